Context: an optimization exercise on an open-source flow, tuned for small area. The choices shown serve that exercise and are no tape-out recipe.
RTL that was checked went through simulation tests only; none was proved equivalent to the original.
Runs are listed by start time; runs that overlapped did not see each other's results, and the first one shown may already differ from the original design.
Some runs may be left out. An edit can pass the tests and still lose a function that they never use.
No functional check of the RTL was part of run 18.

==> design/flow/design.v <==
module CHIP #(                                                                                  
    parameter BIT_W = 32                                                                        
)(                                                                                              
        input               i_clk,                                                              
        input               i_rst_n,                                                            
        input  [BIT_W-1:0]  i_IMEM_data,                                                        
        output [BIT_W-1:0]  o_IMEM_addr,                                                        
        output              o_IMEM_cen,                                                         
        input               i_DMEM_stall,                                                       
        input  [BIT_W-1:0]  i_DMEM_rdata,                                                       
        output              o_DMEM_cen,                                                         
        output              o_DMEM_wen,                                                         
        output [BIT_W-1:0]  o_DMEM_addr,                                                        
        output [BIT_W-1:0]  o_DMEM_wdata,                                                       
        output              o_finish,                                                           
        input               i_cache_finish,                                                     
        output              o_proc_finish                                                       
);                                                                                              
    parameter aupicop = 7'b0010111;
    parameter jalop = 7'b1101111;
    parameter jalrop = 7'b1100111;
    parameter addop = 7'b0110011;
    parameter subop = 7'b0110011;
    parameter andop = 7'b0110011;
    parameter xorop = 7'b0110011;
    parameter addiop = 7'b0010011;
    parameter slliop = 7'b0010011;
    parameter slti = 7'b0010011;
    parameter srai = 7'b0010011;
    parameter lwop = 7'b0000011;
    parameter swop = 7'b0100011;
    parameter mulop = 7'b0110011;
    parameter divop = 7'b0110011;
    parameter beqop = 7'b1100011;
    parameter bgeop = 7'b1100011;
    parameter bltop = 7'b1100011;
    parameter bneop = 7'b1100011;
    parameter ecallop = 7'b1110011;
    parameter jalrf3 = 3'b000;
    parameter addf3 = 3'b000;
    parameter subf3 = 3'b000;
    parameter andf3 = 3'b111;
    parameter xorf3 = 3'b100;
    parameter addif3 = 3'b000;
    parameter sllif3 = 3'b001;
    parameter sltif3 = 3'b010;
    parameter sraif3 = 3'b101;
    parameter lwf3 = 3'b010;
    parameter swf3 = 3'b010;
    parameter mulf3 = 3'b000;
    parameter beqf3 = 3'b000;
    parameter bgef3 = 3'b101;
    parameter bltf3 = 3'b100;
    parameter bnef3 = 3'b001;
    parameter ecallf3 = 3'b000;
    parameter addf7 = 7'b0000000;
    parameter subf7 = 7'b0100000;
    parameter andf7 = 7'b0000000;
    parameter xorf7 = 7'b0000000;
    parameter sllif7 = 7'b0000000;
    parameter sraif7 = 7'b0100000;
    parameter mulf7 = 7'b0000001;
    parameter ecallimm = 12'b000000000000;
        reg [BIT_W-1: 0] PC, next_PC; 
        reg ecallreg;
        reg procreg;
        reg [4:0] register_source_1, register_source_2, register_destination;  
        reg [BIT_W-1: 0] write_data;  
        reg [BIT_W-1: 0] read_data_1, read_data_2;  
        reg [31:0] immediate;
        wire [4:0] rs1, rs2, rd;
        wire [BIT_W-1: 0] wdata;
        wire [BIT_W-1: 0] rdata1, rdata2;
        reg [6:0] opcode;  
        reg [2:0] func3;
        reg [6:0] func7;
        wire [6:0] opcode_w;
        wire [2:0] func3_w;
        wire [6:0] func7_w;
        wire MemRnW, MemtoReg, MemWrite, ALUSrc, RegWrite;  
        wire [1:0] Branch; 
        wire [3:0] ALUOp; 
        reg [BIT_W - 1:0] i_Breg;
        reg [BIT_W - 1:0] final_op;
        reg mul_en, mul_en_old;
        reg mul_valid, mul_counter_valid;
        reg mul_done_reg, mul_done_reg_old;
        wire [BIT_W - 1:0] i_A_wire, i_B_wire;
        wire [BIT_W - 1:0] o_ALU_wire, o_MULDIV_wire;
        wire mul_valid_wire, mul_counter_valid_wire, mul_done;
        reg state, state_nxt;
        assign o_IMEM_cen = state;
        assign o_IMEM_addr = PC;
        assign o_proc_finish = ecallreg;
        assign o_finish = i_cache_finish;
        assign rs1 = register_source_1; 
        assign rs2 = register_source_2;
        assign rd = register_destination;
        assign wdata = write_data;
        assign opcode_w = opcode;
        assign func3_w = func3;
        assign func7_w = func7;
        assign i_A_wire = read_data_1;
        assign i_B_wire = i_Breg;
        assign mul_valid_wire = mul_valid;
        assign mul_counter_valid_wire = mul_counter_valid;
        assign o_DMEM_cen = MemRnW;
        assign o_DMEM_wen = MemWrite;
        assign o_DMEM_wdata = read_data_2;
        assign o_DMEM_addr = final_op;
    Reg_file reg0(               
        .i_clk  (i_clk),
        .i_rst_n(i_rst_n),
        .wen    (RegWrite),
        .rs1    (rs1),
        .rs2    (rs2),
        .rd     (rd),
        .wdata  (wdata),
        .rdata1 (rdata1),
        .rdata2 (rdata2)
    );
    ALU alu0(
        .i_clk   (i_clk),
        .i_rst_n (i_rst_n),
        .i_A     (i_A_wire),
        .i_B     (i_B_wire),
        .ALUOp  (ALUOp),
        .o_data  (o_ALU_wire)
    );
    MULDIV_unit md0(
        .i_clk   (i_clk),
        .i_rst_n (i_rst_n),
        .i_valid (mul_valid_wire),
        .i_A     (i_A_wire),
        .i_B     (i_B_wire),
        .i_counter_valid(mul_counter_valid_wire),
        .o_data  (o_MULDIV_wire),
        .o_done  (mul_done)
    );
    ControlUnit cu0(
        .opcode  (opcode_w),
        .func3   (func3_w),
        .func7   (func7_w),
        .Branch  (Branch),
        .MemRnW  (MemRnW),
        .MemtoReg(MemtoReg),
        .ALUOp   (ALUOp),
        .MemWrite(MemWrite),
        .ALUSrc  (ALUSrc),
        .RegWrite(RegWrite)
    );
    always @(*) begin  
        opcode = i_IMEM_data[6:0];
    end
    always @(*) begin  
        if ( ( !i_DMEM_stall && !mul_en) || mul_done ) begin  
            state_nxt = 1'b1;
        end
        else begin
            state_nxt = 1'b0;
        end
    end
    always @(*) begin  
        case (i_IMEM_data)
            32'h73: begin
                ecallreg = 1;
            end
            default: begin
                ecallreg = 0;
            end
        endcase
        case (Branch)  
            2'b00: begin  
                case (o_IMEM_cen)
                    1'b0: begin
                        next_PC = PC;
                    end
                    1'b1: begin
                        next_PC = PC + 4;
                    end
                    default: begin
                        next_PC = PC;
                    end
                endcase
            end
            2'b01: begin  
                case (o_DMEM_addr)
                    1: begin
                        next_PC = PC + ({i_IMEM_data[31], i_IMEM_data[7], i_IMEM_data[30:25], i_IMEM_data[11:8]} << 1);
                    end
                    default: begin
                        next_PC = PC + 4;
                    end
                endcase
            end
            2'b10: begin  
                case (opcode)
                    aupicop: begin
                        next_PC = PC + 4;
                    end
                    jalop: begin
                        next_PC = $signed(PC) + $signed(immediate);
                    end
                    default: begin
                        next_PC = PC;
                    end
                endcase
            end
            2'b11: begin  
                next_PC = $signed(read_data_1) + $signed(immediate);
            end
            default: begin
                next_PC = PC + 4;
            end
        endcase
    end
    always @(*) begin  
        case (i_IMEM_data[6:0])
            7'b0110011: begin  
                register_source_1 = i_IMEM_data[19:15];
                register_source_2 = i_IMEM_data[24:20];
                register_destination = i_IMEM_data[11:7];
                immediate = 0;
                func3 = i_IMEM_data[14:12];
                func7 = i_IMEM_data[31:25];
            end
            7'b1100111: begin  
                register_source_1 = i_IMEM_data[19:15];
                register_source_2 = 0;
                register_destination = i_IMEM_data[11:7];
                immediate = $signed(i_IMEM_data[31:20]);
                func3 = i_IMEM_data[14:12];
                func7 = 7'b0;
            end
            7'b0010011: begin  
                register_source_1 = i_IMEM_data[19:15];
                register_source_2 = 0;
                register_destination = i_IMEM_data[11:7];
                func3 = i_IMEM_data[14:12];
                case (func3) 
                    3'b000: immediate = $signed(i_IMEM_data[31:20]);  
                    3'b010: immediate = $signed(i_IMEM_data[31:20]);  
                    3'b001: immediate = $signed(i_IMEM_data[24:20]);  
                    3'b101: immediate = $signed(i_IMEM_data[24:20]);  
                    default: immediate = 0;
                endcase
                func7 = 7'b0;
            end
            7'b0000011: begin  
                register_source_1 = i_IMEM_data[19:15];
                register_source_2 = 0;
                register_destination = i_IMEM_data[11:7];
                immediate = $signed(i_IMEM_data[31:20]);
                func3 = i_IMEM_data[14:12];
                func7 = 7'b0;
            end
            7'b1110011: begin  
                register_source_1 = i_IMEM_data[19:15];
                register_source_2 = 0;
                register_destination = i_IMEM_data[11:7];
                immediate = 0;
                func3 = i_IMEM_data[14:12];
                func7 = 7'b0;
            end
            7'b0100011: begin  
                register_source_1 = i_IMEM_data[19:15];
                register_source_2 = i_IMEM_data[24:20];
                register_destination = 0;
                immediate = $signed({i_IMEM_data[31:25], i_IMEM_data[11:7]});
                func3 = i_IMEM_data[14:12];
                func7 = 7'b0;
            end
            7'b1100011: begin  
                register_source_1 = i_IMEM_data[19:15];
                register_source_2 = i_IMEM_data[24:20];
                register_destination = 0;
                immediate = $signed({i_IMEM_data[31], i_IMEM_data[7], i_IMEM_data[30:25], i_IMEM_data[11:8]}  << 1);
                func3 = i_IMEM_data[14:12];
                func7 = 7'b0;
            end
            7'b0010111: begin  
                register_source_1 = 0;
                register_source_2 = 0;
                register_destination = i_IMEM_data[11:7];
                immediate = $signed(i_IMEM_data[31:12] << 12);
                func3 = 3'b0;
                func7 = 7'b0;
            end
            7'b1101111: begin  
                register_source_1 = 0;
                register_source_2 = 0;
                register_destination = i_IMEM_data[11:7];
                immediate = $signed({i_IMEM_data[31], i_IMEM_data[19:12], i_IMEM_data[20], i_IMEM_data[30:21]} << 1);
                func3 = 3'b0;
                func7 = 7'b0;
            end
            default: begin
                register_source_1 = 0;
                register_source_2 = 0;
                register_destination = 0;
                immediate = 0;
                func3 = 3'b0;
                func7 = 7'b0;
            end
        endcase
        case (MemtoReg)  
            0: begin
                case (opcode) 
                    aupicop: begin
                        write_data = $signed(PC) +$signed(immediate);
                    end
                    jalop: begin
                        write_data = PC + 4;
                    end
                    default: begin
                    write_data = o_DMEM_addr; 
                    end
                endcase                        
            end
            1: begin
                write_data = i_DMEM_rdata; 
            end
            default: begin
                write_data = 0;
            end
        endcase
    end
    always @(*) begin  
        read_data_1 = rdata1;
        read_data_2 = rdata2;
        mul_done_reg = mul_done;
    end
    always @(*) begin  
        case (ALUSrc)
            0: begin
                i_Breg = read_data_2; 
            end
            1: begin
                i_Breg = immediate; 
            end
        endcase
    end
    always @(*) begin  
        case (mul_en)
            1'b1: begin
                final_op = o_MULDIV_wire;
            end
            1'b0: begin
                final_op = o_ALU_wire;
            end
            default: begin
                final_op = o_ALU_wire;
            end
        endcase
    end
    always @(*) begin  
        case ({opcode, func7})
            {7'b0110011, 7'b0000001}: begin
                mul_en = 1'b1;
            end
            default begin
                mul_en = 1'b0;
            end
        endcase
    end
    always @(*) begin  
        if ( (!mul_en_old && mul_en) || (mul_done_reg_old && !mul_done_reg) ) begin
            mul_valid = 1;
        end
        else begin
            mul_valid = 0;
        end
    end
    always @(*) begin  
        if ( mul_en && !mul_done_reg ) begin
            mul_counter_valid = 1;
        end
        else begin
            mul_counter_valid = 0;
        end
    end
    always @(posedge i_clk or negedge i_rst_n) begin
        if (!i_rst_n) begin
            PC <= 32'h00010000;  
            state <= 1'b1;
            mul_en_old <= 1'b0;
            mul_done_reg_old <= 1'b0;
        end
        else begin
            PC <= next_PC;
            state <= state_nxt;
            mul_en_old <= mul_en;
            mul_done_reg_old <= mul_done_reg;
        end
    end
endmodule
module Reg_file(i_clk, i_rst_n, wen, rs1, rs2, rd, wdata, rdata1, rdata2);
    parameter BITS = 32;
    parameter word_depth = 32;
    parameter addr_width = 5;  
    input i_clk, i_rst_n, wen;  
    input [BITS-1:0] wdata;
    input [addr_width-1:0] rs1, rs2, rd;
    output [BITS-1:0] rdata1, rdata2;
    reg [BITS-1:0] mem [0:word_depth-1];
    reg [BITS-1:0] mem_nxt [0:word_depth-1];
    integer i;
    assign rdata1 = mem[rs1];
    assign rdata2 = mem[rs2];
    always @(*) begin
        for (i=0; i<word_depth; i=i+1)
            mem_nxt[i] = (wen && (rd == i)) ? wdata : mem[i];
    end
    always @(posedge i_clk or negedge i_rst_n) begin
        if (!i_rst_n) begin
            mem[0] <= 0;
            for (i=1; i<word_depth; i=i+1) begin
                case(i)
                    32'd2: mem[i] <= 32'hbffffff0;
                    32'd3: mem[i] <= 32'h10008000;
                    default: mem[i] <= 32'h0;
                endcase
            end
        end
        else begin
            mem[0] <= 0;
            for (i=1; i<word_depth; i=i+1)
                mem[i] <= mem_nxt[i];
        end       
    end
endmodule
module ALU #(
    parameter BIT_W = 32
)(
    input                       i_clk,    
    input                       i_rst_n,  
    input [BIT_W - 1 : 0]       i_A,      
    input [BIT_W - 1 : 0]       i_B,      
    input [        3 : 0]       ALUOp,   
    output [2*BIT_W - 1 : 0]    o_data   
);
    reg  [ BIT_W-1: 0 ] i_a;
    reg  [ BIT_W-1: 0 ] i_b;
    reg  [ 3: 0 ] aluop;
    reg  [ 2 * BIT_W-1: 0] op;
    assign o_data = op;
    always @(*) begin
        i_a = i_A;
        i_b = i_B;
        case (ALUOp)
            4'b0000: begin  
                op = $signed(i_a) + $signed(i_b);
            end
            4'b0001: begin  
                op = $signed(i_a) - $signed(i_b);
            end
            4'b0010: begin  
                op = i_a & i_b;
            end
            4'b0011: begin  
                op = i_a ^ i_b;
            end
            4'b0100: begin  
                op = i_a << i_b;
            end
            4'b0101: begin  
                op = ($signed(i_a) < $signed(i_b)) ? {63'b0, 1'b1} : {63'b0, 1'b0};
            end
            4'b0110: begin  
                op = i_a >>> i_b;
            end
            4'b1001: begin  
                op = (($signed(i_a) - $signed(i_b)) == 0) ? 1 : 0;
            end
            4'b1010: begin  
                op = (($signed(i_a) - $signed(i_b)) >= 0) ? 1 : 0;
            end      
            4'b1011: begin  
                op = (($signed(i_a) - $signed(i_b)) < 0) ? 1 : 0;
            end
            4'b1100: begin  
                op = (($signed(i_a) - $signed(i_b)) != 0) ? 1 : 0;
            end
            default: begin
                op = 0;
            end
        endcase
    end
endmodule
module MULDIV_unit #(
    parameter BIT_W = 32
)(
    input                       i_clk,    
    input                       i_rst_n,  
    input                       i_valid,  
    input [BIT_W - 1 : 0]       i_A,      
    input [BIT_W - 1 : 0]       i_B,      
    input                       i_counter_valid,
    output [2*BIT_W - 1 : 0]    o_data,   
    output                      o_done    
);
    reg  [  BIT_W-1: 0] operand_a, operand_a_nxt;
    reg  [  BIT_W-1: 0] operand_b, operand_b_nxt;
    reg  [  2*BIT_W: 0] result, result_nxt;    
    reg  [         4: 0] counter, counter_nxt;
    reg valid_signal, valid_signal_nxt;
    reg counter_accu;
    reg result_reset;
    assign o_data = result;
    assign o_done = valid_signal;
    always @(*) begin
        if(!i_valid && i_counter_valid && counter < 31) begin
            counter_nxt = counter + 1;
        end
        else begin
            counter_nxt = 0;
        end
    end
    always @(*) begin
        if (i_valid && counter === 0) begin
            operand_a_nxt = i_A;
            operand_b_nxt = i_B;
        end
        else begin
            operand_a_nxt = operand_a;
            operand_b_nxt = operand_b;
        end
        valid_signal_nxt = (counter == 31) ? 1 : 0;
    end
    always @(*) begin
        if (i_valid && counter === 0) begin
            result_nxt = 0;
        end
        else begin
            result_nxt = (operand_b[counter]) ? (result + ({33'b0, operand_a} << counter)) : result;    
            result_nxt = (counter == 31) ? result_nxt[31:0] : result_nxt;
        end
    end
    always @(posedge i_clk or negedge i_rst_n) begin
        if (!i_rst_n ) begin
            result      <= 0;
            valid_signal <= 0;
            operand_a   <= 0;
            operand_b   <= 0;
            counter <= 0;
        end
        else begin
            result      <= result_nxt;
            valid_signal <= valid_signal_nxt;
            operand_a   <= operand_a_nxt;
            operand_b   <= operand_b_nxt;
            counter <= counter_nxt;
        end
    end
endmodule
module ControlUnit(
    input[6:0]      opcode,
    input[2:0]      func3,
    input[6:0]      func7,
    output[1:0]     Branch,
    output          MemRnW,
    output          MemtoReg,
    output[3:0]     ALUOp,
    output          MemWrite,
    output          ALUSrc,
    output          RegWrite
);
    reg memrnw, memtoreg, memwrite, alusrc, regwrite;
    reg [1:0] branch;
    reg [3:0] aluop;
    assign Branch = branch;
    assign MemRnW = memrnw;
    assign MemtoReg = memtoreg;
    assign ALUOp = aluop;
    assign MemWrite = memwrite;
    assign ALUSrc = alusrc;
    assign RegWrite = regwrite;
    parameter aupicop = 7'b0010111;
    always @(*) begin
        case (opcode)
            7'b0110011: begin
                branch = 2'b00;
                memrnw = 0;
                memtoreg = 0;
                case (func3)
                    3'b000: begin
                        case (func7)
                            7'b0000000: aluop = 4'b0000;  
                            7'b0100000: aluop = 4'b0001;  
                            7'b0000001: aluop = 4'b0111;  
                            default: aluop = 4'b0000;
                        endcase
                    end
                    3'b111: aluop = 4'b0010;  
                    3'b100: begin
                        case(func7)
                            7'b0000000: aluop = 4'b0011;  
                            7'b0000001: aluop = 4'b1000;  
                            default: aluop = 4'b0000;
                        endcase
                    end
                    default: aluop = 4'b0000;
                endcase
                memwrite = 0;
                alusrc = 0;
                regwrite = 1;
            end
            7'b0000011: begin
                branch = 2'b00;
                memrnw = 1;
                memtoreg = 1;
                aluop = 4'b0000;
                memwrite = 0;
                alusrc = 1;
                regwrite = 1;
            end
            7'b0100011: begin
                branch = 2'b00;
                memrnw = 1;
                memtoreg = 0;
                aluop = 4'b0000;
                memwrite = 1;
                alusrc = 1;
                regwrite = 0;
            end
            7'b1100011: begin
                branch = 2'b01;
                memrnw = 0;
                memtoreg = 0;
                case (func3)
                    3'b000: aluop = 4'b1001;  
                    3'b101: aluop = 4'b1010;  
                    3'b100: aluop = 4'b1011;  
                    3'b001: aluop = 4'b1100;  
                    default: aluop = 4'b0000;
                endcase
                memwrite = 0;
                alusrc = 0;
                regwrite = 0;
            end
            7'b0010011: begin
                branch = 2'b00;
                memrnw = 0;
                memtoreg = 0;
                case (func3)
                    3'b000: aluop = 4'b0000;  
                    3'b001: aluop = 4'b0100;  
                    3'b010: aluop = 4'b0101;  
                    3'b101: aluop = 4'b0110;  
                    default: aluop = 4'b0000;
                endcase
                memwrite = 0;
                alusrc = 1;
                regwrite = 1;
            end
            7'b1101111: begin
                branch = 2'b10;
                memrnw = 0;
                memtoreg = 0;
                aluop = 4'b0000;
                memwrite = 0;
                alusrc = 0;
                regwrite = 1;
            end
            7'b1100111: begin
                branch = 2'b11;
                memrnw = 0;
                memtoreg = 0;
                aluop = 4'b0000;
                memwrite = 0;
                alusrc = 0;
                regwrite = 1;
            end
            7'b1110011: begin
                branch = 2'b00;
                memrnw = 0;
                memtoreg = 0;
                aluop = 4'b0000;
                memwrite = 0;
                alusrc = 0;
                regwrite = 0;
            end
            aupicop: begin
                branch = 2'b10;
                memrnw = 0;
                memtoreg = 0;
                aluop = 4'b0000;
                memwrite = 0;
                alusrc = 1;
                regwrite = 1;
            end
            default: begin
                branch = 2'b00;
                memrnw = 0;
                memtoreg = 0;
                aluop = 4'b0000;
                memwrite = 0;
                alusrc = 0;
                regwrite = 0;
            end
        endcase
    end
endmodule
==> design/flow/run.sh <==
#!/bin/bash
# synth_recipe.tcl (not shown) runs the flow's synth.tcl, then flattens the netlist and writes it again
# the make line also repeats each setting of config.mk as NAME=value (left out here)
make -C /OpenROAD-flow-scripts/flow DESIGN_CONFIG=/design/flow/config.mk WORK_HOME=/design/flow/orfs CLKGATE_MAP_FILE= SYNTH_SCRIPT=/design/flow/synth_recipe.tcl finish
==> design/flow/config.mk <==
export PLATFORM = sky130hd
export DESIGN_NAME = CHIP
export DESIGN_NICKNAME = CHIP
export VERILOG_FILES = /design/flow/design.v
export SDC_FILE = /design/flow/constraint.sdc
export NUM_CORES = 4
export LEC_CHECK = 0
export CAP_MARGIN = 20
export CORE_MARGIN = 2
export CORE_UTILIZATION = 30
export SLEW_MARGIN = 20
==> design/flow/constraint.sdc <==
create_clock -name core_clock -period 20.0 [get_ports {i_clk}]
set_input_delay 4.0000 -clock core_clock [delete_from_list [all_inputs] [get_ports {i_clk}]]
set_output_delay 4.0000 -clock core_clock [all_outputs]
set_load 0.01 [all_outputs]
==> impl_metrics.env, run 1 <==
export IMPL_layout_drive_gt1_share=0.131
export IMPL_drv_cap=0
export IMPL_cp_max_fo=16
export IMPL_ys_top_cells_by_area="dfrtp_1 (37%), o21ai_0 (8.9%), nand2_1 (7.7%)"
export IMPL_cpLargestDelayFamily="simple AND/OR/NAND/NOR gates"
export IMPL_synth_cells=9225
export IMPL_antenna_found_initial=97
export IMPL_tightest_slew_ns=1.33
export IMPL_grt_use_met2=0.720
export IMPL_ctsHoldBuffers=0
export IMPL_cts_inserted_buffers=145
export IMPL_cpMostUsedCell="buf_4"
export IMPL_crit_buf_inv=9
export IMPL_synth_compound_area_frac=0.260
export IMPL_hold_class="reg -> reg"
export IMPL_insertion_delay_ns=0.85
export IMPL_slowest_stage="clkdlybuf4s50_1"
export IMPL_first_global_vias=82400
export IMPL_nNetsFinal=9575
export IMPL_fillers=26000
export IMPL_register_area_mm2=0.0283
export IMPL_finalHoldViolCount=0
export IMPL_syn_num_nets=9466
export IMPL_routabilityCongestion=1.09
export IMPL_fin_crit_ns=18.83
export IMPL_area_delta_synth_final_pct=18.2
export IMPL_setup_tns_ns=0
export IMPL_ios=169
export IMPL_holdPathStages=2
export IMPL_gr_usage_all_layers=0.500
export IMPL_cts_clk_slew_worst_paths_ns=0.06
export IMPL_cts_resized=0
export IMPL_required_ns=16.00
export IMPL_synth_adder_area_share=0.0296
export IMPL_crit_type="in -> out"
export IMPL_seq_area_frac_synth=0.377
export IMPL_fp_coreArea_mm2=0.249
export IMPL_maxSlewViolCount=0
export IMPL_skew_ns=0.0762
export IMPL_cts_root_buffer="clkbuf_16"
export IMPL_cts_sinks=1129
export IMPL_reg2reg_slack_ns=10.01
export IMPL_wire_per_inst_um=51.2
export IMPL_cts_tree="built"
export IMPL_ys_types=123
export IMPL_rsz0062_at_grt="no"
export IMPL_synth_avg_cell_area_um2=8.13
export IMPL_worst_setup_path_start_kind="input pin"
export IMPL_synth_top_family_by_area="compound AO/OA/AOI/OAI gates"
export IMPL_wl_um=659000
export IMPL_ys_ff_latch=1129
export IMPL_r2r_end="PC[29]"
export IMPL_htreeDepth=4
export IMPL_synthXorXnorAreaFrac=0.0182
export IMPL_reg2reg_from="reg0.mem[6][10]"
export IMPL_vias=89700
export IMPL_ys_flop_type="dfrtp_1"
export IMPL_grt_overflow_total=0
export IMPL_synth_edff_count=0
export IMPL_core_rowCount=183
export IMPL_status="no timing/DRC/antenna violations"
export IMPL_synth_most_common_cell="nand2_1"
export IMPL_slowest_delay_ns=0.94
export IMPL_top_usage_layer="met2"
export IMPL_vias_per_cell=6.98
export IMPL_grt_pass1_wl_um=847000
export IMPL_timing_slew_headroom=0.112
export IMPL_yosys_area_share_simple=0.219
export IMPL_async_reset_ff_frac=1.00
export IMPL_die_h_um=504
export IMPL_max_clock_freq_ghz=0.0531
export IMPL_multi_input_area_mm2=0.0440
export IMPL_final_antenna_net_count=0
export IMPL_reg2reg_depth=29
export IMPL_drtIter0Drc=14700
export IMPL_synth_area_mm2=0.0750
export IMPL_finalSetupViolations=0
export IMPL_synth_top_area_share=0.366
export IMPL_use_met1=0.587
export IMPL_critPathCaptureType="output pin"
export IMPL_fin_crit_sh=0.941
export IMPL_cp_arrival_ns=14.83
export IMPL_synth_top_cell_by_area="dfrtp_1"
export IMPL_yosysWarnings=9
export IMPL_grt_max_degree=175
export IMPL_synth_common_cells="nand2_1 (1534), o21ai_0 (1338), dfrtp_1 (1098), clkbuf_1 (650), nand3_1 (547)"
export IMPL_min_from="md0.operand_b[24]"
export IMPL_die_area_mm2=0.254
export IMPL_numPortBuffers=166
export IMPL_hold_end="md0.operand_b[24]"
export IMPL_grt_use_met3=0.168
export IMPL_firstDrtPassIters=9
export IMPL_synth_mux_area_frac=0.0446
export IMPL_clock_path_buffers=3
export IMPL_cts_setup_buffers=0
export IMPL_die_x_um=504
export IMPL_dp_hpwl_um=482000
export IMPL_drc=0
export IMPL_start_util=0.302
[worst reg2reg max path: cells and delay by family, from the launching register on]
| kind | cells | cell delay [ns] |
|---|---|---|
| DFF | 1 | 0.43 |
| muxes | 2 | 1.12 |
| AOI/OAI and AO/OA | 13 | 4.62 |
| buffers and inverters | 4 | 0.83 |
| adders and majority gates | 1 | 0.24 |
| and+or+nand+nor | 9 | 2.61 |
[layer usage]
layer,up-vias,routed length (um)
met1,45200,241000
met3,2494,72700
met2,7648,273000
li1,34400,-
met4,40,71800
met5,-,429
[cells in the final DEF, fill, tap and decap left out, drive strengths merged, types with 33 or more instances in the layout]
master,netlist,final
clkdlybuf4s50,0,157
a21o,54,54
inv,141,150
a211oi,48,48
a32o,48,48
clkinv,6,39
a221o,38,38
a221oi,95,95
xnor2,103,103
dfrtp,1098,1098
a21oi,316,316
a32oi,91,91
xor2,51,51
mux2,49,49
and3,102,102
o21a,37,37
a22o,121,121
nand2b,56,56
a211o,34,34
nor4,89,89
diode,0,68
mux4,33,33
and2,61,61
ha,167,167
o21ai,1347,1347
o22ai,64,64
nor2,454,454
nor2b,47,47
a22oi,291,291
o211ai,43,43
buf,158,614
nand4,226,226
mux2i,204,204
clkbuf,651,192
a2111oi,42,42
nand3,548,548
a31oi,67,67
nor3,196,196
nand2,1537,1537
or3,47,47
[final cells by class]
class / count / share of cell area
antenna: 68 / 0.00192
clock buffer: 192 / 0.0451
clock inverter: 73 / 0.0126
inverter: 147 / 0.00622
multi-input combinational: 7140 / 0.496
sequential: 1129 / 0.319
tap: 3330 / 0.0470
timing repair buffer: 771 / 0.0721
[registers in the layout, indices dropped and copies added, names as in the netlist]
register and flops:
reg0.mem 992, md0.valid_signal 1, mul_done_reg_old 1, md0.result 32, md0.operand_b 32, mul_en_old 1
PC 32, md0.operand_a 32, md0.counter 5, state 1
[per-stage QoR]
| stage | instance area [um^2] | hold slack, ns | cells | utilization | setup WS (ns) |
|---|---|---|---|---|---|
| 2_1_floorplan | 75000 | 0.390 | 9225 | - | 5.06 |
| 3_3_place_gp | 83200 | 0.457 | 12500 | 0.335 | 1.50 |
| 3_5_place_dp | 83300 | 0.471 | 12500 | 0.335 | 1.58 |
| 4_1_cts | 88400 | 0.485 | 12800 | 0.356 | 1.53 |
| 5_1_grt | 88500 | 0.504 | 12800 | 0.356 | 1.04 |
| 6_report | 88700 | 0.485 | 12900 | 0.357 | 1.17 |
[kinds of logic (layout without fill, tap and decap cells)]
group                    after synthesis  in the layout
other                                  0             68
AND/OR/NAND/NOR                     3512           3512
XOR/XNOR                             154            154
buffers and inverters                956           1183
adder cells (fa/ha/maj)              174            174
multiplexers                         286            286
flip-flops                          1129           1129
AO/OA/AOI/OAI                       3014           3014
[worst max path at each step]
stage / startpoint / endpoint / slack, ns / cells after the start
after global placement: i_IMEM_data[6] / o_DMEM_addr[0] / 1.50 / 27
final: i_IMEM_data[6] / o_DMEM_addr[0] / 1.17 / 28
after CTS: i_IMEM_data[6] / o_DMEM_addr[0] / 1.53 / 27
after detailed placement: i_IMEM_data[6] / o_DMEM_addr[0] / 1.58 / 27
after floorplan: i_IMEM_data[20] / o_DMEM_addr[0] / 5.06 / 34
after global routing: i_IMEM_data[2] / o_DMEM_addr[0] / 1.04 / 30
Power of run 1 is not shown: the default activity estimate is doubtful for this run.
==> inputs of run 2 (changes only) <==
==> design/flow/design.v (replaced) <==
module CHIP #(                                                                                  
    parameter BIT_W = 32                                                                        
)(                                                                                              
        input               i_clk,                                                              
        input               i_rst_n,                                                            
        input  [BIT_W-1:0]  i_IMEM_data,                                                        
        output [BIT_W-1:0]  o_IMEM_addr,                                                        
        output              o_IMEM_cen,                                                         
        input               i_DMEM_stall,                                                       
        input  [BIT_W-1:0]  i_DMEM_rdata,                                                       
        output              o_DMEM_cen,                                                         
        output              o_DMEM_wen,                                                         
        output [BIT_W-1:0]  o_DMEM_addr,                                                        
        output [BIT_W-1:0]  o_DMEM_wdata,                                                       
        output              o_finish,                                                           
        input               i_cache_finish,                                                     
        output              o_proc_finish                                                       
);                                                                                              
    localparam [3:0] S_INIT  = 4'd0,   
                     S_F0    = 4'd1,   
                     S_F1    = 4'd2,
                     S_F2    = 4'd3,
                     S_MREQ  = 4'd4,   
                     S_MWAIT = 4'd5,
                     S_MDONE = 4'd6,
                     S_WB    = 4'd7,   
                     S_IT    = 4'd8;   
    reg  [2:0]  ph;                    
    reg  [3:0]  fs;                    
    wire        ph0  = (ph == 3'd0);
    wire        ph7  = (ph == 3'd7);
    wire        init = (fs == S_INIT);
    wire [31:0] ins = i_IMEM_data;     
    wire d_ecall = ins[6] & ins[4];
    wire d_br    = ins[6] & ~ins[4] & ~ins[2];
    wire d_jal   = ins[3];
    wire d_jalr  = ins[6] & ~ins[3] & ins[2];
    wire d_auipc = ~ins[6] & ins[2];
    wire d_op    = ~ins[6] & ins[5] & ins[4];
    wire d_opimm = ~ins[6] & ~ins[5] & ins[4] & ~ins[2];
    wire d_load  = ~ins[6] & ~ins[5] & ~ins[4];
    wire d_store = ~ins[6] & ins[5] & ~ins[4];
    reg  [31:0] imm;
    always @(*) begin
        if (d_store)      imm = {{20{ins[31]}}, ins[31:25], ins[11:7]};
        else if (d_br)    imm = {19'b0, ins[31], ins[7], ins[30:25], ins[11:8], 1'b0};
        else if (d_auipc) imm = {{12{ins[19]}}, ins[19:12], 12'b0};
        else if (d_jal)   imm = {{12{ins[19]}}, ins[19:12], ins[20], ins[30:21], 1'b0};
        else              imm = {{20{ins[31]}}, ins[31:20]};
    end
    wire [3:0] immd = imm[ph*4 +: 4];
    reg  [31:0] pc;                    
    reg  [31:0] ar;                    
    reg  [31:0] dr;                    
    reg  [2:0]  off;                   
    reg         c, ic, c2, z, t, mbit, mnext;
    reg  [4:0]  cnt;
    reg  [1:0]  xsel;                  
    reg  [2:0]  ysel;                  
    reg         sub, lop, rdwe, wdinc, pcinc, pcR, cin_t, slti_t, br_t, mcap, cnt_ld, cnt_dec, cap;
    reg  [3:0]  fs_n;
    wire [4:0]  ridx = ((fs == S_F0) & (d_op | d_br | d_store)) ? ins[24:20] : ins[19:15];
    wire [127:0] bots;
    wire [3:0]  A = bots[ridx*4 +: 4];
    wire [3:0]  P = pc[3:0];
    wire [3:0]  dtap = dr[off*4 +: 4];
    wire [3:0]  accL = {ar[2:0], c2 & ~ph0};
    wire [3:0]  accR = {ar[4] & ~ph7, ar[3:1]};
    wire [3:0]  X = (xsel == 2'd1) ? A : (xsel == 2'd2) ? P : 4'd0;
    reg  [3:0]  Yr;
    always @(*) begin
        case (ysel)
            3'd1:    Yr = immd;
            3'd2:    Yr = dtap;
            3'd3:    Yr = accL;
            3'd4:    Yr = accR;
            default: Yr = 4'd0;
        endcase
    end
    wire        cin = ph0 ? (sub | (cin_t & t)) : c;
    wire [4:0]  sum = X + (Yr ^ {4{sub}}) + cin;
    wire [3:0]  R = lop ? (ins[12] ? (X & Yr) : (X ^ Yr)) : sum[3:0];
    wire        zc = (ph0 | z) & (sum[3:0] == 4'd0);
    wire [4:0]  incs = P + (ph0 ? 4'd4 : {3'd0, ic});
    wire [3:0]  wdv = wdinc ? incs[3:0] : R;
    wire [4:0]  cntm1 = cnt - 5'd1;
    always @(*) begin
        xsel = 2'd0; ysel = 3'd0; sub = 1'b0; lop = 1'b0; rdwe = 1'b0; wdinc = 1'b0;
        pcinc = 1'b0; pcR = 1'b0; cin_t = 1'b0; slti_t = 1'b0; br_t = 1'b0; mcap = 1'b0;
        cnt_ld = 1'b0; cnt_dec = 1'b0; cap = 1'b0;
        fs_n = fs;
        case (fs)
            S_INIT: if (ph7) fs_n = S_F0;
            S_F0: begin
                if (d_opimm) begin
                    if (ins[12]) begin                        
                        xsel = ins[24] ? 2'd0 : 2'd1;
                        if (ins[24] | ~|ins[23:20]) begin rdwe = 1'b1; pcinc = 1'b1; end
                        else begin cnt_ld = 1'b1; if (ph7) fs_n = S_IT; end
                    end else if (ins[13]) begin               
                        xsel = 2'd1; ysel = 3'd1; sub = 1'b1; slti_t = 1'b1;
                        if (ph7) fs_n = S_F1;
                    end else begin                            
                        xsel = 2'd1; ysel = 3'd1; rdwe = 1'b1; pcinc = 1'b1;
                    end
                end else if (d_load) begin
                    xsel = 2'd1; ysel = 3'd1; pcinc = 1'b1;
                    if (ph7) fs_n = S_MREQ;
                end else if (d_store | d_br) begin
                    if (ph7) fs_n = S_F1;
                end else if (d_op) begin
                    if (ins[25]) begin                        
                        mcap = ph7; cnt_ld = 1'b1;
                        if (ph7) fs_n = S_IT;
                    end else if (ph7) fs_n = S_F1;
                end else if (d_jal) begin
                    xsel = 2'd2; ysel = 3'd1; pcR = 1'b1; rdwe = 1'b1; wdinc = 1'b1;
                end else if (d_jalr) begin
                    xsel = 2'd1; rdwe = 1'b1;
                    if (ph7) fs_n = S_F1;
                end else if (d_auipc) begin
                    xsel = 2'd2; ysel = 3'd1; rdwe = 1'b1; pcinc = 1'b1;
                end
            end
            S_F1: begin
                if (d_opimm) begin                            
                    cin_t = 1'b1; rdwe = 1'b1; pcinc = 1'b1;
                    if (ph7) fs_n = S_F0;
                end else if (d_store) begin
                    xsel = 2'd1; ysel = 3'd1; pcinc = 1'b1;
                    if (ph7) fs_n = S_MREQ;
                end else if (d_op) begin
                    xsel = 2'd1; ysel = 3'd2; sub = ins[30]; lop = ins[14]; rdwe = 1'b1; pcinc = 1'b1;
                    if (ph7) fs_n = S_F0;
                end else if (d_br) begin
                    xsel = 2'd1; ysel = 3'd2; sub = 1'b1; br_t = 1'b1;
                    if (ph7) fs_n = S_F2;
                end else begin                                
                    xsel = 2'd1; ysel = 3'd1; pcR = 1'b1;
                    if (ph7) fs_n = S_F0;
                end
            end
            S_F2: begin                                       
                xsel = 2'd2; ysel = 3'd1;
                if (t) pcR = 1'b1; else pcinc = 1'b1;
                if (ph7) fs_n = S_F0;
            end
            S_MREQ, S_MWAIT: begin
                if (!i_DMEM_stall) begin
                    cap = 1'b1;
                    fs_n = ph7 ? (d_load ? S_WB : S_F0) : S_MDONE;
                end else fs_n = S_MWAIT;
            end
            S_MDONE: if (ph7) fs_n = d_load ? S_WB : S_F0;
            S_WB: begin
                ysel = 3'd2; rdwe = 1'b1;
                if (ph7) fs_n = S_F0;
            end
            S_IT: begin
                if (d_op) begin                               
                    xsel = mbit ? 2'd1 : 2'd0; ysel = 3'd3;
                    mcap = (ph == cntm1[4:2]);
                end else begin                                
                    ysel = ins[14] ? 3'd4 : 3'd3;
                end
                if (cnt == 5'd0) begin
                    rdwe = 1'b1; pcinc = 1'b1;
                    if (ph7) fs_n = S_F0;
                end else cnt_dec = ph7;
            end
            default: fs_n = S_INIT;
        endcase
    end
    wire [3:0] x2d = ph0 ? 4'h0 : ph7 ? 4'hb : 4'hf;
    wire [3:0] x3d = (ph == 3'd3) ? 4'h8 : ph7 ? 4'h1 : 4'h0;
    wire [3:0] pcd = {3'b0, ph == 3'd4};
    assign bots[3:0] = 4'd0;
    genvar g;
    generate
        for (g = 1; g < 32; g = g + 1) begin : RF
            reg  [31:0] q;
            wire we = init | (rdwe & (ins[11:7] == g));
            wire [3:0] d = init ? ((g == 2) ? x2d : (g == 3) ? x3d : 4'd0) : wdv;
            always @(posedge i_clk) q <= {we ? d : q[3:0], q[31:4]};
            assign bots[g*4 +: 4] = q[3:0];
        end
    endgenerate
    wire       mcsrc = (fs == S_F0) ? A[3] : dtap[cntm1[1:0]];
    wire       mnew  = mcap ? mcsrc : mnext;
    always @(posedge i_clk) begin
        pc    <= {init ? pcd : pcR ? R : pcinc ? incs[3:0] : P, pc[31:4]};
        ar    <= {R, ar[31:4]};
        dr    <= cap ? i_DMEM_rdata : {(fs == S_F0) ? A : dr[3:0], dr[31:4]};
        off   <= cap ? ph + 3'd1 : (fs == S_F0) ? 3'd0 : off;
        c     <= sum[4];
        ic    <= incs[4];
        c2    <= ar[3];
        z     <= zc;
        if (ph7 & slti_t) t <= (X[3] ^ Yr[3]) ? X[3] : sum[3];
        if (ph7 & br_t)   t <= (ins[14] ? sum[3] : zc) ^ ins[12];
        mnext <= mnew;
        if (ph7) mbit <= mnew;
        if (cnt_ld)       cnt <= d_op ? 5'd31 : {1'b0, ins[23:20]} - 5'd1;
        else if (cnt_dec) cnt <= cntm1;
    end
    always @(posedge i_clk or negedge i_rst_n) begin
        if (!i_rst_n) begin
            ph <= 3'd0;
            fs <= S_INIT;
        end else begin
            ph <= ph + 3'd1;
            fs <= fs_n;
        end
    end
    assign o_IMEM_addr   = pc;
    assign o_IMEM_cen    = (fs == S_F0) & ph0;
    assign o_DMEM_cen    = (fs == S_MREQ);
    assign o_DMEM_wen    = d_store;
    assign o_DMEM_addr   = ar;
    assign o_DMEM_wdata  = dr;
    assign o_proc_finish = (fs == S_F0) & d_ecall;
    assign o_finish      = i_cache_finish;
endmodule
==> run 2 against run 1 <==
  * Critical path depth is 10 lower
  * Non-clock buffer count is 592 lower
  * Synthesized cell count is 77% lower
  * Critical path type is now in -> reg
==> impl_metrics.env, run 2 <==
export IMPL_dp_slack_ns=8.90
export IMPL_drv_cap=0
export IMPL_cts_clk_slew_worst_paths_ns=0.07
export IMPL_hold_class="reg -> reg"
export IMPL_ctsHoldBuffers=0
export IMPL_final_antenna_net_count=0
export IMPL_start_util=0.303
export IMPL_cp_arrival_ns=11.11
export IMPL_antenna_found_initial=1
export IMPL_synthXorXnorAreaFrac=0.00547
export IMPL_synth_mux_area_frac=0.0750
export IMPL_die_x_um=314
export IMPL_vias=15400
export IMPL_drc=0
export IMPL_fin_crit_ns=10.56
export IMPL_dp_hpwl_um=39500
export IMPL_seq_area_frac_synth=0.775
export IMPL_grt_overflow_total=0
export IMPL_layout_commonest_cell="dfxtp_1"
export IMPL_cts_root_buffer="clkbuf_16"
export IMPL_core_rowCount=113
export IMPL_synth_top_area_share=0.759
export IMPL_synth_top_family_by_area="multiplexers"
export IMPL_register_area_mm2=0.0224
export IMPL_die_area_mm2=0.0986
export IMPL_synth_area_mm2=0.0288
export IMPL_async_reset_ff_frac=0.00631
export IMPL_grt_pass1_wl_um=90500
export IMPL_ios=169
export IMPL_cts_resized=0
export IMPL_n_antenna_cell=0
export IMPL_required_ns=20.56
export IMPL_yosysWarnings=1
export IMPL_fp_coreArea_mm2=0.0952
export IMPL_synth_common_cells="dfxtp_1 (1093), nand2_1 (269), mux2i_1 (163), clkbuf_1 (60), o21ai_0 (45)"
export IMPL_synth_top_cell_by_area="dfxtp_1"
export IMPL_nNetsFinal=2401
export IMPL_maxSlewViolCount=0
export IMPL_wl_um=59400
export IMPL_ys_flop_type="dfxtp_1"
export IMPL_die_h_um=314
export IMPL_worst_setup_path_start_kind="input pin"
export IMPL_ys_ff_latch=1110
export IMPL_rsz0062_at_grt="no"
export IMPL_cts_inserted_buffers=102
export IMPL_gr_usage_all_layers=0.119
export IMPL_cts_tree="built"
export IMPL_synth_adder_area_share=0.00920
export IMPL_cts_setup_buffers=0
export IMPL_largest_reg_flops=992
export IMPL_setup_ws_ns=9.44
export IMPL_vias_per_cell=4.20
export IMPL_layout_common_cells="dfxtp_1 (1093), nand2_1 (268), clkdlybuf4s50_1 (164), mux2i_1 (163), clkbuf_16 (103)"
export IMPL_area_delta_synth_final_pct=23.1
export IMPL_fillers=8998
export IMPL_tightest_slew_ns=0.980
export IMPL_synth_cells=2111
export IMPL_max_clock_freq_ghz=0.0947
export IMPL_grt_max_degree=66
export IMPL_insertion_delay_ns=0.65
export IMPL_first_global_vias=15000
export IMPL_fin_crit_sh=0.528
export IMPL_skew_ns=0.0334
export IMPL_htreeDepth=3
export IMPL_cts_sinks=1110
export IMPL_timing_slew_headroom=0.345
export IMPL_regMostFlops="RF.q"
export IMPL_ys_types=78
export IMPL_drtIter0Drc=929
export IMPL_yosys_area_share_simple=0.0730
export IMPL_routabilityCongestion=0.908
export IMPL_ys_top_cells_by_area="dfxtp_1 (76%), mux2i_1 (5.7%), nand2_1 (3.5%)"
export IMPL_synth_avg_cell_area_um2=13.7
export IMPL_crit_type="in -> reg"
export IMPL_clock_path_buffers=3
export IMPL_critPathCaptureType="flip-flop"
export IMPL_synth_most_common_cell="dfxtp_1"
export IMPL_status="no timing/DRC/antenna violations"
export IMPL_setup_tns_ns=0
export IMPL_finalHoldViolCount=0
export IMPL_cp_max_fo=30
export IMPL_firstDrtPassIters=5
export IMPL_layout_drive_gt1_share=0.103
export IMPL_hold_ws_ns=0.314
export IMPL_wire_per_inst_um=16.2
export IMPL_numPortBuffers=164
export IMPL_syn_num_nets=2199
export IMPL_finalSetupViolations=0
export IMPL_multi_input_area_mm2=0.00611
export IMPL_synth_edff_count=10
export IMPL_synth_compound_area_frac=0.0481
==> run 2: cell count changes after synthesis, moves of 503 or more <==
cell and change:
clkbuf_1 -590, dfrtp_1 -1091, dfxtp_1 +1093, nand2_1 -1265, nand3_1 -503, o21ai_0 -1293
==> run 2: kinds of logic after synthesis <==
logic type | count (synthesis)
compound gates | 203
xor+xnor | 18
fa+ha+maj | 20
buf+inv | 101
flops | 1110
mux | 195
simple gates | 464
==> run 2: path summary, 6_finish.rpt <==
path | from | to | slack (ns) | cells past startpoint
worst max-delay path | i_IMEM_data[6] | RF[29].q[31] | 9.44 | 18
worst min-delay path | RF[14].q[27] | RF[14].q[23] | 0.31 | 0
min in group asynchronous | i_rst_n | fs[2] | 3.64 | 1
worst max register to register | fs[0] | RF[29].q[31] | 13.15 | 18
max in group asynchronous | i_rst_n | ph[0] | 16.08 | 1
worst min register to register | RF[14].q[27] | RF[14].q[23] | 0.31 | 0
==> run 2: area by class of cell <==
type,instances,share of cell area
Sequential cell,1110,0.630
Multi-Input combinational cell,900,0.172
Clock buffer,136,0.0820
Timing Repair Buffer,179,0.0493
Tap cell,1265,0.0446
Clock inverter,56,0.0199
Inverter,20,0.00211
==> run 2: metal layers <==
metal | track usage | routed length [um]
met5 | 0 | 11
met4 | 0.0358 | 1330
met3 | 0.0264 | 3780
met2 | 0.187 | 26000
met1 | 0.165 | 28300
==> run 2: critical path: stages <==
cell and delay (ns):
clkdlybuf4s50_1 0.87, nor2b_1 0.33, o21ai_2 0.80, mux2i_1 0.70
buf_4 0.27, mux4_2 0.31, o2111ai_1 0.45, nand4_1 0.43
a22o_1 0.37, fa_1 0.45, a21o_1 0.18, a21oi_1 0.17
xnor2_1 0.24, nor2_1 0.07, a21oi_1 0.30, mux2i_1 0.20
or2_2 0.64, mux2i_1 0.28
==> run 2: stage by stage <==
step	instances	cell area [um^2]	utilization
floorplan	2111	28800	-
detailed placement	3473	31900	0.335
finish	3666	35500	0.373
global placement	3473	31900	0.335
CTS	3665	35500	0.373
global route	3666	35500	0.373
Power of run 2 is not shown: the default activity estimate is doubtful for this run.
==> inputs of run 3 (changes only) <==
--- a/design/flow/config.mk
+++ b/design/flow/config.mk
@@ -9,3 +9,4 @@
 export CORE_MARGIN = 2
 export CORE_UTILIZATION = 30
+export CTS_BUF_LIST = sky130_fd_sc_hd__clkbuf_4
 export SLEW_MARGIN = 20
==> run 3 against run 2 <==
  * Fmax rose by 0.42%
  * Critical endpoint is now o_DMEM_wen
  * Register-to-register slack worse by 0.12 ns
  * Critical path depth down 14
==> impl_metrics.env, run 3 <==
export IMPL_maxSlewViolCount=0
export IMPL_layout_commonest_cell="dfxtp_1"
export IMPL_synth_top_cell_by_area="dfxtp_1"
export IMPL_dp_hpwl_um=39500
export IMPL_ys_top_cells_by_area="dfxtp_1 (76%), mux2i_1 (5.7%), nand2_1 (3.5%)"
export IMPL_ctsHoldBuffers=0
export IMPL_fp_coreArea_mm2=0.0952
export IMPL_drtIter0Drc=898
export IMPL_die_area_mm2=0.0986
export IMPL_setup_ws_ns=9.49
export IMPL_area_delta_synth_final_pct=22.2
export IMPL_rsz0062_at_grt="no"
export IMPL_worstPathCellList="clkdlybuf4s50_1 > nand2b_1 > nor2_1 > clkdlybuf4s50_1"
export IMPL_clock_path_buffers=4
export IMPL_final_antenna_net_count=0
export IMPL_cts_root_buffer="clkbuf_4"
export IMPL_cts_inserted_buffers=287
export IMPL_critPathCaptureType="output pin"
export IMPL_slowest_stage="clkdlybuf4s50_1"
export IMPL_hold_class="reg -> reg"
export IMPL_first_global_vias=16700
export IMPL_synth_avg_cell_area_um2=13.7
export IMPL_synth_most_common_cell="dfxtp_1"
export IMPL_status="no timing/DRC/antenna violations"
export IMPL_skew_ns=0.0996
export IMPL_async_reset_ff_frac=0.00631
export IMPL_start_util=0.303
export IMPL_finalHoldViolCount=0
export IMPL_timing_slew_headroom=0.330
export IMPL_antenna_found_initial=2
export IMPL_cpMostUsedCell="clkdlybuf4s50_1"
export IMPL_layout_common_cells="dfxtp_1 (1093), clkbuf_4 (402), nand2_1 (268), clkdlybuf4s50_1 (164), mux2i_1 (163)"
export IMPL_required_ns=16.00
export IMPL_yosysWarnings=1
export IMPL_layout_drive_gt1_share=0.182
export IMPL_crit_buf_inv=2
export IMPL_drc=0
export IMPL_cts_clk_slew_worst_paths_ns=0.06
export IMPL_fin_crit_sh=0.526
export IMPL_ys_ff_latch=1110
export IMPL_drv_cap=0
export IMPL_worst_setup_path_start_kind="input pin"
export IMPL_die_h_um=314
export IMPL_ios=169
export IMPL_hold_ws_ns=0.274
export IMPL_firstDrtPassIters=6
export IMPL_vias=16500
export IMPL_nNetsFinal=2586
export IMPL_syn_num_nets=2199
export IMPL_dp_slack_ns=8.90
export IMPL_ys_flop_type="dfxtp_1"
export IMPL_die_x_um=314
export IMPL_gr_usage_all_layers=0.124
export IMPL_synth_edff_count=10
export IMPL_numPortBuffers=164
export IMPL_fin_crit_ns=10.51
export IMPL_core_rowCount=113
export IMPL_synth_area_mm2=0.0288
export IMPL_ys_types=78
export IMPL_slowest_delay_ns=0.74
export IMPL_grt_pass1_wl_um=93500
export IMPL_finalSetupViolations=0
export IMPL_seq_area_frac_synth=0.775
export IMPL_synth_common_cells="dfxtp_1 (1093), nand2_1 (269), mux2i_1 (163), clkbuf_1 (60), o21ai_0 (45)"
export IMPL_setup_tns_ns=0
export IMPL_crit_type="in -> out"
export IMPL_wl_um=61000
export IMPL_synth_top_area_share=0.759
export IMPL_htreeDepth=5
export IMPL_cts_resized=0
export IMPL_regMostFlops="RF.q"
export IMPL_grt_max_degree=66
export IMPL_cts_tree="built"
export IMPL_cp_max_fo=19
export IMPL_grt_overflow_total=0
export IMPL_largest_reg_flops=992
export IMPL_insertion_delay_ns=1.07
export IMPL_cts_setup_buffers=0
export IMPL_cp_arrival_ns=6.51
export IMPL_cpLargestDelayFamily="buffers and inverters"
export IMPL_routabilityCongestion=0.908
export IMPL_tightest_slew_ns=0.991
export IMPL_synth_cells=2111
export IMPL_wire_per_inst_um=15.5
export IMPL_max_clock_freq_ghz=0.0951
export IMPL_vias_per_cell=4.18
export IMPL_cts_sinks=1110
## run 3: final cells by class
type,instances,area (um^2)
diodes,1,2.50
clock buffers,402,3020
clock inverters,59,338
fillers,9175,59900
inverters,20,75.1
multi-input cells,900,6110
flip-flops and latches,1110,22400
well taps,1265,1580
repair buffers,179,1750
## run 3: worst reg2reg max path: stages, from the launching register on
cell and delay (ns):
dfrtp_1 0.76, or4b_4 0.68, a211oi_1 0.40, a21o_2 0.14, buf_4 0.56, mux2i_1 0.32
mux2i_1 0.15, a22oi_1 0.42, nand4_1 0.44, a22o_1 0.39, fa_1 0.45, a21o_1 0.18
a21oi_1 0.17, xnor2_1 0.24, nor2_1 0.07, a21oi_1 0.33, mux2i_1 0.20, or2_2 0.65
mux2i_1 0.30
## run 3: worst paths after layout
path                                 from            to  slack (ns)  depth (start not counted)
setup / recovery           i_IMEM_data[6]    o_DMEM_wen        9.49                          4
setup reg to reg                    fs[0]  RF[29].q[31]       13.03                         18
hold reg to reg               RF[5].q[16]   RF[5].q[12]        0.27                          0
max in group asynchronous         i_rst_n         fs[0]       16.48                          1
hold / removal                RF[5].q[16]   RF[5].q[12]        0.27                          0
min in group asynchronous         i_rst_n         fs[2]        3.22                          1
## run 3: through the flow
stage / cell area, um^2 / util / cells
4_1_cts: 35200 / 0.370 / 3934
5_1_grt: 35200 / 0.370 / 3936
6_report: 35200 / 0.370 / 3936
3_5_place_dp: 31900 / 0.335 / 3473
2_1_floorplan: 28800 / - / 2111
3_3_place_gp: 31900 / 0.335 / 3473
## run 3: layer usage
metal / track usage / up-vias / share of wire / routed length (um)
li1: - / 8022 / - / -
met1: 0.160 / 7813 / 0.47 / 28400
met2: 0.190 / 528 / 0.45 / 27200
met3: 0.0422 / 95 / 0.070 / 4270
met4: 0.0503 / 2 / 0.018 / 1070
met5: 0 / - / 0.00018 / 11
## run 3: cell families (layout without fill, tap and decap cells)
family                   count (synthesis)  in the layout  synth area share
other                                    0              1                 0
XOR/XNOR                                18             18           0.00547
buffers and inverters                  101            660            0.0141
adder cells (fa/ha/maj)                 20             20           0.00920
AND/OR/NAND/NOR                        464            464            0.0730
AO/OA/AOI/OAI                          203            203            0.0481
multiplexers                           195            195            0.0750
flip-flops                            1110           1110             0.775
Power of run 3 is not shown: the default activity estimate is doubtful for this run.
==> inputs of run 4 (changes only) <==
==> design/flow/flow/run.sh (new file) <==
#!/bin/bash
# Standard ORFS layout with: CTS without dummy loads, small clock buffers with
# bounded sink clusters, and buf_1 cells as the port buffers.
set -euo pipefail
export CTS_ARGS="-sink_clustering_enable -repair_clock_nets -dont_use_dummy_load -buf_list sky130_fd_sc_hd__clkbuf_4 -sink_clustering_size 10 -sink_clustering_max_diameter 50"
export BUFFER_PORTS_ARGS="-buffer_cell sky130_fd_sc_hd__buf_1"
bash standard.sh > flow_make.log 2>&1
==> design/flow/standard.sh (new file) <==
#!/bin/bash
# synth_recipe.tcl (not shown) runs the flow's synth.tcl, then flattens the netlist and writes it again
# the make line also repeats each setting of config.mk as NAME=value (left out here)
make -C /OpenROAD-flow-scripts/flow DESIGN_CONFIG=/design/flow/config.mk WORK_HOME=/design/flow/orfs CLKGATE_MAP_FILE= SYNTH_SCRIPT=/design/flow/synth_recipe.tcl "${@:-finish}"
--- a/design/flow/config.mk
+++ b/design/flow/config.mk
@@ -9,4 +9,3 @@
 export CORE_MARGIN = 2
 export CORE_UTILIZATION = 30
-export CTS_BUF_LIST = sky130_fd_sc_hd__clkbuf_4
 export SLEW_MARGIN = 20
removed: design/flow/run.sh
==> run 4 against run 3 <==
  * Still clean
  * Global-route usage decreased by 0.48 points
  * Clock-buffer cell count down 266
  * Non-clock buffer count increased by 2
  * Fmax increased by 11%
  * Area after synthesis did not move
  * Critical endpoint is now RF[11].q[31]
  * Largest cell class unchanged
==> impl_metrics.env, run 4 <==
export IMPL_status="no timing/DRC/antenna violations"
export IMPL_tightest_slew_ns=1.05
export IMPL_first_global_vias=15000
export IMPL_firstDrtPassIters=5
export IMPL_cp_arrival_ns=10.35
export IMPL_reg2reg_from="fs[0]"
export IMPL_finalSetupViolations=0
export IMPL_numPortBuffers=164
export IMPL_grt_use_met3=0.0338
export IMPL_htreeDepth=4
export IMPL_start_util=0.303
export IMPL_grt_pass1_wl_um=89300
export IMPL_layout_common_cells="dfxtp_1 (1093), nand2_1 (268), buf_1 (164), mux2i_1 (163), clkbuf_4 (136)"
export IMPL_die_area_mm2=0.0986
export IMPL_worstPathCellList="buf_1 > buf_4 > nor3b_2 > o21ai_2 > mux2i_4 > buf_4 > mux2i_1 > a22oi_1 > nand4_1 > a22o_1 > fa_1 > a21o_1 > a21oi_1 > xnor2_1 > nor2_1 > a21oi_1 > mux2i_1 > or2_2 > o21ai_0"
export IMPL_vias_per_cell=4.26
export IMPL_ys_ff_latch=1110
export IMPL_multi_input_area_mm2=0.00611
export IMPL_synth_mux_area_frac=0.0750
export IMPL_fin_crit_sh=0.475
export IMPL_cts_setup_buffers=0
export IMPL_ys_flop_type="dfxtp_1"
export IMPL_timing_slew_headroom=0.293
export IMPL_synth_area_mm2=0.0288
export IMPL_grt_use_met2=0.178
export IMPL_skew_ns=0.109
export IMPL_cts_sinks=1110
export IMPL_dp_hpwl_um=39400
export IMPL_regMostFlops="RF.q"
export IMPL_area_delta_synth_final_pct=10.6
export IMPL_synth_avg_cell_area_um2=13.7
export IMPL_hold_class="reg -> reg"
export IMPL_cp_max_fo=30
export IMPL_async_reset_ff_frac=0.00631
export IMPL_min_from="RF[26].q[14]"
export IMPL_ys_top_cells_by_area="dfxtp_1 (76%), mux2i_1 (5.7%), nand2_1 (3.5%)"
export IMPL_grt_overflow_total=0
export IMPL_yosys_area_share_simple=0.0730
export IMPL_die_h_um=314
export IMPL_required_ns=20.85
export IMPL_drtIter0Drc=1156
export IMPL_syn_num_nets=2199
export IMPL_fillers=9424
export IMPL_ys_types=78
export IMPL_synth_edff_count=10
export IMPL_drc=0
export IMPL_slowest_delay_ns=0.75
export IMPL_cts_root_buffer="clkbuf_4"
export IMPL_crit_type="in -> reg"
export IMPL_routabilityCongestion=0.924
export IMPL_fp_coreArea_mm2=0.0952
export IMPL_ctsHoldBuffers=0
export IMPL_hold_end="RF[26].q[10]"
export IMPL_die_x_um=314
export IMPL_top_usage_layer="met2"
export IMPL_cpLargestDelayFamily="compound AO/OA/AOI/OAI gates"
export IMPL_cts_clk_slew_worst_paths_ns=0.10
export IMPL_synth_top_area_share=0.759
export IMPL_holdPathStages=0
export IMPL_reg2reg_depth=18
export IMPL_critPathCaptureType="flip-flop"
export IMPL_layout_commonest_cell="dfxtp_1"
export IMPL_nNetsFinal=2437
export IMPL_use_met1=0.164
export IMPL_layout_drive_gt1_share=0.0873
export IMPL_largest_reg_flops=992
export IMPL_synth_cells=2111
export IMPL_synth_top_family_by_area="multiplexers"
export IMPL_synth_common_cells="dfxtp_1 (1093), nand2_1 (269), mux2i_1 (163), clkbuf_1 (60), o21ai_0 (45)"
export IMPL_cts_inserted_buffers=136
export IMPL_synth_compound_area_frac=0.0481
export IMPL_synth_adder_area_share=0.00920
export IMPL_synth_top_cell_by_area="dfxtp_1"
export IMPL_slowest_stage="o21ai_2"
export IMPL_cts_resized=0
export IMPL_register_area_mm2=0.0224
export IMPL_insertion_delay_ns=0.98
export IMPL_vias=15400
export IMPL_rsz0062_at_grt="no"
export IMPL_worst_setup_path_start_kind="input pin"
export IMPL_synth_most_common_cell="dfxtp_1"
export IMPL_final_antenna_net_count=0
export IMPL_wire_per_inst_um=16.2
export IMPL_synthXorXnorAreaFrac=0.00547
export IMPL_drv_cap=0
export IMPL_ios=169
export IMPL_maxSlewViolCount=0
export IMPL_r2r_end="RF[11].q[31]"
export IMPL_cts_tree="built"
export IMPL_gr_usage_all_layers=0.119
export IMPL_antenna_found_initial=3
export IMPL_clock_path_buffers=3
export IMPL_fin_crit_ns=9.50
export IMPL_reg2reg_slack_ns=13.04
export IMPL_core_rowCount=113
export IMPL_setup_tns_ns=0
export IMPL_grt_max_degree=71
export IMPL_wl_um=58700
export IMPL_max_clock_freq_ghz=0.105
export IMPL_finalHoldViolCount=0
export IMPL_yosysWarnings=1
export IMPL_seq_area_frac_synth=0.775
export IMPL_crit_buf_inv=3
run 4: cell counts after synthesis:
Identical to the previous run, type by type.
run 4: layout make-up:
class                           count  share of cell area
Antenna cell                        5            0.000392
Clock buffer                      136              0.0320
Inverter                           20             0.00235
Multi-Input combinational cell    900               0.192
Sequential cell                  1110               0.701
Tap cell                         1265              0.0496
Timing Repair Buffer              181              0.0233
run 4: routing by layer:
layer | routed length, um | up-vias
met5 | 0 | -
met4 | 1510 | 0
met3 | 3770 | 106
met2 | 25500 | 473
met1 | 27900 | 7326
li1 | - | 7521
run 4: worst max path at each step:
stage          cells after the start            from           end  slack [ns]
2_1_floorplan                      4  i_IMEM_data[6]    o_DMEM_wen       11.22
3_3_place_gp                      18  i_IMEM_data[6]  RF[16].q[29]        9.67
3_5_place_dp                      20  i_IMEM_data[6]  RF[11].q[31]        9.67
4_1_cts                            5  i_IMEM_data[6]    o_DMEM_wen       10.66
5_1_grt                           20  i_IMEM_data[6]   RF[3].q[31]       10.36
6_report                          19  i_IMEM_data[6]  RF[11].q[31]       10.50
run 4: per-stage QoR:
step / utilization / cell area, um^2 / instances / setup WS (ns) / hold slack [ns]
after CTS: 0.335 / 31900 / 3612 / 10.66 / 0.268
after global routing: 0.335 / 31900 / 3615 / 10.36 / 0.265
final: 0.335 / 31900 / 3617 / 10.50 / 0.264
after global placement: 0.324 / 30900 / 3476 / 9.67 / 0.310
after detailed placement: 0.324 / 30900 / 3476 / 9.67 / 0.312
after floorplan: - / 28800 / 2111 / 11.22 / 0.310
run 4: cell families after synthesis:
logic type,count (synthesis)
AND/OR/NAND/NOR,464
adder cells (fa/ha/maj),20
multiplexers,195
buffers and inverters,101
AO/OA/AOI/OAI,203
XOR/XNOR,18
flip-flops,1110
Power of run 4 is not shown: the default activity estimate is doubtful for this run.
==> inputs of run 5 (changes only) <==
==> design/flow/flow/run.sh (replaced) <==
#!/bin/bash
# Standard ORFS layout with: CTS without dummy loads, small clock buffers with
# bounded sink clusters, and buf_1 cells as the port buffers.
set -euo pipefail
export CTS_ARGS="-sink_clustering_enable -repair_clock_nets -dont_use_dummy_load -buf_list sky130_fd_sc_hd__clkbuf_4 -sink_clustering_size 12 -sink_clustering_max_diameter 40"
export BUFFER_PORTS_ARGS="-buffer_cell sky130_fd_sc_hd__buf_1"
bash standard.sh > flow_make.log 2>&1
--- a/design/flow/config.mk
+++ b/design/flow/config.mk
@@ -8,4 +8,5 @@
 export CAP_MARGIN = 20
 export CORE_MARGIN = 2
-export CORE_UTILIZATION = 30
+export CORE_UTILIZATION = 60
+export PLACE_DENSITY = 0.7
 export SLEW_MARGIN = 20
==> run 5 against run 4 <==
  * Still clean on timing, DRC and antenna
  * Non-clock buffer count unchanged
  * Hold slack worse by 0.0014 ns
  * First-iteration DRC count fell by 25%
  * Sequential share of layout area is 2.2 points higher
  * Clock-buffer cell count shrank 24
  * Sequential cell count stayed put
  * Global-route usage grew 11 points
  * Final cell count fell by 19%
  * Fmax fell by 1.8%
  * Area after synthesis did not move
  * Critical path type unchanged
==> impl_metrics.env, run 5 <==
export IMPL_status="no timing/DRC/antenna violations"
export IMPL_fin_crit_ns=9.68
export IMPL_reg2reg_depth=16
export IMPL_grt_max_degree=82
export IMPL_final_core_util=0.649
export IMPL_setup_ws_ns=10.32
export IMPL_cts_sinks=1110
export IMPL_cpLargestDelayFamily="compound AO/OA/AOI/OAI gates"
export IMPL_synth_top_family_by_area="multiplexers"
export IMPL_crit_buf_inv=3
export IMPL_setup_tns_ns=0
export IMPL_ios=169
export IMPL_synth_avg_cell_area_um2=13.7
export IMPL_slowest_delay_ns=0.78
export IMPL_crit_type="in -> reg"
export IMPL_cts_root_buffer="clkbuf_4"
export IMPL_synth_cells=2111
export IMPL_drtIter0Drc=869
export IMPL_cts_inserted_buffers=112
export IMPL_layout_drive_gt1_share=0.0779
export IMPL_synth_edff_count=10
export IMPL_wire_per_inst_um=19.4
export IMPL_worstPathCellList="buf_1 > buf_4 > nor3b_2 > o21ai_2 > mux2i_4 > buf_4 > mux2_2 > o22ai_1 > or3_1 > nand4_1 > a22o_1 > fa_1 > fa_1 > nor2_1 > a21oi_1 > mux2i_1 > or2_2 > o21ai_0"
export IMPL_wl_um=57100
export IMPL_firstDrtPassIters=5
export IMPL_grt_pass1_wl_um=87800
export IMPL_finalHoldViolCount=0
export IMPL_synth_area_mm2=0.0288
export IMPL_ys_top_cells_by_area="dfxtp_1 (76%), mux2i_1 (5.7%), nand2_1 (3.5%)"
export IMPL_synth_common_cells="dfxtp_1 (1093), nand2_1 (269), mux2i_1 (163), clkbuf_1 (60), o21ai_0 (45)"
export IMPL_yosys_area_share_simple=0.0730
export IMPL_layout_commonest_cell="dfxtp_1"
export IMPL_vias=15400
export IMPL_die_x_um=223
export IMPL_fp_coreArea_mm2=0.0476
export IMPL_gr_usage_all_layers=0.233
export IMPL_vias_per_cell=5.22
export IMPL_layout_common_cells="dfxtp_1 (1093), nand2_1 (268), buf_1 (164), mux2i_1 (163), clkbuf_4 (112)"
export IMPL_holdPathStages=0
export IMPL_slowest_stage="mux2i_4"
export IMPL_seq_area_frac_synth=0.775
export IMPL_final_antenna_net_count=0
export IMPL_synth_top_cell_by_area="dfxtp_1"
export IMPL_synth_top_area_share=0.759
export IMPL_cp_arrival_ns=10.35
export IMPL_hold_ws_ns=0.263
export IMPL_worst_setup_path_start_kind="input pin"
export IMPL_die_area_mm2=0.0498
export IMPL_timing_slew_headroom=0.267
export IMPL_dp_hpwl_um=39100
export IMPL_cts_resized=0
export IMPL_nNetsFinal=2413
export IMPL_core_rowCount=80
export IMPL_required_ns=20.67
export IMPL_regMostFlops="RF.q"
export IMPL_synth_mux_area_frac=0.0750
export IMPL_area_delta_synth_final_pct=7.18
export IMPL_skew_ns=0.150
export IMPL_antenna_found_initial=2
export IMPL_largest_reg_flops=992
export IMPL_yosysWarnings=1
export IMPL_ys_ff_latch=1110
export IMPL_max_clock_freq_ghz=0.103
export IMPL_critical_path_depth=18
export IMPL_grt_overflow_total=0
export IMPL_cts_clk_slew_worst_paths_ns=0.12
export IMPL_hold_class="reg -> reg"
export IMPL_fin_crit_sh=0.484
export IMPL_synth_compound_area_frac=0.0481
export IMPL_critPathCaptureType="flip-flop"
export IMPL_routabilityCongestion=0.933
export IMPL_drc=0
export IMPL_cts_setup_buffers=0
export IMPL_ys_types=78
export IMPL_synthXorXnorAreaFrac=0.00547
export IMPL_dp_slack_ns=9.48
export IMPL_clock_path_buffers=3
export IMPL_synth_adder_area_share=0.00920
export IMPL_drv_cap=0
export IMPL_ctsHoldBuffers=0
export IMPL_htreeDepth=3
export IMPL_die_h_um=223
export IMPL_first_global_vias=15600
export IMPL_synth_most_common_cell="dfxtp_1"
export IMPL_maxSlewViolCount=0
export IMPL_insertion_delay_ns=0.90
export IMPL_ys_flop_type="dfxtp_1"
export IMPL_rsz0062_at_grt="no"
export IMPL_async_reset_ff_frac=0.00631
export IMPL_tightest_slew_ns=1.10
export IMPL_syn_num_nets=2199
export IMPL_start_util=0.605
export IMPL_numPortBuffers=164
export IMPL_cp_max_fo=30
export IMPL_finalSetupViolations=0
export IMPL_cts_tree="built"
-- run 5: cell counts after synthesis --
No cell type changed its count.
-- run 5: worst paths after layout --
path | start | endpoint | slack, ns
max in group asynchronous | i_rst_n | ph[2] | 16.38
worst min register to register | RF[11].q[19] | RF[11].q[15] | 0.26
min in group asynchronous | i_rst_n | fs[2] | 3.19
worst min-delay path | RF[11].q[19] | RF[11].q[15] | 0.26
worst max-delay path | i_IMEM_data[6] | RF[28].q[29] | 10.32
worst max register to register | fs[0] | RF[28].q[29] | 13.19
-- run 5: worst register-to-register path: stages, from the launching register on --
cell	delay, ns
dfrtp_1	0.79
or4b_4	0.67
a211oi_1	0.40
a21o_2	0.15
buf_4	0.59
mux2i_1	0.34
mux2i_1	0.19
a22oi_1	0.34
nand4_1	0.43
a22o_1	0.38
fa_1	0.45
fa_1	0.50
nor2_1	0.12
a21oi_1	0.08
mux2i_1	0.28
or2_2	0.74
o21ai_0	0.25
-- run 5: cells by family (layout without fill, tap and decap cells) --
logic type               after synthesis  after routing
adder cells (fa/ha/maj)               20             20
AO/OA/AOI/OAI                        203            203
multiplexers                         195            195
XOR/XNOR                              18             18
buffers and inverters                101            313
flip-flops                          1110           1110
other                                  0              4
AND/OR/NAND/NOR                      464            464
-- run 5: cell type report --
type / instances / area [um^2]
fillers: 3623 / 16700
clock buffers: 112 / 841
inverters: 20 / 75.1
repair buffers: 181 / 743
multi-input cells: 900 / 6120
well taps: 615 / 769
flip-flops and latches: 1110 / 22400
diodes: 4 / 10.0
-- run 5: metrics by stage --
step	area, um^2	std cells
after CTS	30900	2938
final	30900	2942
after detailed placement	30100	2826
after global routing	30900	2942
after global placement	30100	2826
after floorplan	28800	2111
-- run 5: routing by layer --
layer | vias up | global-route usage | share of wire
met4 | 0 | 0.0961 | 0.035
met5 | - | 0 | 0
met3 | 126 | 0.0469 | 0.052
met1 | 7333 | 0.310 | 0.45
li1 | 7476 | - | -
met2 | 435 | 0.376 | 0.46
Power of run 5 is not shown: the default activity estimate is doubtful for this run.
==> inputs of run 6 (changes only) <==
--- a/design/flow/design.v
+++ b/design/flow/design.v
@@ -41,12 +41,17 @@
     wire d_load  = ~ins[6] & ~ins[5] & ~ins[4];
     wire d_store = ~ins[6] & ins[5] & ~ins[4];
-    reg  [31:0] imm;
-    always @(*) begin
-        if (d_store)      imm = {{20{ins[31]}}, ins[31:25], ins[11:7]};
-        else if (d_br)    imm = {19'b0, ins[31], ins[7], ins[30:25], ins[11:8], 1'b0};
-        else if (d_auipc) imm = {{12{ins[19]}}, ins[19:12], 12'b0};
-        else if (d_jal)   imm = {{12{ins[19]}}, ins[19:12], ins[20], ins[30:21], 1'b0};
-        else              imm = {{20{ins[31]}}, ins[31:20]};
-    end
+    wire i_sb = ins[5] & ~ins[2];              
+    wire i_u  = ins[4] & ins[2];               
+    wire i_uj = ins[2] & (ins[4] | ins[3]);    
+    wire i_b  = i_sb & ins[6];
+    wire [31:0] imm;
+    assign imm[0]     = ~i_u & (i_sb ? ins[7] & ~ins[6] : ins[20] & ~ins[3]);
+    assign imm[3:1]   = i_u ? 3'd0 : i_sb ? ins[10:8] : ins[23:21];
+    assign imm[4]     = ~i_u & (i_sb ? ins[11] : ins[24]);
+    assign imm[10:5]  = i_u ? 6'd0 : ins[30:25];
+    assign imm[11]    = ~i_u & (i_b ? ins[7] : ins[3] ? ins[20] : ins[31]);
+    assign imm[12]    = i_uj ? ins[12] : ins[31];
+    assign imm[19:13] = i_uj ? ins[19:13] : {7{ins[31] & ~i_b}};
+    assign imm[31:20] = {12{i_uj ? ins[19] : ins[31] & ~i_b}};
     wire [3:0] immd = imm[ph*4 +: 4];
     reg  [31:0] pc;                    
@@ -62,5 +67,10 @@
     wire [4:0]  ridx = ((fs == S_F0) & (d_op | d_br | d_store)) ? ins[24:20] : ins[19:15];
     wire [127:0] bots;
-    wire [3:0]  A = bots[ridx*4 +: 4];
+    reg  [3:0]  A;
+    integer k;
+    always @(*) begin
+        A = 4'd0;
+        for (k = 1; k < 32; k = k + 1) A = A | (bots[k*4 +: 4] & {4{ridx == k}});
+    end
     wire [3:0]  P = pc[3:0];
     wire [3:0]  dtap = dr[off*4 +: 4];
==> design/flow/flow/run.sh (replaced) <==
#!/bin/bash
# Standard ORFS layout with: CTS without dummy loads, small clock buffers with
# bounded sink clusters, and buf_1 cells as the port buffers.
set -euo pipefail
export CTS_ARGS="-sink_clustering_enable -repair_clock_nets -dont_use_dummy_load -buf_list sky130_fd_sc_hd__clkbuf_4 -sink_clustering_size 10 -sink_clustering_max_diameter 40"
export BUFFER_PORTS_ARGS="-buffer_cell sky130_fd_sc_hd__buf_1"
bash standard.sh > flow_make.log 2>&1
--- a/design/flow/config.mk
+++ b/design/flow/config.mk
@@ -6,7 +6,7 @@
 export NUM_CORES = 4
 export LEC_CHECK = 0
+export ABC_AREA = 1
 export CAP_MARGIN = 20
 export CORE_MARGIN = 2
-export CORE_UTILIZATION = 60
-export PLACE_DENSITY = 0.7
+export CORE_UTILIZATION = 45
 export SLEW_MARGIN = 20
==> run 6 against run 5 <==
  * Non-clock buffer count fell by 10
  * Final area rose by 0.11%
  * Worst setup slack improved by 0.49 ns
  * Utilization fell by 16 points
  * Via count rose by 9.0%
  * Clock-buffer cell count rose by 25
  * Hold slack got worse by 0.055 ns
  * Sequential cell count did not move
  * Fmax rose by 5.4%
  * Highest routed layer is now met5
  * Final cell count rose by 19%
  * Die area rose by 31%
==> impl_metrics.env, run 6 <==
export IMPL_status="no timing/DRC/antenna violations"
export IMPL_grt_max_degree=35
export IMPL_synth_most_common_cell="dfxtp_1"
export IMPL_layout_commonest_cell="dfxtp_1"
export IMPL_dp_hpwl_um=45100
export IMPL_tightest_slew_ns=0.873
export IMPL_wire_per_inst_um=18.0
export IMPL_first_global_vias=16000
export IMPL_cp_arrival_ns=9.91
export IMPL_die_x_um=255
export IMPL_vias_per_cell=4.78
export IMPL_core_rowCount=92
export IMPL_numPortBuffers=164
export IMPL_cts_clk_slew_worst_paths_ns=0.10
export IMPL_fp_coreArea_mm2=0.0627
export IMPL_die_area_mm2=0.0651
export IMPL_cpMostUsedCell="nand2_1"
export IMPL_maxSlewViolCount=0
export IMPL_synth_top_area_share=0.771
export IMPL_critPathCaptureType="flip-flop"
export IMPL_firstDrtPassIters=7
export IMPL_cts_inserted_buffers=137
export IMPL_antenna_found_initial=3
export IMPL_synth_cells=2389
export IMPL_cts_resized=0
export IMPL_grt_overflow_total=0
export IMPL_ys_types=52
export IMPL_timing_slew_headroom=0.412
export IMPL_ctsHoldBuffers=0
export IMPL_setup_tns_ns=0
export IMPL_drc=0
export IMPL_synth_top_cell_by_area="dfxtp_1"
export IMPL_layout_common_cells="dfxtp_1 (1093), nand2_1 (469), o21ai_0 (179), buf_1 (164), clkbuf_4 (137)"
export IMPL_required_ns=20.72
export IMPL_async_reset_ff_frac=0.00631
export IMPL_worst_setup_path_start_kind="input pin"
export IMPL_insertion_delay_ns=0.98
export IMPL_drtIter0Drc=1282
export IMPL_nNetsFinal=2749
export IMPL_area_delta_synth_final_pct=9.06
export IMPL_synth_common_cells="dfxtp_1 (1093), nand2_1 (470), o21ai_0 (179), inv_1 (131), nor2_1 (125)"
export IMPL_vias=16800
export IMPL_skew_ns=0.130
export IMPL_synth_edff_count=10
export IMPL_finalHoldViolCount=0
export IMPL_regMostFlops="RF.q"
export IMPL_wl_um=63200
export IMPL_finalSetupViolations=0
export IMPL_seq_area_frac_synth=0.788
export IMPL_cts_sinks=1110
export IMPL_cp_max_fo=34
export IMPL_drv_cap=0
export IMPL_cts_root_buffer="clkbuf_4"
export IMPL_syn_num_nets=2477
export IMPL_ys_flop_type="dfxtp_1"
export IMPL_max_clock_freq_ghz=0.109
export IMPL_clock_path_buffers=3
export IMPL_routabilityCongestion=0.907
export IMPL_die_h_um=255
export IMPL_slowest_stage="inv_2"
export IMPL_largest_reg_flops=992
export IMPL_ys_ff_latch=1110
export IMPL_synth_avg_cell_area_um2=11.9
export IMPL_ys_top_cells_by_area="dfxtp_1 (77%), nand2_1 (6.2%), o21ai_0 (3.2%)"
export IMPL_fin_crit_ns=9.18
export IMPL_ios=169
export IMPL_crit_type="in -> reg"
export IMPL_cts_tree="built"
export IMPL_final_antenna_net_count=0
export IMPL_grt_pass1_wl_um=93700
export IMPL_slowest_delay_ns=0.63
export IMPL_yosysWarnings=1
export IMPL_synth_area_mm2=0.0284
export IMPL_layout_drive_gt1_share=0.0771
export IMPL_cts_setup_buffers=0
export IMPL_start_util=0.452
export IMPL_rsz0062_at_grt="no"
export IMPL_hold_class="reg -> reg"
export IMPL_fin_crit_sh=0.459
export IMPL_gr_usage_all_layers=0.196
export IMPL_htreeDepth=4
run 6: path summary, 6_finish.rpt:
check	startpoint	endpoint	slack, ns	depth (start not counted)
worst min-delay path	RF[31].q[25]	RF[31].q[21]	0.21	0
min in group asynchronous	i_rst_n	ph[1]	2.99	1
worst max register to register	fs[3]	RF[5].q[30]	13.64	25
worst max-delay path	i_IMEM_data[6]	RF[5].q[30]	10.82	25
max in group asynchronous	i_rst_n	fs[0]	16.58	1
worst min register to register	RF[31].q[25]	RF[31].q[21]	0.21	0
run 6: cell type report:
cell class / instances / area [um^2]
fill: 5683 / 31800
sequential: 1110 / 22400
multi-input combinational: 1096 / 5290
tap: 846 / 1060
clock buffer: 137 / 1030
timing repair buffer: 171 / 668
inverter: 145 / 544
antenna: 2 / 5.00
run 6: cells by family (layout without fill, tap and decap cells):
| group | count (synthesis) | in the layout | share of synthesized area |
|---|---|---|---|
| xor gates and xnor gates | 13 | 13 | 0.00401 |
| other | 0 | 2 | 0 |
| muxes | 1 | 1 | 0.000353 |
| DFF | 1110 | 1110 | 0.788 |
| and+or+nand+nor | 767 | 767 | 0.114 |
| adders and majority gates | 20 | 20 | 0.00935 |
| buffers and inverters | 183 | 453 | 0.0261 |
| AOI/OAI and AO/OA | 295 | 295 | 0.0584 |
run 6: per-stage QoR:
stage / util / area [um^2] / instances / setup WS (ns) / hold WS, ns
floorplan: - / 28400 / 2389 / 11.63 / 0.310
global placement: 0.477 / 29900 / 3368 / 9.92 / 0.310
detailed placement: 0.477 / 29900 / 3368 / 9.93 / 0.312
CTS: 0.493 / 30900 / 3505 / 10.97 / 0.210
global route: 0.493 / 31000 / 3507 / 10.66 / 0.211
finish: 0.493 / 31000 / 3507 / 10.82 / 0.208
run 6: layer usage:
layer	wire length, um	global-route usage	part of all wire	vias up
met5	13	0	0.00021	-
li1	-	-	-	8165
met1	29400	0.263	0.46	7928
met2	28100	0.305	0.44	546
met4	1700	0.0802	0.027	2
met3	4060	0.0455	0.064	118
run 6: worst max-delay path, delay by kind of cell:
kind                     cells  cell delay, ns
buffers and inverters        3            1.19
adder cells (fa/ha/maj)      2            0.86
XOR/XNOR                     1            0.18
AO/OA/AOI/OAI                4            0.74
AND/OR/NAND/NOR             15            2.89
Power of run 6 is not shown: the default activity estimate is doubtful for this run.
==> inputs of run 7 (changes only) <==
==> design/flow/flow/run.sh (replaced) <==
#!/bin/bash
# Standard ORFS layout with: CTS without dummy loads, small clock buffers with
# bounded sink clusters, and buf_1 cells as the port buffers.
set -euo pipefail
export CTS_ARGS="-sink_clustering_enable -repair_clock_nets -dont_use_dummy_load -buf_list sky130_fd_sc_hd__clkbuf_4 -sink_clustering_size 10 -sink_clustering_max_diameter 50"
export BUFFER_PORTS_ARGS="-buffer_cell sky130_fd_sc_hd__buf_1"
bash standard.sh > flow_make.log 2>&1
--- a/design/flow/config.mk
+++ b/design/flow/config.mk
@@ -9,4 +9,4 @@
 export CAP_MARGIN = 20
 export CORE_MARGIN = 2
-export CORE_UTILIZATION = 45
+export CORE_UTILIZATION = 30
 export SLEW_MARGIN = 20
==> run 7 against run 6 <==
  * Wire length fell by 4.9%
  * Still clean
  * Via count is 1.6% lower
  * Sequential share of layout area shrank 1.1 points
  * Highest routed layer is now met4
  * First-iteration DRC count grew 1.2%
  * Sequential cell count unchanged
==> impl_metrics.env, run 7 <==
export IMPL_htreeDepth=4
export IMPL_final_antenna_net_count=0
export IMPL_finalSetupViolations=0
export IMPL_dp_hpwl_um=42900
export IMPL_layout_common_cells="dfxtp_1 (1093), nand2_1 (469), o21ai_0 (179), buf_1 (164), clkbuf_4 (133)"
export IMPL_wire_per_inst_um=15.4
export IMPL_synth_edff_count=10
export IMPL_die_h_um=312
export IMPL_hold_class="reg -> reg"
export IMPL_antenna_found_initial=2
export IMPL_maxSlewViolCount=0
export IMPL_synth_compound_area_frac=0.0584
export IMPL_rsz0062_at_grt="no"
export IMPL_seq_area_frac_synth=0.788
export IMPL_synth_top_area_share=0.771
export IMPL_critPathCaptureType="flip-flop"
export IMPL_yosysWarnings=1
export IMPL_critPathLaunch="i_IMEM_data[6]"
export IMPL_grt_overflow_total=0
export IMPL_cts_sinks=1110
export IMPL_timing_slew_headroom=0.409
export IMPL_synth_cells=2389
export IMPL_layout_commonest_cell="dfxtp_1"
export IMPL_synthXorXnorAreaFrac=0.00401
export IMPL_yosys_area_share_simple=0.114
export IMPL_ys_flop_type="dfxtp_1"
export IMPL_required_ns=20.73
export IMPL_firstDrtPassIters=8
export IMPL_grt_max_degree=35
export IMPL_layout_drive_gt1_share=0.0757
export IMPL_drc=0
export IMPL_routabilityCongestion=0.934
export IMPL_synth_top_cell_by_area="dfxtp_1"
export IMPL_skew_ns=0.118
export IMPL_reg2reg_from="fs[3]"
export IMPL_status="no timing/DRC/antenna violations"
export IMPL_fin_crit_sh=0.461
export IMPL_vias_per_cell=4.22
export IMPL_die_area_mm2=0.0971
export IMPL_max_clock_freq_ghz=0.109
export IMPL_ys_ff_latch=1110
export IMPL_wl_um=60200
export IMPL_synth_most_common_cell="dfxtp_1"
export IMPL_largest_reg_flops=992
export IMPL_register_area_mm2=0.0224
export IMPL_cts_inserted_buffers=133
export IMPL_numPortBuffers=164
export IMPL_fin_crit_ns=9.21
export IMPL_synth_area_mm2=0.0284
export IMPL_vias=16500
export IMPL_ys_types=52
export IMPL_fillers=9460
export IMPL_core_rowCount=112
export IMPL_gr_usage_all_layers=0.124
export IMPL_nNetsFinal=2745
export IMPL_drtIter0Drc=1298
export IMPL_ios=169
export IMPL_clock_path_buffers=3
export IMPL_cts_tree="built"
export IMPL_async_reset_ff_frac=0.00631
export IMPL_synth_top_family_by_area="simple AND/OR/NAND/NOR gates"
export IMPL_drv_cap=0
export IMPL_die_x_um=312
export IMPL_finalHoldViolCount=0
export IMPL_setup_tns_ns=0
export IMPL_syn_num_nets=2477
export IMPL_cts_setup_buffers=0
export IMPL_first_global_vias=15600
export IMPL_synth_adder_area_share=0.00935
export IMPL_grt_pass1_wl_um=91200
export IMPL_fp_coreArea_mm2=0.0935
export IMPL_min_from="RF[4].q[5]"
export IMPL_crit_type="in -> reg"
export IMPL_ctsHoldBuffers=0
export IMPL_tightest_slew_ns=0.882
export IMPL_cts_resized=0
export IMPL_multi_input_area_mm2=0.00529
export IMPL_synth_avg_cell_area_um2=11.9
export IMPL_worst_setup_path_start_kind="input pin"
export IMPL_regMostFlops="RF.q"
export IMPL_synth_mux_area_frac=0.000353
export IMPL_ys_top_cells_by_area="dfxtp_1 (77%), nand2_1 (6.2%), o21ai_0 (3.2%)"
export IMPL_cp_arrival_ns=9.95
export IMPL_cts_root_buffer="clkbuf_4"
export IMPL_area_delta_synth_final_pct=10.8
export IMPL_start_util=0.304
export IMPL_cp_max_fo=34
export IMPL_insertion_delay_ns=0.96
export IMPL_synth_common_cells="dfxtp_1 (1093), nand2_1 (470), o21ai_0 (179), inv_1 (131), nor2_1 (125)"
export IMPL_cts_clk_slew_worst_paths_ns=0.10
[run 7: changes by cell type in the layout (fill, tap and decap cells not counted), sizes merged]
| cell | before | now |
|---|---|---|
| diode | 2 | 3 |
| clkinv | 2 | 1 |
| clkbuf | 137 | 133 |
| inv | 143 | 144 |
[run 7: cells by family (layout without fill, tap and decap cells)]
kind of cell	Yosys count	count (layout)
simple gates	767	767
mux	1	1
flops	1110	1110
compound gates	295	295
other cells	0	3
buf+inv	183	449
xor+xnor	13	13
fa+ha+maj	20	20
[run 7: final cells by class]
cell class | instances | area share
clock buffers | 133 | 0.0318
repair buffers | 171 | 0.0213
flip-flops and latches | 1110 | 0.711
diodes | 3 | 0.000239
well taps | 1254 | 0.0499
multi-input cells | 1096 | 0.168
inverters | 145 | 0.0173
[run 7: final timing paths]
check	to	slack [ns]	depth (start not counted)
setup / recovery	RF[5].q[28]	10.79	25
hold / removal	RF[4].q[1]	0.26	0
setup reg to reg	RF[5].q[28]	13.65	23
hold reg to reg	RF[4].q[1]	0.26	0
max in group asynchronous	ph[1]	16.60	1
min in group asynchronous	fs[2]	3.02	1
[run 7: worst max-delay path: stages]
cell	delay (ns)
buf_1	0.29
inv_2	0.10
nand2_2	0.16
nand2_1	0.31
nand2_2	0.36
nand2_2	0.11
o21ai_4	0.08
buf_4	0.45
nand2_1	0.25
nor2_1	0.39
nand2_1	0.21
nand2_1	0.11
nor2_1	0.04
nand4_1	0.13
nor2_1	0.06
nand2_1	0.24
nand2_1	0.08
nand2_1	0.12
fa_1	0.44
or2_2	0.31
o21ai_1	0.26
a21oi_1	0.21
inv_1	0.60
buf_4	0.40
o21ai_0	0.18
[run 7: stage by stage]
| step | utilization | hold WS, ns | instance area (um^2) | std cells | setup WS, ns |
|---|---|---|---|---|---|
| final | 0.336 | 0.265 | 31400 | 3912 | 10.79 |
| after global routing | 0.336 | 0.274 | 31400 | 3912 | 10.53 |
| after CTS | 0.336 | 0.271 | 31400 | 3909 | 10.96 |
| after detailed placement | 0.326 | 0.312 | 30400 | 3776 | 9.92 |
| after global placement | 0.326 | 0.310 | 30400 | 3776 | 9.94 |
| after floorplan | - | 0.310 | 28400 | 2389 | 11.63 |
[run 7: layer usage]
metal / vias to the layer above / part of all wire / global-route usage / wire, um
met1: 7578 / 0.46 / 0.165 / 27800
met3: 139 / 0.072 / 0.0351 / 4360
li1: 8186 / - / - / -
met2: 591 / 0.43 / 0.184 / 25800
met4: 0 / 0.037 / 0.0610 / 2200
met5: - / 0 / 0 / 0
Power of run 7 is not shown: the default activity estimate is doubtful for this run.
==> inputs of run 8 (changes only) <==
==> design/flow/flow/run.sh (replaced) <==
#!/bin/bash
# Standard ORFS layout with: CTS without dummy loads, chosen clock buffers with
# bounded sink clusters, and buf_1 cells as the port buffers.
set -euo pipefail
export CTS_ARGS="-sink_clustering_enable -repair_clock_nets -dont_use_dummy_load -buf_list sky130_fd_sc_hd__clkbuf_4 -sink_clustering_size 12 -sink_clustering_max_diameter 35"
export BUFFER_PORTS_ARGS="-buffer_cell sky130_fd_sc_hd__buf_1"
bash standard.sh > flow_make.log 2>&1
==> run 8 against run 7 <==
  * Largest cell class unchanged
  * Sequential share of layout area hardly changed
  * Die area stayed put
  * Critical endpoint unchanged
  * Clock skew is 0.011 ns lower
  * Final cell count hardly changed
  * Register-to-register slack worse by 0.02 ns
  * Critical path depth stayed put
  * Area after synthesis stayed put
  * Via count hardly changed
  * Hold slack worse by 0.017 ns
  * Worst setup slack worse by 0.025 ns
  * Fmax is 0.27% lower
==> impl_metrics.env, run 8 <==
export IMPL_final_core_util=0.336
export IMPL_insertion_delay_ns=0.98
export IMPL_fp_coreArea_mm2=0.0935
export IMPL_synth_top_cell_by_area="dfxtp_1"
export IMPL_start_util=0.304
export IMPL_vias_per_cell=4.22
export IMPL_numPortBuffers=164
export IMPL_ios=169
export IMPL_ys_types=52
export IMPL_synth_most_common_cell="dfxtp_1"
export IMPL_crit_end="RF[5].q[28]"
export IMPL_reg2reg_slack_ns=13.63
export IMPL_maxSlewViolCount=0
export IMPL_fillers=9481
export IMPL_setup_tns_ns=0
export IMPL_clock_path_buffers=3
export IMPL_wire_per_inst_um=15.4
export IMPL_yosysWarnings=1
export IMPL_ctsHoldBuffers=0
export IMPL_dp_slack_ns=9.92
export IMPL_synth_cells=2389
export IMPL_critPathCaptureType="flip-flop"
export IMPL_rsz0062_at_grt="no"
export IMPL_synth_common_cells="dfxtp_1 (1093), nand2_1 (470), o21ai_0 (179), inv_1 (131), nor2_1 (125)"
export IMPL_cpMostUsedCell="nand2_1"
export IMPL_wl_um=60000
export IMPL_cts_resized=0
export IMPL_cts_clk_slew_worst_paths_ns=0.12
export IMPL_area_delta_synth_final_pct=10.7
export IMPL_ys_top_cells_by_area="dfxtp_1 (77%), nand2_1 (6.2%), o21ai_0 (3.2%)"
export IMPL_cts_tree="built"
export IMPL_hold_class="reg -> reg"
export IMPL_fin_crit_ns=9.24
export IMPL_die_h_um=312
export IMPL_timing_slew_headroom=0.433
export IMPL_synth_top_area_share=0.771
export IMPL_seq_area_frac_synth=0.788
export IMPL_setup_ws_ns=10.76
export IMPL_grt_max_degree=35
export IMPL_required_ns=20.69
export IMPL_layout_common_cells="dfxtp_1 (1093), nand2_1 (469), o21ai_0 (179), buf_1 (164)"
export IMPL_cts_setup_buffers=0
export IMPL_core_rowCount=112
export IMPL_synth_edff_count=10
export IMPL_slowest_delay_ns=0.60
export IMPL_critPathLaunch="i_IMEM_data[6]"
export IMPL_gr_usage_all_layers=0.123
export IMPL_synth_area_mm2=0.0284
export IMPL_drv_cap=0
export IMPL_cts_sinks=1110
export IMPL_finalSetupViolations=0
export IMPL_async_reset_ff_frac=0.00631
export IMPL_tightest_slew_ns=0.846
export IMPL_first_global_vias=15500
export IMPL_crit_type="in -> reg"
export IMPL_post_dp_cell_area_mm2=0.0304
export IMPL_dp_hpwl_um=42900
export IMPL_synth_avg_cell_area_um2=11.9
export IMPL_status="no timing/DRC/antenna violations"
export IMPL_grt_pass1_wl_um=90500
export IMPL_reg2reg_from="fs[3]"
export IMPL_die_area_mm2=0.0971
export IMPL_fin_crit_sh=0.462
export IMPL_fin_area_mm2=0.0314
export IMPL_grt_overflow_total=0
export IMPL_ys_ff_latch=1110
export IMPL_routabilityCongestion=0.934
export IMPL_nNetsFinal=2743
export IMPL_layout_commonest_cell="dfxtp_1"
export IMPL_cts_inserted_buffers=131
export IMPL_finalHoldViolCount=0
export IMPL_firstDrtPassIters=5
export IMPL_syn_num_nets=2477
export IMPL_slowest_stage="inv_1"
export IMPL_die_x_um=312
export IMPL_drtIter0Drc=1294
export IMPL_cp_arrival_ns=9.93
export IMPL_final_antenna_net_count=0
export IMPL_holdPathStages=0
export IMPL_cp_max_fo=34
export IMPL_largest_reg_flops=992
export IMPL_regMostFlops="RF.q"
export IMPL_r2r_end="RF[5].q[28]"
export IMPL_skew_ns=0.107
export IMPL_ys_flop_type="dfxtp_1"
export IMPL_reg2reg_depth=23
export IMPL_layout_drive_gt1_share=0.0750
export IMPL_vias=16500
export IMPL_antenna_found_initial=2
export IMPL_cts_root_buffer="clkbuf_4"
export IMPL_htreeDepth=4
export IMPL_drc=0
export IMPL_worst_setup_path_start_kind="input pin"
export IMPL_max_clock_freq_ghz=0.108
[run 8: cells by family (layout without fill, tap and decap cells)]
kind of cell             count (synthesis)  count (layout)  share of synthesized area
multiplexers                             1               1                   0.000353
AO/OA/AOI/OAI                          295             295                     0.0584
AND/OR/NAND/NOR                        767             767                      0.114
other                                    0               3                          0
buffers and inverters                  183             447                     0.0261
XOR/XNOR                                13              13                    0.00401
flip-flops                            1110            1110                      0.788
adder cells (fa/ha/maj)                 20              20                    0.00935
[run 8: worst min path at each step]
stage                  from      endpoint  slack [ns]
3_5_place_dp   RF[27].q[28]  RF[27].q[24]        0.31
3_3_place_gp    RF[1].q[22]   RF[1].q[18]        0.31
5_1_grt        RF[31].q[10]   RF[31].q[6]        0.26
2_1_floorplan   RF[10].q[4]   RF[10].q[0]        0.31
6_report       RF[27].q[26]  RF[27].q[22]        0.25
4_1_cts        RF[27].q[26]  RF[27].q[22]        0.25
[run 8: critical path, delay by kind of cell]
kind,cells,cell delay [ns]
and+or+nand+nor,15,2.90
buffers and inverters,5,1.83
AOI/OAI and AO/OA,4,0.72
adders and majority gates,1,0.44
[run 8: stage by stage]
step	hold WS [ns]	instances
finish	0.248	3910
global route	0.256	3909
CTS	0.246	3907
detailed placement	0.312	3776
global placement	0.310	3776
floorplan	0.310	2389
[run 8: layout make-up]
type	count	area [um^2]	share of cell area
Timing Repair Buffer	171	668	0.0213
Multi-Input combinational cell	1096	5290	0.168
Tap cell	1254	1570	0.0499
Clock buffer	131	983	0.0313
Inverter	145	544	0.0173
Antenna cell	3	7.51	0.000239
Sequential cell	1110	22400	0.712
[run 8: routing by layer]
metal  share of wire  vias up  routed length, um  track usage
met5               0        -                  0            0
met4           0.040        0               2400       0.0617
met3           0.068      149               4100       0.0347
met2            0.43      556              25600        0.182
met1            0.47     7614              28000        0.164
li1                -     8171                  -            -
Power of run 8 is not shown: the default activity estimate is doubtful for this run.
==> inputs of run 9 (changes only) <==
==> design/flow/flow/run.sh (replaced) <==
#!/bin/bash
# Standard ORFS layout with: CTS without dummy loads, chosen clock buffers with
# bounded sink clusters, and buf_1 cells as the port buffers.
set -euo pipefail
export CTS_ARGS="-sink_clustering_enable -repair_clock_nets -dont_use_dummy_load -buf_list sky130_fd_sc_hd__clkbuf_8 -sink_clustering_size 22 -sink_clustering_max_diameter 40"
export BUFFER_PORTS_ARGS="-buffer_cell sky130_fd_sc_hd__buf_1"
bash standard.sh > flow_make.log 2>&1
==> run 9 against run 8 <==
  * Non-clock buffer count stayed put
  * Via count is 1.3% lower
  * Final cell count is 0.77% lower
  * Sequential cell count stayed put
  * Hold slack better by 0.017 ns
  * Register-to-register slack better by 0.06 ns
==> impl_metrics.env, run 9 <==
export IMPL_final_antenna_net_count=0
export IMPL_yosys_area_share_simple=0.114
export IMPL_layout_common_cells="dfxtp_1 (1093), nand2_1 (469), o21ai_0 (179), buf_1 (164), inv_1 (131)"
export IMPL_seq_area_frac_synth=0.788
export IMPL_synth_common_cells="dfxtp_1 (1093), nand2_1 (470), o21ai_0 (179), inv_1 (131), nor2_1 (125)"
export IMPL_synth_mux_area_frac=0.000353
export IMPL_worst_setup_path_start_kind="input pin"
export IMPL_status="no timing/DRC/antenna violations"
export IMPL_ios=169
export IMPL_ys_types=52
export IMPL_dp_hpwl_um=42900
export IMPL_synth_edff_count=10
export IMPL_fillers=9407
export IMPL_die_x_um=312
export IMPL_first_global_vias=15300
export IMPL_die_h_um=312
export IMPL_fin_crit_sh=0.473
export IMPL_cts_tree="built"
export IMPL_tightest_slew_ns=0.849
export IMPL_post_dp_cell_area_mm2=0.0304
export IMPL_maxSlewViolCount=0
export IMPL_skew_ns=0.0768
export IMPL_cts_setup_buffers=0
export IMPL_grt_overflow_total=0
export IMPL_ys_top_cells_by_area="dfxtp_1 (77%), nand2_1 (6.2%), o21ai_0 (3.2%)"
export IMPL_finalHoldViolCount=0
export IMPL_antenna_found_initial=1
export IMPL_synthXorXnorAreaFrac=0.00401
export IMPL_ys_ff_latch=1110
export IMPL_firstDrtPassIters=7
export IMPL_cts_sinks=1110
export IMPL_drc=0
export IMPL_cts_resized=0
export IMPL_cp_max_fo=34
export IMPL_syn_num_nets=2477
export IMPL_dp_slack_ns=9.92
export IMPL_place_inst=3776
export IMPL_ctsHoldBuffers=0
export IMPL_largest_reg_flops=992
export IMPL_grt_max_degree=35
export IMPL_crit_type="in -> reg"
export IMPL_synth_avg_cell_area_um2=11.9
export IMPL_vias=16300
export IMPL_wire_per_inst_um=15.5
export IMPL_nNetsFinal=2713
export IMPL_required_ns=20.50
export IMPL_layout_drive_gt1_share=0.0644
export IMPL_routabilityCongestion=0.934
export IMPL_yosysWarnings=1
export IMPL_layout_commonest_cell="dfxtp_1"
export IMPL_clock_path_buffers=3
export IMPL_synth_compound_area_frac=0.0584
export IMPL_rsz0062_at_grt="no"
export IMPL_timing_slew_headroom=0.431
export IMPL_synth_top_cell_by_area="dfxtp_1"
export IMPL_finalSetupViolations=0
export IMPL_synth_most_common_cell="dfxtp_1"
export IMPL_synth_top_area_share=0.771
export IMPL_vias_per_cell=4.19
export IMPL_synth_adder_area_share=0.00935
export IMPL_core_rowCount=112
export IMPL_insertion_delay_ns=0.72
export IMPL_async_reset_ff_frac=0.00631
export IMPL_drtIter0Drc=1467
export IMPL_fin_cells=3880
export IMPL_fin_crit_ns=9.46
export IMPL_cts_clk_slew_worst_paths_ns=0.09
export IMPL_synth_cells=2389
export IMPL_start_util=0.304
export IMPL_die_area_mm2=0.0971
export IMPL_hold_class="reg -> reg"
export IMPL_setup_tns_ns=0
export IMPL_htreeDepth=3
export IMPL_area_delta_synth_final_pct=12.1
export IMPL_drv_cap=0
export IMPL_fp_coreArea_mm2=0.0935
export IMPL_synth_area_mm2=0.0284
export IMPL_cts_root_buffer="clkbuf_8"
export IMPL_max_clock_freq_ghz=0.106
export IMPL_cp_arrival_ns=9.97
export IMPL_fin_area_mm2=0.0318
export IMPL_setup_ws_ns=10.54
export IMPL_ys_flop_type="dfxtp_1"
export IMPL_grt_pass1_wl_um=90400
export IMPL_cts_inserted_buffers=101
export IMPL_synth_top_family_by_area="simple AND/OR/NAND/NOR gates"
export IMPL_regMostFlops="RF.q"
export IMPL_gr_usage_all_layers=0.122
export IMPL_numPortBuffers=164
export IMPL_wl_um=60000
export IMPL_critPathCaptureType="flip-flop"
[run 9: cell types whose count changed in the layout (fill, tap and decap cells not counted)]
cell      change
clkbuf_4    -131
clkbuf_8    +101
[run 9: stage by stage]
stage	util	hold slack, ns
6_report	0.341	0.265
2_1_floorplan	-	0.310
3_3_place_gp	0.326	0.310
5_1_grt	0.340	0.266
3_5_place_dp	0.326	0.312
4_1_cts	0.340	0.266
[run 9: worst paths after layout]
kind	from	end	slack [ns]	cells after the start
worst max-delay path	i_IMEM_data[6]	RF[5].q[28]	10.54	25
worst min-delay path	RF[6].q[27]	RF[6].q[23]	0.26	0
worst max register to register	fs[3]	RF[5].q[28]	13.69	23
worst min register to register	RF[6].q[27]	RF[6].q[23]	0.26	0
max in group asynchronous	i_rst_n	fs[0]	16.31	1
min in group asynchronous	i_rst_n	fs[1]	3.29	1
[run 9: cells by family (layout without fill, tap and decap cells)]
family | after synthesis | count (layout)
flops | 1110 | 1110
simple gates | 767 | 767
fa+ha+maj | 20 | 20
xor+xnor | 13 | 13
other cells | 0 | 3
buf+inv | 183 | 417
mux | 1 | 1
compound gates | 295 | 295
[run 9: final cells by class]
type                       instances  area [um^2]  area share
antenna                            3         7.51    0.000236
timing repair buffer             171          668      0.0210
multi-input combinational       1096         5290       0.166
sequential                      1110        22400       0.702
clock buffer                     101         1390      0.0437
tap                             1254         1570      0.0493
inverter                         145          544      0.0171
[run 9: per-layer routing]
| layer | global-route usage | wire length [um] |
|---|---|---|
| met3 | 0.0323 | 4140 |
| met1 | 0.165 | 28100 |
| met2 | 0.182 | 25400 |
| met5 | 0 | 0 |
| met4 | 0.0554 | 2330 |
[run 9: worst max-delay path, cell delays in order]
cell and delay [ns]:
buf_1 0.28, inv_2 0.11, nand2_2 0.16, nand2_1 0.32, nand2_2 0.36, nand2_2 0.11, o21ai_4 0.08, buf_4 0.44
nand2_1 0.25, nor2_1 0.40, nand2_1 0.21, nand2_1 0.12, nor2_1 0.04, nand4_1 0.11, nor2_1 0.05, nand2_1 0.24
nand2_1 0.09, nand2_1 0.13, fa_1 0.44, or2_2 0.31, o21ai_1 0.27, a21oi_1 0.21, inv_1 0.60, buf_4 0.40
o21ai_0 0.20
Power of run 9 is not shown: the default activity estimate is doubtful for this run.
==> inputs of run 10 (changes only) <==
==> design/flow/flow/run.sh (replaced) <==
#!/bin/bash
# The standard ORFS layout (standard.sh), with three changes:
#  - ABC maps for area only (a copy of ORFS's scripts with its own abc_area.script);
#  - CTS without dummy loads, clkbuf_4 buffers and bounded sink clusters;
#  - buf_1 cells as the port buffers.
# make's full output goes to flow_make.log; each tool's log is under orfs/logs/.
set -euo pipefail
rm -rf scripts_local
cp -r "$FLOW_HOME/scripts" scripts_local
printf '%s\n' strash dch 'map -a' topo 'stime -c' 'buffer -c' 'upsize -c' 'dnsize -c' > scripts_local/abc_area.script
export SCRIPTS_DIR="$PWD/scripts_local"
export CTS_ARGS="-sink_clustering_enable -repair_clock_nets -dont_use_dummy_load -buf_list sky130_fd_sc_hd__clkbuf_4 -sink_clustering_size 10 -sink_clustering_max_diameter 50"
export BUFFER_PORTS_ARGS="-buffer_cell sky130_fd_sc_hd__buf_1"
bash standard.sh > flow_make.log 2>&1
==> run 10 against run 9 <==
  * Global-route usage shrank 0.074 points
  * Non-clock buffer count shrank 1
  * Utilization shrank 0.50 points
  * Sequential share of layout area grew 2.7 points
  * Still clean on timing, DRC and antenna
  * Sequential cell count is the same
  * Final cell count shrank 6.4%
  * Register-to-register slack lost 1.8 ns
  * Wire length shrank 5.1%
  * Critical path depth grew 6
  * Fmax shrank 11%
  * Area after synthesis shrank 2.7%
  * Highest routed layer is now met5
==> impl_metrics.env, run 10 <==
export IMPL_syn_num_nets=2256
export IMPL_cts_clk_slew_worst_paths_ns=0.10
export IMPL_layout_commonest_cell="dfxtp_1"
export IMPL_synth_top_cell_by_area="dfxtp_1"
export IMPL_ys_ff_latch=1110
export IMPL_dp_hpwl_um=39600
export IMPL_cts_root_buffer="clkbuf_4"
export IMPL_synth_area_mm2=0.0276
export IMPL_hold_class="reg -> reg"
export IMPL_cts_inserted_buffers=136
export IMPL_setup_tns_ns=0
export IMPL_fin_crit_sh=0.534
export IMPL_start_util=0.302
export IMPL_cp_arrival_ns=11.50
export IMPL_antenna_found_initial=4
export IMPL_ctsHoldBuffers=0
export IMPL_ys_types=52
export IMPL_seq_area_frac_synth=0.810
export IMPL_synth_most_common_cell="dfxtp_1"
export IMPL_first_global_vias=14700
export IMPL_final_core_util=0.336
export IMPL_grt_max_degree=37
export IMPL_routabilityCongestion=0.927
export IMPL_cts_setup_buffers=0
export IMPL_area_delta_synth_final_pct=11.1
export IMPL_final_antenna_net_count=0
export IMPL_nNetsFinal=2528
export IMPL_synth_top_area_share=0.793
export IMPL_async_reset_ff_frac=0.00631
export IMPL_finalSetupViolations=0
export IMPL_hold_ws_ns=0.248
export IMPL_synth_edff_count=10
export IMPL_cts_sinks=1110
export IMPL_tightest_slew_ns=1.13
export IMPL_maxSlewViolCount=0
export IMPL_fin_crit_ns=10.68
export IMPL_finalHoldViolCount=0
export IMPL_rsz0062_at_grt="no"
export IMPL_required_ns=20.83
export IMPL_drc=0
export IMPL_status="no timing/DRC/antenna violations"
export IMPL_synth_cells=2168
export IMPL_skew_ns=0.120
export IMPL_slowest_stage="fa_1"
export IMPL_cts_resized=0
export IMPL_ys_top_cells_by_area="dfxtp_1 (79%), nand2_1 (4.4%), o21ai_0 (3.4%)"
export IMPL_ios=169
export IMPL_fp_coreArea_mm2=0.0914
export IMPL_numPortBuffers=164
export IMPL_timing_slew_headroom=0.241
export IMPL_worst_setup_path_start_kind="input pin"
export IMPL_regMostFlops="RF.q"
export IMPL_crit_type="in -> reg"
export IMPL_drtIter0Drc=1012
export IMPL_largest_reg_flops=992
export IMPL_cp_max_fo=31
export IMPL_cts_tree="built"
export IMPL_yosysWarnings=1
export IMPL_critPathCaptureType="flip-flop"
export IMPL_core_rowCount=111
export IMPL_vias_per_cell=4.26
export IMPL_die_area_mm2=0.0945
export IMPL_die_x_um=307
export IMPL_drv_cap=0
export IMPL_wire_per_inst_um=15.7
export IMPL_synth_avg_cell_area_um2=12.7
export IMPL_grt_overflow_total=0
export IMPL_ys_flop_type="dfxtp_1"
export IMPL_grt_pass1_wl_um=86200
export IMPL_clock_path_buffers=3
export IMPL_gr_usage_all_layers=0.121
export IMPL_wl_um=56900
export IMPL_layout_drive_gt1_share=0.0730
export IMPL_die_h_um=307
export IMPL_firstDrtPassIters=9
export IMPL_insertion_delay_ns=0.98
export IMPL_slowest_delay_ns=0.47
export IMPL_layout_common_cells="dfxtp_1 (1093), nand2_1 (326), o21ai_0 (188), buf_1 (164), nor2_1 (139)"
export IMPL_htreeDepth=4
export IMPL_max_clock_freq_ghz=0.0937
export IMPL_synth_common_cells="dfxtp_1 (1093), nand2_1 (326), o21ai_0 (189), nor2_1 (142), inv_1 (79)"
export IMPL_vias=15500
==> run 10: cell types whose count changed in the layout (fill, tap and decap cells not counted), sizes merged, moves of 6 or more <==
cell    delta
a21oi      -9
a221oi    +13
a22oi     +33
a31oi     +27
clkbuf    +35
diode      +6
inv       -58
nand2    -154
nand3     -86
nor2       +8
o32ai      -6
==> run 10: worst max-delay path: cells and delay by family <==
family | cells | cell delay (ns)
AOI/OAI and AO/OA | 12 | 2.99
and+or+nand+nor | 13 | 2.60
adders and majority gates | 2 | 0.90
buffers and inverters | 3 | 0.69
xor gates and xnor gates | 1 | 0.24
==> run 10: kinds of logic after synthesis <==
group                      synth area share
DFF                                   0.810
and+or+nand+nor                      0.0777
AOI/OAI and AO/OA                    0.0814
buffers and inverters                0.0171
adders and majority gates           0.00961
xor gates and xnor gates            0.00444
==> run 10: per-layer routing <==
metal	GRT usage	wire length [um]
met1	0.164	27800
met2	0.179	23600
met3	0.0356	3610
met4	0.0529	1650
met5	0	195
==> run 10: final cells by class <==
class	instances	area [um^2]
Fill cell	9122	60700
Sequential cell	1110	22400
Multi-Input combinational cell	935	4790
Tap cell	1186	1480
Clock buffer	136	1020
Timing Repair Buffer	170	661
Inverter	87	329
Antenna cell	9	22.5
==> run 10: path summary, 6_finish.rpt <==
check                               start      endpoint  slack [ns]  depth (start not counted)
setup reg to reg                    fs[3]  RF[23].q[30]       11.91                         32
setup / recovery           i_IMEM_data[4]  RF[23].q[30]        9.32                         31
hold / removal                 RF[9].q[8]    RF[9].q[4]        0.25                          0
hold reg to reg                RF[9].q[8]    RF[9].q[4]        0.25                          0
min in group asynchronous         i_rst_n         ph[2]        3.02                          1
max in group asynchronous         i_rst_n         fs[0]       16.58                          1
==> run 10: per-stage QoR <==
stage	area, um^2	setup slack [ns]	instances
floorplan	27600	10.92	2168
detailed placement	29600	8.32	3488
CTS	30600	9.40	3624
global route	30700	8.85	3632
global placement	29600	8.38	3488
finish	30700	9.32	3633
Power of run 10 is not shown: the default activity estimate is doubtful for this run.
==> inputs of run 11 (changes only) <==
--- a/design/flow/flow/run.sh
+++ b/design/flow/flow/run.sh
@@ -8,5 +8,5 @@
 rm -rf scripts_local
 cp -r "$FLOW_HOME/scripts" scripts_local
-printf '%s\n' strash dch 'map -a' topo 'stime -c' 'buffer -c' 'upsize -c' 'dnsize -c' > scripts_local/abc_area.script
+printf '%s\n' '&get -n' '&st' '&dch' '&nf -R 1000' '&put' topo 'stime -c' 'buffer -c' 'upsize -c' 'dnsize -c' > scripts_local/abc_area.script
 export SCRIPTS_DIR="$PWD/scripts_local"
 export CTS_ARGS="-sink_clustering_enable -repair_clock_nets -dont_use_dummy_load -buf_list sky130_fd_sc_hd__clkbuf_4 -sink_clustering_size 10 -sink_clustering_max_diameter 50"
==> run 11 against run 10 <==
  * Worst setup slack worse by 1.2 ns
  * Final cell count is 3.6% lower
  * Clock skew is 0.020 ns lower
  * Highest routed layer is now met4
  * Largest cell class unchanged
  * Sequential share of layout area is 0.21 points higher
  * Critical path depth is 1 lower
  * Sequential cell count stayed put
  * First-iteration DRC count is 0.40% higher
==> impl_metrics.env, run 11 <==
export IMPL_die_area_mm2=0.0944
export IMPL_synth_top_area_share=0.793
export IMPL_routabilityCongestion=0.879
export IMPL_core_rowCount=111
export IMPL_slowest_delay_ns=0.53
export IMPL_synth_top_cell_by_area="dfxtp_1"
export IMPL_cp_max_fo=31
export IMPL_status="no timing/DRC/antenna violations"
export IMPL_ys_flop_type="dfxtp_1"
export IMPL_hold_end="RF[6].q[5]"
export IMPL_hold_class="reg -> reg"
export IMPL_drc=0
export IMPL_fin_cells=3503
export IMPL_vias=14800
export IMPL_wire_per_inst_um=15.1
export IMPL_grt_pass1_wl_um=80400
export IMPL_cts_clk_slew_worst_paths_ns=0.09
export IMPL_synth_area_mm2=0.0276
export IMPL_post_dp_cell_area_mm2=0.0296
export IMPL_drv_cap=0
export IMPL_syn_num_nets=2149
export IMPL_crit_type="in -> reg"
export IMPL_synth_edff_count=10
export IMPL_cts_root_buffer="clkbuf_4"
export IMPL_numPortBuffers=164
export IMPL_ys_ff_latch=1110
export IMPL_regMostFlops="RF.q"
export IMPL_die_x_um=307
export IMPL_reg2reg_slack_ns=11.10
export IMPL_synth_cells=2061
export IMPL_gr_usage_all_layers=0.112
export IMPL_drtIter0Drc=1016
export IMPL_min_from="RF[6].q[9]"
export IMPL_layout_commonest_cell="dfxtp_1"
export IMPL_synth_avg_cell_area_um2=13.4
export IMPL_final_antenna_net_count=0
export IMPL_cts_resized=0
export IMPL_cts_setup_buffers=0
export IMPL_synth_most_common_cell="dfxtp_1"
export IMPL_fp_coreArea_mm2=0.0914
export IMPL_required_ns=20.83
export IMPL_reg2reg_depth=31
export IMPL_dp_hpwl_um=36500
export IMPL_cp_arrival_ns=12.66
export IMPL_first_global_vias=14200
export IMPL_async_reset_ff_frac=0.00631
export IMPL_cts_sinks=1110
export IMPL_place_inst=3370
export IMPL_holdPathStages=0
export IMPL_grt_max_degree=35
export IMPL_layout_common_cells="dfxtp_1 (1093), nand2_1 (262), buf_1 (164), o21ai_0 (152), clkbuf_4 (132)"
export IMPL_fillers=9016
export IMPL_timing_slew_headroom=0.293
export IMPL_wl_um=52900
export IMPL_firstDrtPassIters=6
export IMPL_die_h_um=307
export IMPL_synth_common_cells="dfxtp_1 (1093), nand2_1 (262), o21ai_0 (152), nor2_1 (90), a21oi_1 (60)"
export IMPL_setup_tns_ns=0
export IMPL_r2r_end="RF[11].q[31]"
export IMPL_rsz0062_at_grt="no"
export IMPL_cts_inserted_buffers=132
export IMPL_layout_drive_gt1_share=0.0756
export IMPL_start_util=0.302
export IMPL_clock_path_buffers=3
export IMPL_tightest_slew_ns=1.06
export IMPL_skew_ns=0.100
export IMPL_cpMostUsedCell="a221o_1"
export IMPL_insertion_delay_ns=0.96
export IMPL_nNetsFinal=2406
export IMPL_fin_crit_ns=11.83
export IMPL_fin_area_mm2=0.0306
export IMPL_max_clock_freq_ghz=0.0845
export IMPL_htreeDepth=4
export IMPL_dp_slack_ns=7.43
export IMPL_slowest_stage="nor3b_4"
export IMPL_reg2reg_from="fs[3]"
export IMPL_seq_area_frac_synth=0.810
export IMPL_area_delta_synth_final_pct=10.8
export IMPL_setup_ws_ns=8.17
export IMPL_cpLargestDelayFamily="compound AO/OA/AOI/OAI gates"
export IMPL_cts_tree="built"
export IMPL_fin_crit_sh=0.592
export IMPL_finalHoldViolCount=0
export IMPL_maxSlewViolCount=0
export IMPL_largest_reg_flops=992
export IMPL_ys_top_cells_by_area="dfxtp_1 (79%), nand2_1 (3.6%), o21ai_0 (2.8%)"
export IMPL_critPathCaptureType="flip-flop"
export IMPL_crit_buf_inv=2
export IMPL_grt_overflow_total=0
export IMPL_ys_types=63
export IMPL_ios=169
export IMPL_finalSetupViolations=0
export IMPL_ctsHoldBuffers=0
export IMPL_antenna_found_initial=1
export IMPL_worst_setup_path_start_kind="input pin"
export IMPL_yosysWarnings=1
export IMPL_vias_per_cell=4.21
==> run 11: per-stage QoR <==
step / hold slack, ns / utilization
floorplan: 0.310 / -
global placement: 0.310 / 0.324
detailed placement: 0.312 / 0.324
CTS: 0.277 / 0.335
global route: 0.292 / 0.335
finish: 0.281 / 0.335
==> run 11: per-layer routing <==
layer | global-route usage | part of all wire
met1 | 0.143 | 0.47
met2 | 0.175 | 0.44
met3 | 0.0317 | 0.059
met4 | 0.0526 | 0.035
met5 | 0 | 0
==> run 11: cell type report <==
type                       count  area (um^2)  area share
inverter                      18         67.6     0.00221
clock buffer                 132          991      0.0324
sequential                  1110        22400       0.731
antenna                        1         2.50   0.0000818
tap                         1186         1480      0.0485
timing repair buffer         178          721      0.0236
multi-input combinational    878         4960       0.162
==> run 11: worst reg2reg max path, delay by kind of cell, from the launching register on <==
| family | cells | cell delay (ns) |
|---|---|---|
| buf+inv | 1 | 0.28 |
| fa+ha+maj | 1 | 0.36 |
| compound gates | 20 | 5.65 |
| xor+xnor | 1 | 0.37 |
| simple gates | 8 | 1.61 |
| flops | 1 | 0.53 |
==> run 11: how the worst max path moves through the flow <==
stage | slack (ns) | to | startpoint | depth (start not counted)
global route | 8.01 | RF[25].q[31] | i_IMEM_data[6] | 30
CTS | 8.44 | RF[11].q[31] | i_IMEM_data[6] | 30
floorplan | 9.80 | RF[15].q[31] | i_IMEM_data[6] | 31
global placement | 7.45 | RF[14].q[31] | i_IMEM_data[6] | 30
detailed placement | 7.43 | RF[11].q[31] | i_IMEM_data[6] | 30
finish | 8.17 | RF[11].q[31] | i_IMEM_data[6] | 30
==> run 11: logic make-up after synthesis <==
family / count (synthesis) / share of synthesized area
compound gates: 325 / 0.0730
flops: 1110 / 0.810
simple gates: 488 / 0.0766
mux: 28 / 0.0145
xor+xnor: 17 / 0.00540
fa+ha+maj: 20 / 0.00961
buf+inv: 73 / 0.0107
Power of run 11 is not shown: the default activity estimate is doubtful for this run.
==> inputs of run 12 (changes only) <==
--- a/design/flow/flow/run.sh
+++ b/design/flow/flow/run.sh
@@ -8,5 +8,5 @@
 rm -rf scripts_local
 cp -r "$FLOW_HOME/scripts" scripts_local
-printf '%s\n' '&get -n' '&st' '&dch' '&nf -R 1000' '&put' topo 'stime -c' 'buffer -c' 'upsize -c' 'dnsize -c' > scripts_local/abc_area.script
+printf '%s\n' '&get -n' '&st' '&dch' '&nf -R 1000' '&put' > scripts_local/abc_area.script
 export SCRIPTS_DIR="$PWD/scripts_local"
 export CTS_ARGS="-sink_clustering_enable -repair_clock_nets -dont_use_dummy_load -buf_list sky130_fd_sc_hd__clkbuf_4 -sink_clustering_size 10 -sink_clustering_max_diameter 50"
==> run 12 against run 11 <==
  * Wire length grew 2.3%
  * Fmax shrank 6.1%
  * Still clean
  * Global-route usage grew 0.46 points
  * Critical path depth grew 2
  * Clock-buffer cell count is the same
  * Final cell count is the same
  * Critical endpoint is now RF[5].q[31]
  * Non-clock buffer count grew 3
  * Die area shrank 1.0%
  * Hold slack lost 0.0077 ns
==> impl_metrics.env, run 12 <==
export IMPL_drtIter0Drc=1025
export IMPL_min_from="RF[5].q[29]"
export IMPL_drv_cap=0
export IMPL_setup_ws_ns=7.40
export IMPL_start_util=0.303
export IMPL_rsz0062_at_grt="no"
export IMPL_layout_common_cells="dfxtp_1 (1093), nand2_1 (264), buf_1 (164), o21ai_0 (156), clkbuf_4 (132)"
export IMPL_wl_um=54100
export IMPL_reg2reg_from="fs[3]"
export IMPL_fillers=8913
export IMPL_synth_common_cells="dfxtp_1 (1093), nand2_1 (264), o21ai_0 (156), nor2_1 (92), a21oi_1 (62)"
export IMPL_multi_input_area_mm2=0.00489
export IMPL_cts_sinks=1110
export IMPL_finalHoldViolCount=0
export IMPL_hold_end="RF[5].q[25]"
export IMPL_first_global_vias=14200
export IMPL_timing_slew_headroom=0.342
export IMPL_clock_path_buffers=3
export IMPL_cp_max_fo=31
export IMPL_cts_inserted_buffers=132
export IMPL_synth_top_area_share=0.801
export IMPL_status="no timing/DRC/antenna violations"
export IMPL_layout_drive_gt1_share=0.0690
export IMPL_post_dp_cell_area_mm2=0.0295
export IMPL_critPathCaptureType="flip-flop"
export IMPL_cts_tree="built"
export IMPL_cp_arrival_ns=13.45
export IMPL_grt_max_degree=35
export IMPL_firstDrtPassIters=8
export IMPL_htreeDepth=4
export IMPL_die_x_um=306
export IMPL_gr_usage_all_layers=0.116
export IMPL_wl_met3_um=3020
export IMPL_ys_ff_latch=1110
export IMPL_insertion_delay_ns=0.98
export IMPL_worst_setup_path_start_kind="input pin"
export IMPL_synth_most_common_cell="dfxtp_1"
export IMPL_max_clock_freq_ghz=0.0793
export IMPL_routabilityCongestion=0.921
export IMPL_crit_buf_inv=4
export IMPL_met1Wirelength_um=25600
export IMPL_required_ns=20.84
export IMPL_cpLargestDelayFamily="compound AO/OA/AOI/OAI gates"
export IMPL_die_h_um=306
export IMPL_yosysWarnings=1
export IMPL_top_layer="met4"
export IMPL_register_area_mm2=0.0224
export IMPL_numPortBuffers=164
export IMPL_grt_overflow_total=0
export IMPL_layout_commonest_cell="dfxtp_1"
export IMPL_critical_path_depth=32
export IMPL_synth_edff_count=10
export IMPL_async_reset_ff_frac=0.00631
export IMPL_area_delta_synth_final_pct=11.8
export IMPL_hold_class="reg -> reg"
export IMPL_ys_top_cells_by_area="dfxtp_1 (80%), nand2_1 (3.6%), o21ai_0 (2.9%)"
export IMPL_cts_resized=0
export IMPL_reg2reg_depth=34
export IMPL_synth_top_cell_by_area="dfxtp_1"
export IMPL_cts_setup_buffers=0
export IMPL_dp_slack_ns=6.51
export IMPL_slowest_delay_ns=0.74
export IMPL_wire_per_inst_um=15.4
export IMPL_fin_crit_sh=0.630
export IMPL_critPathLaunch="i_IMEM_data[4]"
export IMPL_drc=0
export IMPL_setup_tns_ns=0
export IMPL_core_rowCount=110
export IMPL_ios=169
export IMPL_grt_pass1_wl_um=82400
export IMPL_synth_area_mm2=0.0273
export IMPL_holdPathStages=0
export IMPL_dp_hpwl_um=37000
export IMPL_seq_area_frac_synth=0.819
export IMPL_reg2reg_slack_ns=10.46
export IMPL_vias=15000
export IMPL_cpMostUsedCell="a221o_1"
export IMPL_antenna_found_initial=2
export IMPL_die_area_mm2=0.0935
export IMPL_r2r_end="RF[5].q[31]"
export IMPL_cts_clk_slew_worst_paths_ns=0.10
export IMPL_fp_coreArea_mm2=0.0901
export IMPL_ys_flop_type="dfxtp_1"
export IMPL_vias_per_cell=4.29
export IMPL_regMostFlops="RF.q"
export IMPL_fin_crit_ns=12.60
export IMPL_ctsHoldBuffers=0
export IMPL_skew_ns=0.101
export IMPL_nNetsFinal=2409
export IMPL_tightest_slew_ns=0.977
export IMPL_slowest_stage="nor3b_1"
export IMPL_finalSetupViolations=0
export IMPL_cts_root_buffer="clkbuf_4"
export IMPL_synth_cells=2007
export IMPL_ys_types=50
export IMPL_final_antenna_net_count=0
export IMPL_syn_num_nets=2095
export IMPL_largest_reg_flops=992
export IMPL_fin_area_mm2=0.0305
export IMPL_wl_met2_um=23400
export IMPL_maxSlewViolCount=0
export IMPL_crit_type="in -> reg"
export IMPL_synth_avg_cell_area_um2=13.6
==> run 12: cell families (layout without fill, tap and decap cells) <==
| logic type | after synthesis | count (layout) | share of synthesized area |
|---|---|---|---|
| mux | 28 | 28 | 0.0145 |
| simple gates | 488 | 488 | 0.0761 |
| xor+xnor | 17 | 17 | 0.00545 |
| fa+ha+maj | 20 | 20 | 0.00971 |
| other cells | 0 | 8 | 0 |
| buf+inv | 19 | 331 | 0.00275 |
| compound gates | 325 | 325 | 0.0729 |
| flops | 1110 | 1110 | 0.819 |
==> run 12: cell type report <==
class,instances,area share
diodes,8,0.000656
multi-input cells,878,0.160
clock buffers,132,0.0325
repair buffers,181,0.0243
well taps,1176,0.0482
flip-flops and latches,1110,0.732
inverters,18,0.00221
==> run 12: how the worst max path moves through the flow <==
stage	slack, ns	end
4_1_cts	7.54	RF[5].q[31]
3_3_place_gp	6.50	RF[15].q[31]
2_1_floorplan	8.81	RF[10].q[31]
5_1_grt	6.86	RF[28].q[31]
6_report	7.40	RF[5].q[31]
3_5_place_dp	6.51	RF[13].q[31]
==> run 12: worst reg2reg max path: cells and delay by family (launching register included) <==
kind	cells	cell delay, ns
AOI/OAI and AO/OA	20	6.06
xor gates and xnor gates	1	0.36
adders and majority gates	1	0.39
buffers and inverters	4	0.85
DFF	1	0.49
and+or+nand+nor	8	1.30
==> run 12: layer usage <==
metal	GRT usage	vias to the layer above
met1	0.154	7003
met5	0	-
li1	-	7413
met3	0.0323	135
met4	0.0601	0
met2	0.173	470
==> run 12: stage by stage <==
step,util,std cells,hold WS (ns)
6_report,0.339,3503,0.274
5_1_grt,0.339,3500,0.270
4_1_cts,0.339,3495,0.268
3_5_place_dp,0.328,3363,0.312
3_3_place_gp,0.328,3363,0.310
2_1_floorplan,-,2007,0.310
Power of run 12 is not shown: the default activity estimate is doubtful for this run.
==> inputs of run 13 (changes only) <==
--- a/design/flow/flow/run.sh
+++ b/design/flow/flow/run.sh
@@ -10,5 +10,5 @@
 printf '%s\n' '&get -n' '&st' '&dch' '&nf -R 1000' '&put' > scripts_local/abc_area.script
 export SCRIPTS_DIR="$PWD/scripts_local"
-export CTS_ARGS="-sink_clustering_enable -repair_clock_nets -dont_use_dummy_load -buf_list sky130_fd_sc_hd__clkbuf_4 -sink_clustering_size 10 -sink_clustering_max_diameter 50"
+export CTS_ARGS="-sink_clustering_enable -repair_clock_nets -dont_use_dummy_load -buf_list sky130_fd_sc_hd__clkbuf_4 -sink_clustering_size 11 -sink_clustering_max_diameter 50"
 export BUFFER_PORTS_ARGS="-buffer_cell sky130_fd_sc_hd__buf_1"
 bash standard.sh > flow_make.log 2>&1
==> run 13 against run 12 <==
  * Still clean on timing, DRC and antenna
  * Clock skew decreased by 0.010 ns
  * Critical path depth unchanged
  * Worst setup slack got worse by 0.072 ns
  * Final cell count decreased by 0.69%
  * Synthesized cell count unchanged
  * Wire length decreased by 0.95%
  * Sequential share of layout area increased by 0.35 points
  * Utilization decreased by 0.16 points
  * Register-to-register slack about the same
  * Hold slack got worse by 0.0093 ns
  * Critical path type unchanged
  * Critical endpoint is now RF[13].q[31]
==> impl_metrics.env, run 13 <==
export IMPL_status="no timing/DRC/antenna violations"
export IMPL_numPortBuffers=164
export IMPL_reg2reg_from="fs[3]"
export IMPL_skew_ns=0.0910
export IMPL_drv_cap=0
export IMPL_synth_top_area_share=0.801
export IMPL_ys_flop_type="dfxtp_1"
export IMPL_syn_num_nets=2095
export IMPL_tightest_slew_ns=0.991
export IMPL_routabilityCongestion=0.921
export IMPL_crit_type="in -> reg"
export IMPL_async_reset_ff_frac=0.00631
export IMPL_cp_max_fo=31
export IMPL_insertion_delay_ns=0.89
export IMPL_layout_commonest_cell="dfxtp_1"
export IMPL_die_h_um=306
export IMPL_slowest_delay_ns=0.74
export IMPL_die_area_mm2=0.0935
export IMPL_area_delta_synth_final_pct=11.3
export IMPL_cts_tree="built"
export IMPL_maxSlewViolCount=0
export IMPL_grt_pass1_wl_um=81300
export IMPL_rsz0062_at_grt="no"
export IMPL_vias_per_cell=4.28
export IMPL_gr_usage_all_layers=0.114
export IMPL_first_global_vias=14100
export IMPL_setup_tns_ns=0
export IMPL_regMostFlops="RF.q"
export IMPL_ys_types=50
export IMPL_cts_clk_slew_worst_paths_ns=0.11
export IMPL_critPathLaunch="i_IMEM_data[4]"
export IMPL_largest_reg_flops=992
export IMPL_reg2reg_depth=34
export IMPL_cts_sinks=1110
export IMPL_critPathCaptureType="flip-flop"
export IMPL_wl_um=53600
export IMPL_synth_avg_cell_area_um2=13.6
export IMPL_ys_top_cells_by_area="dfxtp_1 (80%), nand2_1 (3.6%), o21ai_0 (2.9%)"
export IMPL_max_clock_freq_ghz=0.0789
export IMPL_fin_crit_ns=12.68
export IMPL_grt_max_degree=35
export IMPL_drtIter0Drc=1048
export IMPL_dp_hpwl_um=37000
export IMPL_yosysWarnings=1
export IMPL_grt_overflow_total=0
export IMPL_synth_most_common_cell="dfxtp_1"
export IMPL_final_antenna_net_count=0
export IMPL_synth_cells=2007
export IMPL_cts_inserted_buffers=115
export IMPL_cts_resized=0
export IMPL_clock_path_buffers=3
export IMPL_required_ns=20.77
export IMPL_crit_end="RF[13].q[31]"
export IMPL_drc=0
export IMPL_fin_crit_sh=0.634
export IMPL_die_x_um=306
export IMPL_synth_common_cells="dfxtp_1 (1093), nand2_1 (264), o21ai_0 (156), nor2_1 (92), a21oi_1 (62)"
export IMPL_synth_area_mm2=0.0273
export IMPL_ios=169
export IMPL_core_rowCount=110
export IMPL_cp_arrival_ns=13.44
export IMPL_start_util=0.303
export IMPL_ys_ff_latch=1110
export IMPL_worst_setup_path_start_kind="input pin"
export IMPL_finalSetupViolations=0
export IMPL_layout_common_cells="dfxtp_1 (1093), nand2_1 (264), buf_1 (164), o21ai_0 (156), clkbuf_4 (115)"
export IMPL_synth_top_cell_by_area="dfxtp_1"
export IMPL_ctsHoldBuffers=0
export IMPL_antenna_found_initial=1
export IMPL_synth_edff_count=10
export IMPL_r2r_end="RF[13].q[31]"
export IMPL_finalHoldViolCount=0
export IMPL_vias=14900
export IMPL_layout_drive_gt1_share=0.0621
export IMPL_nNetsFinal=2392
export IMPL_cts_root_buffer="clkbuf_4"
export IMPL_slowest_stage="nor3b_1"
export IMPL_reg2reg_slack_ns=10.45
export IMPL_fillers=8916
export IMPL_timing_slew_headroom=0.333
export IMPL_cts_setup_buffers=0
export IMPL_wire_per_inst_um=15.4
export IMPL_firstDrtPassIters=7
export IMPL_fp_coreArea_mm2=0.0901
export IMPL_seq_area_frac_synth=0.819
export IMPL_cpMostUsedCell="a221o_1"
export IMPL_hold_class="reg -> reg"
export IMPL_htreeDepth=3
run 13: changes by cell type in the layout (fill, tap and decap cells not counted):
| cell | previous run | this run |
|---|---|---|
| clkbuf_4 | 132 | 115 |
| diode_2 | 8 | 1 |
run 13: kinds of logic after synthesis:
kind of cell	synth area share
simple gates	0.0761
compound gates	0.0729
buf+inv	0.00275
flops	0.819
fa+ha+maj	0.00971
xor+xnor	0.00545
mux	0.0145
run 13: worst max-delay path: cells and delay by family:
| family | cells | cell delay [ns] |
|---|---|---|
| XOR/XNOR | 1 | 0.36 |
| adder cells (fa/ha/maj) | 1 | 0.39 |
| buffers and inverters | 4 | 0.89 |
| AO/OA/AOI/OAI | 20 | 6.08 |
| AND/OR/NAND/NOR | 6 | 1.68 |
run 13: metrics by stage:
| stage | utilization | instances | area, um^2 | hold slack, ns | setup slack (ns) |
|---|---|---|---|---|---|
| final | 0.337 | 3479 | 30400 | 0.264 | 7.32 |
| after CTS | 0.337 | 3478 | 30400 | 0.263 | 7.42 |
| after detailed placement | 0.328 | 3363 | 29500 | 0.312 | 6.51 |
| after global routing | 0.337 | 3479 | 30400 | 0.257 | 6.76 |
| after global placement | 0.328 | 3363 | 29500 | 0.310 | 6.50 |
| after floorplan | - | 2007 | 27300 | 0.310 | 8.81 |
run 13: per-layer routing:
metal	vias up	share of wire	track usage	routed length, um
met4	0	0.035	0.0544	1880
li1	7362	-	-	-
met2	481	0.43	0.173	23300
met1	6946	0.47	0.153	25400
met5	-	0	0	0
met3	111	0.056	0.0258	2990
run 13: how the worst min path moves through the flow:
stage / endpoint / start / cells past startpoint / slack [ns]
after floorplan: RF[10].q[0] / RF[10].q[4] / 0 / 0.31
after global placement: RF[16].q[10] / RF[16].q[14] / 0 / 0.31
after detailed placement: RF[2].q[1] / RF[2].q[5] / 0 / 0.31
after CTS: RF[17].q[15] / RF[17].q[19] / 0 / 0.26
after global routing: RF[15].q[20] / RF[15].q[24] / 0 / 0.26
final: RF[15].q[20] / RF[15].q[24] / 0 / 0.26
run 13: final cells by class:
cell class | count | area [um^2] | share of cell area
Antenna cell | 1 | 2.50 | 0.0000823
Clock buffer | 115 | 863 | 0.0284
Inverter | 18 | 67.6 | 0.00222
Multi-Input combinational cell | 878 | 4890 | 0.161
Sequential cell | 1110 | 22400 | 0.736
Tap cell | 1176 | 1470 | 0.0484
Timing Repair Buffer | 181 | 743 | 0.0245
Power of run 13 is not shown: the default activity estimate is doubtful for this run.
==> inputs of run 14 (changes only) <==
--- a/design/flow/config.mk
+++ b/design/flow/config.mk
@@ -7,6 +7,6 @@
 export LEC_CHECK = 0
 export ABC_AREA = 1
-export CAP_MARGIN = 20
+export CAP_MARGIN = 5
 export CORE_MARGIN = 2
 export CORE_UTILIZATION = 30
-export SLEW_MARGIN = 20
+export SLEW_MARGIN = 5
==> run 14 against run 13 <==
  * Hold slack is the same
  * Still clean on timing, DRC and antenna
  * Utilization did not move
  * Final cell count did not move
  * Register-to-register slack barely moved
  * Critical path type unchanged
  * Critical path depth stayed put
  * Clock skew unchanged
  * Global-route usage stayed put
  * Area after synthesis unchanged
  * Synthesized cell count unchanged
  * Via count is the same
==> impl_metrics.env, run 14 <==
export IMPL_status="no timing/DRC/antenna violations"
export IMPL_dp_slack_ns=6.51
export IMPL_seq_area_frac_synth=0.819
export IMPL_setup_tns_ns=0
export IMPL_firstDrtPassIters=7
export IMPL_synth_top_area_share=0.801
export IMPL_fillers=8916
export IMPL_core_rowCount=110
export IMPL_synth_common_cells="dfxtp_1 (1093), nand2_1 (264), o21ai_0 (156), nor2_1 (92), a21oi_1 (62)"
export IMPL_layout_commonest_cell="dfxtp_1"
export IMPL_hold_class="reg -> reg"
export IMPL_synth_edff_count=10
export IMPL_routabilityCongestion=0.921
export IMPL_syn_num_nets=2095
export IMPL_maxSlewViolCount=0
export IMPL_synth_most_common_cell="dfxtp_1"
export IMPL_dp_hpwl_um=37000
export IMPL_crit_type="in -> reg"
export IMPL_setup_ws_ns=7.32
export IMPL_area_delta_synth_final_pct=11.3
export IMPL_wl_um=53600
export IMPL_fin_crit_sh=0.634
export IMPL_layout_drive_gt1_share=0.0621
export IMPL_wl_met2_um=23300
export IMPL_die_h_um=306
export IMPL_die_x_um=306
export IMPL_top_layer="met4"
export IMPL_die_area_mm2=0.0935
export IMPL_skew_ns=0.0910
export IMPL_ios=169
export IMPL_synth_area_mm2=0.0273
export IMPL_synth_cells=2007
export IMPL_cts_inserted_buffers=115
export IMPL_vias=14900
export IMPL_wire_per_inst_um=15.4
export IMPL_antenna_found_initial=1
export IMPL_nNetsFinal=2392
export IMPL_async_reset_ff_frac=0.00631
export IMPL_fin_crit_ns=12.68
export IMPL_insertion_delay_ns=0.89
export IMPL_cts_tree="built"
export IMPL_timing_slew_headroom=0.333
export IMPL_rsz0062_at_grt="no"
export IMPL_tightest_slew_ns=0.991
export IMPL_worst_setup_path_start_kind="input pin"
export IMPL_cts_root_buffer="clkbuf_4"
export IMPL_grt_max_degree=35
export IMPL_ctsHoldBuffers=0
export IMPL_synth_avg_cell_area_um2=13.6
export IMPL_finalHoldViolCount=0
export IMPL_cts_resized=0
export IMPL_regMostFlops="RF.q"
export IMPL_cpMostUsedCell="a221o_1"
export IMPL_cpLargestDelayFamily="compound AO/OA/AOI/OAI gates"
export IMPL_critPathCaptureType="flip-flop"
export IMPL_gr_usage_all_layers=0.114
export IMPL_required_ns=20.77
export IMPL_ys_types=50
export IMPL_cp_arrival_ns=13.44
export IMPL_htreeDepth=3
export IMPL_wl_met3_um=2990
export IMPL_cts_setup_buffers=0
export IMPL_max_clock_freq_ghz=0.0789
export IMPL_ys_top_cells_by_area="dfxtp_1 (80%), nand2_1 (3.6%), o21ai_0 (2.9%)"
export IMPL_slowest_delay_ns=0.74
export IMPL_grt_overflow_total=0
export IMPL_ys_ff_latch=1110
export IMPL_crit_buf_inv=4
export IMPL_vias_per_cell=4.28
export IMPL_cts_clk_slew_worst_paths_ns=0.11
export IMPL_first_global_vias=14100
export IMPL_synth_top_cell_by_area="dfxtp_1"
export IMPL_finalSetupViolations=0
export IMPL_fp_coreArea_mm2=0.0901
export IMPL_cp_max_fo=31
export IMPL_drv_cap=0
export IMPL_final_antenna_net_count=0
export IMPL_ys_flop_type="dfxtp_1"
export IMPL_largest_reg_flops=992
export IMPL_numPortBuffers=164
export IMPL_start_util=0.303
export IMPL_fin_area_mm2=0.0304
export IMPL_met1Wirelength_um=25400
export IMPL_post_dp_cell_area_mm2=0.0295
export IMPL_clock_path_buffers=3
export IMPL_grt_pass1_wl_um=81300
export IMPL_slowest_stage="nor3b_1"
export IMPL_layout_common_cells="dfxtp_1 (1093), nand2_1 (264), buf_1 (164), o21ai_0 (156), clkbuf_4 (115)"
export IMPL_drc=0
export IMPL_yosysWarnings=1
export IMPL_cts_sinks=1110
export IMPL_drtIter0Drc=1048
-- run 14: cell counts after synthesis --
Identical to the previous run, type by type.
-- run 14: final cells by class --
| class | instances | area [um^2] | area share |
|---|---|---|---|
| sequential | 1110 | 22400 | 0.736 |
| inverter | 18 | 67.6 | 0.00222 |
| timing repair buffer | 181 | 743 | 0.0245 |
| antenna | 1 | 2.50 | 0.0000823 |
| multi-input combinational | 878 | 4890 | 0.161 |
| clock buffer | 115 | 863 | 0.0284 |
| tap | 1176 | 1470 | 0.0484 |
-- run 14: per-stage QoR --
step,hold slack (ns),cells,util
floorplan,0.310,2007,-
global placement,0.310,3363,0.328
detailed placement,0.312,3363,0.328
CTS,0.263,3478,0.337
global route,0.257,3479,0.337
finish,0.264,3479,0.337
-- run 14: cell families after synthesis --
group	after synthesis	share of synthesized area
AND/OR/NAND/NOR	488	0.0761
multiplexers	28	0.0145
XOR/XNOR	17	0.00545
flip-flops	1110	0.819
AO/OA/AOI/OAI	325	0.0729
adder cells (fa/ha/maj)	20	0.00971
buffers and inverters	19	0.00275
-- run 14: worst reg2reg max path: cells and delay by family (launching register included) --
family	cells	cell delay [ns]
buffers and inverters	4	0.85
AOI/OAI and AO/OA	20	6.07
and+or+nand+nor	8	1.31
adders and majority gates	1	0.39
xor gates and xnor gates	1	0.36
DFF	1	0.49
-- run 14: per-layer routing --
| metal | track usage | vias to the layer above |
|---|---|---|
| li1 | - | 7362 |
| met1 | 0.153 | 6946 |
| met2 | 0.173 | 481 |
| met3 | 0.0258 | 111 |
| met4 | 0.0544 | 0 |
| met5 | 0 | - |
-- run 14: final timing paths --
| check | startpoint | depth (start not counted) | end | slack, ns |
|---|---|---|---|---|
| worst max-delay path | i_IMEM_data[4] | 32 | RF[13].q[31] | 7.32 |
| worst min-delay path | RF[15].q[24] | 0 | RF[15].q[20] | 0.26 |
| worst max register to register | fs[3] | 34 | RF[13].q[31] | 10.45 |
| worst min register to register | RF[15].q[24] | 0 | RF[15].q[20] | 0.26 |
| max in group asynchronous | i_rst_n | 1 | ph[0] | 16.53 |
| min in group asynchronous | i_rst_n | 1 | ph[2] | 3.07 |
Power of run 14 is not shown: the default activity estimate is doubtful for this run.
==> inputs of run 15 (changes only) <==
--- a/design/flow/config.mk
+++ b/design/flow/config.mk
@@ -7,6 +7,8 @@
 export LEC_CHECK = 0
 export ABC_AREA = 1
-export CAP_MARGIN = 5
+export CAP_MARGIN = 20
 export CORE_MARGIN = 2
 export CORE_UTILIZATION = 30
-export SLEW_MARGIN = 5
+export GPL_ROUTABILITY_DRIVEN = 0
+export GPL_TIMING_DRIVEN = 0
+export SLEW_MARGIN = 20
==> run 15 against run 14 <==
  * Still clean
  * Final cell count rose by 0.23%
  * Global-route usage is 0.065 points lower
  * Worst setup slack got worse by 1.5 ns
  * Register-to-register slack worse by 1.9 ns
  * First-iteration DRC count down 11%
  * Largest cell class unchanged
==> impl_metrics.env, run 15 <==
export IMPL_status="no timing/DRC/antenna violations"
export IMPL_ys_ff_latch=1110
export IMPL_fin_cells=3487
export IMPL_layout_drive_gt1_share=0.0654
export IMPL_gr_usage_all_layers=0.113
export IMPL_maxSlewViolCount=0
export IMPL_r2r_end="RF[25].q[31]"
export IMPL_yosysWarnings=1
export IMPL_largest_reg_flops=992
export IMPL_setup_tns_ns=0
export IMPL_die_h_um=306
export IMPL_tightest_slew_ns=1.12
export IMPL_first_global_vias=14300
export IMPL_hold_ws_ns=0.283
export IMPL_cts_tree="built"
export IMPL_core_rowCount=110
export IMPL_crit_type="in -> reg"
export IMPL_rsz0062_at_grt="no"
export IMPL_wire_per_inst_um=15.3
export IMPL_synth_most_common_cell="dfxtp_1"
export IMPL_final_antenna_net_count=0
export IMPL_ios=169
export IMPL_cts_sinks=1110
export IMPL_ys_flop_type="dfxtp_1"
export IMPL_dp_hpwl_um=38300
export IMPL_drv_cap=0
export IMPL_ys_types=50
export IMPL_hold_end="RF[6].q[21]"
export IMPL_synth_common_cells="dfxtp_1 (1093), nand2_1 (264), o21ai_0 (156), nor2_1 (92), a21oi_1 (62)"
export IMPL_layout_commonest_cell="dfxtp_1"
export IMPL_htreeDepth=3
export IMPL_skew_ns=0.0707
export IMPL_area_delta_synth_final_pct=11.5
export IMPL_cts_root_buffer="clkbuf_4"
export IMPL_firstDrtPassIters=6
export IMPL_die_area_mm2=0.0935
export IMPL_final_core_util=0.338
export IMPL_cts_inserted_buffers=114
export IMPL_die_x_um=306
export IMPL_crit_buf_inv=4
export IMPL_clock_path_buffers=3
export IMPL_wl_um=53400
export IMPL_syn_num_nets=2095
export IMPL_cts_resized=0
export IMPL_grt_pass1_wl_um=81100
export IMPL_fin_crit_ns=14.19
export IMPL_cp_max_fo=13
export IMPL_synth_cells=2007
export IMPL_min_from="RF[6].q[25]"
export IMPL_critPathCaptureType="flip-flop"
export IMPL_synth_edff_count=10
export IMPL_grt_max_degree=34
export IMPL_finalHoldViolCount=0
export IMPL_async_reset_ff_frac=0.00631
export IMPL_cp_arrival_ns=14.96
export IMPL_cts_setup_buffers=0
export IMPL_cts_clk_slew_worst_paths_ns=0.10
export IMPL_numPortBuffers=165
export IMPL_hold_class="reg -> reg"
export IMPL_seq_area_frac_synth=0.819
export IMPL_drtIter0Drc=933
export IMPL_start_util=0.303
export IMPL_synth_top_area_share=0.801
export IMPL_slowest_stage="a221oi_1"
export IMPL_place_inst=3371
export IMPL_fin_crit_sh=0.710
export IMPL_synth_area_mm2=0.0273
export IMPL_vias=15000
export IMPL_reg2reg_slack_ns=8.58
export IMPL_holdPathStages=0
export IMPL_vias_per_cell=4.31
export IMPL_fp_coreArea_mm2=0.0901
export IMPL_cpMostUsedCell="a221o_1"
export IMPL_grt_overflow_total=0
export IMPL_ys_top_cells_by_area="dfxtp_1 (80%), nand2_1 (3.6%), o21ai_0 (2.9%)"
export IMPL_nNetsFinal=2399
export IMPL_synth_top_cell_by_area="dfxtp_1"
export IMPL_timing_slew_headroom=0.256
export IMPL_reg2reg_from="fs[3]"
export IMPL_max_clock_freq_ghz=0.0705
export IMPL_slowest_delay_ns=0.78
export IMPL_required_ns=20.77
export IMPL_regMostFlops="RF.q"
export IMPL_reg2reg_depth=33
export IMPL_finalSetupViolations=0
export IMPL_ctsHoldBuffers=0
export IMPL_layout_common_cells="dfxtp_1 (1093), nand2_1 (264), buf_1 (165), o21ai_0 (156), clkbuf_4 (114)"
export IMPL_synth_avg_cell_area_um2=13.6
export IMPL_worst_setup_path_start_kind="input pin"
export IMPL_drc=0
export IMPL_insertion_delay_ns=0.87
export IMPL_cpLargestDelayFamily="compound AO/OA/AOI/OAI gates"
export IMPL_antenna_found_initial=2
[run 15: metrics by stage]
step | cell area, um^2 | setup slack (ns)
finish | 30500 | 5.81
global route | 30500 | 5.53
CTS | 30500 | 6.12
detailed placement | 29600 | 5.18
floorplan | 27300 | 8.81
global placement | 29400 | 3.84
[run 15: worst max path at each step]
stage	from	endpoint	slack [ns]	cells past startpoint
after floorplan	i_IMEM_data[4]	RF[10].q[31]	8.81	29
after global placement	i_IMEM_data[6]	RF[15].q[31]	3.84	29
after detailed placement	i_IMEM_data[6]	RF[25].q[31]	5.18	32
after CTS	i_IMEM_data[6]	RF[25].q[31]	6.12	32
after global routing	i_IMEM_data[6]	RF[25].q[31]	5.53	32
final	i_IMEM_data[6]	RF[25].q[31]	5.81	32
[run 15: cells by family (layout without fill, tap and decap cells)]
family,Yosys count,after routing,share of synthesized area
DFF,1110,1110,0.819
and+or+nand+nor,488,488,0.0761
AOI/OAI and AO/OA,325,325,0.0729
muxes,28,28,0.0145
adders and majority gates,20,20,0.00971
buffers and inverters,19,321,0.00275
xor gates and xnor gates,17,17,0.00545
other,0,2,0
[run 15: metal layers]
metal / up-vias / global-route usage / wire length, um
met3: 149 / 0.0284 / 3360
li1: 7356 / - / -
met5: - / 0 / 0
met2: 551 / 0.172 / 23100
met4: 0 / 0.0568 / 2320
met1: 6971 / 0.149 / 24600
[run 15: worst register-to-register path: cells and delay by family (launching register included)]
kind / cells / cell delay (ns)
AND/OR/NAND/NOR: 8 / 2.45
flip-flops: 1 / 0.50
XOR/XNOR: 1 / 0.38
buffers and inverters: 3 / 0.65
adder cells (fa/ha/maj): 1 / 0.40
AO/OA/AOI/OAI: 20 / 6.96
[run 15: final cells by class]
class | count | area, um^2
antenna | 2 | 5.00
buffer | 1 | 7.51
clock buffer | 114 | 856
fill | 8861 | 59700
inverter | 18 | 67.6
multi-input combinational | 878 | 4900
sequential | 1110 | 22400
tap | 1176 | 1470
timing repair buffer | 188 | 793
Power of run 15 is not shown: the default activity estimate is doubtful for this run.
==> inputs of run 16 (changes only) <==
--- a/design/flow/config.mk
+++ b/design/flow/config.mk
@@ -10,5 +10,4 @@
 export CORE_MARGIN = 2
 export CORE_UTILIZATION = 30
-export GPL_ROUTABILITY_DRIVEN = 0
 export GPL_TIMING_DRIVEN = 0
 export SLEW_MARGIN = 20
==> run 16 against run 15 <==
  * Global-route usage grew 0.20 points
  * Utilization grew 0.065 points
  * Non-clock buffer count grew 2
  * Clock skew grew 0.031 ns
  * Final area grew 0.19%
  * First-iteration DRC count shrank 3.2%
  * Area after synthesis is the same
  * Critical endpoint is now RF[14].q[31]
  * Largest cell class unchanged
  * Highest routed layer is now met5
==> impl_metrics.env, run 16 <==
export IMPL_area_delta_synth_final_pct=11.7
export IMPL_hold_end="RF[11].q[15]"
export IMPL_yosysWarnings=1
export IMPL_synth_top_area_share=0.801
export IMPL_maxSlewViolCount=0
export IMPL_regMostFlops="RF.q"
export IMPL_drtIter0Drc=903
export IMPL_ys_types=50
export IMPL_status="no timing/DRC/antenna violations"
export IMPL_syn_num_nets=2095
export IMPL_ios=169
export IMPL_finalSetupViolations=0
export IMPL_fin_crit_ns=14.10
export IMPL_vias_per_cell=4.27
export IMPL_seq_area_frac_synth=0.819
export IMPL_start_util=0.303
export IMPL_cts_setup_buffers=0
export IMPL_fp_coreArea_mm2=0.0901
export IMPL_core_rowCount=110
export IMPL_slowest_delay_ns=0.76
export IMPL_cts_sinks=1110
export IMPL_grt_pass1_wl_um=82700
export IMPL_crit_type="in -> reg"
export IMPL_nNetsFinal=2402
export IMPL_synth_edff_count=10
export IMPL_cts_resized=0
export IMPL_htreeDepth=3
export IMPL_firstDrtPassIters=7
export IMPL_ys_flop_type="dfxtp_1"
export IMPL_reg2reg_from="fs[3]"
export IMPL_async_reset_ff_frac=0.00631
export IMPL_setup_ws_ns=5.90
export IMPL_cpLargestDelayFamily="compound AO/OA/AOI/OAI gates"
export IMPL_grt_overflow_total=0
export IMPL_worst_setup_path_start_kind="input pin"
export IMPL_reg2reg_slack_ns=8.64
export IMPL_vias=14900
export IMPL_grt_use_met3=0.0295
export IMPL_required_ns=20.75
export IMPL_max_clock_freq_ghz=0.0709
export IMPL_insertion_delay_ns=0.92
export IMPL_cts_root_buffer="clkbuf_4"
export IMPL_cp_arrival_ns=14.85
export IMPL_cp_max_fo=13
export IMPL_skew_ns=0.101
export IMPL_layout_commonest_cell="dfxtp_1"
export IMPL_dp_hpwl_um=38200
export IMPL_layout_common_cells="dfxtp_1 (1093), nand2_1 (264), buf_1 (165), o21ai_0 (156), clkbuf_4 (115)"
export IMPL_critical_path_depth=32
export IMPL_numPortBuffers=165
export IMPL_cpMostUsedCell="a221o_1"
export IMPL_grt_max_degree=32
export IMPL_synth_most_common_cell="dfxtp_1"
export IMPL_rsz0062_at_grt="no"
export IMPL_synth_cells=2007
export IMPL_top_usage_layer="met2"
export IMPL_die_h_um=306
export IMPL_crit_buf_inv=4
export IMPL_cts_clk_slew_worst_paths_ns=0.11
export IMPL_use_met1=0.153
export IMPL_die_area_mm2=0.0935
export IMPL_cts_tree="built"
export IMPL_die_x_um=306
export IMPL_cts_inserted_buffers=115
export IMPL_final_antenna_net_count=0
export IMPL_timing_slew_headroom=0.302
export IMPL_reg2reg_depth=33
export IMPL_grt_use_met2=0.172
export IMPL_tightest_slew_ns=1.04
export IMPL_first_global_vias=14500
export IMPL_drv_cap=0
export IMPL_critPathCaptureType="flip-flop"
export IMPL_wire_per_inst_um=15.4
export IMPL_slowest_stage="or2_0"
export IMPL_drc=0
export IMPL_finalHoldViolCount=0
export IMPL_largest_reg_flops=992
export IMPL_synth_area_mm2=0.0273
export IMPL_gr_usage_all_layers=0.115
export IMPL_r2r_end="RF[14].q[31]"
export IMPL_setup_tns_ns=0
export IMPL_synth_top_cell_by_area="dfxtp_1"
export IMPL_wl_um=53700
export IMPL_ys_top_cells_by_area="dfxtp_1 (80%), nand2_1 (3.6%), o21ai_0 (2.9%)"
export IMPL_clock_path_buffers=3
export IMPL_dp_slack_ns=5.03
export IMPL_holdPathStages=0
export IMPL_ys_ff_latch=1110
export IMPL_hold_class="reg -> reg"
export IMPL_layout_drive_gt1_share=0.0670
export IMPL_synth_avg_cell_area_um2=13.6
export IMPL_min_from="RF[11].q[19]"
export IMPL_routabilityCongestion=0.912
export IMPL_antenna_found_initial=4
export IMPL_synth_common_cells="dfxtp_1 (1093), nand2_1 (264), o21ai_0 (156), nor2_1 (92), a21oi_1 (62)"
export IMPL_fin_crit_sh=0.705
export IMPL_ctsHoldBuffers=0
-- run 16: cell type report --
class / count / area [um^2]
antenna: 5 / 12.5
buffer: 1 / 7.51
clock buffer: 115 / 863
fill: 8839 / 59600
inverter: 18 / 67.6
multi-input combinational: 878 / 4900
sequential: 1110 / 22400
tap: 1176 / 1470
timing repair buffer: 190 / 836
-- run 16: cells by family after synthesis --
logic type / after synthesis / synth area share
compound gates: 325 / 0.0729
xor+xnor: 17 / 0.00545
fa+ha+maj: 20 / 0.00971
buf+inv: 19 / 0.00275
flops: 1110 / 0.819
mux: 28 / 0.0145
simple gates: 488 / 0.0761
-- run 16: how the worst max path moves through the flow --
stage                   startpoint            to  slack [ns]
global placement    i_IMEM_data[6]  RF[10].q[31]        3.60
floorplan           i_IMEM_data[4]  RF[10].q[31]        8.81
detailed placement  i_IMEM_data[6]  RF[11].q[31]        5.03
CTS                 i_IMEM_data[6]  RF[10].q[31]        6.00
finish              i_IMEM_data[6]  RF[14].q[31]        5.90
global route        i_IMEM_data[6]  RF[11].q[31]        5.61
-- run 16: metal layers --
metal  share of wire  up-vias
met5         0.00024        -
met4           0.043        2
met3           0.058      138
met2            0.43      487
met1            0.47     6895
li1                -     7385
-- run 16: per-stage QoR --
step | std cells | area, um^2 | hold WS, ns | util
floorplan | 2007 | 27300 | 0.310 | -
global placement | 3348 | 29400 | 0.310 | 0.326
detailed placement | 3373 | 29600 | 0.312 | 0.329
CTS | 3488 | 30500 | 0.252 | 0.338
global route | 3493 | 30500 | 0.249 | 0.339
finish | 3493 | 30500 | 0.251 | 0.339
-- run 16: worst register-to-register path, delay by kind of cell, from the launching register on --
family | cells | cell delay (ns)
AOI/OAI and AO/OA | 20 | 6.89
and+or+nand+nor | 8 | 2.54
buffers and inverters | 3 | 0.62
DFF | 1 | 0.50
adders and majority gates | 1 | 0.39
xor gates and xnor gates | 1 | 0.34
Power of run 16 is not shown: the default activity estimate is doubtful for this run.
==> inputs of run 17 (changes only) <==
--- a/design/flow/flow/run.sh
+++ b/design/flow/flow/run.sh
@@ -10,5 +10,5 @@
 printf '%s\n' '&get -n' '&st' '&dch' '&nf -R 1000' '&put' > scripts_local/abc_area.script
 export SCRIPTS_DIR="$PWD/scripts_local"
-export CTS_ARGS="-sink_clustering_enable -repair_clock_nets -dont_use_dummy_load -buf_list sky130_fd_sc_hd__clkbuf_4 -sink_clustering_size 11 -sink_clustering_max_diameter 50"
+export CTS_ARGS="-sink_clustering_enable -repair_clock_nets -dont_use_dummy_load -buf_list sky130_fd_sc_hd__clkbuf_4 -sink_clustering_size 11 -sink_clustering_max_diameter 70"
 export BUFFER_PORTS_ARGS="-buffer_cell sky130_fd_sc_hd__buf_1"
 bash standard.sh > flow_make.log 2>&1
--- a/design/flow/config.mk
+++ b/design/flow/config.mk
@@ -10,4 +10,3 @@
 export CORE_MARGIN = 2
 export CORE_UTILIZATION = 30
-export GPL_TIMING_DRIVEN = 0
 export SLEW_MARGIN = 20
==> run 17 against run 16 <==
  * Final area down 0.49%
  * Via count down 0.38%
  * Area after synthesis unchanged
  * Clock-buffer cell count down 4
  * Fmax up 10%
  * Utilization down 0.17 points
  * Sequential cell count unchanged
  * Still clean
  * Critical path type unchanged
  * Final cell count down 0.43%
  * Sequential share of layout area up 0.36 points
  * First-iteration DRC count up 8.0%
  * Wire length about the same
==> impl_metrics.env, run 17 <==
export IMPL_synth_common_cells="dfxtp_1 (1093), nand2_1 (264), o21ai_0 (156), nor2_1 (92), a21oi_1 (62)"
export IMPL_cp_arrival_ns=13.55
export IMPL_cts_tree="built"
export IMPL_async_reset_ff_frac=0.00631
export IMPL_grt_overflow_total=0
export IMPL_vias_per_cell=4.27
export IMPL_crit_type="in -> reg"
export IMPL_vias=14900
export IMPL_dp_hpwl_um=37000
export IMPL_gr_usage_all_layers=0.114
export IMPL_drv_cap=0
export IMPL_timing_slew_headroom=0.333
export IMPL_insertion_delay_ns=0.88
export IMPL_multi_input_area_mm2=0.00489
export IMPL_regMostFlops="RF.q"
export IMPL_required_ns=20.77
export IMPL_fillers=8927
export IMPL_synth_most_common_cell="dfxtp_1"
export IMPL_clock_path_buffers=3
export IMPL_layout_drive_gt1_share=0.0605
export IMPL_synth_cells=2007
export IMPL_grt_pass1_wl_um=81600
export IMPL_drc=0
export IMPL_worst_setup_path_start_kind="input pin"
export IMPL_cts_clk_slew_worst_paths_ns=0.11
export IMPL_routabilityCongestion=0.921
export IMPL_ctsHoldBuffers=0
export IMPL_status="no timing/DRC/antenna violations"
export IMPL_htreeDepth=3
export IMPL_drtIter0Drc=975
export IMPL_cts_sinks=1110
export IMPL_ios=169
export IMPL_rsz0062_at_grt="no"
export IMPL_skew_ns=0.0748
export IMPL_firstDrtPassIters=7
export IMPL_antenna_found_initial=2
export IMPL_ys_flop_type="dfxtp_1"
export IMPL_cts_inserted_buffers=111
export IMPL_ys_top_cells_by_area="dfxtp_1 (80%), nand2_1 (3.6%), o21ai_0 (2.9%)"
export IMPL_synth_top_area_share=0.801
export IMPL_max_clock_freq_ghz=0.0782
export IMPL_setup_tns_ns=0
export IMPL_ys_ff_latch=1110
export IMPL_critPathCaptureType="flip-flop"
export IMPL_reg2reg_slack_ns=10.34
export IMPL_first_global_vias=14100
export IMPL_wire_per_inst_um=15.4
export IMPL_layout_common_cells="dfxtp_1 (1093), nand2_1 (264), buf_1 (164), o21ai_0 (156), clkbuf_4 (111)"
export IMPL_synth_avg_cell_area_um2=13.6
export IMPL_finalHoldViolCount=0
export IMPL_synth_edff_count=10
export IMPL_grt_max_degree=35
export IMPL_register_area_mm2=0.0224
export IMPL_finalSetupViolations=0
export IMPL_hold_class="reg -> reg"
export IMPL_seq_area_frac_synth=0.819
export IMPL_nNetsFinal=2388
export IMPL_ys_types=50
export IMPL_start_util=0.303
export IMPL_slowest_delay_ns=0.76
export IMPL_cp_max_fo=31
export IMPL_yosysWarnings=1
export IMPL_syn_num_nets=2095
export IMPL_cpLargestDelayFamily="compound AO/OA/AOI/OAI gates"
export IMPL_die_x_um=306
export IMPL_area_delta_synth_final_pct=11.2
export IMPL_synth_area_mm2=0.0273
export IMPL_die_area_mm2=0.0935
export IMPL_numPortBuffers=164
export IMPL_largest_reg_flops=992
export IMPL_wl_um=53700
export IMPL_final_antenna_net_count=0
export IMPL_slowest_stage="a221oi_1"
export IMPL_tightest_slew_ns=1.00
export IMPL_fp_coreArea_mm2=0.0901
export IMPL_synth_top_cell_by_area="dfxtp_1"
export IMPL_fin_crit_ns=12.78
export IMPL_layout_commonest_cell="dfxtp_1"
export IMPL_crit_buf_inv=4
export IMPL_cts_resized=0
export IMPL_cpMostUsedCell="a221o_1"
export IMPL_fin_crit_sh=0.639
export IMPL_maxSlewViolCount=0
export IMPL_core_rowCount=110
export IMPL_cts_setup_buffers=0
export IMPL_die_h_um=306
export IMPL_cts_root_buffer="clkbuf_4"
## run 17: cell counts after synthesis
Identical to the previous run, type by type.
## run 17: worst reg2reg max path, delay by kind of cell, from the launching register on
kind	cells	cell delay (ns)
buf+inv	4	0.86
simple gates	8	1.31
flops	1	0.49
xor+xnor	1	0.36
compound gates	20	6.18
fa+ha+maj	1	0.39
## run 17: final cells by class
class                           count  area share
Clock buffer                      111      0.0274
Antenna cell                        4    0.000330
Multi-Input combinational cell    878       0.161
Timing Repair Buffer              181      0.0245
Inverter                           18     0.00222
Tap cell                         1176      0.0485
Sequential cell                  1110       0.736
## run 17: through the flow
stage | utilization | std cells | hold WS (ns) | cell area (um^2) | setup WS (ns)
floorplan | - | 2007 | 0.310 | 27300 | 8.81
global placement | 0.328 | 3363 | 0.310 | 29500 | 6.50
detailed placement | 0.328 | 3363 | 0.312 | 29500 | 6.51
CTS | 0.337 | 3474 | 0.265 | 30400 | 7.43
global route | 0.337 | 3477 | 0.288 | 30400 | 6.82
finish | 0.337 | 3478 | 0.284 | 30400 | 7.22
## run 17: per-layer routing
metal,up-vias,wire [um],track usage
li1,7357,-,-
met2,466,23100,0.172
met3,121,3040,0.0266
met1,6906,25600,0.154
met5,-,0,0
met4,0,2010,0.0537
## run 17: final timing paths
kind,start,endpoint,cells after the start
setup / recovery,i_IMEM_data[4],RF[11].q[31],32
hold / removal,RF[19].q[31],RF[19].q[27],0
setup reg to reg,fs[3],RF[11].q[31],34
hold reg to reg,RF[19].q[31],RF[19].q[27],0
max in group asynchronous,i_rst_n,ph[0],1
min in group asynchronous,i_rst_n,ph[1],1
## run 17: logic make-up (layout without fill, tap and decap cells)
logic type	Yosys count	count (layout)	synth area share
DFF	1110	1110	0.819
other	0	4	0
adders and majority gates	20	20	0.00971
buffers and inverters	19	310	0.00275
AOI/OAI and AO/OA	325	325	0.0729
muxes	28	28	0.0145
and+or+nand+nor	488	488	0.0761
xor gates and xnor gates	17	17	0.00545
Power of run 17 is not shown: the default activity estimate is doubtful for this run.
==> inputs of run 18 (changes only) <==
--- a/design/flow/design.v
+++ b/design/flow/design.v
@@ -61,9 +61,12 @@
     reg         c, ic, c2, z, t, mbit, mnext;
     reg  [4:0]  cnt;
+    reg         st_req;                
+    reg         mbusy;                 
     reg  [1:0]  xsel;                  
     reg  [2:0]  ysel;                  
-    reg         sub, lop, rdwe, wdinc, pcinc, pcR, cin_t, slti_t, br_t, mcap, cnt_ld, cnt_dec, cap;
+    reg         sub, lop, rdwe, wdinc, pcinc, pcR, cin_t, slti_t, br_t, mcap, cnt_ld, cnt_dec, cap, st_go;
     reg  [3:0]  fs_n;
-    wire [4:0]  ridx = ((fs == S_F0) & (d_op | d_br | d_store)) ? ins[24:20] : ins[19:15];
+    wire        rs2z = ~|ins[24:20];
+    wire [4:0]  ridx = ((fs == S_F0) & (d_op | d_store | (d_br & ~rs2z))) ? ins[24:20] : ins[19:15];
     wire [127:0] bots;
     reg  [3:0]  A;
@@ -75,5 +78,6 @@
     wire [3:0]  P = pc[3:0];
     wire [3:0]  dtap = dr[off*4 +: 4];
-    wire [3:0]  accL = {ar[2:0], c2 & ~ph0};
+    wire [3:0]  asrc = (fs == S_F0) ? A : ar[3:0];
+    wire [3:0]  accL = {asrc[2:0], c2 & ~ph0};
     wire [3:0]  accR = {ar[4] & ~ph7, ar[3:1]};
     wire [3:0]  X = (xsel == 2'd1) ? A : (xsel == 2'd2) ? P : 4'd0;
@@ -85,4 +89,5 @@
             3'd3:    Yr = accL;
             3'd4:    Yr = accR;
+            3'd5:    Yr = i_DMEM_rdata[3:0];
             default: Yr = 4'd0;
         endcase
@@ -95,8 +100,9 @@
     wire [3:0]  wdv = wdinc ? incs[3:0] : R;
     wire [4:0]  cntm1 = cnt - 5'd1;
+    wire        mwait = st_req | (mbusy & i_DMEM_stall);
     always @(*) begin
         xsel = 2'd0; ysel = 3'd0; sub = 1'b0; lop = 1'b0; rdwe = 1'b0; wdinc = 1'b0;
         pcinc = 1'b0; pcR = 1'b0; cin_t = 1'b0; slti_t = 1'b0; br_t = 1'b0; mcap = 1'b0;
-        cnt_ld = 1'b0; cnt_dec = 1'b0; cap = 1'b0;
+        cnt_ld = 1'b0; cnt_dec = 1'b0; cap = 1'b0; st_go = 1'b0;
         fs_n = fs;
         case (fs)
@@ -105,7 +111,12 @@
                 if (d_opimm) begin
                     if (ins[12]) begin                        
-                        xsel = ins[24] ? 2'd0 : 2'd1;
-                        if (ins[24] | ~|ins[23:20]) begin rdwe = 1'b1; pcinc = 1'b1; end
-                        else begin cnt_ld = 1'b1; if (ph7) fs_n = S_IT; end
+                        if (ins[24] | ~|ins[23:20]) begin     
+                            xsel = ins[24] ? 2'd0 : 2'd1; rdwe = 1'b1; pcinc = 1'b1;
+                        end else begin
+                            if (ins[14]) xsel = 2'd1;         
+                            else ysel = 3'd3;                 
+                            if (~ins[14] & (ins[23:20] == 4'd1)) begin rdwe = 1'b1; pcinc = 1'b1; end
+                            else begin cnt_ld = 1'b1; if (ph7) fs_n = S_IT; end
+                        end
                     end else if (ins[13]) begin               
                         xsel = 2'd1; ysel = 3'd1; sub = 1'b1; slti_t = 1'b1;
@@ -114,9 +125,15 @@
                         xsel = 2'd1; ysel = 3'd1; rdwe = 1'b1; pcinc = 1'b1;
                     end
-                end else if (d_load) begin
-                    xsel = 2'd1; ysel = 3'd1; pcinc = 1'b1;
-                    if (ph7) fs_n = S_MREQ;
-                end else if (d_store | d_br) begin
+                end else if (d_load) begin                    
+                    xsel = 2'd1; ysel = 3'd1;
+                    if (ph7 & ~mwait) fs_n = S_MREQ;
+                end else if (d_store) begin
+                    pcinc = 1'b1;
                     if (ph7) fs_n = S_F1;
+                end else if (d_br) begin
+                    if (rs2z) begin                           
+                        xsel = 2'd1; sub = 1'b1; br_t = 1'b1;
+                        if (ph7) fs_n = S_F2;
+                    end else if (ph7) fs_n = S_F1;
                 end else if (d_op) begin
                     if (ins[25]) begin                        
@@ -127,6 +144,7 @@
                     xsel = 2'd2; ysel = 3'd1; pcR = 1'b1; rdwe = 1'b1; wdinc = 1'b1;
                 end else if (d_jalr) begin
-                    xsel = 2'd1; rdwe = 1'b1;
-                    if (ph7) fs_n = S_F1;
+                    xsel = 2'd1;
+                    if (ins[11:7] == 5'd0) begin ysel = 3'd1; pcR = 1'b1; end    
+                    else begin rdwe = 1'b1; if (ph7) fs_n = S_F1; end
                 end else if (d_auipc) begin
                     xsel = 2'd2; ysel = 3'd1; rdwe = 1'b1; pcinc = 1'b1;
@@ -137,7 +155,7 @@
                     cin_t = 1'b1; rdwe = 1'b1; pcinc = 1'b1;
                     if (ph7) fs_n = S_F0;
-                end else if (d_store) begin
-                    xsel = 2'd1; ysel = 3'd1; pcinc = 1'b1;
-                    if (ph7) fs_n = S_MREQ;
+                end else if (d_store) begin                   
+                    xsel = 2'd1; ysel = 3'd1;
+                    if (ph7 & ~mwait) begin st_go = 1'b1; fs_n = S_F0; end
                 end else if (d_op) begin
                     xsel = 2'd1; ysel = 3'd2; sub = ins[30]; lop = ins[14]; rdwe = 1'b1; pcinc = 1'b1;
@@ -156,13 +174,19 @@
                 if (ph7) fs_n = S_F0;
             end
-            S_MREQ, S_MWAIT: begin
+            S_MREQ: begin                                     
+                if (!i_DMEM_stall) begin                      
+                    cap = 1'b1; ysel = 3'd5; rdwe = 1'b1; pcinc = 1'b1;
+                    fs_n = S_WB;
+                end else fs_n = S_MWAIT;
+            end
+            S_MWAIT: begin
                 if (!i_DMEM_stall) begin
                     cap = 1'b1;
-                    fs_n = ph7 ? (d_load ? S_WB : S_F0) : S_MDONE;
-                end else fs_n = S_MWAIT;
-            end
-            S_MDONE: if (ph7) fs_n = d_load ? S_WB : S_F0;
-            S_WB: begin
-                ysel = 3'd2; rdwe = 1'b1;
+                    fs_n = ph7 ? S_WB : S_MDONE;
+                end
+            end
+            S_MDONE: if (ph7) fs_n = S_WB;
+            S_WB: begin                                       
+                ysel = 3'd2; rdwe = 1'b1; pcinc = 1'b1;
                 if (ph7) fs_n = S_F0;
             end
@@ -205,5 +229,5 @@
         c     <= sum[4];
         ic    <= incs[4];
-        c2    <= ar[3];
+        c2    <= asrc[3];
         z     <= zc;
         if (ph7 & slti_t) t <= (X[3] ^ Yr[3]) ? X[3] : sum[3];
@@ -211,5 +235,5 @@
         mnext <= mnew;
         if (ph7) mbit <= mnew;
-        if (cnt_ld)       cnt <= d_op ? 5'd31 : {1'b0, ins[23:20]} - 5'd1;
+        if (cnt_ld)       cnt <= d_op ? 5'd31 : {1'b0, ins[23:20]} - (ins[14] ? 5'd1 : 5'd2);
         else if (cnt_dec) cnt <= cntm1;
     end
@@ -218,16 +242,20 @@
             ph <= 3'd0;
             fs <= S_INIT;
+            st_req <= 1'b0;
+            mbusy <= 1'b0;
         end else begin
             ph <= ph + 3'd1;
             fs <= fs_n;
+            st_req <= st_go;
+            mbusy <= (st_req | mbusy) & i_DMEM_stall;
         end
     end
     assign o_IMEM_addr   = pc;
     assign o_IMEM_cen    = (fs == S_F0) & ph0;
-    assign o_DMEM_cen    = (fs == S_MREQ);
-    assign o_DMEM_wen    = d_store;
+    assign o_DMEM_cen    = (fs == S_MREQ) | st_req;
+    assign o_DMEM_wen    = st_req;
     assign o_DMEM_addr   = ar;
     assign o_DMEM_wdata  = dr;
-    assign o_proc_finish = (fs == S_F0) & d_ecall;
+    assign o_proc_finish = (fs == S_F0) & d_ecall & ~st_req & ~mbusy;
     assign o_finish      = i_cache_finish;
 endmodule
--- a/design/flow/flow/run.sh
+++ b/design/flow/flow/run.sh
@@ -10,5 +10,5 @@
 printf '%s\n' '&get -n' '&st' '&dch' '&nf -R 1000' '&put' > scripts_local/abc_area.script
 export SCRIPTS_DIR="$PWD/scripts_local"
-export CTS_ARGS="-sink_clustering_enable -repair_clock_nets -dont_use_dummy_load -buf_list sky130_fd_sc_hd__clkbuf_4 -sink_clustering_size 11 -sink_clustering_max_diameter 70"
+export CTS_ARGS="-sink_clustering_enable -repair_clock_nets -dont_use_dummy_load -buf_list sky130_fd_sc_hd__clkbuf_4 -sink_clustering_size 11 -sink_clustering_max_diameter 50"
 export BUFFER_PORTS_ARGS="-buffer_cell sky130_fd_sc_hd__buf_1"
 bash standard.sh > flow_make.log 2>&1
==> run 18 against run 17 <==
  * Still clean
  * Clock skew increased by 0.032 ns
  * First-iteration DRC count increased by 4.1%
  * Utilization decreased by 0.067 points
  * Non-clock buffer count decreased by 3
  * Clock-buffer cell count increased by 4
  * Sequential share of layout area decreased by 0.80 points
  * Final cell count increased by 2.7%
  * Worst setup slack got worse by 0.020 ns
  * Die area increased by 1.3%
  * Largest cell class unchanged
  * Highest routed layer is now met5
==> impl_metrics.env, run 18 <==
export IMPL_max_clock_freq_ghz=0.0781
export IMPL_cts_setup_buffers=0
export IMPL_dp_hpwl_um=38700
export IMPL_drc=0
export IMPL_synth_most_common_cell="dfxtp_1"
export IMPL_register_area_mm2=0.0224
export IMPL_fp_coreArea_mm2=0.0915
export IMPL_crit_end="RF[22].q[31]"
export IMPL_async_reset_ff_frac=0.00809
export IMPL_synth_cells=2091
export IMPL_ctsHoldBuffers=0
export IMPL_cts_root_buffer="clkbuf_4"
export IMPL_synth_area_mm2=0.0277
export IMPL_die_x_um=308
export IMPL_ys_types=54
export IMPL_hold_class="reg -> reg"
export IMPL_wl_um=55600
export IMPL_fin_crit_sh=0.640
export IMPL_critPathCaptureType="flip-flop"
export IMPL_reg2reg_depth=33
export IMPL_synth_edff_count=10
export IMPL_r2r_end="RF[22].q[31]"
export IMPL_maxSlewViolCount=0
export IMPL_critPathLaunch="i_IMEM_data[6]"
export IMPL_cp_max_fo=31
export IMPL_regMostFlops="RF.q"
export IMPL_nNetsFinal=2474
export IMPL_grt_max_degree=44
export IMPL_yosysWarnings=1
export IMPL_reg2reg_slack_ns=10.90
export IMPL_cts_inserted_buffers=115
export IMPL_syn_num_nets=2180
export IMPL_wire_per_inst_um=15.6
export IMPL_vias=15300
export IMPL_setup_tns_ns=0
export IMPL_layout_commonest_cell="dfxtp_1"
export IMPL_clock_path_buffers=3
export IMPL_antenna_found_initial=3
export IMPL_ys_top_cells_by_area="dfxtp_1 (79%), nand2_1 (4.2%), o21ai_0 (2.9%)"
export IMPL_area_delta_synth_final_pct=11.2
export IMPL_holdPathStages=0
export IMPL_layout_common_cells="dfxtp_1 (1093), nand2_1 (311), buf_1 (164), o21ai_0 (156), nor2_1 (152)"
export IMPL_routabilityCongestion=0.885
export IMPL_finalHoldViolCount=0
export IMPL_final_core_util=0.336
export IMPL_cp_arrival_ns=13.48
export IMPL_htreeDepth=3
export IMPL_crit_type="in -> reg"
export IMPL_cpMostUsedCell="a221o_1"
export IMPL_synth_common_cells="dfxtp_1 (1093), nand2_1 (311), o21ai_0 (161), nor2_1 (153), a21oi_1 (52)"
export IMPL_start_util=0.302
export IMPL_numPortBuffers=164
export IMPL_grt_pass1_wl_um=85200
export IMPL_layout_drive_gt1_share=0.0613
export IMPL_slowest_delay_ns=0.70
export IMPL_gr_usage_all_layers=0.117
export IMPL_slowest_stage="a221oi_1"
export IMPL_min_from="RF[26].q[8]"
export IMPL_multi_input_area_mm2=0.00522
export IMPL_synth_avg_cell_area_um2=13.2
export IMPL_insertion_delay_ns=0.87
export IMPL_cts_resized=0
export IMPL_cts_tree="built"
export IMPL_synth_top_cell_by_area="dfxtp_1"
export IMPL_largest_reg_flops=992
export IMPL_ys_flop_type="dfxtp_1"
export IMPL_final_antenna_net_count=0
export IMPL_status="no timing/DRC/antenna violations"
export IMPL_core_rowCount=111
export IMPL_cts_sinks=1112
export IMPL_ios=169
export IMPL_ys_ff_latch=1112
export IMPL_fin_crit_ns=12.80
export IMPL_first_global_vias=14800
export IMPL_tightest_slew_ns=1.07
export IMPL_vias_per_cell=4.28
export IMPL_seq_area_frac_synth=0.810
export IMPL_worst_setup_path_start_kind="input pin"
export IMPL_drtIter0Drc=1015
export IMPL_skew_ns=0.107
export IMPL_required_ns=20.68
export IMPL_rsz0062_at_grt="no"
export IMPL_die_h_um=308
export IMPL_grt_overflow_total=0
export IMPL_drv_cap=0
export IMPL_cts_clk_slew_worst_paths_ns=0.11
export IMPL_die_area_mm2=0.0947
export IMPL_timing_slew_headroom=0.284
export IMPL_fillers=9071
export IMPL_firstDrtPassIters=5
export IMPL_synth_top_area_share=0.791
export IMPL_finalSetupViolations=0
export IMPL_reg2reg_from="fs[3]"
[run 18: changes by cell type in the layout (fill, tap and decap cells not counted), moves of 6 or more]
cell / previous run / this run
a211oi_1: 2 / 8
nand2b_1: 12 / 4
a221o_1: 25 / 10
a21oi_1: 62 / 52
mux2i_1: 16 / 22
a22oi_1: 13 / 20
nor3_1: 53 / 20
nand2_1: 264 / 311
nor2_1: 91 / 152
[run 18: final cells by class]
type	instances	share of cell area
Inverter	18	0.00220
Clock buffer	115	0.0281
Sequential cell	1112	0.728
Tap cell	1186	0.0482
Antenna cell	3	0.000244
Timing Repair Buffer	178	0.0234
Multi-Input combinational cell	960	0.170
[run 18: cells by family (layout without fill, tap and decap cells)]
logic type | Yosys count | count (layout) | share of synthesized area
mux | 33 | 33 | 0.0165
simple gates | 572 | 572 | 0.0860
fa+ha+maj | 21 | 21 | 0.0103
compound gates | 318 | 318 | 0.0697
xor+xnor | 16 | 16 | 0.00506
flops | 1112 | 1112 | 0.810
other cells | 0 | 3 | 0
buf+inv | 19 | 311 | 0.00271
[run 18: worst min path at each step]
stage                               to  slack (ns)
after global routing       RF[23].q[7]        0.25
after detailed placement  RF[29].q[25]        0.31
after floorplan            RF[10].q[0]        0.31
final                      RF[26].q[4]        0.27
after global placement     RF[1].q[24]        0.31
after CTS                 RF[24].q[23]        0.25
[run 18: worst max-delay path, delay by kind of cell]
| kind | cells | cell delay (ns) |
|---|---|---|
| simple gates | 10 | 2.42 |
| xor+xnor | 2 | 0.35 |
| mux | 1 | 0.49 |
| buf+inv | 4 | 1.53 |
| fa+ha+maj | 1 | 0.37 |
| compound gates | 16 | 4.23 |
[run 18: metrics by stage]
| step | worst slack, ns | hold slack (ns) | area, um^2 | instances |
|---|---|---|---|---|
| after detailed placement | 6.35 | 0.312 | 29900 | 3454 |
| after CTS | 7.30 | 0.247 | 30800 | 3569 |
| after global placement | 6.39 | 0.310 | 29900 | 3454 |
| after floorplan | 8.28 | 0.310 | 27700 | 2091 |
| after global routing | 6.74 | 0.247 | 30800 | 3570 |
| final | 7.20 | 0.267 | 30800 | 3572 |
[run 18: routing by layer]
metal | global-route usage | routed length (um) | up-vias
li1 | - | - | 7573
met1 | 0.153 | 25800 | 7099
met2 | 0.183 | 24400 | 478
met3 | 0.0261 | 3380 | 132
met4 | 0.0580 | 2060 | 2
met5 | 0 | 13 | -
Power of run 18 is not shown: the default activity estimate is doubtful for this run.
==> inputs of run 19 (changes only) <==
--- a/design/flow/design.v
+++ b/design/flow/design.v
@@ -68,5 +68,5 @@
     reg  [3:0]  fs_n;
     wire        rs2z = ~|ins[24:20];
-    wire [4:0]  ridx = ((fs == S_F0) & (d_op | d_store | (d_br & ~rs2z))) ? ins[24:20] : ins[19:15];
+    wire [4:0]  ridx = ((fs == S_F0) & (d_op | d_store | d_br)) ? ins[24:20] : ins[19:15];
     wire [127:0] bots;
     reg  [3:0]  A;
@@ -78,5 +78,5 @@
     wire [3:0]  P = pc[3:0];
     wire [3:0]  dtap = dr[off*4 +: 4];
-    wire [3:0]  asrc = (fs == S_F0) ? A : ar[3:0];
+    wire [3:0]  asrc = ar[3:0];
     wire [3:0]  accL = {asrc[2:0], c2 & ~ph0};
     wire [3:0]  accR = {ar[4] & ~ph7, ar[3:1]};
@@ -114,8 +114,6 @@
                             xsel = ins[24] ? 2'd0 : 2'd1; rdwe = 1'b1; pcinc = 1'b1;
                         end else begin
-                            if (ins[14]) xsel = 2'd1;         
-                            else ysel = 3'd3;                 
-                            if (~ins[14] & (ins[23:20] == 4'd1)) begin rdwe = 1'b1; pcinc = 1'b1; end
-                            else begin cnt_ld = 1'b1; if (ph7) fs_n = S_IT; end
+                            xsel = 2'd1;
+                            cnt_ld = 1'b1; if (ph7) fs_n = S_IT;
                         end
                     end else if (ins[13]) begin               
@@ -132,5 +130,5 @@
                     if (ph7) fs_n = S_F1;
                 end else if (d_br) begin
-                    if (rs2z) begin                           
+                    if (1'b0) begin
                         xsel = 2'd1; sub = 1'b1; br_t = 1'b1;
                         if (ph7) fs_n = S_F2;
@@ -145,5 +143,5 @@
                 end else if (d_jalr) begin
                     xsel = 2'd1;
-                    if (ins[11:7] == 5'd0) begin ysel = 3'd1; pcR = 1'b1; end    
+                    if (1'b0) begin ysel = 3'd1; pcR = 1'b1; end
                     else begin rdwe = 1'b1; if (ph7) fs_n = S_F1; end
                 end else if (d_auipc) begin
@@ -235,5 +233,5 @@
         mnext <= mnew;
         if (ph7) mbit <= mnew;
-        if (cnt_ld)       cnt <= d_op ? 5'd31 : {1'b0, ins[23:20]} - (ins[14] ? 5'd1 : 5'd2);
+        if (cnt_ld)       cnt <= d_op ? 5'd31 : {1'b0, ins[23:20]} - 5'd1;
         else if (cnt_dec) cnt <= cntm1;
     end
==> run 19 against run 18 <==
  * Clock skew fell by 0.052 ns
  * Critical path depth shrank 3
  * Sequential cell count stayed put
  * Fmax increased by 5.7%
  * Wire length fell by 2.8%
  * Die area down 0.85%
  * Global-route usage down 0.20 points
  * Register-to-register slack worse by 0.17 ns
==> impl_metrics.env, run 19 <==
export IMPL_start_util=0.304
export IMPL_synth_most_common_cell="dfxtp_1"
export IMPL_rsz0062_at_grt="no"
export IMPL_cts_sinks=1112
export IMPL_slowest_delay_ns=0.80
export IMPL_max_clock_freq_ghz=0.0826
export IMPL_die_h_um=306
export IMPL_tightest_slew_ns=1.04
export IMPL_seq_area_frac_synth=0.817
export IMPL_die_x_um=306
export IMPL_finalHoldViolCount=0
export IMPL_grt_pass1_wl_um=83600
export IMPL_vias_per_cell=4.29
export IMPL_final_antenna_net_count=0
export IMPL_clock_path_buffers=3
export IMPL_regMostFlops="RF.q"
export IMPL_fin_crit_ns=12.11
export IMPL_fin_crit_sh=0.606
export IMPL_skew_ns=0.0557
export IMPL_firstDrtPassIters=5
export IMPL_die_area_mm2=0.0939
export IMPL_crit_buf_inv=4
export IMPL_status="no timing/DRC/antenna violations"
export IMPL_setup_tns_ns=0
export IMPL_core_rowCount=110
export IMPL_async_reset_ff_frac=0.00809
export IMPL_wl_um=54000
export IMPL_synth_mux_area_frac=0.0156
export IMPL_synth_adder_area_share=0.00921
export IMPL_fillers=8992
export IMPL_synth_top_area_share=0.798
export IMPL_synth_avg_cell_area_um2=13.5
export IMPL_htreeDepth=3
export IMPL_slowest_stage="a221oi_1"
export IMPL_synth_compound_area_frac=0.0729
export IMPL_syn_num_nets=2112
export IMPL_drc=0
export IMPL_top_usage_layer="met2"
export IMPL_cts_resized=0
export IMPL_synth_cells=2025
export IMPL_cts_root_buffer="clkbuf_4"
export IMPL_vias=15000
export IMPL_ys_top_cells_by_area="dfxtp_1 (80%), nand2_1 (3.9%), o21ai_0 (2.9%)"
export IMPL_synth_top_cell_by_area="dfxtp_1"
export IMPL_grt_overflow_total=0
export IMPL_finalSetupViolations=0
export IMPL_ys_types=48
export IMPL_layout_commonest_cell="dfxtp_1"
export IMPL_layout_drive_gt1_share=0.0605
export IMPL_maxSlewViolCount=0
export IMPL_cp_arrival_ns=12.91
export IMPL_synth_area_mm2=0.0274
export IMPL_grt_use_met3=0.0282
export IMPL_wire_per_inst_um=15.5
export IMPL_gr_usage_all_layers=0.115
export IMPL_yosysWarnings=1
export IMPL_drv_cap=0
export IMPL_worst_setup_path_start_kind="input pin"
export IMPL_crit_type="in -> reg"
export IMPL_cts_inserted_buffers=113
export IMPL_insertion_delay_ns=0.91
export IMPL_synth_edff_count=10
export IMPL_cts_clk_slew_worst_paths_ns=0.12
export IMPL_use_met1=0.157
export IMPL_layout_common_cells="dfxtp_1 (1093), nand2_1 (286), buf_1 (164), o21ai_0 (154), clkbuf_4 (113)"
export IMPL_cpLargestDelayFamily="compound AO/OA/AOI/OAI gates"
export IMPL_cts_tree="built"
export IMPL_cpMostUsedCell="a221o_1"
export IMPL_ys_flop_type="dfxtp_1"
export IMPL_ios=169
export IMPL_synthXorXnorAreaFrac=0.00543
export IMPL_timing_slew_headroom=0.306
export IMPL_area_delta_synth_final_pct=11.1
export IMPL_required_ns=20.80
export IMPL_synth_top_family_by_area="simple AND/OR/NAND/NOR gates"
export IMPL_numPortBuffers=164
export IMPL_critPathCaptureType="flip-flop"
export IMPL_grt_max_degree=40
export IMPL_antenna_found_initial=5
export IMPL_hold_class="reg -> reg"
export IMPL_routabilityCongestion=0.912
export IMPL_synth_common_cells="dfxtp_1 (1093), nand2_1 (287), o21ai_0 (157), nor2_1 (85), nor3_1 (58)"
export IMPL_largest_reg_flops=992
export IMPL_dp_hpwl_um=36900
export IMPL_first_global_vias=14700
export IMPL_drtIter0Drc=976
export IMPL_fp_coreArea_mm2=0.0903
export IMPL_grt_use_met2=0.176
export IMPL_ys_ff_latch=1112
export IMPL_nNetsFinal=2402
export IMPL_cp_max_fo=31
export IMPL_ctsHoldBuffers=0
export IMPL_yosys_area_share_simple=0.0773
export IMPL_cts_setup_buffers=0
-- run 19: cell types whose count changed in the layout (fill, tap and decap cells not counted), moves of 5 or more --
| cell | change |
|---|---|
| and3_1 | -5 |
| o211ai_1 | +5 |
| mux2i_1 | -5 |
| nand2_1 | -25 |
| a22oi_1 | -5 |
| nor2_1 | -67 |
| a31oi_1 | +8 |
| a221o_1 | +10 |
| nor3_1 | +37 |
| a211oi_1 | -8 |
-- run 19: through the flow --
step	cell area, um^2	hold slack [ns]	utilization	instances	setup WS (ns)
finish	30500	0.310	0.338	3494	7.89
global route	30500	0.285	0.338	3494	7.53
CTS	30500	0.307	0.338	3489	7.99
detailed placement	29600	0.312	0.328	3376	7.07
global placement	29600	0.309	0.328	3376	7.16
floorplan	27400	0.310	-	2025	8.41
-- run 19: final timing paths --
check | from | end | slack, ns | cells past startpoint
setup / recovery | i_IMEM_data[6] | RF[22].q[31] | 7.89 | 31
hold / removal | ar[13] | ar[9] | 0.31 | 0
setup reg to reg | fs[1] | RF[22].q[31] | 10.73 | 31
hold reg to reg | ar[13] | ar[9] | 0.31 | 0
max in group asynchronous | i_rst_n | mbusy | 16.49 | 1
min in group asynchronous | i_rst_n | fs[3] | 3.07 | 1
-- run 19: kinds of logic (layout without fill, tap and decap cells) --
kind of cell	after synthesis	after routing
AOI/OAI and AO/OA	324	324
xor gates and xnor gates	17	17
adders and majority gates	19	19
buffers and inverters	19	307
DFF	1112	1112
muxes	31	31
other	0	5
and+or+nand+nor	503	503
-- run 19: final cells by class --
cell class	instances	area, um^2	area share
clock buffer	113	848	0.0278
tap	1176	1470	0.0483
inverter	18	67.6	0.00222
multi-input combinational	894	4980	0.163
sequential	1112	22400	0.735
antenna	5	12.5	0.000410
timing repair buffer	176	706	0.0231
-- run 19: routing by layer --
| layer | wire length [um] | vias to the layer above |
|---|---|---|
| li1 | - | 7426 |
| met1 | 26000 | 6975 |
| met2 | 23000 | 442 |
| met3 | 3240 | 137 |
| met4 | 1790 | 4 |
| met5 | 27 | - |
Power of run 19 is not shown: the default activity estimate is doubtful for this run.

==> port drivers added, routing unchanged <==
The results above use ideal ports. As a check the final layouts listed here were re-extracted and re-timed, cells and wires unchanged.
Step 1: set_driving_cell puts a clkbuf_16 on i_clk and a buf_2 on each other input, an assumption about the parent block.
Step 2 also shifts input and output timing later by t, the mid clock arrival at the registers, as if the neighbouring blocks saw the same clock.
a / b / c = ideal / step 1 / step 2; a / b = the first two.
run	shift t [ns]	slack for setup (ns)	clock arrival spread, ns	pins driven straight from the clock port
run 1	0.915	1.173 / 1.145 / 1.145	0.078 / 0.078	1
run 2	0.700	9.444 / 9.464 / 8.764	0.035 / 0.035	1
run 3	1.081	9.488 / 9.452 / 8.685	0.101 / 0.102	1
run 4	0.984	10.501 / 10.532 / 9.558	0.114 / 0.114	1
run 5	0.874	10.323 / 10.350 / 9.476	0.151 / 0.150	1
run 6	0.972	10.817 / 10.845 / 9.874	0.130 / 0.131	1
run 7	0.968	10.787 / 10.823 / 9.855	0.129 / 0.129	1
run 8	0.984	10.761 / 10.799 / 9.815	0.110 / 0.110	1
run 9	0.732	10.536 / 10.571 / 9.839	0.092 / 0.092	1
run 10	0.982	9.324 / 9.354 / 8.372	0.120 / 0.120	1
run 11	0.969	8.170 / 8.198 / 7.229	0.100 / 0.100	1
run 12	0.996	7.397 / 7.441 / 6.445	0.101 / 0.101	1
run 13	0.904	7.325 / 7.361 / 6.457	0.098 / 0.099	1
run 14	0.904	7.325 / 7.361 / 6.457	0.098 / 0.099	1
run 15	0.895	5.809 / 5.845 / 4.950	0.074 / 0.075	1
run 16	0.929	5.900 / 5.936 / 5.007	0.105 / 0.105	1
run 17	0.904	7.220 / 7.254 / 6.349	0.075 / 0.075	1
run 18	0.876	7.200 / 7.230 / 6.354	0.116 / 0.116	1
run 19	0.944	7.889 / 7.879 / 6.935	0.063 / 0.062	1
After both steps every run listed still meets setup and hold. For run 19, which loses most, drivers alone change the setup slack by -0.010 ns; drivers and shift together by -0.954 ns.
